Source: an optimization exercise on an open RTL-to-GDS flow (aim: small area). Production flows keep margins and buffers that such runs may drop.
Where RTL was checked, it was by simulation tests only, not by an equivalence proof against the original.
The runs stand in the order in which they began. Some may have run side by side, so a run need not build on the results above it, and the first need not be the original design.
The series may have gaps, and a smaller design here may also do less where the tests do not look.
The RTL of runs 2 to 5, 16 and 17 was laid out without a check of its function.
The clock cells of runs 11 and 14 to 17 come from the design's own scripts or RTL, not from TritonCTS.
The clock port is modelled as an ideal driver, which makes a skipped or thinned clock tree look cheaper than it is; a real chip needs a root buffer or a tree.
Power figures rest on the tool's default switching activity, not on a simulated workload.

`flow/constraint.sdc`:
```
create_clock -name core_clock -period 10.0 [get_ports {clock}]
set_input_delay 2.0000 -clock core_clock [delete_from_list [all_inputs] [get_ports {clock}]]
set_output_delay 2.0000 -clock core_clock [all_outputs]
set_load 0.01 [all_outputs]
```
`flow/run.sh`:
```
#!/bin/bash
# synth_recipe.tcl (not shown) runs the flow's synth.tcl, then flattens the netlist and writes it again
# the make line also repeats each setting of config.mk as NAME=value (left out here)
make -C /OpenROAD-flow-scripts/flow DESIGN_CONFIG=/design/flow/config.mk WORK_HOME=/design/flow/orfs CLKGATE_MAP_FILE= SYNTH_SCRIPT=/design/flow/synth_recipe.tcl finish
```
`flow/config.mk`:
```
export PLATFORM = sky130hd
export DESIGN_NAME = All_Combined
export DESIGN_NICKNAME = All_Combined
export VERILOG_FILES = /design/flow/design.v
export SDC_FILE = /design/flow/constraint.sdc
export NUM_CORES = 4
export LEC_CHECK = 0
export CAP_MARGIN = 20
export CORE_MARGIN = 2
export CORE_UTILIZATION = 40
export PLACE_DENSITY = 0.6
export SLEW_MARGIN = 20
```
`flow/design.v`:
```
`timescale 1ns / 1ps
module VGA_Sync(
    input clock, reset,
    output hSync, vSync, videoON, pTick,
    output [9:0] pixelX, pixelY  
    );
    localparam HORIZONTAL_DISPLAY = 640;
    localparam HORIZONTAL_LEFT = 16;
    localparam HORIZONTAL_RIGHT = 48;
    localparam HORIZONTAL_RETRACE = 96;
    localparam VERTICAL_DISPLAY = 480;
    localparam VERTICAL_TOP = 11;
    localparam VERTICAL_BOTTOM = 31;
    localparam VERTICAL_RETRACE = 2;
    reg[9:0] horizontalCount, verticalCount;
    reg[9:0] horizontalCountNext, verticalCountNext;
    reg verticalSync, horizontalSync;
    wire verticalSyncNext, horizontalSyncNext;
    wire verticalEnd, horizontalEnd;
    always@(posedge clock or posedge reset)
    begin
        if(reset)
        begin
            verticalSync <= 0;
            horizontalSync <= 0;
            horizontalCount <= 0;
            verticalCount <= 0;
        end
        else
        begin
            verticalSync <= verticalSyncNext;
            horizontalSync <= horizontalSyncNext;
            verticalCount <= verticalCountNext;
            horizontalCount <= horizontalCountNext;
        end
    end
    assign verticalEnd = (verticalCount==(VERTICAL_DISPLAY + VERTICAL_TOP + VERTICAL_BOTTOM + VERTICAL_RETRACE-1));
    assign horizontalEnd = (horizontalCount==(HORIZONTAL_DISPLAY + HORIZONTAL_LEFT + HORIZONTAL_RIGHT + HORIZONTAL_RETRACE-1));
    always@(*)
    begin
        begin
            if(horizontalEnd)
            horizontalCountNext = 0;
            else
            horizontalCountNext = horizontalCount + 1;
        end
    end
    always@(*)     
    begin
        if(horizontalEnd)   
        begin
            if(verticalEnd)
            verticalCountNext = 0;
            else
            verticalCountNext = verticalCount + 1;
        end
        else
        verticalCountNext = verticalCount;
    end
    assign horizontalSyncNext = (horizontalCount>=(HORIZONTAL_DISPLAY+HORIZONTAL_RIGHT) && horizontalCount<=(HORIZONTAL_DISPLAY+HORIZONTAL_RIGHT+HORIZONTAL_RETRACE-1));
    assign verticalSyncNext = (verticalCount>=(VERTICAL_DISPLAY+VERTICAL_BOTTOM) && verticalCount<=(VERTICAL_DISPLAY+VERTICAL_BOTTOM+VERTICAL_RETRACE-1));
    assign videoON = (verticalCount <= VERTICAL_DISPLAY && horizontalCount <= HORIZONTAL_DISPLAY);
    assign hSync = horizontalSync;
    assign vSync = verticalSync;
    assign pixelX = horizontalCount;
    assign pixelY = verticalCount;
    assign pTick = 1'b1;     
endmodule
`timescale 1ns / 1ps
module PaddleBallBricks(
    input clock, reset,
    input[9:0] pixelX, pixelY,    
    output [3:0] objRed,
    output [3:0] objGreen,
    output [3:0] objBlue,
    input btnL,
    input btnR,
    input serve,
    input[9:0] serveX, serveY,
    input serveDirX, serveDirY
    );
    wire brick1, brick2, brick3, brick4, brick5;
    reg brick1_ON, brick2_ON, brick3_ON, brick4_ON, brick5_ON;
    wire borderL, borderT, borderR, borderD;
    reg[3:0] redWire, greenWire, blueWire;
    parameter brickBottom = 62;
    parameter brick1_L=60, brick1_R=130;
    parameter brick2_L=180, brick2_R=250;
    parameter brick3_L=300, brick3_R=370;
    parameter brick4_L=420, brick4_R=490;
    parameter brick5_L=540, brick5_R=610;
    assign brick1 = (pixelX>=60 && pixelX<=130 && pixelY>=52 && pixelY<=62);
    assign brick2 = (pixelX>=180 && pixelX<=250 && pixelY>=52 && pixelY<=62);
    assign brick3 = (pixelX>=300 && pixelX<=370 && pixelY>=52 && pixelY<=62);
    assign brick4 = (pixelX>=420 && pixelX<=490 && pixelY>=52 && pixelY<=62);
    assign brick5 = (pixelX>=540 && pixelX<=610 && pixelY>=52 && pixelY<=62);
    assign borderL = (pixelX>=42 && pixelX<=51 && pixelY>=42 && pixelY<=471);
    assign borderT = (pixelX>=42 && pixelX<=631 && pixelY>=32 && pixelY<=42);
    assign borderR = (pixelX>=631 && pixelX<=640 && pixelY>=32 && pixelY<=480);
    assign borderD = (pixelX>=42 && pixelX<=631 && pixelY>=471 && pixelY<=480);
    reg gameOver;
    wire ballWire, barWire;
    always@(posedge clock)
    begin
        if(borderL | borderT | borderR | borderD) 
        begin
            redWire <= 4'b0000;
            greenWire <= 4'b1111;
            blueWire <= 4'b0000;
        end
        else if(brick1 & brick1_ON & !gameOver) 
        begin
            redWire <= 4'b1101;
            greenWire <= 4'b1111;
            blueWire <= 4'b0100;
        end
        else if(brick2 & brick2_ON & !gameOver)
        begin
            redWire <= 4'b1101;
            greenWire <= 4'b0101;
            blueWire <= 4'b1100;
        end
        else if(brick3 & brick3_ON & !gameOver)
        begin
            redWire <= 4'b0101;
            greenWire <= 4'b1001;
            blueWire <= 4'b0001;
        end
        else if(brick4 & brick4_ON & !gameOver)
        begin
            redWire <= 4'b0110;
            greenWire <= 4'b1101;
            blueWire <= 4'b1001;
        end
        else if(brick5 & brick5_ON & !gameOver)
        begin
            redWire <= 4'b1110;
            greenWire <= 4'b1001;
            blueWire <= 4'b1001;
        end
        else if(ballWire & !gameOver)
        begin
            redWire <= 4'b1111;
            greenWire <= 4'b1111;
            blueWire <= 4'b0000;
        end
        else if(barWire & !gameOver)
        begin
            redWire <= 4'b1111;
            greenWire <= 4'b1100;
            blueWire <= 4'b0100;
        end
        else 
        begin
            redWire <= 4'b0000;
            greenWire <= 4'b0000;
            blueWire <= 4'b0000;
        end
    end
    assign objRed = redWire;
    assign objGreen = greenWire;
    assign objBlue = blueWire;
    wire sixtyHzTick;    
    localparam SPEED_POS = 1;
    localparam SPEED_NEG = -1;
    reg [9:0] ballRegX, ballRegY;
    wire [9:0] ballWireX, ballWireY;
    wire[9:0] left, right, top, bottom; 
    reg[9:0] incrementRegX, incrementRegY;
    reg[9:0] incrementWireX, incrementWireY;
    always@(posedge clock or posedge reset)
    begin
        if(reset)    
        begin
            ballRegX <= 0;
            ballRegY <= 0;
            gameOver <= 0;
            incrementRegX <= 0;
            incrementRegY <= 0;
        end
        else if(serve)
        begin
            ballRegX <= serveX;
            ballRegY <= serveY;
            incrementRegX <= serveDirX ? SPEED_POS : SPEED_NEG;
            incrementRegY <= serveDirY ? SPEED_POS : SPEED_NEG;
            gameOver <= 0;
        end
        else
        begin
            ballRegX <= ballWireX;
            ballRegY <= ballWireY;
            incrementRegX <= incrementWireX;
            incrementRegY <= incrementWireY;
            if(gameOverWire)
            gameOver <= 1;
        end
    end 
    assign sixtyHzTick = (pixelY==481) && (pixelX==0);
    assign left = ballRegX;
    assign right = left + 10 - 1;    
    assign top = ballRegY;
    assign bottom = top + 10 - 1;
    wire ball;    
    assign ball = ( (pixelX >= left) && (pixelX <=right) && (pixelY >= top) && (pixelY <= bottom) );
    assign ballWireX = (sixtyHzTick)? (ballRegX + incrementRegX) : (ballRegX);
    assign ballWireY = (sixtyHzTick)? (ballRegY + incrementRegY) : (ballRegY);
    wire brick1_Hit, brick2_Hit, brick3_Hit, brick4_Hit, brick5_Hit; 
    assign brick1_Hit = (top<brickBottom && (left>brick1_L && right<brick1_R));
    assign brick2_Hit = (top<brickBottom && (left>brick2_L && right<brick2_R));
    assign brick3_Hit = (top<brickBottom && (left>brick3_L && right<brick3_R));
    assign brick4_Hit = (top<brickBottom && (left>brick4_L && right<brick4_R));
    assign brick5_Hit = (top<brickBottom && (left>brick5_L && right<brick5_R));
    wire value;
    assign value = (brick1_Hit|brick2_Hit|brick3_Hit|brick4_Hit|brick5_Hit)?(0):(1);
    always@(posedge clock or posedge reset)
    begin
        if(reset)
        begin
            brick1_ON <= 1;
            brick2_ON <= 1;
            brick3_ON <= 1;
            brick4_ON <= 1;
            brick5_ON <= 1;
        end
        else if(brick1_Hit)
        begin
            brick1_ON <= value;
        end
        else if(brick2_Hit)
        begin
            brick2_ON <= value;
        end 
        else if(brick3_Hit)
        begin
            brick3_ON <= value;
        end
        else if(brick4_Hit)
        begin
            brick4_ON <= value;
        end
        else if(brick5_Hit)
        begin
            brick5_ON <= value;
        end
    end
    wire[9:0] leftWireBar, rightWireBar; 
    reg gameOverWire;
    always@(*)
    begin
        incrementWireX = incrementRegX;
        incrementWireY = incrementRegY;
        gameOverWire = 0;
        if(left<=52)
        incrementWireX = SPEED_POS;
        else if(right>=630)
        incrementWireX = SPEED_NEG;
        else if(top<=42)
        incrementWireY = SPEED_POS;
        else if(bottom>=460 && left>=leftWireBar && right<=rightWireBar)
        incrementWireY = SPEED_NEG;
        else if(bottom>=470)
        gameOverWire = 1;
    end
    assign ballWire = ball;
    localparam BAR_TOP = 460;  
    localparam BAR_BOTTOM = 465;  
    localparam BAR_SIZE = 64;  
    localparam BAR_STEP = 8;  
    localparam MAX_X = 640;
    localparam MAX_Y = 480;
    wire [9:0] LeftBar, rightBar;
    reg[9:0] barRegX;
    reg[9:0] barWireX;
    always@(posedge clock or posedge reset)
    begin
        if(reset)
        begin
            barRegX <= 10'b0000000000;
        end
        else
        begin
            barRegX <= barWireX;
        end
    end
    assign leftWireBar = barRegX;
    assign rightWireBar = barRegX + BAR_SIZE;
    assign barWire = (pixelX>=leftWireBar && pixelX<=rightWireBar && pixelY>=BAR_TOP && pixelY<=BAR_BOTTOM);
    always@(*)
    begin
        barWireX = barRegX;
        if(sixtyHzTick)
        begin
            if(btnL & (leftWireBar > (0)))
            begin
                barWireX = barRegX - BAR_STEP; 
            end
            else if(btnR & (rightWireBar < (MAX_X - BAR_STEP)))
            begin
                barWireX = barRegX + BAR_STEP;
            end
            else barWireX = barRegX; 
        end
    end 
endmodule
`timescale 1ns / 1ps
module All_Combined(
    input clock, reset,
    output hSync, vSync,
    output[3:0] vgaRed,
    output[3:0] vgaGreen,
    output[3:0] vgaBlue,
    input btnL,  
    input btnR,  
    input serve,             
    input[9:0] serveX,
    input[9:0] serveY,
    input serveDirX,         
    input serveDirY          
    );
    wire videoON;
    wire [9:0] pixelX, pixelY;
    wire clock25;    
    reg[3:0] red, green, blue;
    reg[3:0] redWire, greenWire, blueWire;
    VGA_Sync syncGate(.clock(clock), .reset(reset), .hSync(hSync), .vSync(vSync),
    .videoON(videoON), .pTick(clock25), .pixelX(pixelX), .pixelY(pixelY));
    PaddleBallBricks mygate(.clock(clock), .reset(reset), .pixelX(pixelX), .pixelY(pixelY), 
        .objRed(vgaRed), .objGreen(vgaGreen), .objBlue(vgaBlue), .btnL(btnL), .btnR(btnR),
        .serve(serve), .serveX(serveX), .serveY(serveY), .serveDirX(serveDirX), .serveDirY(serveDirY));
endmodule
```
==> flow_summary.json, run 1 <==
{
  "rsz0062_at_grt": "no",
  "critPathLaunchType": "primary input",
  "finalWirelength_um": 17800,
  "vias_per_cell": 5.59,
  "async_flop_share_pct": 84.3,
  "syn_area_um2": 6820,
  "grt_overflow": 0,
  "synth_compound_area_share_pct": 22.1,
  "synth_fa_ha_area_share_pct": 18.7,
  "port-buffer-count": 39,
  "slew_headroom_pct": 40.0,
  "synth_edf_count": 0,
  "p_per_area_nw_per_um2": 111,
  "worstSetupEndpointType": "register",
  "layout-drive-gt1-share_pct": 4.11,
  "cp.arrival_ps": 4160,
  "drtIter0Drc": 434,
  "yosys.area_share.simple_pct": 20.1,
  "critPathBufInv": 2,
  "design.core.area_um2": 16600,
  "worstMarginPinSlew_ps": 892,
  "maxCapViolations": 0,
  "finalSetupViolations": 0,
  "synthesis.nets": 974,
  "fmax_mhz": 254,
  "yosys.area.top_type": "dfrtp_1",
  "synth_top_cells_by_area": "dfrtp_1 20%, ha_1 18%, o21ai_0 5.1%",
  "hold_viol": 0,
  "clk_pin_slew_ps": 60,
  "antenna_left": 0,
  "drc": 0,
  "postSynthAreaPerCell_um2": 8.06,
  "cts_buffer_depth": 2,
  "wl_per_cell_um": 16.2,
  "layout_commonest_cell": "ha_1",
  "reg2reg_depth": 13,
  "cp.depth": 11,
  "crit_path_max_incr_delay_ps": 390,
  "synthMuxAreaShare_pct": 1.32,
  "start_util_pct": 41.0,
  "cts_hold_buf": 0,
  "synth_top_area_share_pct": 19.8,
  "setup.worst_path.start": "btnL",
  "layout.nets": 998,
  "seq_area_frac_synth_pct": 25.0,
  "vias": 6129,
  "critPathMaxFanout": 5,
  "place_congestion": 0.907,
  "reg2reg_slack_ps": 6240,
  "status": "no timing/DRC/antenna violations",
  "ys_types": 69,
  "hp-class": "reg2reg",
  "final_max_slew_viol_count": 0,
  "critPathRequiredTime_ps": 10220,
  "track_usage_pct": 20.7,
  "layout_common_cells": "97 x ha_1, 76 x nand2_1, 70 x o21ai_0",
  "io-pin-count": 41,
  "synth_xor_area_share_pct": 6.67,
  "cts_setup_buffers": 0,
  "cts_sinks": 70,
  "drt-pass1-iter-count": 5,
  "finalPower_mw": 0.855,
  "root_buffer": "clkbuf_16",
  "path_cells": "clkdlybuf4s50_1 -> o41ai_1 -> inv_1 -> ha_1 -> a21oi_1 -> o21bai_1 -> a21o_1 -> a21oi_1 -> xnor2_1 -> nor2_1 -> xnor2_1",
  "reg2reg_from": "mygate.ballRegY[0]",
  "die_area_um2": 18100,
  "hpwl_um": 13300,
  "num_rows": 47,
  "netlist_instances": 847,
  "clock_skew_ps": 8.13,
  "finalCritPeriodShare_pct": 39.3,
  "fin_setup_tns_ps": 0,
  "crit_type": "in2reg",
  "cp-endpoint": "mygate.barRegX[9]",
  "cp_slowest_cell": "clkdlybuf4s50_1",
  "synth-warning-count": 2,
  "diodes": 0,
  "antenna_found_initial": 0,
  "die_w_um": 135,
  "period_minus_slack_ps": 3930,
  "fill_cells": 1685,
  "area_delta_synth_final_pct": 12.5,
  "cts_tree": "built",
  "synth_ff_type": "dfrtp_1",
  "grt_pass1_vias": 5828,
  "p_leak_nw": 3.44,
  "synth_seq_cells": 70,
  "cts-buffers-inserted": 9,
  "grt_pass1_wl_um": 29800,
  "synth_top_family_by_area": "compound AO/OA/AOI/OAI gates",
  "htreeDepth": 3,
  "r2r-end": "mygate.redWire[3]",
  "cts_resized": 0,
  "die_h_um": 135,
  "path_delay_family": "compound AO/OA/AOI/OAI gates",
  "irDropWorstVdd_uv": 89.7,
  "grt_max_degree": 60,
  "insertion_delay_ps": 350
}
stage by stage:
step           utilization (%)  instances  area (um^2)  hold WS [ps]  setup WS, ps
2_1_floorplan                -        847         6820           421          6340
4_1_cts                   46.1       1096         7680           459          6090
6_report                  46.1       1096         7680           457          6070
5_1_grt                   46.1       1096         7680           472          5880
3_5_place_dp              44.4       1080         7380           450          5730
3_3_place_gp              44.4       1080         7380           449          5740
cell usage after synthesis (3+ instances only):
| cell | instances |
|---|---|
| a211oi_1 | 9 |
| a21o_1 | 20 |
| a21oi_1 | 56 |
| a31oi_1 | 14 |
| and2_1 | 5 |
| and3_1 | 9 |
| and4_1 | 6 |
| buf_2 | 3 |
| buf_6 | 4 |
| clkbuf_1 | 23 |
| dfrtp_1 | 54 |
| dfstp_2 | 5 |
| dfxtp_1 | 11 |
| fa_1 | 3 |
| ha_1 | 97 |
| inv_1 | 67 |
| mux2i_1 | 9 |
| nand2_1 | 76 |
| nand2b_1 | 10 |
| nand3_1 | 29 |
| nand4_1 | 14 |
| nand4b_1 | 3 |
| nor2_1 | 62 |
| nor2b_1 | 10 |
| nor3_1 | 26 |
| nor4_1 | 6 |
| o211ai_1 | 4 |
| o21a_1 | 10 |
| o21ai_0 | 70 |
| o21bai_1 | 6 |
| o22ai_1 | 4 |
| o31a_1 | 3 |
| o31ai_1 | 12 |
| or3_1 | 10 |
| or4_1 | 3 |
| xnor2_1 | 35 |
| xor2_1 | 17 |
worst register-to-register path, cell delays in order (launching register included):
cell and delay, ps:
dfrtp_1 470, ha_1 290, a21oi_1 400, nor2_1 130
xnor2_1 160, ha_1 280, and4_1 230, and4_1 220
nand2b_1 110, o22ai_1 70, nor4_1 670, a21boi_2 380
o31ai_1 120, a21oi_1 170
cell families (layout without fill, tap and decap cells):
group	after synthesis	after routing
fa+ha+maj	100	100
mux	9	9
flops	70	70
other cells	1	1
compound gates	237	237
xor+xnor	52	52
buf+inv	100	129
simple gates	278	278
routing by layer:
| metal | part of all wire (%) | vias up | track usage, % | routed length, um |
|---|---|---|---|---|
| li1 | - | 3096 | - | - |
| met1 | 48 | 2868 | 28.6 | 8520 |
| met2 | 45 | 146 | 33.7 | 8070 |
| met3 | 5.1 | 19 | 3.12 | 901 |
| met4 | 1.6 | 0 | 6.26 | 287 |
| met5 | 0 | - | 0 | 0 |
sequential cells by signal (all words and copies together), names as in the netlist:
name and count:
mygate.brick3_ON 1, mygate.gameOver 1, mygate.blueWire 3, mygate.brick5_ON 1, mygate.greenWire 4, mygate.redWire 4
syncGate.verticalCount 10, mygate.ballRegX 10, mygate.incrementRegY 2, syncGate.verticalSync 1, mygate.brick4_ON 1, mygate.brick2_ON 1
syncGate.horizontalSync 1, mygate.incrementRegX 2, mygate.brick1_ON 1, mygate.barRegX 7, syncGate.horizontalCount 10, mygate.ballRegY 10
cell type report:
type,count,area (um^2),share of cell area [%]
multi-input cells,677,4710,61.4
clock buffers,11,254,3.31
repair buffers,45,435,5.67
clock inverters,5,40.0,0.522
flip-flops and latches,70,1700,22.2
well taps,220,275,3.59
inverters,68,255,3.33
how the worst min path moves through the flow:
stage / start / end / slack [ps] / cells past startpoint
after floorplan: mygate.brick3_ON / mygate.brick3_ON / 420 / 2
after global placement: mygate.brick3_ON / mygate.brick3_ON / 450 / 2
after detailed placement: mygate.brick2_ON / mygate.brick2_ON / 450 / 1
after CTS: mygate.brick2_ON / mygate.brick2_ON / 460 / 1
after global routing: mygate.brick2_ON / mygate.brick2_ON / 470 / 1
final: mygate.brick2_ON / mygate.brick2_ON / 460 / 1
power breakdown:
| group | leakage [nW] | switching, mW | total (mW) | internal [mW] |
|---|---|---|---|---|
| Combinational | 2.47 | 0.121 | 0.217 | 0.0958 |
| Sequential | 0.823 | 0.0247 | 0.316 | 0.291 |
| Clock | 0.145 | 0.137 | 0.322 | 0.185 |
| Total | 3.44 | 0.283 | 0.855 | 0.572 |
==> inputs of run 2 (changes only) <==
==> flow/design.v (replaced) <==
module All_Combined(
    input clock, reset,
    output hSync, vSync,
    output [3:0] vgaRed,
    output [3:0] vgaGreen,
    output [3:0] vgaBlue,
    input btnL,
    input btnR,
    input serve,
    input [9:0] serveX,
    input [9:0] serveY,
    input serveDirX,
    input serveDirY
    );
    function automatic ge10(input [9:0] a, input [9:0] c);
        integer i;
        reg r;
        begin
            r = 1'b1;
            for (i = 0; i < 10; i = i + 1)
                r = c[i] ? (a[i] & r) : (a[i] | r);
            ge10 = r;
        end
    endfunction
    function automatic le10(input [9:0] a, input [9:0] c);
        integer i;
        reg r;
        begin
            r = 1'b1;
            for (i = 0; i < 10; i = i + 1)
                r = c[i] ? (~a[i] | r) : (~a[i] & r);
            le10 = r;
        end
    endfunction
    function automatic near10(input [9:0] a, input [9:0] b);
        integer i;
        reg br;
        reg [9:0] d;
        begin
            br = 1'b0;
            for (i = 0; i < 10; i = i + 1) begin
                d[i] = a[i] ^ b[i] ^ br;
                br = (~a[i] & b[i]) | (~(a[i] ^ b[i]) & br);
            end
            near10 = ~br & ~|d[9:4] & ~(d[3] & (d[2] | d[1]));
        end
    endfunction
    reg [9:0] x, y;           
    wire xEnd = x[9] & x[8] & (&x[4:0]);           
    wire yEnd = y[9] & y[3] & y[1] & y[0];         
    wire [9:0] xInc, yInc;
    wire [10:0] xc, yc;
    assign xc[0] = 1'b1;
    assign yc[0] = 1'b1;
    genvar gi;
    generate for (gi = 0; gi < 10; gi = gi + 1) begin : inc
        assign xInc[gi] = x[gi] ^ xc[gi];
        assign yInc[gi] = y[gi] ^ yc[gi];
        assign xc[gi+1] = xc[gi] & x[gi];
        assign yc[gi+1] = yc[gi] & y[gi];
    end endgenerate
    always @(posedge clock or posedge reset)
        if (reset) begin
            x <= 0; y <= 0;
        end else begin
            x <= xEnd ? 10'd0 : xInc;
            if (xEnd) y <= yEnd ? 10'd0 : yInc;
        end
    wire x0 = ~|x;
    assign hSync = ge10(x, 689) & le10(x, 784);
    assign vSync = x0 ? (y == 512 || y == 513) : (y == 511 || y == 512);
    reg [9:0] ballX, ballY;
    reg vx, vy;               
    reg vyZero;               
    reg gameOver;
    reg [4:0] brickOff;       
    reg [6:0] bar;            
    wire tick = x0 && (y == 481);
    wire [6:0] ph;
    wire [7:0] pb;
    assign pb[0] = 1'b0;
    generate for (gi = 0; gi < 7; gi = gi + 1) begin : padsub
        assign ph[gi] = ballX[gi+3] ^ bar[gi] ^ pb[gi];
        assign pb[gi+1] = (~ballX[gi+3] & bar[gi]) | (~(ballX[gi+3] ^ bar[gi]) & pb[gi]);
    end endgenerate
    wire ballFar = ge10(ballX, 1015);              
    wire pad = (~pb[7] & ~|ph[6:3] & ~&ph[2:0]) | ballFar;
    wire r1 = le10(ballX, 52);
    wire r2 = ge10(ballX, 621) & ~ballFar;
    wire r3 = le10(ballY, 42);
    wire yFar = ge10(ballY, 1015);
    wire r4 = ge10(ballY, 451) & ~yFar & pad;
    wire r5 = ge10(ballY, 461) & ~yFar;
    wire [10:0] cx, cy;
    assign cx[0] = tick;
    assign cy[0] = tick & ~vyZero;
    generate for (gi = 0; gi < 10; gi = gi + 1) begin : mv
        assign cx[gi+1] = cx[gi] & ~(ballX[gi] ^ vx);
        assign cy[gi+1] = cy[gi] & ~(ballY[gi] ^ vy);
    end endgenerate
    always @(posedge clock or posedge reset)
        if (reset) begin
            ballX <= 0; ballY <= 0; vyZero <= 1; gameOver <= 0;
        end else if (serve) begin
            ballX <= serveX; ballY <= serveY; vyZero <= 0; gameOver <= 0;
        end else begin
            ballX <= ballX ^ cx[9:0];
            ballY <= ballY ^ cy[9:0];
            if (!r1 && !r2 && (r3 || r4)) vyZero <= 0;
            if (!r1 && !r2 && !r3 && !r4 && r5) gameOver <= 1;
        end
    always @(posedge clock)
        if (serve) begin
            vx <= serveDirX; vy <= serveDirY;
        end else begin
            if (r1) vx <= 1;
            else if (r2) vx <= 0;
            else if (r3) vy <= 1;
            else if (r4) vy <= 0;
        end
    wire hitRow = le10(ballY, 61);
    wire [4:0] hit;
    assign hit[0] = hitRow & ((ge10(ballX, 61) & le10(ballX, 120)) | ballFar);
    assign hit[1] = hitRow & ge10(ballX, 181) & le10(ballX, 240);
    assign hit[2] = hitRow & ge10(ballX, 301) & le10(ballX, 360);
    assign hit[3] = hitRow & ge10(ballX, 421) & le10(ballX, 480);
    assign hit[4] = hitRow & ge10(ballX, 541) & le10(ballX, 600);
    always @(posedge clock or posedge reset)
        if (reset) brickOff <= 0;
        else brickOff <= brickOff | hit;
    wire barMax = bar[6] & bar[2] & bar[1] & bar[0];     
    wire barDn = btnL & |bar;
    wire barEn = tick & (barDn | (btnR & ~barMax));
    wire [7:0] cb;
    assign cb[0] = barEn;
    generate for (gi = 0; gi < 7; gi = gi + 1) begin : bmv
        assign cb[gi+1] = cb[gi] & (bar[gi] ^ barDn);
    end endgenerate
    always @(posedge clock or posedge reset)
        if (reset) bar <= 0;
        else bar <= bar ^ cb[6:0];
    wire border = (ge10(x, 42) & le10(x, 51) & ge10(y, 42) & le10(y, 471)) |
                  (ge10(x, 42) & le10(x, 631) & ((ge10(y, 32) & le10(y, 42)) | (ge10(y, 471) & le10(y, 480)))) |
                  (ge10(x, 631) & le10(x, 640) & ge10(y, 32) & le10(y, 480));
    wire brickRow = ge10(y, 52) & le10(y, 62);
    wire ng = ~gameOver;
    wire b1 = brickRow & ge10(x, 60) & le10(x, 130) & ~brickOff[0];
    wire b2 = brickRow & ge10(x, 180) & le10(x, 250) & ~brickOff[1];
    wire b3 = brickRow & ge10(x, 300) & le10(x, 370) & ~brickOff[2];
    wire b4 = brickRow & ge10(x, 420) & le10(x, 490) & ~brickOff[3];
    wire b5 = brickRow & ge10(x, 540) & le10(x, 610) & ~brickOff[4];
    wire ball = near10(x, ballX) & near10(y, ballY);
    wire [6:0] bd;
    wire [7:0] bbr;
    assign bbr[0] = 1'b0;
    generate for (gi = 0; gi < 7; gi = gi + 1) begin : barsub
        assign bd[gi] = x[gi+3] ^ bar[gi] ^ bbr[gi];
        assign bbr[gi+1] = (~x[gi+3] & bar[gi]) | (~(x[gi+3] ^ bar[gi]) & bbr[gi]);
    end endgenerate
    wire padl = ~bbr[7] & (~|bd[6:3] | (bd == 7'd8 & ~|x[2:0])) & ge10(y, 460) & le10(y, 465);
    localparam [3:0] C_BLACK = 4'd0, C_BORDER = 4'd1, C_B1 = 4'd2, C_B2 = 4'd3, C_B3 = 4'd4,
                     C_B4 = 4'd5, C_B5 = 4'd6, C_BALL = 4'd7, C_BAR = 4'd8;
    reg [3:0] code;
    always @(posedge clock)
        if (border)          code <= C_BORDER;
        else if (b1 & ng)    code <= C_B1;
        else if (b2 & ng)    code <= C_B2;
        else if (b3 & ng)    code <= C_B3;
        else if (b4 & ng)    code <= C_B4;
        else if (b5 & ng)    code <= C_B5;
        else if (ball & ng)  code <= C_BALL;
        else if (padl & ng)  code <= C_BAR;
        else                 code <= C_BLACK;
    reg [11:0] rgb;
    always @(*)
        case (code)
            C_BORDER: rgb = 12'h0F0;
            C_B1:     rgb = 12'hDF4;
            C_B2:     rgb = 12'hD5C;
            C_B3:     rgb = 12'h591;
            C_B4:     rgb = 12'h6D9;
            C_B5:     rgb = 12'hE99;
            C_BALL:   rgb = 12'hFF0;
            C_BAR:    rgb = 12'hFC4;
            default:  rgb = 12'h000;
        endcase
    assign vgaRed = rgb[11:8];
    assign vgaGreen = rgb[7:4];
    assign vgaBlue = rgb[3:0];
endmodule
==> run 2 against run 1 <==
Compared with the run above:
- still clean
- total power is 23% lower
- register-to-register slack worse by 1700 ps
- die area is 23% lower
- area after synthesis is 23% lower
- final area is 22% lower
- flip-flop and latch count is 10 lower
- clock power is 15% lower
- critical path type is now reg2reg
==> flow_summary.json, run 2 <==
{
  "vias_per_cell": 5.45,
  "cp.arrival_ps": 5700,
  "cts_sinks": 60,
  "p_clk_share_pct": 41.5,
  "cts_tree": "built",
  "critPathRequiredTime_ps": 10260,
  "layout-drive-gt1-share_pct": 7.13,
  "postSynthAreaPerCell_um2": 9.02,
  "synth_top_cells_by_area": "dfrtp_1 25%, fa_1 11%, ha_1 7.2%",
  "finalCritPeriodShare_pct": 54.4,
  "swShare_pct": 28.4,
  "io-pin-count": 41,
  "final_max_slew_viol_count": 0,
  "hp-class": "reg2reg",
  "async_flop_share_pct": 90.0,
  "slew_headroom_pct": 52.4,
  "min_to": "vyZero",
  "grt_pass1_vias": 4188,
  "power_frac_comb_pct": 14.3,
  "min_path_cells": 2,
  "switchingPower_mw": 0.188,
  "netlist_instances": 581,
  "fill_cells": 1264,
  "cpMostUsedCell": "fa_1",
  "insertion_delay_ps": 330,
  "maxCapViolations": 0,
  "irDropWorstVdd_uv": 81.4,
  "port-buffer-count": 39,
  "critPathLaunchType": "register",
  "cts_buffer_depth": 2,
  "track_usage_pct": 18.9,
  "cts_hold_buf": 0,
  "yosys.area.top_type": "dfrtp_1",
  "vias": 4220,
  "wl_per_cell_um": 16.0,
  "layout.nets": 685,
  "design.core.area_um2": 12700,
  "cp_slowest_cell": "dfrtp_1",
  "ys_types": 81,
  "area_delta_synth_final_pct": 13.9,
  "period_minus_slack_ps": 5440,
  "path_cells": "nor2b_1 -> fa_1 -> inv_1 -> fa_1 -> inv_1 -> fa_1 -> fa_1 -> fa_1 -> fa_1 -> fa_1 -> fa_1 -> inv_1 -> fa_1 -> and4b_1 -> nand4_1 -> nor4_1 -> nor2_1 -> or2_2 -> a21oi_1",
  "reg2reg_from": "ballY[0]",
  "synth-warning-count": 1,
  "die_h_um": 118,
  "root_buffer": "clkbuf_16",
  "reg2reg_depth": 19,
  "status": "no timing/DRC/antenna violations",
  "die_w_um": 118,
  "synth_commonest_cells": "58 x inv_1, 53 x dfrtp_1, 50 x nand2_1",
  "clk_pin_slew_ps": 50,
  "grt_max_degree": 55,
  "place_congestion": 0.926,
  "rsz0062_at_grt": "no",
  "start_util_pct": 41.2,
  "synth_seq_cells": 60,
  "die_area_um2": 14000,
  "diodes": 0,
  "grt_overflow": 0,
  "min_from": "vyZero",
  "fmax_mhz": 184,
  "r2r-end": "code[1]",
  "seq_area_frac_synth_pct": 28.5,
  "p_seq_share_pct": 44.2,
  "worstMarginPinSlew_ps": 714,
  "cts_setup_buffers": 0,
  "clock_skew_ps": 11.7,
  "htreeDepth": 3,
  "hold_viol": 0,
  "drtIter0Drc": 205,
  "reg2reg_slack_ps": 4560,
  "crit_type": "reg2reg",
  "antenna_left": 0,
  "num_rows": 41,
  "synth_top_area_share_pct": 25.3,
  "p_leak_nw": 2.53,
  "finalWirelength_um": 12400,
  "finalInstanceArea_um2": 5970,
  "place_area_um2": 5720,
  "cts_resized": 0,
  "worstSetupEndpointType": "register",
  "drc": 0,
  "hpwl_um": 9240,
  "finalSetupViolations": 0,
  "grt_pass1_wl_um": 21100,
  "critPathMaxFanout": 7,
  "crit_path_max_incr_delay_ps": 460,
  "drt-pass1-iter-count": 5,
  "synth_most_common_cell": "inv_1",
  "p_int_mw": 0.474,
  "p_per_area_nw_per_um2": 111,
  "layout_commonest_cell": "inv_1",
  "cts-buffers-inserted": 9,
  "fin_setup_tns_ps": 0,
  "syn_area_um2": 5240,
  "synth_ff_type": "dfrtp_1",
  "synthesis.nets": 668,
  "synth_edf_count": 2,
  "layout_common_cells": "57 x inv_1, 53 x dfrtp_1, 50 x nand2_1",
  "antenna_found_initial": 0
}
## run 2: cell count changes in the layout (fill, tap and decap cells not counted), moves of 9 or more
| cell | delta |
|---|---|
| inv_1 | -9 |
| o21ai_0 | -44 |
| nand3_1 | -16 |
| nor2_1 | -31 |
| o21ai_1 | +11 |
| a21oi_1 | -39 |
| nand2_1 | -26 |
| o31ai_1 | -9 |
| ha_1 | -67 |
| a21o_1 | -14 |
| fa_1 | +27 |
## run 2: worst max-delay path, delay by kind of cell, from the launching register on
kind	cells	cell delay, ps
fa+ha+maj	9	3200
simple gates	6	1360
flops	1	460
buf+inv	3	200
compound gates	1	140
## run 2: layout make-up
cell class | instances | area [um^2] | area share (%)
Clock inverter | 3 | 13.8 | 0.231
Timing Repair Buffer | 42 | 413 | 6.92
Sequential cell | 60 | 1490 | 25.0
Clock buffer | 13 | 240 | 4.02
Inverter | 58 | 218 | 3.65
Multi-Input combinational cell | 427 | 3380 | 56.6
Tap cell | 172 | 215 | 3.61
## run 2: metrics by stage
step                      worst slack (ps)  utilization (%)  hold slack [ps]  instances  power [mW]
final                                 4560             46.9              483        775       0.661
after CTS                             4560             46.9              487        775       0.665
after global routing                  4260             46.9              507        775       0.692
after global placement                4670             44.9              476        759       0.388
after detailed placement              4590             44.9              473        759       0.391
after floorplan                       4910                -              431        581       0.356
## run 2: how the worst max path moves through the flow
stage / depth (start not counted) / from / endpoint / slack, ps
after floorplan: 20 / ballY[0] / code[1] / 4910
after global placement: 19 / ballY[0] / code[1] / 4670
after detailed placement: 19 / ballY[0] / code[1] / 4590
after CTS: 19 / ballY[0] / code[1] / 4560
after global routing: 19 / ballY[0] / code[1] / 4260
final: 19 / ballY[0] / code[1] / 4560
## run 2: logic make-up after synthesis
logic type | Yosys count | synth area share (%)
AO/OA/AOI/OAI | 120 | 16.5
multiplexers | 10 | 2.05
AND/OR/NAND/NOR | 200 | 21.2
XOR/XNOR | 36 | 6.02
flip-flops | 60 | 28.5
other | 1 | 0.0716
buffers and inverters | 94 | 7.07
adder cells (fa/ha/maj) | 60 | 18.6
## run 2: metal layers
| metal | track usage, % | share of wire [%] | vias to the layer above |
|---|---|---|---|
| met5 | 0 | 0 | - |
| met4 | 6.85 | 2.0 | 0 |
| met3 | 3.52 | 4.7 | 23 |
| met2 | 30.3 | 48 | 128 |
| met1 | 25.5 | 46 | 2022 |
| li1 | - | - | 2047 |
## run 2: power by group through the flow
stage / Combinational [mW] / Clock, mW / Sequential [mW]
floorplan: 0.0824 / 0 / 0.274
global placement: 0.0926 / 0 / 0.295
detailed placement: 0.0950 / 0 / 0.296
CTS: 0.0956 / 0.277 / 0.292
global route: 0.107 / 0.289 / 0.296
finish: 0.0943 / 0.274 / 0.293
==> inputs of run 3 (changes only) <==
--- a/flow/config.mk
+++ b/flow/config.mk
@@ -8,5 +8,7 @@
 export CAP_MARGIN = 20
 export CORE_MARGIN = 2
 export CORE_UTILIZATION = 40
+export CTS_BUF_LIST = sky130_fd_sc_hd__clkbuf_4
+export CTS_CLUSTER_SIZE = 30
 export PLACE_DENSITY = 0.6
 export SLEW_MARGIN = 20
==> run 3 against run 2 <==
Compared with the run above:
- still clean
- non-clock buffer count did not move
- hold slack improved by 4.5 ps
- wire length fell by 0.33%
- sequential power barely moved
- clock-buffer cell count did not move
- largest cell class unchanged
==> flow_summary.json, run 3 <==
{
  "setup.worst_path.start": "ballY[0]",
  "fill_cells": 1274,
  "critPathBufInv": 3,
  "cts_resized": 0,
  "insertion_delay_ps": 440,
  "cp.arrival_ps": 5840,
  "fin_setup_tns_ps": 0,
  "layout_common_cells": "57 x inv_1, 53 x dfrtp_1, 50 x nand2_1",
  "cp.depth": 19,
  "synth_ff_type": "dfrtp_1",
  "min_from": "vyZero",
  "seq_area_frac_synth_pct": 28.5,
  "vias": 4210,
  "track_usage_pct": 18.8,
  "io-pin-count": 41,
  "rsz0062_at_grt": "no",
  "grt_pass1_wl_um": 21100,
  "layout-drive-gt1-share_pct": 7.79,
  "path_cells": "nor2b_1 -> fa_1 -> inv_1 -> fa_1 -> inv_1 -> fa_1 -> fa_1 -> fa_1 -> fa_1 -> fa_1 -> fa_1 -> inv_1 -> fa_1 -> and4b_1 -> nand4_1 -> nor4_1 -> nor2_1 -> or2_2 -> a21oi_1",
  "place_area_um2": 5720,
  "reg2reg_depth": 19,
  "diodes": 0,
  "die_h_um": 118,
  "finalPower_mw": 0.540,
  "hp-class": "reg2reg",
  "critPathRequiredTime_ps": 10370,
  "critPathMaxFanout": 7,
  "root_buffer": "clkbuf_4",
  "syn_area_um2": 5240,
  "cts_tree": "built",
  "period_minus_slack_ps": 5480,
  "finalWirelength_um": 12400,
  "critPathLaunchType": "register",
  "synth_top_cells_by_area": "dfrtp_1 25%, fa_1 11%, ha_1 7.2%",
  "grt_overflow": 0,
  "cts-buffers-inserted": 9,
  "finalInstanceArea_um2": 5830,
  "place_congestion": 0.926,
  "finalCritPeriodShare_pct": 54.8,
  "synth-warning-count": 1,
  "fin_util_pct": 45.8,
  "crit_type": "reg2reg",
  "synth_edf_count": 2,
  "antenna_found_initial": 0,
  "synth_top_area_share_pct": 25.3,
  "hpwl_um": 9240,
  "cts_buffer_depth": 2,
  "design.core.area_um2": 12700,
  "fmax_mhz": 183,
  "yosys.area.top_type": "dfrtp_1",
  "port-buffer-count": 39,
  "min_path_cells": 2,
  "worstMarginPinSlew_ps": 721,
  "grt_max_degree": 55,
  "holdWs_ps": 488,
  "wl_per_cell_um": 16.0,
  "ys_types": 81,
  "synth_seq_cells": 60,
  "drtIter0Drc": 188,
  "status": "no timing/DRC/antenna violations",
  "cpMostUsedCell": "fa_1",
  "area_delta_synth_final_pct": 11.2,
  "drc": 0,
  "grt_pass1_vias": 4210,
  "layout_commonest_cell": "inv_1",
  "start_util_pct": 41.2,
  "p_per_area_nw_per_um2": 92.7,
  "htreeDepth": 3,
  "slew_headroom_pct": 52.0,
  "clock_skew_ps": 16.4,
  "maxCapViolations": 0,
  "synth_commonest_cells": "58 x inv_1, 53 x dfrtp_1, 50 x nand2_1",
  "reg2reg_from": "ballY[0]",
  "final_max_slew_viol_count": 0,
  "antenna_left": 0,
  "cts_hold_buf": 0,
  "synthesis.nets": 668,
  "irDropWorstVdd_uv": 55.2,
  "p_leak_nw": 2.47,
  "async_flop_share_pct": 90.0,
  "cts_setup_buffers": 0,
  "worstSetupEndpointType": "register",
  "synth_most_common_cell": "inv_1",
  "die_w_um": 118,
  "cp_slowest_cell": "dfrtp_1",
  "path_delay_family": "adder cells",
  "drt-pass1-iter-count": 7,
  "postSynthAreaPerCell_um2": 9.02,
  "num_rows": 41,
  "finalSetupViolations": 0,
  "cts_sinks": 60,
  "die_area_um2": 14000,
  "clk_pin_slew_ps": 110,
  "netlist_instances": 581,
  "layout.nets": 685,
  "vias_per_cell": 5.43,
  "hold_viol": 0,
  "crit_path_max_incr_delay_ps": 480
}
## run 3: cell counts after synthesis
Identical to the previous run, type by type.
## run 3: worst paths after layout
path / to / slack, ps
worst max register to register: code[1] / 4520
min in group asynchronous: ballY[4] / 2070
worst min-delay path: vyZero / 490
worst min register to register: vyZero / 490
max in group asynchronous: bar[5] / 7450
worst max-delay path: code[1] / 4520
## run 3: power by group
group / internal, mW / total, mW / switching [mW]
logic: 0.0482 / 0.0941 / 0.0459
clock network: 0.0608 / 0.154 / 0.0936
registers: 0.259 / 0.292 / 0.0330
total: 0.368 / 0.540 / 0.173
## run 3: final cells by class
class | instances | area, um^2 | area share [%]
timing repair buffer | 42 | 413 | 7.09
inverter | 58 | 218 | 3.74
tap | 172 | 215 | 3.69
sequential | 60 | 1490 | 25.6
clock inverter | 3 | 13.8 | 0.236
clock buffer | 13 | 97.6 | 1.67
multi-input combinational | 427 | 3380 | 58.0
## run 3: metrics by stage
step	setup WS (ps)	std cells
6_report	4520	775
5_1_grt	4230	775
4_1_cts	4540	775
3_5_place_dp	4590	759
3_3_place_gp	4670	759
2_1_floorplan	4910	581
## run 3: cell families after synthesis
family,share of synthesized area [%]
other cells,0.0716
mux,2.05
buf+inv,7.07
flops,28.5
simple gates,21.2
fa+ha+maj,18.6
xor+xnor,6.02
compound gates,16.5
## run 3: metal layers
metal  GRT usage [%]  share of wire, %
met3            3.33               5.4
met2            29.9                47
met5               0                 0
met4            7.07               2.1
met1            25.6                45
## run 3: worst min-delay path: stages (launching register included)
cell and delay [ps]:
dfstp_2 410, inv_1 50, nor2_1 40
==> inputs of run 4 (changes only) <==
--- a/flow/config.mk
+++ b/flow/config.mk
@@ -8,7 +8,8 @@
 export CAP_MARGIN = 20
 export CORE_MARGIN = 2
 export CORE_UTILIZATION = 40
-export CTS_BUF_LIST = sky130_fd_sc_hd__clkbuf_4
-export CTS_CLUSTER_SIZE = 30
+export CTS_BUF_LIST = sky130_fd_sc_hd__clkbuf_8
+export CTS_CLUSTER_DIAMETER = 300
+export CTS_CLUSTER_SIZE = 60
 export PLACE_DENSITY = 0.6
 export SLEW_MARGIN = 20
==> run 4 against run 3 <==
Compared with the run above:
- still clean on timing, DRC and antenna
- hold slack lost 4.2 ps
- final area grew 0.71%
- area after synthesis is the same
- die area is the same
- critical path type unchanged
- largest cell class unchanged
==> flow_summary.json, run 4 <==
{
  "status": "no timing/DRC/antenna violations",
  "clk_pin_slew_ps": 70,
  "critPathMaxFanout": 7,
  "antenna_left": 0,
  "grt_pass1_vias": 4212,
  "antenna_found_initial": 0,
  "layout-drive-gt1-share_pct": 7.13,
  "synth_top_area_share_pct": 25.3,
  "cp.arrival_ps": 5710,
  "die_w_um": 118,
  "finalCritPeriodShare_pct": 54.3,
  "postSynthAreaPerCell_um2": 9.02,
  "layout_commonest_cell": "inv_1",
  "root_buffer": "clkbuf_8",
  "synth_commonest_cells": "58 x inv_1, 53 x dfrtp_1, 50 x nand2_1",
  "final_max_slew_viol_count": 0,
  "critPathLaunchType": "register",
  "p_clk_share_pct": 32.2,
  "cts_buffer_depth": 2,
  "worstSetupEndpointType": "register",
  "slew_headroom_pct": 52.5,
  "p_per_area_nw_per_um2": 97.1,
  "finalSetupViolations": 0,
  "crit_type": "reg2reg",
  "port-buffer-count": 39,
  "multi_input_area_um2": 3380,
  "track_usage_pct": 18.6,
  "htreeDepth": 3,
  "vias_per_cell": 5.47,
  "drc": 0,
  "hpwl_um": 9240,
  "p_seq_share_pct": 51.3,
  "drt-pass1-iter-count": 5,
  "irDropWorstVdd_uv": 58.1,
  "hold_viol": 0,
  "grt_max_degree": 55,
  "grt_pass1_wl_um": 20900,
  "grt_overflow": 0,
  "synth_edf_count": 2,
  "diodes": 0,
  "fmax_mhz": 184,
  "period_minus_slack_ps": 5430,
  "p_int_mw": 0.392,
  "syn_area_um2": 5240,
  "die_area_um2": 14000,
  "async_flop_share_pct": 90.0,
  "final-seq-area_um2": 1490,
  "power_frac_comb_pct": 16.5,
  "vias": 4236,
  "dp_slack_ps": 4590,
  "area_delta_synth_final_pct": 12.0,
  "rsz0062_at_grt": "no",
  "finalWirelength_um": 12300,
  "synthesis.nets": 668,
  "place_congestion": 0.926,
  "drtIter0Drc": 240,
  "design.core.area_um2": 12700,
  "synth_seq_cells": 60,
  "swShare_pct": 31.2,
  "yosys.area.top_type": "dfrtp_1",
  "cts-buffers-inserted": 9,
  "fin_setup_tns_ps": 0,
  "layout_common_cells": "61 x inv_1, 53 x dfrtp_1, 50 x nand2_1",
  "synth_ff_type": "dfrtp_1",
  "synth_most_common_cell": "inv_1",
  "synth_top_cells_by_area": "dfrtp_1 25%, fa_1 11%, ha_1 7.2%",
  "start_util_pct": 41.2,
  "layout.nets": 685,
  "netlist_instances": 581,
  "switchingPower_mw": 0.178,
  "synth-warning-count": 1,
  "insertion_delay_ps": 360,
  "p_leak_nw": 2.50,
  "cts_sinks": 60,
  "hp-class": "reg2reg",
  "reg2reg_slack_ps": 4570,
  "cts_setup_buffers": 0,
  "holdWs_ps": 483,
  "cts_tree": "built",
  "maxCapViolations": 0,
  "worstMarginPinSlew_ps": 712,
  "critPathRequiredTime_ps": 10280,
  "final.setup.worst_slack_ps": 4570,
  "die_h_um": 118,
  "num_rows": 41,
  "clock_skew_ps": 14.0,
  "fill_cells": 1277,
  "cts_hold_buf": 0,
  "seq_area_frac_synth_pct": 28.5,
  "cts_resized": 0,
  "io-pin-count": 41,
  "wl_per_cell_um": 15.9,
  "ys_types": 81
}
run 4: worst paths after layout:
path | from | end | depth (start not counted)
worst max-delay path | ballY[0] | code[1] | 19
worst min-delay path | vyZero | vyZero | 2
worst max register to register | ballY[0] | code[1] | 19
worst min register to register | vyZero | vyZero | 2
max in group asynchronous | reset | bar[5] | 3
min in group asynchronous | reset | y[3] | 3
run 4: logic make-up after synthesis:
family	Yosys count	synth area share (%)
other	1	0.0716
AOI/OAI and AO/OA	120	16.5
muxes	10	2.05
adders and majority gates	60	18.6
buffers and inverters	94	7.07
and+or+nand+nor	200	21.2
xor gates and xnor gates	36	6.02
DFF	60	28.5
run 4: power groups by stage:
stage          Combinational, mW  Sequential, mW  Clock [mW]
2_1_floorplan             0.0824           0.274           0
3_3_place_gp              0.0926           0.295           0
3_5_place_dp              0.0950           0.296           0
4_1_cts                   0.0955           0.291       0.187
5_1_grt                    0.107           0.295       0.197
6_report                  0.0941           0.292       0.184
run 4: cell type report:
cell class	count	share of cell area, %
clock buffer	9	2.11
tap	172	3.67
clock inverter	7	0.490
sequential	60	25.4
timing repair buffer	42	7.04
inverter	58	3.71
multi-input combinational	427	57.5
run 4: worst max-delay path, cell delays in order, from the launching register on:
cell     delay [ps]
dfrtp_1         460
nor2b_1         180
fa_1            360
inv_1            80
fa_1            160
inv_1            50
fa_1            370
fa_1            390
fa_1            390
fa_1            380
fa_1            390
fa_1            360
inv_1            70
fa_1            400
and4b_1         240
nand4_1          90
nor4_1          450
nor2_1          100
or2_2           290
a21oi_1         140
run 4: layer usage:
metal | global-route usage (%) | routed length (um) | vias up | share of wire, %
met4 | 6.62 | 273 | 0 | 2.2
met3 | 3.09 | 653 | 28 | 5.3
met5 | 0 | 0 | - | 0
met1 | 25.6 | 5680 | 2023 | 46
li1 | - | - | 2044 | -
met2 | 29.6 | 5720 | 141 | 46
run 4: through the flow:
| step | std cells | total power [mW] | area [um^2] | util (%) |
|---|---|---|---|---|
| after floorplan | 581 | 0.356 | 5240 | - |
| after global placement | 759 | 0.388 | 5720 | 44.9 |
| after detailed placement | 759 | 0.391 | 5720 | 44.9 |
| after CTS | 775 | 0.573 | 5870 | 46.1 |
| after global routing | 775 | 0.599 | 5870 | 46.1 |
| final | 775 | 0.570 | 5870 | 46.1 |
==> inputs of run 5 (changes only) <==
--- a/flow/config.mk
+++ b/flow/config.mk
@@ -8,8 +8,8 @@
 export CAP_MARGIN = 20
 export CORE_MARGIN = 2
 export CORE_UTILIZATION = 40
-export CTS_BUF_LIST = sky130_fd_sc_hd__clkbuf_8
-export CTS_CLUSTER_DIAMETER = 300
-export CTS_CLUSTER_SIZE = 60
+export CTS_BUF_LIST = sky130_fd_sc_hd__clkbuf_4
+export CTS_CLUSTER_DIAMETER = 100
+export CTS_CLUSTER_SIZE = 20
 export PLACE_DENSITY = 0.6
 export SLEW_MARGIN = 20
==> run 5 against run 4 <==
Compared with the run above:
- still clean
- cell count unchanged
- global-route usage increased by 0.21 points
- area after synthesis unchanged
- die area unchanged
- wire length is 0.56% higher
- synthesized cell count is the same
- final area down 0.70%
- flip-flop and latch count stayed put
- critical endpoint unchanged
- largest cell class unchanged
==> flow_summary.json, run 5 <==
{
  "layout_commonest_cell": "inv_1",
  "cts_sinks": 60,
  "syn_area_um2": 5240,
  "reg2reg_from": "ballY[0]",
  "synth_top_area_share_pct": 25.3,
  "cpMostUsedCell": "fa_1",
  "cp.arrival_ps": 5840,
  "hp-class": "reg2reg",
  "critPathLaunchType": "register",
  "finalInstanceArea_um2": 5830,
  "reg2reg_depth": 19,
  "fmax_mhz": 183,
  "io-pin-count": 41,
  "cp_slowest_cell": "dfrtp_1",
  "p_per_area_nw_per_um2": 92.7,
  "seq_area_frac_synth_pct": 28.5,
  "layout.nets": 685,
  "wl_per_cell_um": 16.0,
  "drc": 0,
  "postSynthAreaPerCell_um2": 9.02,
  "final_max_slew_viol_count": 0,
  "worstSetupEndpointType": "register",
  "layout-drive-gt1-share_pct": 7.79,
  "area_delta_synth_final_pct": 11.2,
  "cts_tree": "built",
  "rsz0062_at_grt": "no",
  "synth_commonest_cells": "58 x inv_1, 53 x dfrtp_1, 50 x nand2_1",
  "crit_type": "reg2reg",
  "yosys.area.top_type": "dfrtp_1",
  "synthesis.nets": 668,
  "port-buffer-count": 39,
  "synth_edf_count": 2,
  "synth_top_cells_by_area": "dfrtp_1 25%, fa_1 11%, ha_1 7.2%",
  "cp.depth": 19,
  "ys_types": 81,
  "cts_resized": 0,
  "worstMarginPinSlew_ps": 721,
  "critPathRequiredTime_ps": 10370,
  "grt_pass1_vias": 4210,
  "p_leak_nw": 2.47,
  "root_buffer": "clkbuf_4",
  "synth_ff_type": "dfrtp_1",
  "critPathMaxFanout": 7,
  "irDropWorstVdd_uv": 55.2,
  "grt_pass1_wl_um": 21100,
  "finalWirelength_um": 12400,
  "drtIter0Drc": 188,
  "die_area_um2": 14000,
  "period_minus_slack_ps": 5480,
  "cts_buffer_depth": 2,
  "finalCritPeriodShare_pct": 54.8,
  "synth-warning-count": 1,
  "hpwl_um": 9240,
  "crit_path_max_incr_delay_ps": 480,
  "fin_setup_tns_ps": 0,
  "grt_overflow": 0,
  "htreeDepth": 3,
  "track_usage_pct": 18.8,
  "hold_viol": 0,
  "diodes": 0,
  "vias_per_cell": 5.43,
  "cts_hold_buf": 0,
  "antenna_found_initial": 0,
  "grt_max_degree": 55,
  "start_util_pct": 41.2,
  "min_from": "vyZero",
  "die_h_um": 118,
  "reg2reg_slack_ps": 4520,
  "place_area_um2": 5720,
  "layout_common_cells": "57 x inv_1, 53 x dfrtp_1, 50 x nand2_1",
  "min_path_cells": 2,
  "synth_seq_cells": 60,
  "netlist_instances": 581,
  "num_rows": 41,
  "design.core.area_um2": 12700,
  "maxCapViolations": 0,
  "insertion_delay_ps": 440,
  "holdWs_ps": 488,
  "finalSetupViolations": 0,
  "synth_most_common_cell": "inv_1",
  "critPathBufInv": 3,
  "drt-pass1-iter-count": 7,
  "min_to": "vyZero",
  "setup.worst_path.start": "ballY[0]",
  "async_flop_share_pct": 90.0,
  "r2r-end": "code[1]",
  "vias": 4210,
  "place_congestion": 0.926,
  "antenna_left": 0,
  "path_delay_family": "adder cells",
  "clk_pin_slew_ps": 110,
  "die_w_um": 118,
  "clock_skew_ps": 16.4,
  "finalPower_mw": 0.540,
  "status": "no timing/DRC/antenna violations",
  "cts_setup_buffers": 0,
  "slew_headroom_pct": 52.0,
  "path_cells": "nor2b_1 -> fa_1 -> inv_1 -> fa_1 -> inv_1 -> fa_1 -> fa_1 -> fa_1 -> fa_1 -> fa_1 -> fa_1 -> inv_1 -> fa_1 -> and4b_1 -> nand4_1 -> nor4_1 -> nor2_1 -> or2_2 -> a21oi_1",
  "cts-buffers-inserted": 9
}
run 5: changes by cell type in the layout (fill, tap and decap cells not counted), sizes merged:
cell	change
clkbuf	+4
inv	-4
run 5: cells by family (layout without fill, tap and decap cells):
family | count (synthesis) | in the layout | synth area share, %
AO/OA/AOI/OAI | 120 | 120 | 16.5
XOR/XNOR | 36 | 36 | 6.02
adder cells (fa/ha/maj) | 60 | 60 | 18.6
buffers and inverters | 94 | 116 | 7.07
flip-flops | 60 | 60 | 28.5
multiplexers | 10 | 10 | 2.05
other | 1 | 1 | 0.0716
AND/OR/NAND/NOR | 200 | 200 | 21.2
run 5: how the worst max path moves through the flow:
| stage | slack (ps) | to |
|---|---|---|
| final | 4520 | code[1] |
| after floorplan | 4910 | code[1] |
| after global routing | 4230 | code[1] |
| after global placement | 4670 | code[1] |
| after detailed placement | 4590 | code[1] |
| after CTS | 4540 | code[1] |
run 5: final cells by class:
cell class	instances	area (um^2)
clock inverter	3	13.8
multi-input combinational	427	3380
inverter	58	218
sequential	60	1490
timing repair buffer	42	413
fill	1274	6900
clock buffer	13	97.6
tap	172	215
run 5: through the flow:
step	setup WS (ps)	util, %	std cells
final	4520	45.8	775
after global routing	4230	45.8	775
after CTS	4540	45.8	775
after detailed placement	4590	44.9	759
after global placement	4670	44.9	759
after floorplan	4910	-	581
run 5: per-layer routing:
layer / vias to the layer above / part of all wire [%] / track usage (%)
li1: 2046 / - / -
met1: 2004 / 45 / 25.6
met2: 135 / 47 / 29.9
met3: 25 / 5.4 / 3.33
met4: 0 / 2.1 / 7.07
met5: - / 0 / 0
run 5: power by group:
group	internal, mW	total (mW)	leakage [nW]	switching (mW)
combinational	0.0482	0.0941	1.66	0.0459
sequential	0.259	0.292	0.739	0.0330
clock	0.0608	0.154	0.0692	0.0936
run 5: worst register-to-register path: cells and delay by family, from the launching register on:
kind	cells	cell delay (ps)
flops	1	480
buf+inv	3	210
simple gates	6	1380
compound gates	1	140
fa+ha+maj	9	3200
==> inputs of run 6 (changes only) <==
--- a/flow/design.v
+++ b/flow/design.v
@@ -71,7 +71,7 @@
     assign vSync = x0 ? (y == 512 || y == 513) : (y == 511 || y == 512);
     reg [9:0] ballX, ballY;
     reg vx, vy;               
-    reg vyZero;               
+    reg vyOn;                 
     reg gameOver;
     reg [4:0] brickOff;       
     reg [6:0] bar;            
@@ -93,20 +93,20 @@
     wire r5 = ge10(ballY, 461) & ~yFar;
     wire [10:0] cx, cy;
     assign cx[0] = tick;
-    assign cy[0] = tick & ~vyZero;
+    assign cy[0] = tick & vyOn;
     generate for (gi = 0; gi < 10; gi = gi + 1) begin : mv
         assign cx[gi+1] = cx[gi] & ~(ballX[gi] ^ vx);
         assign cy[gi+1] = cy[gi] & ~(ballY[gi] ^ vy);
     end endgenerate
     always @(posedge clock or posedge reset)
         if (reset) begin
-            ballX <= 0; ballY <= 0; vyZero <= 1; gameOver <= 0;
+            ballX <= 0; ballY <= 0; vyOn <= 0; gameOver <= 0;
         end else if (serve) begin
-            ballX <= serveX; ballY <= serveY; vyZero <= 0; gameOver <= 0;
+            ballX <= serveX; ballY <= serveY; vyOn <= 1; gameOver <= 0;
         end else begin
             ballX <= ballX ^ cx[9:0];
             ballY <= ballY ^ cy[9:0];
-            if (!r1 && !r2 && (r3 || r4)) vyZero <= 0;
+            if (!r1 && !r2 && (r3 || r4)) vyOn <= 1;
             if (!r1 && !r2 && !r3 && !r4 && r5) gameOver <= 1;
         end
     always @(posedge clock)
@@ -158,33 +158,35 @@
         assign bbr[gi+1] = (~x[gi+3] & bar[gi]) | (~(x[gi+3] ^ bar[gi]) & bbr[gi]);
     end endgenerate
     wire padl = ~bbr[7] & (~|bd[6:3] | (bd == 7'd8 & ~|x[2:0])) & ge10(y, 460) & le10(y, 465);
-    localparam [3:0] C_BLACK = 4'd0, C_BORDER = 4'd1, C_B1 = 4'd2, C_B2 = 4'd3, C_B3 = 4'd4,
-                     C_B4 = 4'd5, C_B5 = 4'd6, C_BALL = 4'd7, C_BAR = 4'd8;
-    reg [3:0] code;
-    always @(posedge clock)
-        if (border)          code <= C_BORDER;
-        else if (b1 & ng)    code <= C_B1;
-        else if (b2 & ng)    code <= C_B2;
-        else if (b3 & ng)    code <= C_B3;
-        else if (b4 & ng)    code <= C_B4;
-        else if (b5 & ng)    code <= C_B5;
-        else if (ball & ng)  code <= C_BALL;
-        else if (padl & ng)  code <= C_BAR;
-        else                 code <= C_BLACK;
-    reg [11:0] rgb;
-    always @(*)
-        case (code)
-            C_BORDER: rgb = 12'h0F0;
-            C_B1:     rgb = 12'hDF4;
-            C_B2:     rgb = 12'hD5C;
-            C_B3:     rgb = 12'h591;
-            C_B4:     rgb = 12'h6D9;
-            C_B5:     rgb = 12'hE99;
-            C_BALL:   rgb = 12'hFF0;
-            C_BAR:    rgb = 12'hFC4;
-            default:  rgb = 12'h000;
-        endcase
-    assign vgaRed = rgb[11:8];
-    assign vgaGreen = rgb[7:4];
-    assign vgaBlue = rgb[3:0];
+    wire cBorder = border;
+    wire cObj = ~border & ng;
+    wire cb1 = cObj & b1;
+    wire cb2 = cObj & ~b1 & b2;
+    wire cb3 = cObj & ~b1 & ~b2 & b3;
+    wire cb4 = cObj & ~b1 & ~b2 & ~b3 & b4;
+    wire cb5 = cObj & ~b1 & ~b2 & ~b3 & ~b4 & b5;
+    wire cBall = cObj & ~b1 & ~b2 & ~b3 & ~b4 & ~b5 & ball;
+    wire cBar = cObj & ~b1 & ~b2 & ~b3 & ~b4 & ~b5 & ~ball & padl;
+    reg qR3;
+    always @(posedge clock) qR3 <= cb1 | cb2 | cb5 | cBall | cBar;
+    reg qR1;
+    always @(posedge clock) qR1 <= cb4 | cb5 | cBall | cBar;
+    reg qG1;
+    always @(posedge clock) qG1 <= cBorder | cb1 | cBall;
+    reg qG0;
+    always @(posedge clock) qG0 <= cBorder | cb1 | cb2 | cb3 | cb4 | cb5 | cBall;
+    wire R3 = qR3;
+    wire R1 = qR1;
+    wire G1 = qG1;
+    wire G0 = qG0;
+    wire R2 = (R3) | (~G1 & G0);
+    wire R0 = (R3 & G1) | (R3 & ~G0) | (~R1 & ~G1 & G0);
+    wire G3 = (~R3 & G0) | (R1) | (G1);
+    wire G2 = ~((~R3 & ~R1 & ~G1) | (R3 & R1 & ~G1 & G0));
+    wire B3 = (~R3 & R1) | (R3 & ~G1 & G0);
+    wire B2 = (R3 & ~R1) | (R3 & ~G0);
+    wire B0 = (~R3 & ~G1 & G0) | (R1 & ~G1 & G0);
+    assign vgaRed = {R3, R2, R1, R0};
+    assign vgaGreen = {G3, G2, G1, G0};
+    assign vgaBlue = {B3, B2, 1'b0, B0};
 endmodule
--- a/flow/config.mk
+++ b/flow/config.mk
@@ -9,7 +9,5 @@
 export CORE_MARGIN = 2
 export CORE_UTILIZATION = 40
 export CTS_BUF_LIST = sky130_fd_sc_hd__clkbuf_4
-export CTS_CLUSTER_DIAMETER = 100
-export CTS_CLUSTER_SIZE = 20
 export PLACE_DENSITY = 0.6
 export SLEW_MARGIN = 20
==> run 6 against run 5 <==
Compared with the run above:
- first-iteration DRC count grew 31%
- combinational power is 1% lower
- fmax fell by 11%
- global-route usage rose by 0.32 points
- final area fell by 0.99%
- wire length is 3.0% higher
- clock skew fell by 3.9 ps
- area after synthesis barely moved
- sequential power about the same
- utilization decreased by 0.45 points
- die area is essentially flat
==> flow_summary.json, run 6 <==
{
  "status": "no timing/DRC/antenna violations",
  "cts-buffers-inserted": 9,
  "crit_type": "reg2reg",
  "final_max_slew_viol_count": 0,
  "synth_seq_cells": 60,
  "die_h_um": 118,
  "area_delta_synth_final_pct": 10.1,
  "holdWs_ps": 499,
  "layout_common_cells": "55 x inv_1, 54 x dfrtp_1, 49 x o21ai_0",
  "wl_per_cell_um": 16.6,
  "synth_top_cells_by_area": "dfrtp_1 26%, fa_1 11%, ha_1 6.2%",
  "track_usage_pct": 19.1,
  "layout.nets": 674,
  "seq_area_frac_synth_pct": 28.5,
  "post-place-cells": 752,
  "period_minus_slack_ps": 6160,
  "cp-endpoint": "qR1",
  "cts_resized": 0,
  "setup.worst_path.start": "ballX[0]",
  "synth_top_area_share_pct": 25.8,
  "finalCritPeriodShare_pct": 61.6,
  "layout-drive-gt1-share_pct": 7.05,
  "die_area_um2": 14000,
  "grt_pass1_wl_um": 21600,
  "clk_pin_slew_ps": 110,
  "synthesis.nets": 664,
  "synth_ff_type": "dfrtp_1",
  "ys_types": 68,
  "clock_skew_ps": 12.5,
  "postSynthAreaPerCell_um2": 9.02,
  "start_util_pct": 41.2,
  "io-pin-count": 41,
  "antenna_found_initial": 0,
  "root_buffer": "clkbuf_4",
  "drc": 0,
  "critPathMaxFanout": 8,
  "synth_edf_count": 2,
  "yosys.area.top_type": "dfrtp_1",
  "synth_most_common_cell": "inv_1",
  "hold_viol": 0,
  "worstSetupEndpointType": "register",
  "reg2reg_depth": 17,
  "hp-class": "reg2reg",
  "reg2reg_from": "ballX[0]",
  "finalSetupViolations": 0,
  "cp.arrival_ps": 6430,
  "grt_overflow": 0,
  "irDropWorstVdd_uv": 65.2,
  "p_leak_nw": 2.32,
  "cts_sinks": 60,
  "cts_tree": "built",
  "vias_per_cell": 5.50,
  "layout_commonest_cell": "inv_1",
  "place_congestion": 0.905,
  "port-buffer-count": 39,
  "slew_headroom_pct": 43.8,
  "htreeDepth": 3,
  "cts_hold_buf": 0,
  "insertion_delay_ps": 410,
  "grt_pass1_vias": 4211,
  "fin_setup_tns_ps": 0,
  "fmax_mhz": 162,
  "critPathRequiredTime_ps": 10280,
  "netlist_instances": 581,
  "async_flop_share_pct": 90.0,
  "design.core.area_um2": 12700,
  "r2r-end": "qR1",
  "synth_commonest_cells": "56 x inv_1, 54 x dfrtp_1, 49 x o21ai_0",
  "grt_max_degree": 55,
  "cts_setup_buffers": 0,
  "place_area_um2": 5620,
  "critPathLaunchType": "register",
  "rsz0062_at_grt": "no",
  "num_rows": 41,
  "maxCapViolations": 0,
  "fin_util_pct": 45.3,
  "finalWirelength_um": 12800,
  "vias": 4222,
  "stdcell_count": 768,
  "reg2reg_slack_ps": 3840,
  "synth-warning-count": 1,
  "finalInstanceArea_um2": 5770,
  "syn_area_um2": 5240,
  "drt-pass1-iter-count": 4,
  "antenna_left": 0,
  "cts_buffer_depth": 2,
  "diodes": 0,
  "fill_cells": 1278,
  "hpwl_um": 9690,
  "drtIter0Drc": 246,
  "p_per_area_nw_per_um2": 100,
  "worstMarginPinSlew_ps": 832,
  "die_w_um": 118
}
[run 6: cell families after synthesis]
logic type                 Yosys count  synth area share (%)
DFF                                 60                  28.5
AOI/OAI and AO/OA                  130                  17.5
and+or+nand+nor                    193                  20.2
adders and majority gates           56                  17.7
xor gates and xnor gates            36                  6.02
other                                1                0.0716
muxes                                7                  1.48
buffers and inverters               98                  8.57
[run 6: area by class of cell]
type	count	area, um^2	area share [%]
clock inverters	7	81.3	1.41
multi-input cells	423	3300	57.2
repair buffers	41	405	7.03
inverters	56	210	3.64
clock buffers	9	67.6	1.17
well taps	172	215	3.73
flip-flops and latches	60	1490	25.9
[run 6: critical path: stages (launching register included)]
cell and delay [ps]:
dfrtp_1 480, nor2b_1 180, fa_1 360, inv_1 80
fa_1 160, inv_1 60, fa_1 390, fa_1 390
fa_1 390, fa_1 390, fa_1 390, fa_1 390
fa_1 490, nand4_1 90, or4b_2 640, nor4_1 630
a311oi_1 90, a2111oi_0 450
[run 6: worst min path at each step]
stage	slack (ps)	cells past startpoint	start	endpoint
after global placement	470	1	brickOff[3]	brickOff[3]
after global routing	520	1	x[0]	x[0]
final	500	1	x[0]	x[0]
after floorplan	430	1	brickOff[0]	brickOff[0]
after CTS	500	1	x[0]	x[0]
after detailed placement	470	1	brickOff[3]	brickOff[3]
[run 6: through the flow]
stage	setup WS, ps	power (mW)
after CTS	3910	0.583
after global placement	4080	0.384
final	3840	0.578
after floorplan	4380	0.352
after detailed placement	3960	0.387
after global routing	3560	0.612
[run 6: report_power, final]
part	internal [mW]	switching (mW)	leakage, nW
clock	0.0982	0.0965	0.0822
combinational	0.0469	0.0460	1.51
sequential	0.259	0.0312	0.727
[run 6: per-layer routing]
metal | global-route usage (%) | share of wire (%) | vias to the layer above
met5 | 0 | 0 | -
met4 | 6.47 | 2.2 | 0
met3 | 2.80 | 4.5 | 21
met2 | 30.2 | 46 | 124
met1 | 26.8 | 48 | 2034
li1 | - | - | 2043
==> inputs of run 7 (changes only) <==
==> flow/flow/run.sh (new file) <==
#!/bin/bash
# Own layout flow: the standard ORFS flow (standard.sh) with three changes.
#  1. Synthesis: the standard flow's synthesis script, whose ORFS synth.tcl is swapped for a copy that
#     skips the full-adder extraction and maps with the area-oriented ABC script flow/area.abc.
#     Everything up to and including flip-flop mapping is unchanged, so the registers (names,
#     count, cell types) are those of the standard synthesis.
#  2. Port buffers: buf_1 instead of the default buffer cell (every port still gets one).
#  3. Clock tree: no dummy loads.
# Each tool's output goes to the ORFS logs under orfs/logs; make's own output to make.log.
set -euo pipefail
W=$(pwd)
F=$W/flow

sed "s#^source \$::env(SCRIPTS_DIR)/synth.tcl\$#source $W/synth_own.tcl#" synth_recipe.tcl > own_synth.tcl
grep -q "source $W/synth_own.tcl" own_synth.tcl

sed "s#^  log_cmd abc {\*}\$abc_args\$#  log_cmd abc -script $F/area.abc {*}\$lib_args {*}\$lib_dont_use_args#" \
  "$FLOW_HOME/scripts/synth.tcl" > synth_own.tcl
grep -q "area.abc" synth_own.tcl

sed "s#SYNTH_SCRIPT=[^ ]*#SYNTH_SCRIPT=$W/own_synth.tcl#" standard.sh > own_standard.sh
grep -q "SYNTH_SCRIPT=$W/own_synth.tcl" own_standard.sh

export ADDER_MAP_FILE=
export BUFFER_PORTS_ARGS="-buffer_cell sky130_fd_sc_hd__buf_1"
export CTS_ARGS="-sink_clustering_enable -repair_clock_nets -dont_use_dummy_load"

bash own_standard.sh > make.log 2>&1
==> flow/flow/area.abc (new file) <==
strash
&get -n
&fraig -x
&put
scorr
dc2
strash
balance; rewrite; refactor; balance; rewrite; rewrite -z; balance; refactor -z; rewrite -z; balance
dc2
balance; rewrite; refactor; balance; rewrite; rewrite -z; balance; refactor -z; rewrite -z; balance
&get -n
&dch -f
&nf -R 1000
&put
==> flow/standard.sh (new file) <==
#!/bin/bash
# synth_recipe.tcl (not shown) runs the flow's synth.tcl, then flattens the netlist and writes it again
# the make line also repeats each setting of config.mk as NAME=value (left out here)
make -C /OpenROAD-flow-scripts/flow DESIGN_CONFIG=/design/flow/config.mk WORK_HOME=/design/flow/orfs CLKGATE_MAP_FILE= SYNTH_SCRIPT=/design/flow/synth_recipe.tcl "${@:-finish}"
--- a/flow/config.mk
+++ b/flow/config.mk
@@ -8,6 +8,5 @@
 export CAP_MARGIN = 20
 export CORE_MARGIN = 2
 export CORE_UTILIZATION = 40
-export CTS_BUF_LIST = sky130_fd_sc_hd__clkbuf_4
 export PLACE_DENSITY = 0.6
 export SLEW_MARGIN = 20
removed: flow/run.sh
==> run 7 against run 6 <==
Compared with the run above:
- highest routed layer unchanged
- still clean on timing, DRC and antenna
- die area decreased by 14%
- register-to-register slack better by 2200 ps
- clock power decreased by 13%
- final area shrank 16%
- largest cell class unchanged
- first-iteration DRC count is 10% lower
==> flow_summary.json, run 7 <==
{
  "drtIter0Drc": 221,
  "vias": 4408,
  "cp.arrival_ps": 2750,
  "irDropWorstVdd_uv": 77.0,
  "htreeDepth": 3,
  "cts_sinks": 60,
  "finalSetupViolations": 0,
  "worstMarginPinSlew_ps": 778,
  "design.core.area_um2": 10900,
  "synth_top_area_share_pct": 30.1,
  "ys_types": 54,
  "syn_area_um2": 4490,
  "postSynthAreaPerCell_um2": 7.68,
  "drc": 0,
  "grt_max_degree": 55,
  "reg2reg_slack_ps": 6000,
  "num_rows": 38,
  "hp-class": "reg2reg",
  "insertion_delay_ps": 360,
  "antenna_found_initial": 0,
  "finalInstanceArea_um2": 4850,
  "finalPower_mw": 0.558,
  "reg2reg_from": "x[3]",
  "synth_edf_count": 2,
  "r2r-end": "bar[6]",
  "reg2reg_depth": 13,
  "cts_tree": "built",
  "crit_type": "reg2out",
  "status": "no timing/DRC/antenna violations",
  "fill_cells": 1129,
  "cp_slowest_cell": "dfrtp_1",
  "die_area_um2": 12100,
  "netlist_instances": 584,
  "min_path_cells": 1,
  "cts_resized": 0,
  "die_h_um": 110,
  "hpwl_um": 8780,
  "path_cells": "nor2_1 -> nand2_1 -> nor4_1 -> nand2_1 -> or2_0 -> o22ai_1 -> a32o_1 -> buf_1",
  "synth_seq_cells": 60,
  "cts_buffer_depth": 2,
  "area_delta_synth_final_pct": 8.11,
  "min_to": "brickOff[2]",
  "synth-warning-count": 1,
  "wl_per_cell_um": 15.8,
  "clock_skew_ps": 21.6,
  "root_buffer": "clkbuf_8",
  "cts_hold_buf": 0,
  "yosys.area.top_type": "dfrtp_1",
  "track_usage_pct": 21.8,
  "critPathLaunchType": "register",
  "layout_commonest_cell": "nor2_1",
  "async_flop_share_pct": 90.0,
  "vias_per_cell": 5.79,
  "grt_overflow": 0,
  "grt_pass1_vias": 4072,
  "finalCritPeriodShare_pct": 47.5,
  "cts-buffers-inserted": 9,
  "p_per_area_nw_per_um2": 115,
  "antenna_left": 0,
  "maxCapViolations": 0,
  "place_area_um2": 4730,
  "fin_util_pct": 44.6,
  "place_congestion": 0.894,
  "hold_viol": 0,
  "final_max_slew_viol_count": 0,
  "synth_commonest_cells": "68 x nor2_1, 63 x nand2_1, 59 x a21oi_1",
  "layout.nets": 650,
  "io-pin-count": 41,
  "synth_top_cells_by_area": "dfrtp_1 30%, xnor2_1 7.2%, a21oi_1 6.6%",
  "worstSetupEndpointType": "output pin",
  "critPathMaxFanout": 17,
  "cts_setup_buffers": 0,
  "cpMostUsedCell": "nand2_1",
  "slew_headroom_pct": 48.1,
  "die_w_um": 110,
  "final.setup.worst_slack_ps": 5250,
  "dp_slack_ps": 5110,
  "min_from": "brickOff[2]",
  "finalWirelength_um": 12000,
  "crit_path_max_incr_delay_ps": 570,
  "diodes": 0,
  "synth_most_common_cell": "nor2_1",
  "period_minus_slack_ps": 4750,
  "layout-drive-gt1-share_pct": 1.93,
  "critPathRequiredTime_ps": 8000,
  "fin_setup_tns_ps": 0,
  "rsz0062_at_grt": "no",
  "seq_area_frac_synth_pct": 33.2,
  "layout_common_cells": "68 x nor2_1, 63 x nand2_1, 59 x a21oi_1",
  "clk_pin_slew_ps": 70,
  "grt_pass1_wl_um": 20200,
  "fmax_mhz": 211,
  "synth_ff_type": "dfrtp_1",
  "port-buffer-count": 39,
  "drt-pass1-iter-count": 5,
  "start_util_pct": 41.2,
  "synthesis.nets": 611,
  "p_leak_nw": 1.84
}
[run 7: cell types whose count changed after synthesis, sizes merged, moves of 7 or more]
cell / delta
fa: -30
clkinv: +20
clkbuf: -23
ha: -26
inv: -56
xor2: +8
nor2b: +8
nor4: -9
nand2: +19
nor3: +11
xnor2: +13
a21oi: +43
buf: -7
nor2: +36
[run 7: how the worst max path moves through the flow]
stage          depth (start not counted)     end  startpoint
5_1_grt                                8   vSync        x[3]
4_1_cts                                8   vSync        x[3]
6_report                               8   vSync        x[3]
3_3_place_gp                          11  bar[6]        btnL
3_5_place_dp                          11  bar[6]        btnL
2_1_floorplan                         10  bar[6]        btnL
[run 7: logic make-up (layout without fill, tap and decap cells)]
family / after synthesis / after routing / share of synthesized area [%]
buf+inv: 32 / 69 / 3.68
simple gates: 256 / 256 / 27.3
fa+ha+maj: 1 / 1 / 0.223
xor+xnor: 57 / 57 / 11.1
mux: 2 / 2 / 0.502
flops: 60 / 60 / 33.2
compound gates: 175 / 175 / 23.9
other cells: 1 / 1 / 0.0836
[run 7: area by class of cell]
| type | count | area, um^2 | area share [%] |
|---|---|---|---|
| timing repair buffer | 40 | 155 | 3.20 |
| inverter | 20 | 75.1 | 1.55 |
| multi-input combinational | 492 | 2830 | 58.3 |
| sequential | 60 | 1490 | 30.7 |
| clock buffer | 9 | 124 | 2.55 |
| tap | 140 | 175 | 3.61 |
[run 7: routing by layer]
layer / GRT usage [%] / vias up / share of wire, % / wire length, um
li1: - / 2182 / - / -
met1: 29.8 / 2078 / 47 / 5600
met2: 34.7 / 125 / 47 / 5650
met3: 4.45 / 23 / 4.6 / 558
met4: 6.51 / 0 / 1.8 / 213
met5: 0 / - / 0 / 0
[run 7: metrics by stage]
| step | std cells | hold WS [ps] |
|---|---|---|
| 2_1_floorplan | 584 | 421 |
| 3_3_place_gp | 752 | 450 |
| 6_report | 761 | 468 |
| 4_1_cts | 761 | 470 |
| 5_1_grt | 761 | 496 |
| 3_5_place_dp | 752 | 457 |
[run 7: where the power goes]
part,internal (mW),leakage [nW],switching (mW)
Sequential,0.261,0.729,0.0361
Combinational,0.0434,1.05,0.0488
Clock,0.0799,0.0647,0.0892
[run 7: critical path: cells and delay by family (launching register included)]
kind | cells | cell delay, ps
and+or+nand+nor | 5 | 1290
buffers and inverters | 1 | 150
AOI/OAI and AO/OA | 2 | 390
DFF | 1 | 570
==> inputs of run 8 (changes only) <==
--- a/flow/flow/run.sh
+++ b/flow/flow/run.sh
@@ -23,6 +23,6 @@
 
 export ADDER_MAP_FILE=
 export BUFFER_PORTS_ARGS="-buffer_cell sky130_fd_sc_hd__buf_1"
-export CTS_ARGS="-sink_clustering_enable -repair_clock_nets -dont_use_dummy_load"
+export CTS_ARGS="-sink_clustering_enable -repair_clock_nets -dont_use_dummy_load -buf_list sky130_fd_sc_hd__clkbuf_16 -sink_clustering_size 100 -sink_clustering_max_diameter 1000"
 
 bash own_standard.sh > make.log 2>&1
==> run 8 against run 7 <==
Compared with the run above:
- setup slack better by 27 ps
- area after synthesis unchanged
- clock power up 52%
- synthesized cell count unchanged
- final area up 2.1%
- first-iteration DRC count up 13%
- hold slack worse by 7.7 ps
- total power up 16%
- fmax up 0.58%
- still clean on timing, DRC and antenna
==> flow_summary.json, run 8 <==
{
  "status": "no timing/DRC/antenna violations",
  "yosys.area.top_type": "dfrtp_1",
  "layout-drive-gt1-share_pct": 1.93,
  "final_max_slew_viol_count": 0,
  "finalSetupViolations": 0,
  "synth_top_cells_by_area": "dfrtp_1 30%, xnor2_1 7.2%, a21oi_1 6.6%",
  "grt_pass1_wl_um": 20400,
  "post-place-cells": 752,
  "insertion_delay_ps": 340,
  "layout_common_cells": "68 x nor2_1, 63 x nand2_1, 59 x a21oi_1",
  "cts_buffer_depth": 2,
  "synth_seq_cells": 60,
  "finalInstanceArea_um2": 4950,
  "hp-class": "reg2reg",
  "hold_viol": 0,
  "num_rows": 38,
  "synth_edf_count": 2,
  "cts_hold_buf": 0,
  "reg2reg_slack_ps": 6000,
  "place_congestion": 0.894,
  "holdWs_ps": 461,
  "antenna_left": 0,
  "diodes": 0,
  "htreeDepth": 3,
  "seq_area_frac_synth_pct": 33.2,
  "vias": 4404,
  "hpwl_um": 8780,
  "crit_type": "reg2out",
  "die_h_um": 110,
  "synthesis.nets": 611,
  "synth_commonest_cells": "68 x nor2_1, 63 x nand2_1, 59 x a21oi_1",
  "antenna_found_initial": 0,
  "die_area_um2": 12100,
  "cpMostUsedCell": "nand2_1",
  "netlist_instances": 584,
  "root_buffer": "clkbuf_16",
  "clock_skew_ps": 13.8,
  "critPathRequiredTime_ps": 8000,
  "stdcell_count": 761,
  "cts_resized": 0,
  "slew_headroom_pct": 48.2,
  "cts_sinks": 60,
  "cts-buffers-inserted": 9,
  "cp_slowest_cell": "dfrtp_1",
  "path_cells": "nor2_1 -> nand2_1 -> nor4_1 -> nand2_1 -> or2_0 -> o22ai_1 -> a32o_1 -> buf_1",
  "wl_per_cell_um": 15.9,
  "critPathMaxFanout": 17,
  "start_util_pct": 41.2,
  "p_per_area_nw_per_um2": 130,
  "irDropWorstVdd_uv": 90.2,
  "clk_pin_slew_ps": 50,
  "grt_max_degree": 55,
  "synth_ff_type": "dfrtp_1",
  "drc": 0,
  "design.core.area_um2": 10900,
  "syn_area_um2": 4490,
  "track_usage_pct": 22.0,
  "synth-warning-count": 1,
  "async_flop_share_pct": 90.0,
  "layout_commonest_cell": "nor2_1",
  "grt_overflow": 0,
  "finalCritPeriodShare_pct": 47.2,
  "grt_pass1_vias": 4091,
  "p_leak_nw": 1.89,
  "layout.nets": 650,
  "ys_types": 54,
  "fmax_mhz": 212,
  "fin_setup_tns_ps": 0,
  "drtIter0Drc": 249,
  "synth_most_common_cell": "nor2_1",
  "postSynthAreaPerCell_um2": 7.68,
  "area_delta_synth_final_pct": 10.4,
  "period_minus_slack_ps": 4720,
  "crit_path_max_incr_delay_ps": 560,
  "worstMarginPinSlew_ps": 777,
  "die_w_um": 110,
  "critPathLaunchType": "register",
  "cp.arrival_ps": 2720,
  "rsz0062_at_grt": "no",
  "maxCapViolations": 0,
  "port-buffer-count": 39,
  "cts_setup_buffers": 0,
  "synth_top_area_share_pct": 30.1,
  "io-pin-count": 41,
  "vias_per_cell": 5.79,
  "finalWirelength_um": 12100,
  "place_area_um2": 4730,
  "cts_tree": "built",
  "drt-pass1-iter-count": 6,
  "worstSetupEndpointType": "output pin"
}
run 8: changes by cell type in the layout (fill, tap and decap cells not counted):
cell,change
clkbuf_8,-9
clkbuf_16,+9
run 8: area by class of cell:
| class | count | area [um^2] |
|---|---|---|
| multi-input cells | 492 | 2830 |
| flip-flops and latches | 60 | 1490 |
| clock buffers | 9 | 225 |
| well taps | 140 | 175 |
| fillers | 1114 | 5940 |
| inverters | 20 | 75.1 |
| repair buffers | 40 | 155 |
run 8: final timing paths:
path,startpoint,end,cells past startpoint
max in group asynchronous,reset,y[9],3
max reg2reg,x[3],bar[6],13
min reg2reg,brickOff[2],brickOff[2],1
max,x[3],vSync,8
min in group asynchronous,reset,ballX[8],3
min,brickOff[2],brickOff[2],1
run 8: stage by stage:
stage / utilization (%) / total power, mW / setup WS, ps
floorplan: - / 0.360 / 5690
global placement: 43.4 / 0.390 / 5270
detailed placement: 43.4 / 0.393 / 5110
CTS: 45.5 / 0.653 / 5300
global route: 45.5 / 0.678 / 5040
finish: 45.5 / 0.646 / 5280
run 8: critical path: cells and delay by family, from the launching register on:
family / cells / cell delay (ps)
simple gates: 5 / 1290
flops: 1 / 560
compound gates: 2 / 380
buf+inv: 1 / 150
run 8: cells by family after synthesis:
kind of cell               Yosys count  synth area share, %
adders and majority gates            1                0.223
buffers and inverters               32                 3.68
other                                1               0.0836
AOI/OAI and AO/OA                  175                 23.9
and+or+nand+nor                    256                 27.3
DFF                                 60                 33.2
muxes                                2                0.502
xor gates and xnor gates            57                 11.1
run 8: power by group:
group	switching [mW]	internal [mW]	leakage [nW]
clock	0.100	0.157	0.111
combinational	0.0486	0.0434	1.05
sequential	0.0360	0.261	0.729
total	0.185	0.461	1.89
run 8: per-layer routing:
layer / up-vias / routed length (um) / global-route usage, %
li1: 2185 / - / -
met1: 2065 / 5580 / 30.2
met2: 129 / 5670 / 34.8
met3: 25 / 548 / 3.56
met4: 0 / 265 / 8.41
met5: - / 0 / 0
==> inputs of run 9 (changes only) <==
--- a/flow/flow/run.sh
+++ b/flow/flow/run.sh
@@ -23,6 +23,6 @@
 
 export ADDER_MAP_FILE=
 export BUFFER_PORTS_ARGS="-buffer_cell sky130_fd_sc_hd__buf_1"
-export CTS_ARGS="-sink_clustering_enable -repair_clock_nets -dont_use_dummy_load -buf_list sky130_fd_sc_hd__clkbuf_16 -sink_clustering_size 100 -sink_clustering_max_diameter 1000"
+export CTS_ARGS="-repair_clock_nets -dont_use_dummy_load -buf_list sky130_fd_sc_hd__clkbuf_4"
 
 bash own_standard.sh > make.log 2>&1
==> run 9 against run 8 <==
Compared with the run above:
- non-clock buffer count is the same
- utilization down 1.4 points
- register-to-register slack about the same
- global-route usage fell by 0.17 points
- clock power down 51%
- area after synthesis unchanged
- critical endpoint unchanged
==> flow_summary.json, run 9 <==
{
  "status": "no timing/DRC/antenna violations",
  "dp_slack_ps": 5110,
  "p_leak_nw": 1.82,
  "io-pin-count": 41,
  "drtIter0Drc": 236,
  "cts_setup_buffers": 0,
  "hp-class": "reg2reg",
  "fin_util_pct": 44.1,
  "cts_resized": 0,
  "critPathMaxFanout": 17,
  "antenna_found_initial": 0,
  "synth_top_area_share_pct": 30.1,
  "die_w_um": 110,
  "critPathBufInv": 1,
  "power_frac_comb_pct": 17.9,
  "layout.nets": 650,
  "final-seq-area_um2": 1490,
  "insertion_delay_ps": 450,
  "grt_overflow": 0,
  "worstMarginPinSlew_ps": 787,
  "switchingPower_mw": 0.169,
  "use_met3_pct": 5.16,
  "met2_usage_pct": 34.4,
  "critPathLaunchType": "register",
  "fmax_mhz": 208,
  "rsz0062_at_grt": "no",
  "die_h_um": 110,
  "grt_pass1_wl_um": 20200,
  "swShare_pct": 32.9,
  "layout_common_cells": "68 x nor2_1, 63 x nand2_1, 59 x a21oi_1",
  "top_usage_layer": "met2",
  "place_congestion": 0.894,
  "cts_buffer_depth": 2,
  "critPathRequiredTime_ps": 8000,
  "vias": 4392,
  "cts_sinks": 60,
  "p_seq_share_pct": 57.6,
  "p_clk_share_pct": 24.5,
  "final.setup.worst_slack_ps": 5180,
  "p_int_mw": 0.345,
  "use_met1_pct": 29.9,
  "die_area_um2": 12100,
  "cpMostUsedCell": "nand2_1",
  "slew_headroom_pct": 47.5,
  "layout_commonest_cell": "nor2_1",
  "multi_input_area_um2": 2830,
  "hpwl_um": 8780,
  "drc": 0,
  "port-buffer-count": 39,
  "cts_hold_buf": 0,
  "synth_xor_area_share_pct": 11.1,
  "layout-drive-gt1-share_pct": 1.93,
  "ys_types": 54,
  "synth_most_common_cell": "nor2_1",
  "grt_max_degree": 55,
  "synth_fa_ha_area_share_pct": 0.223,
  "finalWirelength_um": 12000,
  "maxCapViolations": 0,
  "design.core.area_um2": 10900,
  "synthMuxAreaShare_pct": 0.502,
  "hold_viol": 0,
  "finalPower_mw": 0.515,
  "synth_top_cells_by_area": "dfrtp_1 30%, xnor2_1 7.2%, a21oi_1 6.6%",
  "crit_path_max_incr_delay_ps": 570,
  "synth_edf_count": 2,
  "p_per_area_nw_per_um2": 107,
  "start_util_pct": 41.2,
  "synth_top_family_by_area": "simple AND/OR/NAND/NOR gates",
  "grt_pass1_vias": 4059,
  "yosys.area.top_type": "dfrtp_1",
  "synth_seq_cells": 60,
  "synth_ff_type": "dfrtp_1",
  "synth_commonest_cells": "68 x nor2_1, 63 x nand2_1, 59 x a21oi_1",
  "cts-buffers-inserted": 9,
  "path_delay_family": "simple AND/OR/NAND/NOR gates",
  "finalCritPeriodShare_pct": 48.2,
  "worstSetupEndpointType": "output pin",
  "async_flop_share_pct": 90.0,
  "root_buffer": "clkbuf_4",
  "htreeDepth": 3,
  "synth-warning-count": 1,
  "seq_area_frac_synth_pct": 33.2,
  "clock_skew_ps": 34.8,
  "area_delta_synth_final_pct": 6.92,
  "num_rows": 38,
  "netlist_instances": 584,
  "cp.arrival_ps": 2820,
  "final_max_slew_viol_count": 0,
  "yosys.area_share.simple_pct": 27.3,
  "irDropWorstVdd_uv": 67.4,
  "period_minus_slack_ps": 4820,
  "fin_setup_tns_ps": 0,
  "path_cells": "nor2_1 -> nand2_1 -> nor4_1 -> nand2_1 -> or2_0 -> o22ai_1 -> a32o_1 -> buf_1",
  "cp_slowest_cell": "dfrtp_1",
  "antenna_left": 0,
  "drt-pass1-iter-count": 5,
  "syn_area_um2": 4490,
  "synthesis.nets": 611,
  "vias_per_cell": 5.76,
  "finalSetupViolations": 0,
  "fill_cells": 1130,
  "synth_compound_area_share_pct": 23.9,
  "crit_type": "reg2out",
  "cts_tree": "built",
  "wl_per_cell_um": 15.7,
  "clk_pin_slew_ps": 110,
  "track_usage_pct": 21.9,
  "postSynthAreaPerCell_um2": 7.68
}
## run 9: changes by cell type in the layout (fill, tap and decap cells not counted)
cell | previous run | this run
clkbuf_16 | 9 | 0
clkbuf_4 | 0 | 9
diode_2 | 0 | 1
## run 9: final timing paths
| path | start | to | slack (ps) | depth (start not counted) |
|---|---|---|---|---|
| max in group asynchronous | reset | bar[1] | 7780 | 3 |
| setup reg to reg | x[3] | bar[6] | 6000 | 13 |
| setup / recovery | x[3] | vSync | 5180 | 8 |
| min in group asynchronous | reset | x[9] | 1720 | 3 |
| hold reg to reg | brickOff[2] | brickOff[2] | 480 | 1 |
| hold / removal | brickOff[2] | brickOff[2] | 480 | 1 |
## run 9: through the flow
step                hold slack (ps)  area (um^2)  instances
floorplan                       421         4490        584
global placement                450         4730        752
detailed placement              457         4730        752
CTS                             480         4790        761
global route                    507         4790        761
finish                          478         4800        762
## run 9: metal layers
| layer | part of all wire [%] | routed length [um] |
|---|---|---|
| met5 | 0 | 0 |
| met4 | 2.2 | 259 |
| met3 | 4.8 | 573 |
| met2 | 46 | 5570 |
| met1 | 47 | 5580 |
## run 9: layout make-up
| cell class | count | area share (%) |
|---|---|---|
| clock buffers | 9 | 1.41 |
| repair buffers | 40 | 3.23 |
| multi-input cells | 492 | 59.0 |
| diodes | 1 | 0.0522 |
| flip-flops and latches | 60 | 31.1 |
| inverters | 20 | 1.56 |
| well taps | 140 | 3.65 |
## run 9: kinds of logic (layout without fill, tap and decap cells)
group,count (synthesis),count (layout)
xor gates and xnor gates,57,57
DFF,60,60
adders and majority gates,1,1
muxes,2,2
other,1,2
buffers and inverters,32,69
AOI/OAI and AO/OA,175,175
and+or+nand+nor,256,256
## run 9: worst reg2reg max path, cell delays in order, from the launching register on
cell,delay (ps)
dfrtp_1,570
nor2_1,320
nand2_1,120
nor4_1,390
nand2_1,130
or2_0,320
nor3_1,330
o211ai_1,200
a211oi_1,370
nand2_1,150
a211oi_1,370
o211ai_1,200
a211oi_1,310
xnor2_1,150
## run 9: power groups by stage
stage / Combinational [mW] / Sequential, mW / Clock (mW)
after global routing: 0.106 / 0.300 / 0.142
final: 0.0922 / 0.296 / 0.126
after detailed placement: 0.0924 / 0.301 / 0
after global placement: 0.0897 / 0.300 / 0
after floorplan: 0.0720 / 0.288 / 0
after CTS: 0.0930 / 0.296 / 0.132
==> inputs of run 10 (changes only) <==
--- a/flow/flow/area.abc
+++ b/flow/flow/area.abc
@@ -9,6 +9,8 @@
 dc2
 balance; rewrite; refactor; balance; rewrite; rewrite -z; balance; refactor -z; rewrite -z; balance
 &get -n
-&dch -f
-&nf -R 1000
+&deepsyn -T 60
 &put
+strash
+dch -f
+amap
==> run 10 against run 9 <==
Compared with the run above:
- register-to-register slack improved by 510 ps
- final area decreased by 5.3%
- sequential share of layout area increased by 1.7 points
==> flow_summary.json, run 10 <==
{
  "status": "no timing/DRC/antenna violations",
  "synth_top_family_by_area": "compound AO/OA/AOI/OAI gates",
  "area_delta_synth_final_pct": 7.49,
  "synth_commonest_cells": "141 x nor2_1, 87 x clkinv_1, 62 x nand2_1",
  "design.core.area_um2": 10300,
  "root_buffer": "clkbuf_4",
  "critPathMaxFanout": 4,
  "worstSetupEndpointType": "output pin",
  "p_seq_share_pct": 55.8,
  "final_max_slew_viol_count": 0,
  "cp.arrival_ps": 2310,
  "power_frac_comb_pct": 19.1,
  "grt_pass1_wl_um": 20300,
  "fin_setup_tns_ps": 0,
  "cp_slowest_cell": "dfrtp_1",
  "stdcell_count": 794,
  "insertion_delay_ps": 440,
  "synth_top_cells_by_area": "dfrtp_1 32%, nor2_1 13%, clkinv_1 7.7%",
  "start_util_pct": 41.1,
  "irDropWorstVdd_uv": 69.2,
  "path_cells": "nor2_1 -> nand2_1 -> nor2_1 -> clkinv_1 -> nor2_1 -> nand3_1 -> nor2_1 -> nor2_1 -> o21ai_0 -> buf_1",
  "synthesis.nets": 646,
  "worstMarginPinSlew_ps": 835,
  "grt_overflow": 0,
  "path_delay_family": "simple AND/OR/NAND/NOR gates",
  "netlist_instances": 619,
  "min_from": "vyOn",
  "synth_ff_type": "dfrtp_1",
  "num_rows": 37,
  "grt_max_degree": 55,
  "antenna_left": 0,
  "synth_seq_cells": 60,
  "htreeDepth": 3,
  "drt-pass1-iter-count": 5,
  "cts_setup_buffers": 0,
  "vias": 4488,
  "ys_types": 45,
  "drc": 0,
  "critPathLaunchType": "register",
  "yosys.area.top_type": "dfrtp_1",
  "switchingPower_mw": 0.169,
  "cts_resized": 0,
  "layout.nets": 687,
  "finalWirelength_um": 12100,
  "setup.worst_path.start": "x[1]",
  "synth_xor_area_share_pct": 0,
  "postSynthAreaPerCell_um2": 6.83,
  "hp-class": "reg2reg",
  "crit_type": "reg2out",
  "synthMuxAreaShare_pct": 0,
  "layout-drive-gt1-share_pct": 1.98,
  "reg2reg_from": "x[1]",
  "synth_compound_area_share_pct": 27.6,
  "seq_area_frac_synth_pct": 35.3,
  "antenna_found_initial": 0,
  "syn_area_um2": 4230,
  "finalSetupViolations": 0,
  "cts_buffer_depth": 2,
  "clk_pin_slew_ps": 100,
  "finalCritPeriodShare_pct": 43.1,
  "synth_edf_count": 2,
  "post-place-cells": 785,
  "die_h_um": 107,
  "die_w_um": 107,
  "layout_common_cells": "141 x nor2_1, 86 x clkinv_1, 62 x nand2_1",
  "cts_hold_buf": 0,
  "p_leak_nw": 1.67,
  "io-pin-count": 41,
  "fill_cells": 1075,
  "hold_viol": 0,
  "die_area_um2": 11400,
  "maxCapViolations": 0,
  "p_int_mw": 0.336,
  "wl_per_cell_um": 15.3,
  "critPathRequiredTime_ps": 8000,
  "async_flop_share_pct": 90.0,
  "vias_per_cell": 5.65,
  "synth-warning-count": 1,
  "rsz0062_at_grt": "no",
  "place_congestion": 0.961,
  "cts_sinks": 60,
  "diodes": 0,
  "synth_fa_ha_area_share_pct": 0,
  "p_per_area_nw_per_um2": 111,
  "track_usage_pct": 22.8,
  "synth_most_common_cell": "nor2_1",
  "period_minus_slack_ps": 4310,
  "port-buffer-count": 39,
  "synth_top_area_share_pct": 32.0,
  "layout_commonest_cell": "nor2_1",
  "hpwl_um": 9270,
  "crit_path_max_incr_delay_ps": 430,
  "clock_skew_ps": 25.2,
  "fmax_mhz": 232,
  "p_clk_share_pct": 25.1,
  "cts_tree": "built",
  "grt_pass1_vias": 4200,
  "slew_headroom_pct": 42.9,
  "cpMostUsedCell": "nor2_1",
  "critPathBufInv": 2,
  "drtIter0Drc": 423,
  "yosys.area_share.simple_pct": 27.2,
  "swShare_pct": 33.4,
  "cts-buffers-inserted": 9
}
[run 10: changes by cell type in the layout (fill, tap and decap cells not counted), sizes merged, moves of 13 or more]
cell    change
xor2       -20
o21ai      +13
clkinv     +67
nor2       +73
xnor2      -37
a21oi      -16
nand3      -14
o22ai      +13
[run 10: path summary, 6_finish.rpt]
check | endpoint | slack, ps | cells after the start
worst max-delay path | vSync | 5690 | 10
worst min-delay path | vyOn | 490 | 1
worst max register to register | ballY[8] | 6510 | 20
worst min register to register | vyOn | 490 | 1
max in group asynchronous | x[5] | 7760 | 3
min in group asynchronous | ballX[8] | 1730 | 3
[run 10: through the flow]
step / cell area [um^2] / total power [mW] / hold WS (ps) / util (%) / setup WS, ps
3_5_place_dp: 4470 / 0.381 / 464 / 43.5 / 6200
6_report: 4540 / 0.504 / 487 / 44.2 / 5690
3_3_place_gp: 4470 / 0.380 / 460 / 43.5 / 6210
5_1_grt: 4540 / 0.533 / 525 / 44.2 / 5590
2_1_floorplan: 4230 / 0.356 / 421 / - / 6520
4_1_cts: 4540 / 0.508 / 492 / 44.2 / 5720
[run 10: area by class of cell]
cell class	count	area (um^2)	area share [%]
well taps	136	170	3.75
clock buffers	9	67.6	1.49
multi-input cells	460	2320	51.0
repair buffers	42	169	3.72
flip-flops and latches	60	1490	32.8
inverters	87	327	7.19
[run 10: power by group through the flow]
stage | clock network [mW] | registers [mW] | logic [mW]
after CTS | 0.131 | 0.281 | 0.0964
after global routing | 0.138 | 0.284 | 0.111
after floorplan | 0 | 0.277 | 0.0789
after global placement | 0 | 0.285 | 0.0951
after detailed placement | 0 | 0.286 | 0.0960
final | 0.127 | 0.281 | 0.0962
[run 10: routing by layer]
layer | global-route usage (%) | vias to the layer above | wire length, um
met3 | 3.40 | 34 | 867
met2 | 34.1 | 194 | 5280
met5 | 0 | - | 0
met4 | 10.9 | 0 | 393
met1 | 32.2 | 2011 | 5600
li1 | - | 2249 | -
[run 10: worst register-to-register path: cells and delay by family (launching register included)]
| family | cells | cell delay, ps |
|---|---|---|
| flip-flops | 1 | 430 |
| AND/OR/NAND/NOR | 9 | 1480 |
| buffers and inverters | 5 | 610 |
| AO/OA/AOI/OAI | 6 | 840 |
[run 10: logic make-up after synthesis]
logic type | after synthesis
buf+inv | 99
other cells | 1
simple gates | 271
compound gates | 188
flops | 60
==> inputs of run 11 (changes only) <==
--- a/flow/flow/run.sh
+++ b/flow/flow/run.sh
@@ -5,7 +5,7 @@
 #     Everything up to and including flip-flop mapping is unchanged, so the registers (names,
 #     count, cell types) are those of the standard synthesis.
 #  2. Port buffers: buf_1 instead of the default buffer cell (every port still gets one).
-#  3. Clock tree: no dummy loads.
+#  3. Clock tree: flow/cts_hook.tcl replaces the H-tree with one level of clock buffers.
 # Each tool's output goes to the ORFS logs under orfs/logs; make's own output to make.log.
 set -euo pipefail
 W=$(pwd)
@@ -23,6 +23,8 @@
 
 export ADDER_MAP_FILE=
 export BUFFER_PORTS_ARGS="-buffer_cell sky130_fd_sc_hd__buf_1"
-export CTS_ARGS="-repair_clock_nets -dont_use_dummy_load -buf_list sky130_fd_sc_hd__clkbuf_4"
+export PRE_CTS_TCL=$F/cts_hook.tcl
+export CTS_NBUF=4
+export CTS_BUFCELL=sky130_fd_sc_hd__clkbuf_8
 
 bash own_standard.sh > make.log 2>&1
==> flow/flow/cts_hook.tcl (new file) <==
rename clock_tree_synthesis my_unused_cts
proc my_bisect { sinks nparts axis } {
  if { $nparts <= 1 } { return [list $sinks] }
  set sorted [lsort -integer -index $axis $sinks]
  set half [expr {[llength $sorted] / 2}]
  set next [expr {1 - $axis}]
  return [concat [my_bisect [lrange $sorted 0 [expr {$half - 1}]] [expr {$nparts / 2}] $next] \
                 [my_bisect [lrange $sorted $half end] [expr {$nparts / 2}] $next]]
}
proc clock_tree_synthesis { args } {
  set nbuf $::env(CTS_NBUF)
  set cell $::env(CTS_BUFCELL)
  set block [ord::get_db_block]
  set master [[ord::get_db] findMaster $cell]
  set net [[$block findBTerm clock] getNet]
  set sinks {}
  foreach it [$net getITerms] {
    set box [[$it getInst] getBBox]
    lappend sinks [list [expr {([$box xMin] + [$box xMax]) / 2}] [expr {([$box yMin] + [$box yMax]) / 2}] $it]
  }
  puts "manual clock buffering: [llength $sinks] sinks, $nbuf x $cell"
  set b 0
  foreach group [my_bisect $sinks $nbuf 0] {
    set sx 0; set sy 0
    foreach s $group { incr sx [lindex $s 0]; incr sy [lindex $s 1] }
    set inst [odb::dbInst_create $block $master "clkbuf_leaf_$b"]
    set newnet [odb::dbNet_create $block "clknet_leaf_$b"]
    $newnet setSigType CLOCK
    foreach s $group {
      set it [lindex $s 2]
      $it disconnect
      $it connect $newnet
    }
    [$inst findITerm A] connect $net
    [$inst findITerm X] connect $newnet
    $inst setLocation [expr {$sx / [llength $group]}] [expr {$sy / [llength $group]}]
    $inst setPlacementStatus PLACED
    puts "  clkbuf_leaf_$b: [llength $group] sinks"
    incr b
  }
  $net setSigType CLOCK
  set_propagated_clock [all_clocks]
}
==> run 11 against run 10 <==
Compared with the run above:
- via count down 0.53%
- combinational power up 8%
- register-to-register slack worse by 470 ps
- setup slack better by 190 ps
- total power down 1.9%
- fmax up 4.5%
- utilization down 0.25 points
- clock power down 17%
- wire length up 1.7%
- critical endpoint unchanged
==> flow_summary.json, run 11 <==
{
  "grt_overflow": 0,
  "fmax_mhz": 243,
  "die_area_um2": 11400,
  "vias": 4464,
  "place_area_um2": 4480,
  "port-buffer-count": 39,
  "yosys.area_share.simple_pct": 26.6,
  "antenna_found_initial": 0,
  "clk_pin_slew_ps": 120,
  "io-pin-count": 41,
  "place_congestion": 0.933,
  "finalWirelength_um": 12300,
  "min_from": "vyOn",
  "clock_skew_ps": 22.1,
  "num_rows": 37,
  "critPathRequiredTime_ps": 8000,
  "synth_top_family_by_area": "compound AO/OA/AOI/OAI gates",
  "crit_type": "reg2out",
  "vias_per_cell": 5.64,
  "diodes": 0,
  "setup.worst_path.start": "x[1]",
  "cpMostUsedCell": "nor2_1",
  "status": "no timing/DRC/antenna violations",
  "synth_edf_count": 2,
  "yosys.area.top_type": "dfrtp_1",
  "power_frac_comb_pct": 21.1,
  "netlist_instances": 622,
  "layout_commonest_cell": "nor2_1",
  "synth_seq_cells": 60,
  "layout.nets": 684,
  "crit_path_max_incr_delay_ps": 440,
  "finalInstanceArea_um2": 4540,
  "slew_headroom_pct": 38.3,
  "synthesis.nets": 649,
  "maxCapViolations": 0,
  "drtIter0Drc": 282,
  "cp_slowest_cell": "dfrtp_1",
  "antenna_left": 0,
  "finalCritPeriodShare_pct": 41.2,
  "insertion_delay_ps": 170,
  "finalSetupViolations": 0,
  "cts_setup_buffers": 0,
  "design.core.area_um2": 10300,
  "synth_top_cells_by_area": "dfrtp_1 32%, nor2_1 12%, clkinv_1 8.0%",
  "critPathBufInv": 1,
  "seq_area_frac_synth_pct": 35.2,
  "critPathMaxFanout": 5,
  "cts_hold_buf": 0,
  "async_flop_share_pct": 90.0,
  "fin_setup_tns_ps": 0,
  "grt_pass1_wl_um": 20700,
  "path_delay_family": "simple AND/OR/NAND/NOR gates",
  "synth_xor_area_share_pct": 0,
  "cts_resized": 0,
  "start_util_pct": 41.1,
  "drc": 0,
  "synth_most_common_cell": "nor2_1",
  "ys_types": 43,
  "syn_area_um2": 4240,
  "grt_max_degree": 55,
  "synth_commonest_cells": "140 x nor2_1, 90 x clkinv_1, 61 x nand2_1",
  "layout-drive-gt1-share_pct": 1.07,
  "final_max_slew_viol_count": 0,
  "synth_top_area_share_pct": 31.9,
  "hpwl_um": 9730,
  "synth_ff_type": "dfrtp_1",
  "reg2reg_slack_ps": 6040,
  "p_leak_nw": 1.64,
  "p_clk_share_pct": 21.3,
  "grt_pass1_vias": 4169,
  "hp-class": "reg2reg",
  "worstMarginPinSlew_ps": 918,
  "die_w_um": 107,
  "synth_compound_area_share_pct": 28.0,
  "worstSetupEndpointType": "output pin",
  "wl_per_cell_um": 15.6,
  "path_cells": "nor2_1 -> nand2_1 -> nor2_1 -> nand2_1 -> or3_1 -> nor2_1 -> nor2_1 -> o21ai_0 -> buf_1",
  "irDropWorstVdd_uv": 69.1,
  "p_int_mw": 0.335,
  "reg2reg_from": "x[0]",
  "switchingPower_mw": 0.159,
  "layout_common_cells": "140 x nor2_1, 89 x clkinv_1, 61 x nand2_1",
  "cp.arrival_ps": 2120,
  "die_h_um": 107,
  "synthMuxAreaShare_pct": 0,
  "postSynthAreaPerCell_um2": 6.82,
  "area_delta_synth_final_pct": 6.99,
  "track_usage_pct": 22.2,
  "critPathLaunchType": "register",
  "p_seq_share_pct": 57.6,
  "drt-pass1-iter-count": 5,
  "synth_fa_ha_area_share_pct": 0,
  "synth-warning-count": 1,
  "period_minus_slack_ps": 4120,
  "p_per_area_nw_per_um2": 109,
  "hold_viol": 0,
  "rsz0062_at_grt": "no",
  "swShare_pct": 32.3
}
## run 11: changes by cell type after synthesis, moves of 3 or more
cell       change
nor4_1         -5
nand3_1        -6
a21oi_1        -4
a31oi_1        +6
clkinv_1       +3
nor3_1         +9
o2111ai_1      +3
## run 11: cell families after synthesis
group	Yosys count
other	1
buffers and inverters	102
AND/OR/NAND/NOR	268
AO/OA/AOI/OAI	191
flip-flops	60
## run 11: path summary, 6_finish.rpt
kind | to | depth (start not counted)
max in group asynchronous | x[8] | 3
min in group asynchronous | x[1] | 3
min reg2reg | vyOn | 1
min | vyOn | 1
max | vSync | 9
max reg2reg | y[8] | 19
## run 11: power groups by stage
stage | combinational, mW | sequential, mW | clock (mW)
2_1_floorplan | 0.0854 | 0.279 | 0
3_3_place_gp | 0.103 | 0.288 | 0
3_5_place_dp | 0.104 | 0.288 | 0
4_1_cts | 0.105 | 0.284 | 0.109
5_1_grt | 0.120 | 0.287 | 0.118
6_report | 0.104 | 0.285 | 0.105
## run 11: per-stage QoR
stage	cells	hold slack, ps	total power [mW]	setup WS, ps	utilization [%]
after global placement	787	463	0.391	6130	43.4
final	791	495	0.494	5880	43.9
after floorplan	622	436	0.364	6380	-
after global routing	791	526	0.525	5430	43.9
after detailed placement	787	467	0.393	6100	43.4
after CTS	791	495	0.497	5900	43.9
## run 11: per-layer routing
| layer | vias to the layer above | wire length (um) | global-route usage [%] |
|---|---|---|---|
| li1 | 2246 | - | - |
| met1 | 2059 | 5920 | 33.1 |
| met2 | 145 | 5540 | 36.4 |
| met3 | 14 | 639 | 1.03 |
| met4 | 0 | 235 | 3.62 |
| met5 | - | 0 | 0 |
## run 11: layout make-up
class / instances / area [um^2]
buffer: 4 / 55.1
multi-input combinational: 460 / 2320
tap: 136 / 170
sequential: 60 / 1490
timing repair buffer: 41 / 161
inverter: 90 / 338
fill: 1088 / 5790
## run 11: worst register-to-register path: cells and delay by family (launching register included)
family | cells | cell delay [ps]
buf+inv | 6 | 770
simple gates | 13 | 2650
flops | 1 | 400
==> inputs of run 12 (changes only) <==
--- a/flow/flow/run.sh
+++ b/flow/flow/run.sh
@@ -5,7 +5,7 @@
 #     Everything up to and including flip-flop mapping is unchanged, so the registers (names,
 #     count, cell types) are those of the standard synthesis.
 #  2. Port buffers: buf_1 instead of the default buffer cell (every port still gets one).
-#  3. Clock tree: flow/cts_hook.tcl replaces the H-tree with one level of clock buffers.
+#  3. Clock tree: no dummy loads.
 # Each tool's output goes to the ORFS logs under orfs/logs; make's own output to make.log.
 set -euo pipefail
 W=$(pwd)
@@ -23,8 +23,6 @@
 
 export ADDER_MAP_FILE=
 export BUFFER_PORTS_ARGS="-buffer_cell sky130_fd_sc_hd__buf_1"
-export PRE_CTS_TCL=$F/cts_hook.tcl
-export CTS_NBUF=4
-export CTS_BUFCELL=sky130_fd_sc_hd__clkbuf_8
+export CTS_ARGS="-repair_clock_nets -dont_use_dummy_load -buf_list sky130_fd_sc_hd__clkbuf_4"
 
 bash own_standard.sh > make.log 2>&1
--- a/flow/config.mk
+++ b/flow/config.mk
@@ -7,6 +7,6 @@
 export LEC_CHECK = 0
 export CAP_MARGIN = 20
 export CORE_MARGIN = 2
-export CORE_UTILIZATION = 40
-export PLACE_DENSITY = 0.6
+export CORE_UTILIZATION = 65
+export PLACE_DENSITY = 0.75
 export SLEW_MARGIN = 20
removed: flow/flow/cts_hook.tcl
==> run 12 against run 11 <==
Compared with the run above:
- area after synthesis fell by 0.35%
- utilization is 27 points higher
- hold slack worse by 14 ps
- first-iteration DRC count rose by 110%
- critical endpoint unchanged
==> flow_summary.json, run 12 <==
{
  "status": "no timing/DRC/antenna violations",
  "stdcell_count": 735,
  "layout_commonest_cell": "nor2_1",
  "diodes": 0,
  "critPathMaxFanout": 4,
  "track_usage_pct": 33.5,
  "vias": 4685,
  "layout-drive-gt1-share_pct": 1.98,
  "die_w_um": 84.6,
  "final-seq-area_um2": 1490,
  "grt_pass1_vias": 4246,
  "finalCritPeriodShare_pct": 42.1,
  "clk_pin_slew_ps": 80,
  "finalSetupViolations": 0,
  "syn_area_um2": 4230,
  "synth_seq_cells": 60,
  "antenna_found_initial": 0,
  "layout_common_cells": "141 x nor2_1, 86 x clkinv_1, 62 x nand2_1",
  "port-buffer-count": 39,
  "postSynthAreaPerCell_um2": 6.83,
  "place_area_um2": 4390,
  "synthesis.nets": 646,
  "layout.nets": 687,
  "finalWirelength_um": 11400,
  "crit_type": "reg2out",
  "htreeDepth": 3,
  "fmax_mhz": 237,
  "hp-class": "reg2reg",
  "netlist_instances": 619,
  "seq_area_frac_synth_pct": 35.3,
  "place_congestion": 0.898,
  "fill_cells": 565,
  "maxCapViolations": 0,
  "cp.arrival_ps": 2210,
  "cts_resized": 0,
  "start_util_pct": 66.9,
  "cts_setup_buffers": 0,
  "drt-pass1-iter-count": 5,
  "die_area_um2": 7160,
  "cts_sinks": 60,
  "clock_skew_ps": 24.1,
  "synth_commonest_cells": "141 x nor2_1, 87 x clkinv_1, 62 x nand2_1",
  "die_h_um": 84.6,
  "antenna_left": 0,
  "p_leak_nw": 1.68,
  "multi_input_area_um2": 2320,
  "irDropWorstVdd_uv": 82.8,
  "final_max_slew_viol_count": 0,
  "insertion_delay_ps": 420,
  "drtIter0Drc": 590,
  "finalPower_mw": 0.501,
  "cts_buffer_depth": 2,
  "grt_max_degree": 55,
  "slew_headroom_pct": 53.0,
  "synth_ff_type": "dfrtp_1",
  "fin_setup_tns_ps": 0,
  "root_buffer": "clkbuf_4",
  "synth_edf_count": 2,
  "synth_top_cells_by_area": "dfrtp_1 32%, nor2_1 13%, clkinv_1 7.7%",
  "cts-buffers-inserted": 9,
  "grt_pass1_wl_um": 19400,
  "synth_most_common_cell": "nor2_1",
  "rsz0062_at_grt": "no",
  "critPathRequiredTime_ps": 8000,
  "worstSetupEndpointType": "output pin",
  "num_rows": 29,
  "worstMarginPinSlew_ps": 687,
  "synth_top_area_share_pct": 32.0,
  "wl_per_cell_um": 15.5,
  "post-place-cells": 725,
  "hold_viol": 0,
  "design.core.area_um2": 6310,
  "cts_tree": "built",
  "hpwl_um": 8620,
  "p_per_area_nw_per_um2": 112,
  "vias_per_cell": 6.37,
  "async_flop_share_pct": 90.0,
  "drc": 0,
  "cts_hold_buf": 0,
  "grt_overflow": 0,
  "finalInstanceArea_um2": 4470,
  "yosys.area.top_type": "dfrtp_1",
  "critPathLaunchType": "register",
  "period_minus_slack_ps": 4210,
  "holdWs_ps": 482,
  "ys_types": 45,
  "area_delta_synth_final_pct": 5.83,
  "io-pin-count": 41,
  "synth-warning-count": 1
}
==> run 12: final timing paths <==
kind                             start     endpoint  slack [ps]  cells past startpoint
hold / removal             brickOff[0]  brickOff[0]         480                      1
setup reg to reg                  x[1]     ballY[8]        6600                     20
hold reg to reg            brickOff[0]  brickOff[0]         480                      1
max in group asynchronous        reset     ballY[8]        7770                      3
setup / recovery                  x[1]        vSync        5790                     10
min in group asynchronous        reset     ballX[1]        1740                      3
==> run 12: through the flow <==
step                util (%)  setup slack (ps)
floorplan                  -              6520
global placement        69.6              5820
detailed placement      69.6              5690
CTS                     70.7              5830
global route            70.8              5560
finish                  70.8              5790
==> run 12: kinds of logic (layout without fill, tap and decap cells) <==
family	Yosys count	count (layout)	synth area share [%]
other cells	1	1	0.0888
simple gates	271	271	27.2
flops	60	60	35.3
buf+inv	99	138	9.86
compound gates	188	188	27.6
==> run 12: where the power goes <==
part	internal, mW	switching [mW]
clock network	0.0417	0.0834
logic	0.0348	0.0613
registers	0.259	0.0208
total	0.336	0.165
==> run 12: area by class of cell <==
cell class,count,area share [%]
multi-input cells,460,51.8
flip-flops and latches,60,33.4
clock buffers,9,1.51
well taps,77,2.15
repair buffers,42,3.86
inverters,87,7.30
==> run 12: critical path, stage by stage (launching register included) <==
cell,delay [ps]
dfrtp_1,430
nor2_1,150
nand2_1,130
nor2_1,190
clkinv_1,140
nor2_1,110
nand3_1,110
nor2_1,140
nor2_1,50
o21ai_0,180
buf_1,170
==> run 12: per-layer routing <==
metal	up-vias	global-route usage (%)	routed length, um
li1	2253	-	-
met1	2082	46.7	4860
met2	290	50.3	4910
met3	60	6.78	1120
met4	0	15.3	489
met5	-	0	0
==> inputs of run 13 (changes only) <==
--- a/flow/design.v
+++ b/flow/design.v
@@ -63,12 +63,13 @@
         if (reset) begin
             x <= 0; y <= 0;
         end else begin
-            x <= xEnd ? 10'd0 : xInc;
-            if (xEnd) y <= yEnd ? 10'd0 : yInc;
+            x <= {xInc[9:8] & ~{2{xEnd}}, xInc[7:6], xInc[5] & ~xEnd, xInc[4:0]};
+            if (xEnd) y <= {yInc[9] & ~yEnd, yInc[8:4], yInc[3:2] & ~{2{yEnd}}, yInc[1:0]};
         end
     wire x0 = ~|x;
-    assign hSync = ge10(x, 689) & le10(x, 784);
-    assign vSync = x0 ? (y == 512 || y == 513) : (y == 511 || y == 512);
+    assign hSync = ge10(x, 689) & ~(x[9] & x[8] & x[4] & |x[3:0]);
+    wire y512 = y[9] & ~|y[3:1];                   
+    assign vSync = x0 ? y512 : ((y512 & ~y[0]) | (~y[9] & &y[8:0]));
     reg [9:0] ballX, ballY;
     reg vx, vy;               
     reg vyOn;                 
--- a/flow/config.mk
+++ b/flow/config.mk
@@ -7,6 +7,6 @@
 export LEC_CHECK = 0
 export CAP_MARGIN = 20
 export CORE_MARGIN = 2
-export CORE_UTILIZATION = 65
-export PLACE_DENSITY = 0.75
+export CORE_UTILIZATION = 40
+export PLACE_DENSITY = 0.6
 export SLEW_MARGIN = 20
==> run 13 against run 12 <==
Compared with the run above:
- setup slack worse by 320 ps
- register-to-register slack worse by 740 ps
- wire length grew 11%
- cell count grew 4.1%
- critical path depth did not move
- hold slack improved by 7.1 ps
- area after synthesis is 1.2% lower
- sequential share of layout area shrank 0.084 points
- total power fell by 0.24%
- clock power is essentially flat
- flip-flop and latch count unchanged
- still clean on timing, DRC and antenna
==> flow_summary.json, run 13 <==
{
  "power_frac_comb_pct": 19.6,
  "switchingPower_mw": 0.167,
  "layout-drive-gt1-share_pct": 1.91,
  "async_flop_share_pct": 90.0,
  "synth_top_cells_by_area": "dfrtp_1 32%, nor2_1 11%, clkinv_1 7.2%",
  "drtIter0Drc": 337,
  "grt_pass1_wl_um": 21300,
  "fin_setup_tns_ps": 0,
  "root_buffer": "clkbuf_4",
  "min_from": "vyOn",
  "area_delta_synth_final_pct": 7.40,
  "irDropWorstVdd_uv": 62.7,
  "critPathLaunchType": "register",
  "place_area_um2": 4420,
  "min_path_cells": 1,
  "path_delay_family": "simple AND/OR/NAND/NOR gates",
  "reg2reg_depth": 19,
  "htreeDepth": 3,
  "synth-warning-count": 1,
  "worstMarginPinSlew_ps": 889,
  "hp-class": "reg2reg",
  "slew_headroom_pct": 39.9,
  "drc": 0,
  "p_clk_share_pct": 25.2,
  "reg2reg_from": "x[0]",
  "finalSetupViolations": 0,
  "dp_slack_ps": 5870,
  "swShare_pct": 33.3,
  "vias_per_cell": 5.81,
  "p_seq_share_pct": 55.2,
  "cpMostUsedCell": "nor2_1",
  "clock_skew_ps": 33.5,
  "die_h_um": 106,
  "antenna_left": 0,
  "critPathMaxFanout": 5,
  "cts_sinks": 60,
  "grt_overflow": 0,
  "finalInstanceArea_um2": 4480,
  "layout_commonest_cell": "nor2_1",
  "wl_per_cell_um": 16.5,
  "design.core.area_um2": 10200,
  "cp_slowest_cell": "dfrtp_1",
  "final_max_slew_viol_count": 0,
  "vias": 4442,
  "cts_resized": 0,
  "finalWirelength_um": 12600,
  "die_area_um2": 11300,
  "cts_buffer_depth": 2,
  "num_rows": 37,
  "synth_ff_type": "dfrtp_1",
  "synth_most_common_cell": "nor2_1",
  "worstSetupEndpointType": "output pin",
  "cts-buffers-inserted": 9,
  "path_cells": "clkinv_1 -> nor2_1 -> nor2_1 -> nand2_1 -> nor2_1 -> nand2_1 -> nor3_1 -> nor2_1 -> o32ai_1 -> buf_1",
  "status": "no timing/DRC/antenna violations",
  "fill_cells": 1082,
  "layout.nets": 658,
  "finalPower_mw": 0.500,
  "cts_setup_buffers": 0,
  "port-buffer-count": 39,
  "final.setup.worst_slack_ps": 5470,
  "synth_commonest_cells": "127 x nor2_1, 80 x clkinv_1, 60 x nand2_1",
  "fmax_mhz": 221,
  "start_util_pct": 40.8,
  "antenna_found_initial": 0,
  "netlist_instances": 591,
  "layout_common_cells": "127 x nor2_1, 79 x clkinv_1, 60 x nand2_1",
  "maxCapViolations": 0,
  "ys_types": 47,
  "diodes": 0,
  "clk_pin_slew_ps": 100,
  "critPathBufInv": 2,
  "cp.depth": 10,
  "insertion_delay_ps": 440,
  "track_usage_pct": 24.0,
  "postSynthAreaPerCell_um2": 7.06,
  "period_minus_slack_ps": 4530,
  "grt_max_degree": 55,
  "rsz0062_at_grt": "no",
  "synth_top_area_share_pct": 32.4,
  "yosys.area.top_type": "dfrtp_1",
  "p_leak_nw": 1.68,
  "hold_viol": 0,
  "cts_hold_buf": 0,
  "syn_area_um2": 4170,
  "grt_pass1_vias": 4314,
  "critPathRequiredTime_ps": 8000,
  "seq_area_frac_synth_pct": 35.7,
  "synth_seq_cells": 60,
  "cp.arrival_ps": 2530,
  "hpwl_um": 9690,
  "p_per_area_nw_per_um2": 112,
  "finalCritPeriodShare_pct": 45.3,
  "synthesis.nets": 618,
  "io-pin-count": 41,
  "die_w_um": 106,
  "cts_tree": "built",
  "crit_type": "reg2out",
  "synth_edf_count": 2,
  "setup.worst_path.start": "x[0]",
  "p_int_mw": 0.334,
  "drt-pass1-iter-count": 5,
  "crit_path_max_incr_delay_ps": 440,
  "place_congestion": 0.938
}
## run 13: changes by cell type in the layout (fill, tap and decap cells not counted), moves of 5 or more
| cell | before | now |
|---|---|---|
| clkinv_1 | 86 | 79 |
| a21oi_1 | 43 | 32 |
| a22oi_1 | 3 | 8 |
| nor2_1 | 141 | 127 |
| o22a_1 | 2 | 13 |
| o21ai_0 | 60 | 55 |
## run 13: worst paths after layout
kind	end	slack [ps]
max	vSync	5470
min	vyOn	490
max in group asynchronous	bar[5]	7760
max reg2reg	ballY[9]	5860
min in group asynchronous	ballX[3]	1740
min reg2reg	vyOn	490
## run 13: cell families (layout without fill, tap and decap cells)
| family | count (synthesis) | count (layout) | synth area share (%) |
|---|---|---|---|
| AO/OA/AOI/OAI | 189 | 189 | 29.6 |
| buffers and inverters | 92 | 130 | 9.35 |
| AND/OR/NAND/NOR | 248 | 248 | 25.1 |
| flip-flops | 60 | 60 | 35.7 |
| other | 1 | 1 | 0.0898 |
| XOR/XNOR | 1 | 1 | 0.210 |
## run 13: power by group through the flow
| stage | clock (mW) | sequential (mW) | combinational (mW) |
|---|---|---|---|
| floorplan | 0 | 0.273 | 0.0770 |
| global placement | 0 | 0.280 | 0.0960 |
| detailed placement | 0 | 0.280 | 0.0974 |
| CTS | 0.128 | 0.275 | 0.0979 |
| global route | 0.142 | 0.278 | 0.112 |
| finish | 0.126 | 0.276 | 0.0979 |
## run 13: metal layers
metal | wire length (um) | part of all wire, % | track usage (%) | vias to the layer above
met5 | 0 | 0 | 0 | -
met4 | 396 | 3.1 | 11.2 | 0
met3 | 778 | 6.2 | 4.35 | 39
met2 | 5620 | 45 | 36.2 | 191
met1 | 5830 | 46 | 33.2 | 2035
li1 | - | - | - | 2177
## run 13: through the flow
stage / util (%) / instances / hold WS [ps]
after floorplan: - / 591 / 428
after global placement: 43.2 / 756 / 458
after detailed placement: 43.2 / 756 / 466
after CTS: 43.8 / 765 / 494
after global routing: 43.8 / 765 / 531
final: 43.8 / 765 / 489
## run 13: final cells by class
class	instances	area [um^2]	area share (%)
multi-input combinational	439	2290	51.1
clock buffer	9	67.6	1.51
sequential	60	1490	33.3
inverter	80	300	6.70
timing repair buffer	41	161	3.60
tap	136	170	3.80
==> inputs of run 14 (changes only) <==
--- a/flow/flow/run.sh
+++ b/flow/flow/run.sh
@@ -5,7 +5,7 @@
 #     Everything up to and including flip-flop mapping is unchanged, so the registers (names,
 #     count, cell types) are those of the standard synthesis.
 #  2. Port buffers: buf_1 instead of the default buffer cell (every port still gets one).
-#  3. Clock tree: no dummy loads.
+#  3. Clock tree: flow/cts_hook.tcl replaces the H-tree with one level of clock buffers.
 # Each tool's output goes to the ORFS logs under orfs/logs; make's own output to make.log.
 set -euo pipefail
 W=$(pwd)
@@ -23,6 +23,8 @@
 
 export ADDER_MAP_FILE=
 export BUFFER_PORTS_ARGS="-buffer_cell sky130_fd_sc_hd__buf_1"
-export CTS_ARGS="-repair_clock_nets -dont_use_dummy_load -buf_list sky130_fd_sc_hd__clkbuf_4"
+export PRE_CTS_TCL=$F/cts_hook.tcl
+export CTS_NBUF=2
+export CTS_BUFCELL=sky130_fd_sc_hd__clkbuf_16
 
 bash own_standard.sh > make.log 2>&1
==> flow/flow/cts_hook.tcl (new file) <==
rename clock_tree_synthesis my_unused_cts
proc my_bisect { sinks nparts axis } {
  if { $nparts <= 1 } { return [list $sinks] }
  set sorted [lsort -integer -index $axis $sinks]
  set half [expr {[llength $sorted] / 2}]
  set next [expr {1 - $axis}]
  return [concat [my_bisect [lrange $sorted 0 [expr {$half - 1}]] [expr {$nparts / 2}] $next] \
                 [my_bisect [lrange $sorted $half end] [expr {$nparts / 2}] $next]]
}
proc clock_tree_synthesis { args } {
  set nbuf $::env(CTS_NBUF)
  set cell $::env(CTS_BUFCELL)
  set block [ord::get_db_block]
  set master [[ord::get_db] findMaster $cell]
  set net [[$block findBTerm clock] getNet]
  set sinks {}
  foreach it [$net getITerms] {
    set box [[$it getInst] getBBox]
    lappend sinks [list [expr {([$box xMin] + [$box xMax]) / 2}] [expr {([$box yMin] + [$box yMax]) / 2}] $it]
  }
  puts "manual clock buffering: [llength $sinks] sinks, $nbuf x $cell"
  set b 0
  foreach group [my_bisect $sinks $nbuf 0] {
    set sx 0; set sy 0
    foreach s $group { incr sx [lindex $s 0]; incr sy [lindex $s 1] }
    set inst [odb::dbInst_create $block $master "clkbuf_leaf_$b"]
    set newnet [odb::dbNet_create $block "clknet_leaf_$b"]
    $newnet setSigType CLOCK
    foreach s $group {
      set it [lindex $s 2]
      $it disconnect
      $it connect $newnet
    }
    [$inst findITerm A] connect $net
    [$inst findITerm X] connect $newnet
    $inst setLocation [expr {$sx / [llength $group]}] [expr {$sy / [llength $group]}]
    $inst setPlacementStatus PLACED
    puts "  clkbuf_leaf_$b: [llength $group] sinks"
    incr b
  }
  $net setSigType CLOCK
  set_propagated_clock [all_clocks]
}
--- a/flow/config.mk
+++ b/flow/config.mk
@@ -7,6 +7,6 @@
 export LEC_CHECK = 0
 export CAP_MARGIN = 20
 export CORE_MARGIN = 2
-export CORE_UTILIZATION = 40
-export PLACE_DENSITY = 0.6
+export CORE_UTILIZATION = 65
+export PLACE_DENSITY = 0.75
 export SLEW_MARGIN = 20
==> run 14 against run 13 <==
Compared with the run above:
- clock skew decreased by 20 ps
- critical path depth up 9
- sequential share of layout area rose by 0.69 points
- clock power fell by about 20%
- global-route usage up 8.6 points
- area after synthesis is the same
- critical path type is now reg2reg
- largest power group unchanged
==> flow_summary.json, run 14 <==
{
  "post-place-cells": 697,
  "diodes": 0,
  "clock_skew_ps": 13.7,
  "layout_common_cells": "127 x nor2_1, 79 x clkinv_1, 60 x nand2_1",
  "io-pin-count": 41,
  "grt_max_degree": 55,
  "maxCapViolations": 0,
  "finalPower_mw": 0.474,
  "synth-warning-count": 1,
  "crit_type": "reg2reg",
  "clk_pin_slew_ps": 120,
  "place_congestion": 0.951,
  "synth_edf_count": 2,
  "p_per_area_nw_per_um2": 108,
  "die_w_um": 84.1,
  "vias": 4437,
  "reg2reg_from": "x[0]",
  "slew_headroom_pct": 34.3,
  "rsz0062_at_grt": "no",
  "wl_per_cell_um": 16.1,
  "fin_util_pct": 70.0,
  "finalSetupViolations": 0,
  "wl_met3_um": 983,
  "top_layer": "met4",
  "port-buffer-count": 39,
  "critPathRequiredTime_ps": 10120,
  "synth_xor_area_share_pct": 0.210,
  "hp-class": "reg2reg",
  "yosys.area.top_type": "dfrtp_1",
  "antenna_left": 0,
  "ys_types": 47,
  "cts_resized": 0,
  "grt_pass1_vias": 4046,
  "grt_overflow": 0,
  "final_max_slew_viol_count": 0,
  "r2r-end": "ballY[9]",
  "layout.nets": 651,
  "reg2reg_slack_ps": 5550,
  "die_h_um": 84.1,
  "vias_per_cell": 6.35,
  "design.core.area_um2": 6280,
  "finalCritPeriodShare_pct": 44.5,
  "antenna_found_initial": 0,
  "drt-pass1-iter-count": 5,
  "finalWirelength_um": 11300,
  "synthesis.nets": 618,
  "path_cells": "clkinv_1 -> nor2_1 -> nor2_1 -> nand2_1 -> nor2_1 -> nand2_1 -> nor3_1 -> nor4b_1 -> nand2_1 -> a211oi_1 -> clkinv_1 -> nor2_1 -> o221ai_1 -> clkinv_1 -> o221ai_1 -> nor2_1 -> nor2_1 -> a21oi_1 -> o22a_1",
  "synth_fa_ha_area_share_pct": 0,
  "synth_top_area_share_pct": 32.4,
  "critPathLaunchType": "register",
  "layout-drive-gt1-share_pct": 0.804,
  "critPathMaxFanout": 5,
  "layout_commonest_cell": "nor2_1",
  "synth_top_family_by_area": "compound AO/OA/AOI/OAI gates",
  "status": "no timing/DRC/antenna violations",
  "drtIter0Drc": 470,
  "die_area_um2": 7080,
  "worstMarginPinSlew_ps": 971,
  "fin_setup_tns_ps": 0,
  "postSynthAreaPerCell_um2": 7.06,
  "p_leak_nw": 1.67,
  "fill_cells": 546,
  "synthMuxAreaShare_pct": 0,
  "cts_setup_buffers": 0,
  "grt_pass1_wl_um": 19100,
  "cpMostUsedCell": "nor2_1",
  "async_flop_share_pct": 90.0,
  "cts_hold_buf": 0,
  "stdcell_count": 699,
  "start_util_pct": 66.5,
  "seq_area_frac_synth_pct": 35.7,
  "insertion_delay_ps": 180,
  "setup.worst_path.start": "x[0]",
  "netlist_instances": 591,
  "reg2reg_depth": 19,
  "cp-endpoint": "ballY[9]",
  "synth_compound_area_share_pct": 29.6,
  "final.setup.worst_slack_ps": 5550,
  "num_rows": 29,
  "wl_met1_um": 4970,
  "wl_met2_um": 5010,
  "area_delta_synth_final_pct": 5.22,
  "cp.arrival_ps": 4570,
  "irDropWorstVdd_uv": 162,
  "synth_commonest_cells": "127 x nor2_1, 80 x clkinv_1, 60 x nand2_1",
  "drc": 0,
  "dp_slack_ps": 5650,
  "hpwl_um": 8730,
  "synth_top_cells_by_area": "dfrtp_1 32%, nor2_1 11%, clkinv_1 7.2%",
  "cp_slowest_cell": "nor4b_1",
  "track_usage_pct": 32.6,
  "synth_most_common_cell": "nor2_1",
  "hold_viol": 0,
  "period_minus_slack_ps": 4450,
  "yosys.area_share.simple_pct": 25.1,
  "synth_seq_cells": 60,
  "worstSetupEndpointType": "register",
  "fmax_mhz": 224,
  "synth_ff_type": "dfrtp_1",
  "syn_area_um2": 4170,
  "crit_path_max_incr_delay_ps": 850
}
-- run 14: cell counts after synthesis --
Identical to the previous run, type by type.
-- run 14: worst min-delay path by stage --
stage / startpoint / endpoint / slack (ps) / cells past startpoint
5_1_grt: brickOff[2] / brickOff[2] / 510 / 1
6_report: brickOff[2] / brickOff[2] / 490 / 1
2_1_floorplan: brickOff[2] / brickOff[2] / 430 / 1
3_3_place_gp: brickOff[2] / brickOff[2] / 460 / 1
4_1_cts: brickOff[2] / brickOff[2] / 490 / 1
3_5_place_dp: brickOff[2] / brickOff[2] / 460 / 1
-- run 14: cells by family after synthesis --
group | after synthesis
flops | 60
other cells | 1
compound gates | 189
buf+inv | 92
simple gates | 248
xor+xnor | 1
-- run 14: metal layers --
metal  GRT usage, %  vias up
met5              0        -
met4           7.92        0
met3           3.15       28
met2           51.7      256
met1           48.6     2000
li1               -     2153
-- run 14: critical path, delay by kind of cell, from the launching register on --
kind,cells,cell delay (ps)
DFF,1,450
buffers and inverters,3,350
and+or+nand+nor,11,2560
AOI/OAI and AO/OA,5,1050
-- run 14: cell type report --
cell class / count / area, um^2 / area share, %
Sequential cell: 60 / 1490 / 34.0
Timing Repair Buffer: 41 / 161 / 3.68
Inverter: 80 / 300 / 6.84
Multi-Input combinational cell: 439 / 2290 / 52.2
Tap cell: 77 / 96.3 / 2.19
Buffer: 2 / 50.0 / 1.14
-- run 14: stage by stage --
step	hold slack, ps	instance area, um^2
floorplan	428	4170
global placement	461	4340
detailed placement	463	4340
CTS	490	4390
global route	510	4390
finish	494	4390
-- run 14: report_power, final --
part	leakage [nW]	internal (mW)	total [mW]	switching (mW)
clock	0.0246	0.0374	0.101	0.0632
combinational	0.923	0.0349	0.0974	0.0624
sequential	0.718	0.257	0.276	0.0191
total	1.67	0.329	0.474	0.145
==> inputs of run 15 (changes only) <==
--- a/flow/flow/run.sh
+++ b/flow/flow/run.sh
@@ -24,7 +24,7 @@
 export ADDER_MAP_FILE=
 export BUFFER_PORTS_ARGS="-buffer_cell sky130_fd_sc_hd__buf_1"
 export PRE_CTS_TCL=$F/cts_hook.tcl
-export CTS_NBUF=2
-export CTS_BUFCELL=sky130_fd_sc_hd__clkbuf_16
+export CTS_NBUF=4
+export CTS_BUFCELL=sky130_fd_sc_hd__clkbuf_8
 
 bash own_standard.sh > make.log 2>&1
==> run 15 against run 14 <==
Compared with the run above:
- utilization grew 0.080 points
- sequential power about the same
- wire length up 0.41%
- clock skew decreased by 0.87 ps
- first-iteration DRC count is 6.6% higher
- total power rose by 0.15%
- global-route usage rose by 0.19 points
- register-to-register slack got worse by 120 ps
- synthesized cell count unchanged
- critical endpoint unchanged
==> flow_summary.json, run 15 <==
{
  "status": "no timing/DRC/antenna violations",
  "p_per_area_nw_per_um2": 108,
  "synth_edf_count": 2,
  "finalCritPeriodShare_pct": 45.7,
  "insertion_delay_ps": 160,
  "rsz0062_at_grt": "no",
  "synth-warning-count": 1,
  "slew_headroom_pct": 28.6,
  "synth_commonest_cells": "127 x nor2_1, 80 x clkinv_1, 60 x nand2_1",
  "seq_area_frac_synth_pct": 35.7,
  "ys_types": 47,
  "drt-pass1-iter-count": 5,
  "clock_skew_ps": 12.9,
  "cp.arrival_ps": 4670,
  "antenna_left": 0,
  "antenna_found_initial": 0,
  "io-pin-count": 41,
  "fmax_mhz": 219,
  "layout_commonest_cell": "nor2_1",
  "critPathLaunchType": "register",
  "die_area_um2": 7080,
  "stdcell_count": 701,
  "finalPower_mw": 0.475,
  "area_delta_synth_final_pct": 5.34,
  "grt_max_degree": 55,
  "worstMarginPinSlew_ps": 1060,
  "finalSetupViolations": 0,
  "critPathRequiredTime_ps": 10100,
  "wl_per_cell_um": 16.2,
  "cts_hold_buf": 0,
  "finalInstanceArea_um2": 4400,
  "grt_pass1_wl_um": 19200,
  "final-seq-area_um2": 1490,
  "syn_area_um2": 4170,
  "fin_setup_tns_ps": 0,
  "final.setup.worst_slack_ps": 5430,
  "synthesis.nets": 618,
  "synth_most_common_cell": "nor2_1",
  "grt_pass1_vias": 4055,
  "cts_setup_buffers": 0,
  "netlist_instances": 591,
  "grt_overflow": 0,
  "synth_top_cells_by_area": "dfrtp_1 32%, nor2_1 11%, clkinv_1 7.2%",
  "synth_seq_cells": 60,
  "diodes": 0,
  "num_rows": 29,
  "layout_common_cells": "127 x nor2_1, 79 x clkinv_1, 60 x nand2_1",
  "p_leak_nw": 1.67,
  "final_max_slew_viol_count": 0,
  "period_minus_slack_ps": 4570,
  "synth_top_area_share_pct": 32.4,
  "finalWirelength_um": 11300,
  "die_h_um": 84.1,
  "synth_ff_type": "dfrtp_1",
  "hpwl_um": 8730,
  "port-buffer-count": 39,
  "dp_slack_ps": 5650,
  "fill_cells": 547,
  "place_area_um2": 4340,
  "worstSetupEndpointType": "register",
  "cts_resized": 0,
  "holdWs_ps": 491,
  "post-place-cells": 697,
  "critPathMaxFanout": 5,
  "drtIter0Drc": 501,
  "track_usage_pct": 32.8,
  "postSynthAreaPerCell_um2": 7.06,
  "layout-drive-gt1-share_pct": 1.12,
  "maxCapViolations": 0,
  "yosys.area.top_type": "dfrtp_1",
  "drc": 0,
  "layout.nets": 653,
  "hold_viol": 0,
  "vias_per_cell": 6.36,
  "design.core.area_um2": 6280,
  "place_congestion": 0.951,
  "clk_pin_slew_ps": 110,
  "irDropWorstVdd_uv": 127,
  "vias": 4458,
  "start_util_pct": 66.5,
  "hp-class": "reg2reg",
  "async_flop_share_pct": 90.0,
  "fin_util_pct": 70.0,
  "die_w_um": 84.1,
  "crit_type": "reg2reg",
  "multi_input_area_um2": 2290
}
==> run 15: cell counts after synthesis <==
Identical to the previous run, type by type.
==> run 15: cell type report <==
cell class	count	area share (%)
tap	77	2.19
sequential	60	33.9
timing repair buffer	41	3.67
inverter	80	6.83
buffer	4	1.25
multi-input combinational	439	52.1
==> run 15: worst max-delay path: stages (launching register included) <==
cell and delay, ps:
dfrtp_1 450, clkinv_1 80, nor2_1 60, nor2_1 160, nand2_1 90, nor2_1 130
nand2_1 100, nor3_1 470, nor4b_1 910, nand2_1 200, a211oi_1 420, clkinv_1 180
nor2_1 230, o221ai_1 200, clkinv_1 100, o221ai_1 160, nor2_1 210, nor2_1 70
a21oi_1 150, o22a_1 140
==> run 15: routing by layer <==
layer / up-vias / wire length (um) / GRT usage, %
met3: 41 / 1030 / 3.24
li1: 2161 / - / -
met4: 0 / 411 / 9.53
met5: - / 0 / 0
met1: 2003 / 4920 / 48.8
met2: 253 / 4960 / 51.4
==> run 15: kinds of logic after synthesis <==
| logic type | count (synthesis) | share of synthesized area (%) |
|---|---|---|
| buffers and inverters | 92 | 9.35 |
| flip-flops | 60 | 35.7 |
| AO/OA/AOI/OAI | 189 | 29.6 |
| XOR/XNOR | 1 | 0.210 |
| other | 1 | 0.0898 |
| AND/OR/NAND/NOR | 248 | 25.1 |
==> run 15: power by group <==
part	switching, mW	total, mW	internal [mW]
clock	0.0645	0.102	0.0371
combinational	0.0624	0.0974	0.0349
sequential	0.0188	0.276	0.257
==> run 15: worst paths after layout <==
| check | startpoint | to | slack, ps | depth (start not counted) |
|---|---|---|---|---|
| hold / removal | brickOff[2] | brickOff[2] | 490 | 1 |
| setup reg to reg | x[0] | ballY[9] | 5430 | 19 |
| max in group asynchronous | reset | bar[4] | 7520 | 3 |
| hold reg to reg | brickOff[2] | brickOff[2] | 490 | 1 |
| min in group asynchronous | reset | ballX[0] | 1990 | 3 |
| setup / recovery | x[0] | ballY[9] | 5430 | 19 |
==> inputs of run 16 (changes only) <==
--- a/flow/design.v
+++ b/flow/design.v
@@ -172,21 +172,21 @@
     always @(posedge clock) qR3 <= cb1 | cb2 | cb5 | cBall | cBar;
     reg qR1;
     always @(posedge clock) qR1 <= cb4 | cb5 | cBall | cBar;
+    reg qR0;
+    always @(posedge clock) qR0 <= cb1 | cb2 | cb3 | cBall | cBar;
     reg qG1;
     always @(posedge clock) qG1 <= cBorder | cb1 | cBall;
-    reg qG0;
-    always @(posedge clock) qG0 <= cBorder | cb1 | cb2 | cb3 | cb4 | cb5 | cBall;
     wire R3 = qR3;
     wire R1 = qR1;
+    wire R0 = qR0;
     wire G1 = qG1;
-    wire G0 = qG0;
-    wire R2 = (R3) | (~G1 & G0);
-    wire R0 = (R3 & G1) | (R3 & ~G0) | (~R1 & ~G1 & G0);
-    wire G3 = (~R3 & G0) | (R1) | (G1);
-    wire G2 = ~((~R3 & ~R1 & ~G1) | (R3 & R1 & ~G1 & G0));
-    wire B3 = (~R3 & R1) | (R3 & ~G1 & G0);
-    wire B2 = (R3 & ~R1) | (R3 & ~G0);
-    wire B0 = (~R3 & ~G1 & G0) | (R1 & ~G1 & G0);
+    wire R2 = (R1) | (R0);
+    wire G3 = (~R3 & R0) | (R1) | (G1);
+    wire G2 = (~R3 & R1) | (R3 & R0) | (G1);
+    wire G0 = (~R1 & R0) | (R1 & ~R0) | (G1);
+    wire B3 = (R3 & ~R1 & ~G1) | (R1 & ~R0);
+    wire B2 = (R3 & ~R1) | (R3 & R0 & ~G1);
+    wire B0 = (~R3 & R0) | (R1 & ~R0);
     assign vgaRed = {R3, R2, R1, R0};
     assign vgaGreen = {G3, G2, G1, G0};
     assign vgaBlue = {B3, B2, 1'b0, B0};
==> run 16 against run 15 <==
Compared with the run above:
- still clean
- flip-flop and latch count is the same
- combinational power grew 16%
- area after synthesis grew 0.78%
- cell count grew 2.4%
- total power grew 4.0%
- synthesized cell count grew 2.9%
- clock skew shrank 4.9 ps
- critical path depth shrank 3
- final area grew 0.74%
- first-iteration DRC count shrank 16%
- wire length grew 1.2%
- critical endpoint is now bar[6]
- largest power group unchanged
==> flow_summary.json, run 16 <==
{
  "status": "no timing/DRC/antenna violations",
  "cts_hold_buf": 0,
  "hpwl_um": 8780,
  "die_h_um": 84.4,
  "start_util_pct": 66.6,
  "reg2reg_from": "x[1]",
  "antenna_found_initial": 0,
  "io-pin-count": 41,
  "die_w_um": 84.4,
  "grt_pass1_vias": 4094,
  "reg2reg_depth": 16,
  "synth-warning-count": 1,
  "finalSetupViolations": 0,
  "use_met1_pct": 47.5,
  "die_area_um2": 7130,
  "layout-drive-gt1-share_pct": 1.09,
  "setup.worst_path.start": "x[1]",
  "final_max_slew_viol_count": 0,
  "netlist_instances": 608,
  "critPathRequiredTime_ps": 10060,
  "p_clk_share_pct": 20.1,
  "post-place-cells": 714,
  "place_congestion": 0.990,
  "synth_top_family_by_area": "compound AO/OA/AOI/OAI gates",
  "period_minus_slack_ps": 4120,
  "vias_per_cell": 6.28,
  "p_int_mw": 0.337,
  "top_usage_layer": "met2",
  "ys_types": 43,
  "synthMuxAreaShare_pct": 0,
  "worstMarginPinSlew_ps": 1020,
  "layout.nets": 670,
  "p_leak_nw": 1.69,
  "switchingPower_mw": 0.157,
  "finalCritPeriodShare_pct": 41.2,
  "clock_skew_ps": 7.99,
  "design.core.area_um2": 6310,
  "drtIter0Drc": 422,
  "vias": 4508,
  "synth_top_cells_by_area": "dfrtp_1 32%, nor2_1 12%, clkinv_1 7.8%",
  "multi_input_area_um2": 2300,
  "p_per_area_nw_per_um2": 111,
  "min_path_cells": 1,
  "finalWirelength_um": 11500,
  "grt_overflow": 0,
  "met2_usage_pct": 53.5,
  "cts_setup_buffers": 0,
  "fin_setup_tns_ps": 0,
  "antenna_left": 0,
  "synth_commonest_cells": "140 x nor2_1, 87 x clkinv_1, 61 x nand2_1",
  "seq_area_frac_synth_pct": 35.5,
  "area_delta_synth_final_pct": 5.29,
  "use_met3_pct": 2.26,
  "synth_ff_type": "dfrtp_1",
  "power_frac_comb_pct": 22.9,
  "irDropWorstVdd_uv": 144,
  "worstSetupEndpointType": "register",
  "postSynthAreaPerCell_um2": 6.92,
  "drt-pass1-iter-count": 5,
  "layout_commonest_cell": "nor2_1",
  "final-seq-area_um2": 1490,
  "synthesis.nets": 635,
  "synth_compound_area_share_pct": 28.6,
  "grt_max_degree": 55,
  "hp-class": "reg2reg",
  "port-buffer-count": 39,
  "diodes": 0,
  "reg2reg_slack_ps": 5880,
  "rsz0062_at_grt": "no",
  "p_seq_share_pct": 57.0,
  "synth_fa_ha_area_share_pct": 0,
  "drc": 0,
  "fill_cells": 581,
  "maxCapViolations": 0,
  "yosys.area.top_type": "dfrtp_1",
  "stdcell_count": 718,
  "track_usage_pct": 32.3,
  "holdWs_ps": 504,
  "swShare_pct": 31.7,
  "clk_pin_slew_ps": 100,
  "wl_per_cell_um": 16.0,
  "synth_most_common_cell": "nor2_1",
  "insertion_delay_ps": 160,
  "num_rows": 29,
  "yosys.area_share.simple_pct": 26.0,
  "cts_resized": 0,
  "async_flop_share_pct": 90.0,
  "syn_area_um2": 4210,
  "cp.arrival_ps": 4170,
  "r2r-end": "bar[6]",
  "fmax_mhz": 243,
  "hold_viol": 0,
  "fin_util_pct": 70.2,
  "critPathMaxFanout": 5,
  "crit_type": "reg2reg",
  "grt_pass1_wl_um": 19300,
  "critPathLaunchType": "register",
  "synth_seq_cells": 60,
  "layout_common_cells": "140 x nor2_1, 86 x clkinv_1, 61 x nand2_1",
  "cp-endpoint": "bar[6]",
  "synth_xor_area_share_pct": 0,
  "slew_headroom_pct": 31.6,
  "synth_top_area_share_pct": 32.1,
  "synth_edf_count": 2
}
-- run 16: cell count changes in the layout (fill, tap and decap cells not counted), moves of 3 or more --
cell,delta
nor2_1,+13
o22ai_1,+4
a211oi_1,-4
o22a_1,-3
a21oi_1,+10
o21a_1,-3
nand3_1,-4
nor3_1,+4
o21ai_0,-12
clkinv_1,+7
o31ai_1,+3
-- run 16: stage by stage --
stage	total power [mW]	worst slack, ps	instance area [um^2]
detailed placement	0.397	5800	4370
finish	0.494	5880	4430
CTS	0.492	5960	4430
global placement	0.392	6000	4370
floorplan	0.375	6300	4210
global route	0.519	5530	4430
-- run 16: layout make-up --
class	count	share of cell area (%)
multi-input combinational	449	51.9
tap	77	2.18
buffer	4	1.24
sequential	60	33.7
inverter	87	7.37
timing repair buffer	41	3.64
-- run 16: worst min-delay path by stage --
stage | to | start
3_5_place_dp | brickOff[3] | brickOff[3]
5_1_grt | brickOff[3] | brickOff[3]
6_report | brickOff[3] | brickOff[3]
4_1_cts | brickOff[3] | brickOff[3]
2_1_floorplan | brickOff[3] | brickOff[3]
3_3_place_gp | brickOff[3] | brickOff[3]
-- run 16: power by group through the flow --
stage,clock network [mW],logic (mW),registers [mW]
after floorplan,0,0.0969,0.278
after global placement,0,0.108,0.284
after detailed placement,0,0.111,0.285
after CTS,0.0996,0.112,0.281
after global routing,0.107,0.128,0.284
final,0.0994,0.113,0.281
-- run 16: routing by layer --
| layer | up-vias | wire length [um] |
|---|---|---|
| li1 | 2203 | - |
| met1 | 2048 | 5060 |
| met2 | 226 | 5130 |
| met3 | 31 | 935 |
| met4 | 0 | 337 |
| met5 | - | 0 |
-- run 16: worst max-delay path: stages, from the launching register on --
cell	delay, ps
dfrtp_1	440
nor2_1	150
nand2_1	110
nor2_1	190
nand4_1	150
nor2_1	200
clkinv_1	100
nor3_1	820
o21ai_0	400
a211oi_1	420
clkinv_1	170
nor2_1	200
clkinv_1	120
nor3_1	240
a31oi_1	90
nor2_1	140
nor2_1	60
-- run 16: cells by family after synthesis --
kind of cell | after synthesis
other | 1
buffers and inverters | 99
AOI/OAI and AO/OA | 186
DFF | 60
and+or+nand+nor | 262
==> inputs of run 17 (changes only) <==
--- a/flow/design.v
+++ b/flow/design.v
@@ -110,15 +110,10 @@
             if (!r1 && !r2 && (r3 || r4)) vyOn <= 1;
             if (!r1 && !r2 && !r3 && !r4 && r5) gameOver <= 1;
         end
-    always @(posedge clock)
-        if (serve) begin
-            vx <= serveDirX; vy <= serveDirY;
-        end else begin
-            if (r1) vx <= 1;
-            else if (r2) vx <= 0;
-            else if (r3) vy <= 1;
-            else if (r4) vy <= 0;
-        end
+    always @(posedge clock) begin
+        vx <= serve ? serveDirX : (r1 | (~r2 & vx));
+        vy <= serve ? serveDirY : ((~r1 & ~r2 & r3) | (vy & (r1 | r2 | ~r4)));
+    end
     wire hitRow = le10(ballY, 61);
     wire [4:0] hit;
     assign hit[0] = hitRow & ((ge10(ballX, 61) & le10(ballX, 120)) | ballFar);
@@ -172,21 +167,21 @@
     always @(posedge clock) qR3 <= cb1 | cb2 | cb5 | cBall | cBar;
     reg qR1;
     always @(posedge clock) qR1 <= cb4 | cb5 | cBall | cBar;
-    reg qR0;
-    always @(posedge clock) qR0 <= cb1 | cb2 | cb3 | cBall | cBar;
     reg qG1;
     always @(posedge clock) qG1 <= cBorder | cb1 | cBall;
+    reg qG0;
+    always @(posedge clock) qG0 <= cBorder | cb1 | cb2 | cb3 | cb4 | cb5 | cBall;
     wire R3 = qR3;
     wire R1 = qR1;
-    wire R0 = qR0;
     wire G1 = qG1;
-    wire R2 = (R1) | (R0);
-    wire G3 = (~R3 & R0) | (R1) | (G1);
-    wire G2 = (~R3 & R1) | (R3 & R0) | (G1);
-    wire G0 = (~R1 & R0) | (R1 & ~R0) | (G1);
-    wire B3 = (R3 & ~R1 & ~G1) | (R1 & ~R0);
-    wire B2 = (R3 & ~R1) | (R3 & R0 & ~G1);
-    wire B0 = (~R3 & R0) | (R1 & ~R0);
+    wire G0 = qG0;
+    wire R2 = (R3) | (~G1 & G0);
+    wire R0 = (R3 & G1) | (R3 & ~G0) | (~R1 & ~G1 & G0);
+    wire G3 = (~R3 & G0) | (R1) | (G1);
+    wire G2 = ~((~R3 & ~R1 & ~G1) | (R3 & R1 & ~G1 & G0));
+    wire B3 = (~R3 & R1) | (R3 & ~G1 & G0);
+    wire B2 = (R3 & ~R1) | (R3 & ~G0);
+    wire B0 = (~R3 & ~G1 & G0) | (R1 & ~G1 & G0);
     assign vgaRed = {R3, R2, R1, R0};
     assign vgaGreen = {G3, G2, G1, G0};
     assign vgaBlue = {B3, B2, 1'b0, B0};
==> run 17 against run 16 <==
Compared with the run above:
- hold slack got worse by 22 ps
- sequential share of layout area is 0.68 points lower
- final area up 0.71%
- clock skew up 3.8 ps
- total power fell by 6.8%
- flip-flop and latch count is the same
- fmax rose by 0.66%
==> flow_summary.json, run 17 <==
{
  "status": "no timing/DRC/antenna violations",
  "power_frac_comb_pct": 18.5,
  "vias_per_cell": 6.45,
  "synth_most_common_cell": "nor2_1",
  "reg2reg_slack_ps": 6040,
  "die_area_um2": 7180,
  "grt_pass1_vias": 4347,
  "p_seq_share_pct": 59.5,
  "synth_seq_cells": 60,
  "ys_types": 43,
  "fin_util_pct": 70.7,
  "switchingPower_mw": 0.139,
  "worstMarginPinSlew_ps": 783,
  "syn_area_um2": 4240,
  "p_clk_share_pct": 22.0,
  "fin_setup_tns_ps": 0,
  "maxCapViolations": 0,
  "clk_pin_slew_ps": 110,
  "synth_top_cells_by_area": "dfrtp_1 32%, nor2_1 13%, clkinv_1 8.2%",
  "netlist_instances": 625,
  "drt-pass1-iter-count": 5,
  "p_leak_nw": 1.72,
  "finalSetupViolations": 0,
  "wl_per_cell_um": 16.6,
  "fmax_mhz": 245,
  "yosys.area.top_type": "dfrtp_1",
  "final_max_slew_viol_count": 0,
  "die_h_um": 84.7,
  "synth_commonest_cells": "147 x nor2_1, 93 x clkinv_1, 67 x nand2_1",
  "seq_area_frac_synth_pct": 34.7,
  "start_util_pct": 67.1,
  "grt_pass1_wl_um": 20100,
  "p_int_mw": 0.321,
  "drc": 0,
  "rsz0062_at_grt": "no",
  "hold_viol": 0,
  "layout-drive-gt1-share_pct": 1.06,
  "cts_resized": 0,
  "diodes": 0,
  "synth_ff_type": "dfrtp_1",
  "period_minus_slack_ps": 4090,
  "critPathMaxFanout": 6,
  "final-seq-area_um2": 1470,
  "area_delta_synth_final_pct": 5.26,
  "swShare_pct": 30.2,
  "synthesis.nets": 652,
  "track_usage_pct": 33.6,
  "port-buffer-count": 39,
  "antenna_left": 0,
  "drtIter0Drc": 555,
  "grt_max_degree": 55,
  "crit_type": "reg2out",
  "io-pin-count": 41,
  "synth_edf_count": 0,
  "finalWirelength_um": 12200,
  "vias": 4744,
  "layout_commonest_cell": "nor2_1",
  "hp-class": "reg2reg",
  "grt_overflow": 0,
  "design.core.area_um2": 6310,
  "finalCritPeriodShare_pct": 40.9,
  "postSynthAreaPerCell_um2": 6.78,
  "place_congestion": 0.940,
  "p_per_area_nw_per_um2": 103,
  "critPathRequiredTime_ps": 8000,
  "cts_setup_buffers": 0,
  "synth-warning-count": 1,
  "async_flop_share_pct": 90.0,
  "insertion_delay_ps": 160,
  "critPathLaunchType": "register",
  "cts_hold_buf": 0,
  "layout.nets": 687,
  "die_w_um": 84.7,
  "num_rows": 29,
  "multi_input_area_um2": 2330,
  "cp.arrival_ps": 2090,
  "antenna_found_initial": 0,
  "worstSetupEndpointType": "output pin",
  "irDropWorstVdd_uv": 143,
  "fill_cells": 542,
  "hpwl_um": 9310,
  "layout_common_cells": "147 x nor2_1, 92 x clkinv_1, 67 x nand2_1",
  "clock_skew_ps": 11.8,
  "slew_headroom_pct": 46.4,
  "synth_top_area_share_pct": 31.9
}
-- run 17: changes by cell type in the layout (fill, tap and decap cells not counted), moves of 6 or more --
cell,previous run,this run
nand2_1,61,67
clkinv_1,86,92
nor3_1,30,20
a21oi_1,42,36
o22a_1,10,2
o21ai_0,43,59
nor2_1,140,147
-- run 17: path summary, 6_finish.rpt --
kind | startpoint | end | cells past startpoint
hold reg to reg | vyOn | vyOn | 1
max in group asynchronous | reset | ballY[8] | 3
setup / recovery | x[3] | vSync | 9
hold / removal | vyOn | vyOn | 1
min in group asynchronous | reset | bar[1] | 3
setup reg to reg | x[1] | ballY[8] | 24
-- run 17: cells by family (layout without fill, tap and decap cells) --
kind of cell	count (synthesis)	in the layout	synth area share [%]
buf+inv	105	138	10.4
flops	60	60	34.7
simple gates	267	267	26.2
other cells	1	1	0.0885
compound gates	192	192	28.7
-- run 17: area by class of cell --
type / count / share of cell area [%]
Tap cell: 77 / 2.16
Multi-Input combinational cell: 460 / 52.2
Sequential cell: 60 / 33.0
Buffer: 4 / 1.23
Timing Repair Buffer: 41 / 3.62
Inverter: 93 / 7.83
-- run 17: power groups by stage --
| stage | clock network, mW | registers [mW] | logic [mW] |
|---|---|---|---|
| floorplan | 0 | 0.271 | 0.0605 |
| global placement | 0 | 0.277 | 0.0792 |
| detailed placement | 0 | 0.278 | 0.0827 |
| CTS | 0.103 | 0.273 | 0.0831 |
| global route | 0.109 | 0.276 | 0.0949 |
| finish | 0.101 | 0.274 | 0.0850 |
-- run 17: critical path, cell delays in order, from the launching register on --
cell and delay (ps):
dfrtp_1 460, nor2_1 210, clkinv_1 150, nor3_1 220
and3_1 220, nand2_1 60, nor2_1 210, o211ai_1 110
o41ai_1 100, buf_1 190
-- run 17: per-layer routing --
metal  vias up  part of all wire, %  track usage, %
li1       2270                    -               -
met1      2144                   42            48.3
met2       292                   46            55.8
met3        38                  9.2            1.97
met4         0                  2.7            8.23
met5         -                    0               0
-- run 17: metrics by stage --
stage          hold slack [ps]  cell area (um^2)  cells  power (mW)  worst slack, ps
2_1_floorplan              433              4240    625       0.331             6360
3_3_place_gp               448              4410    731       0.356             6130
3_5_place_dp               454              4410    731       0.360             5930
4_1_cts                    481              4460    735       0.459             5940
5_1_grt                    501              4460    735       0.480             5660
6_report                   482              4460    735       0.460             5910

-- afterwards: timing with drivers on the ports --
The results above use ideal ports. As a check the final layouts listed here were re-extracted and re-timed, cells and wires unchanged. Step 1 (the two cells are an assumption about what drives the block):
set clk [get_ports {clock}]
set_driving_cell -lib_cell sky130_fd_sc_hd__clkbuf_16 $clk
set_driving_cell -lib_cell sky130_fd_sc_hd__buf_2 [delete_from_list [all_inputs] $clk]
Step 2 adds t to the input delays and takes it off the output delays; t is the mean of the earliest and latest rising clock arrival at the registers after step 1. Input paths then give back, and output paths get back, about the clock's delay inside the block. a / b / c = no drivers / after step 1 / after step 2; a / b = the first two.
| run | shift t [ns] | setup slack, ns | cell pins on the clock port's net |
|---|---|---|---|
| run 1 | 0.392 | 6.067 / 6.092 / 5.700 | 1 |
| run 2 | 0.371 | 4.560 / 4.560 / 4.560 | 1 |
| run 3 | 0.469 | 4.522 / 4.522 / 4.522 | 1 |
| run 4 | 0.386 | 4.571 / 4.571 / 4.571 | 1 |
| run 5 | 0.469 | 4.522 / 4.522 / 4.522 | 1 |
| run 6 | 0.436 | 3.843 / 3.843 / 3.843 | 1 |
| run 7 | 0.384 | 5.255 / 5.219 / 5.058 | 1 |
| run 8 | 0.376 | 5.282 / 5.239 / 5.042 | 1 |
| run 9 | 0.465 | 5.183 / 5.152 / 5.025 | 1 |
| run 10 | 0.458 | 5.694 / 5.663 / 6.121 | 1 |
| run 11 | 0.232 | 5.879 / 5.809 / 6.037 | 4 |
| run 12 | 0.438 | 5.787 / 5.758 / 6.196 | 1 |
| run 13 | 0.454 | 5.470 / 5.438 / 5.864 | 1 |
| run 14 | 0.221 | 5.545 / 5.545 / 5.545 | 2 |
| run 15 | 0.225 | 5.430 / 5.430 / 5.430 | 4 |
| run 16 | 0.224 | 5.883 / 5.883 / 5.732 | 4 |
| run 17 | 0.222 | 5.910 / 5.843 / 5.899 | 4 |
After both steps every run listed still meets setup and hold. The setup slack of run 1, which loses most, moves by +0.025 ns with the drivers and by -0.367 ns with both steps.
